This design comes from an exercise in tuning for small area on the open sky130 flow, not from production work.
Where RTL was checked, it was by simulation tests only, not by an equivalence proof against the original.
Runs are listed by start time; runs that overlapped did not see each other's results, and the first one shown may already differ from the original design.
Some runs may be left out. An edit can pass the tests and still lose a function that they never use.
Function not checked in runs 1 and 3 to 5: the RTL went through the layout flow alone.
No driver is modelled on the clock port, so clocking that relies on it looks cheaper here than on a real chip.
No activity file was given, so power comes from the tool's default toggle rates.

<file path="flow/constraint.sdc">
create_clock -name core_clock -period 12.0 [get_ports {clk}]
set_input_delay 2.4000 -clock core_clock [delete_from_list [all_inputs] [get_ports {clk}]]
set_output_delay 2.4000 -clock core_clock [all_outputs]
set_load 0.01 [all_outputs]
</file>
<file path="flow/config.mk">
export PLATFORM = sky130hd
export DESIGN_NAME = Stopwatch_main
export DESIGN_NICKNAME = Stopwatch_main
export VERILOG_FILES = /design/flow/design.v
export SDC_FILE = /design/flow/constraint.sdc
export NUM_CORES = 4
export LEC_CHECK = 0
export CAP_MARGIN = 20
export CORE_MARGIN = 2
export CORE_UTILIZATION = 40
export SLEW_MARGIN = 20
</file>
<file path="flow/design.v">
`timescale 1ns / 1ps
module hexto7segment(
    input [3:0] x,
    output reg [7:0] r
    );
    always @(*)
        case(x)
            4'b0000: r = 8'b10000001;
            4'b0001: r = 8'b11001111;
            4'b0010: r = 8'b10010010;
            4'b0011: r = 8'b10000110;
            4'b0100: r = 8'b11001100;
            4'b0101: r = 8'b10100100;
            4'b0110: r = 8'b10100000;
            4'b0111: r = 8'b10001111;
            4'b1000: r = 8'b10000000;
            4'b1001: r = 8'b10001100;
            4'b1010: r = 8'b10001000;
            4'b1011: r = 8'b11100000;
            4'b1100: r = 8'b10110001;
            4'b1101: r = 8'b11000010;
            4'b1110: r = 8'b10110000;
            4'b1111: r = 8'b10111000;
        endcase
endmodule
`timescale 1ns / 1ps
module Mux_behavioral(
    input [13:0] i0,
    input [13:0] i1,
    input [13:0] i2,
    input [13:0] i3,
    input wire [1:0] s,
    output reg [13:0] y
    );
    always @(*) begin
        y = 1'b0;
            case(s)
            2'b00 : y = i0;
            2'b01 : y = i1;
            2'b10 : y = i2;
            2'b11 : y = i3;
            default : begin
                y = 0;
            end
            endcase
    end
endmodule
`timescale 1ns / 1ps
module Mux_input(
    input wire [13:0] A,
    input [13:0] i0,
    input [13:0] i1,
    input [13:0] i2,
    input [13:0] i3,
    input [1:0] s,
    output reg [13:0] x,
    output reg [13:0] y
    );
    always@(*) begin
        case(s)
            2'b00:begin
                x = A + 1;
                y = i0; 
            end
            2'b01:begin
                x = A + 1;
                y = i1; 
            end
            2'b10:begin
                x = A - 1;
                y = i2; 
            end
            2'b11:begin
                x = A - 1;
                y = i1; 
            end
            default begin
                x = 0;
                y = 0;
            end
        endcase
    end
endmodule
`timescale 1ns / 1ps
module clk_div_display(
    input clk,
    input rst,
    output wire clk_out_state,
    output wire clk_out_fast
    );
    reg [6:0] COUNT;
    reg [6:0] COUNT_next;
    always @(*) begin
            COUNT_next = COUNT + 1;
            if(COUNT_next >= 100) begin
                COUNT_next = 0;
            end
    end
    assign clk_out_state = COUNT_next[6] & ~COUNT[6];
    assign clk_out_fast = COUNT_next[1] & ~COUNT[1];
    always @(posedge clk) begin
            if(rst)
                COUNT <= 0;
            else
                COUNT <= COUNT_next;
    end
endmodule
`timescale 1ns / 1ps
module stopwatch_state(
    input clk,
    input en,
    input start,
    input rst,
    input T_comp,
    output reg [1:0] T_s,
    output reg T_ld
    );
    localparam [1:0] SW_Init = 0,
                     SW_Tick = 1,
                     SW_Pause = 2;
    reg [1:0] SW_State;
    reg [1:0] next_state;
    reg [1:0] State_Toggle;
    localparam [1:0] State_s0 = 0, State_s1 = 1, State_s2 = 2, State_s3 = 3;
    reg tick;
    always@(posedge clk) begin
      if(rst) begin
            SW_State = SW_Init;
            State_Toggle = State_s0;
            tick = 0;
            T_s <= 2'b00;
            T_ld <= 1'b1;
      end
      else if(en) begin
        if(rst) begin
            SW_State = SW_Init;
            State_Toggle = State_s0;
            tick = 0;
        end
        else begin
                case(State_Toggle)
                    State_s0 : begin
                        if(!start)
                            State_Toggle = State_s0;
                        else if(rst)
                            State_Toggle = State_s0;
                        else
                            State_Toggle = State_s1;
                    end
                    State_s1 : begin
                        if(start)
                            State_Toggle = State_s1;
                        else if(rst)
                            State_Toggle = State_s0;
                        else
                            State_Toggle = State_s2;
                    end
                    State_s2 : begin
                        if(!start)
                            State_Toggle = State_s2;
                        else if(rst)
                            State_Toggle = State_s0;
                        else
                            State_Toggle = State_s3;
                    end
                    State_s3 : begin
                        if(!start)
                            State_Toggle = State_s0;
                        else if(rst)
                            State_Toggle = State_s0;
                        else
                            State_Toggle = State_s3;
                    end
                    default : begin
                        State_Toggle = State_s0;
                    end
                endcase
                case(State_Toggle)
                    State_s0 : begin
                        tick = 1'b0;
                    end
                    State_s1 : begin
                        tick = 1'b1;
                    end
                    State_s2 : begin
                        tick = 1'b1;
                    end
                    State_s3 : begin
                        tick = 1'b0;
                    end
                    default : begin
                        tick = 1'b0;
                    end
                endcase                
                case(SW_State)
                    SW_Init : begin
                        if(rst) begin
                            SW_State = SW_Init;
                        end
                        else if(tick && !rst && !T_comp) begin
                            SW_State = SW_Tick;
                        end
                        else if(!rst && T_comp) begin
                            SW_State = SW_Pause;
                        end
                        else begin
                            SW_State = SW_Init;
                        end
                    end
                    SW_Tick : begin
                        if(rst) begin
                            SW_State = SW_Init;
                        end
                        else if(tick && !T_comp && !rst) begin
                            SW_State = SW_Tick;
                        end
                        else if(!rst &&(!tick || (tick && T_comp))) begin
                            SW_State = SW_Pause;
                        end
                        else begin
                            SW_State = SW_Init;
                        end
                    end
                    SW_Pause : begin
                        if(rst) begin
                            SW_State = SW_Init;
                        end
                        else if(!rst &&(!tick || (tick && T_comp))) begin
                            SW_State = SW_Pause;
                        end
                        else if(tick && !rst && !T_comp) begin
                            SW_State = SW_Tick;
                        end
                        else begin
                            SW_State = SW_Init;
                        end
                    end
                    default : begin
                        SW_State = SW_Init;
                    end
                endcase
        end
        case(SW_State)
            SW_Init : begin
                T_s <= 2'b00; 
                T_ld <= 1'b1;
            end
            SW_Tick : begin
                T_s <= 2'b01; 
                T_ld <= 1'b1;
            end
            SW_Pause : begin
                T_s <= 2'b10; 
                T_ld <= 1'b1;
            end
            default : begin
                T_s <= 2'b00;
                T_ld <= 1'b1;
            end
        endcase
      end
    end
endmodule
`timescale 1ns / 1ps
module stopwatch_datapath(
    input [1:0] T_s,
    input [1:0] mode,
    input [3:0] init_0,
    input [3:0] init_1,
    input T_ld,
    input clk,
    input en,
    input rst,
    output reg [13:0] T,
    output reg T_comp
    );
    wire [13:0] increment;
    wire [13:0] T_out;
    wire [13:0] T_initial;
    wire [13:0] T_init_low;
    wire [13:0] T_init_high;
    wire [13:0] init_value;
    wire data_clock;
    assign T_init_low = 0;
    assign T_init_high = 9999;
    assign init_value = (init_1*10)+init_0;
    assign data_clock = clk;
    localparam [1:0] Mux_i0 = 0, Mux_i1 = 1, Mux_i2 = 2;
    Mux_input m2(.A(T), .i0(T_init_low), .i1(init_value*(100)), .i2(T_init_high), .i3(11), .s(mode), .x(increment), .y(T_initial));
    Mux_behavioral m1(.i0(T_initial), .i1(increment), .i2(T), .i3(0), .s(T_s), .y(T_out));
    always@(posedge data_clock) begin
      if(rst) begin
        T_comp <= 0;
        T <= 0;
      end
      else if(en) begin
        case(mode)
            2'b00:begin
                if(T_out >= 9998) begin 
                    T_comp <= 1;
                end
                else begin
                    T_comp <= 0;
                end
            end
            2'b01:begin
                if(T_out >= 9998) begin 
                    T_comp <= 1;
                end
                else begin
                    T_comp <= 0;
                end
            end
            2'b10:begin
                if(T_out <= 0001 || T_out > 9999) begin 
                    T_comp <= 1;
                end
                else begin
                    T_comp <= 0;
                end
            end
            2'b11:begin
                if(T_out <= 0001 || T_out > 9999) begin 
                    T_comp <= 1;
                end
                else begin
                    T_comp <= 0;
                end
            end
        endcase
        if(T_ld)
            T <= T_out;
      end
    end
endmodule
`timescale 1ns / 1ps
module time_mux_state_machine(
    input clk,
    input en,
    input rst,
    input [7:0] in0,
    input [7:0] in1,
    input [7:0] in2,
    input [7:0] in3,
    output reg [3:0] an,
    output reg [7:0] sseg
    );
    reg [1:0] state;
    reg [1:0] next_state;
    always @(*) begin
        case(state)  
            2'b00: next_state = 2'b01;
            2'b01: next_state = 2'b10;
            2'b10: next_state = 2'b11;
            2'b11: next_state = 2'b00;
            default: begin
                next_state = 2'b00;
            end
        endcase
    end
    always @(posedge clk) begin
      if(rst) begin
        sseg <= 8'b11111111;
        an <= 4'b1111;
      end
      else if(en) begin
        case(state)  
            2'b00: sseg <= in0 & 8'b11111111;
            2'b01: sseg <= in1 & 8'b11111111;
            2'b10: sseg <= in2 & 8'b01111111;
            2'b11: sseg <= in3 & 8'b11111111;
            default: begin
                sseg <= in0;
            end
        endcase
        case(state)  
            2'b00: an <= 4'b1110;
            2'b01: an <= 4'b1101;
            2'b10: an <= 4'b1011;
            2'b11: an <= 4'b0111;
            default: begin
                an <= 4'b1110;
            end
        endcase
      end
    end
    always @(posedge clk) begin
            if(rst)
                state <= 2'b00;
            else if(en)
                state <= next_state;
    end
endmodule
`timescale 1ns / 1ps
module time_multiplexing_main(
    input clk,
    input en,
    input rst,
    input [15:0] sw,
    output [3:0] an,
    output [7:0] sseg
    );
    wire [7:0] in0, in1, in2, in3;
    hexto7segment c1 (.x(sw[3:0]), .r(in0));
    hexto7segment c2 (.x(sw[7:4]), .r(in1));
    hexto7segment c3 (.x(sw[11:8]), .r(in2));
    hexto7segment c4 (.x(sw[15:12]), .r(in3));
    time_mux_state_machine c6(
        .clk(clk),
        .en(en),
        .rst(rst),
        .in0(in0),
        .in1(in1),
        .in2(in2),
        .in3(in3),
        .an(an),
        .sseg(sseg));
endmodule
`timescale 1ns / 1ps
module Stopwatch_main(
    input clk,
    input wire rst,
    input wire start,
    input wire [1:0] mode,
    input wire [3:0] init_0,
    input wire [3:0] init_1,
    output [7:0] sseg,
    output [3:0] an
    );
    wire [1:0] T_s;
    wire T_ld, T_comp;
    wire [13:0] T;
    reg [15:0] sw;
    wire slow_clk;
    wire fast_clk;
    clk_div_display c0(.clk(clk), .rst(rst), .clk_out_state(slow_clk), .clk_out_fast(fast_clk));
    stopwatch_state s0(.clk(clk), .en(slow_clk), .start(start), .rst(rst), .T_comp(T_comp), .T_s(T_s), .T_ld(T_ld) );
    stopwatch_datapath s1(.T_s(T_s), .mode(mode), .init_0(init_0), .init_1(init_1), .T_ld(T_ld), .clk(clk), .en(slow_clk), .rst(rst), .T(T), .T_comp(T_comp));
    always@(T) begin
        sw[3:0] = T % 10;
        sw[7:4] = (T/10)%10;
        sw[11:8] = (T/100)%(10);
        sw[15:12] = (T/1000)%(10);
    end
    time_multiplexing_main d0(.clk(clk), .en(fast_clk), .rst(rst), .sw(sw), .an(an), .sseg(sseg));
endmodule
</file>
<file path="flow/run.sh">
#!/bin/bash
# synth_recipe.tcl (not shown) runs the flow's synth.tcl, then flattens the netlist and writes it again
# the make line also repeats each setting of config.mk as NAME=value (left out here)
make -C /OpenROAD-flow-scripts/flow DESIGN_CONFIG=/design/flow/config.mk WORK_HOME=/design/flow/orfs CLKGATE_MAP_FILE= SYNTH_SCRIPT=/design/flow/synth_recipe.tcl finish
</file>
==> results of run 1 <==
## cell usage after synthesis (17+ instances only)
library cell / n
sky130_fd_sc_hd__a211oi_1: 55
sky130_fd_sc_hd__a21o_1: 26
sky130_fd_sc_hd__a21oi_1: 133
sky130_fd_sc_hd__a31oi_1: 30
sky130_fd_sc_hd__clkbuf_1: 83
sky130_fd_sc_hd__dfxtp_1: 41
sky130_fd_sc_hd__ha_1: 94
sky130_fd_sc_hd__inv_1: 65
sky130_fd_sc_hd__mux2i_1: 25
sky130_fd_sc_hd__nand2_1: 163
sky130_fd_sc_hd__nand2b_1: 31
sky130_fd_sc_hd__nand3_1: 77
sky130_fd_sc_hd__nor2_1: 171
sky130_fd_sc_hd__nor2b_1: 19
sky130_fd_sc_hd__nor3_1: 54
sky130_fd_sc_hd__o211ai_1: 27
sky130_fd_sc_hd__o21a_1: 17
sky130_fd_sc_hd__o21ai_0: 106
sky130_fd_sc_hd__o22ai_1: 20
sky130_fd_sc_hd__o31ai_1: 25
sky130_fd_sc_hd__or2_2: 21
sky130_fd_sc_hd__or3_1: 18
sky130_fd_sc_hd__xnor2_1: 75
## flip-flops by register name, summed over array words and instances (netlist names)
name and cells:
s0.State_Toggle 2, s1.T 14, c0.COUNT 7, s0.SW_State 2, d0.c6.sseg 7, d0.c6.an 4, s0.T_s 2, d0.c6.state 2
s1.T_comp 1
## power breakdown
part,total (mW),switching [mW],leakage [nW],internal [mW]
combinational,0.306,0.166,4.45,0.140
sequential,0.152,0.00731,0.334,0.145
clock,0.135,0.0578,0.0652,0.0776
total,0.593,0.231,4.85,0.362
## area by class of cell
type	count	area (sq um)
Fill cell	3112	16900
Multi-Input combinational cell	1538	10410
Sequential cell	41	820.8
Tap cell	390	488.0
Timing Repair Buffer	52	450.4
Inverter	74	277.8
Clock buffer	8	136.4
## worst max-delay path: cells and delay by family (launching register included)
family / cells / cell delay, ps
AOI/OAI and AO/OA: 14 / 4490
xor gates and xnor gates: 1 / 190
adders and majority gates: 2 / 700
DFF: 1 / 300
and+or+nand+nor: 15 / 5300
## stage by stage
stage | setup slack [ps] | hold slack (ps)
floorplan | 2168 | 438.1
global placement | 825.4 | 446.4
detailed placement | 308.0 | 457.2
CTS | 245.4 | 472.0
global route | 125.4 | 492.5
finish | 891.5 | 468.9
## kinds of logic after synthesis
family / count (synthesis)
AOI/OAI and AO/OA: 637
xor gates and xnor gates: 90
adders and majority gates: 109
buffers and inverters: 184
DFF: 41
muxes: 43
and+or+nand+nor: 659
## worst paths after layout
kind / cells past startpoint / end / slack, ps / start
worst max-delay path: 32 / d0.c6.sseg[6] / 890 / s1.T[11]
worst min-delay path: 1 / d0.c6.an[1] / 470 / d0.c6.an[1]
worst min register to register: 1 / d0.c6.an[1] / 470 / d0.c6.an[1]
worst max register to register: 32 / d0.c6.sseg[6] / 890 / s1.T[11]
## timing repair
item	in CTS	in global routing
hold endpoints to repair	0	0
buffers inserted	0	8
setup endpoints to repair	0	7
gates resized for setup	0	6
## metal layers
layer  vias to the layer above  part of all wire [%]  GRT usage (%)
met2                       427                    46          38.67
met4                         0                   2.1          6.818
met5                         -                     0              0
met3                        58                   4.7          1.439
li1                       6580                     -              -
met1                      6395                    47          31.75
==> results.tsv, run 1 <==
metric	value	unit
Hold Vio Cnt, Final	0	
Max Clock Freq	0.09002	GHz
area of the die	31230	sq um
Top FF cell, synth	sky130_fd_sc_hd__dfxtp_1	
routability congestion estimate	0.9122	
nature of the critical path endpoint	flop	
TritonCTS clock tree	built	
final routed wirelength across all metal layers	36.97	mm
post-synthesis share of cell area spent on full adders, half adders and majority gates	11.70	%
number of failing setup endpoints in the final timing report	0	
per-instance average area after synthesis	6.768	sq um
post-synth design cell area	11930	sq um
type of the worst setup path	reg2reg	
commonest cells after routing, fill and taps aside	sky130_fd_sc_hd__nor2_1, sky130_fd_sc_hd__nand2_1, sky130_fd_sc_hd__a21oi_1	
Distinct cells, synth	106	
initial antenna violation count	0	
diode insertion count for antenna repair	0	
H-tree level count	2	
Post-synth EDFFs	0	
syn_nets	1877	
Post-Synth Simple-Gate Area	27.57	%
Critical Path Start Type	flop	
Total Power	0.5931	mW
Slew Limit Fails	0	
pin slew with the least headroom to its limit	929.6	ps
final worst path period need	11110	ps
sequential share of the synthesized area	6.879	%
Layout Cells excl Fill	2103	
data required time of the critical path	12180	ps
post-route design area	12580	sq um
number of buffers on the longest clock path	2	
per-cell routed wire length	17.58	um
Die Y	176.7	um
Post-CTS Hold Buffers	0	
cell types with the largest area share after synthesis	sky130_fd_sc_hd__ha_1, sky130_fd_sc_hd__dfxtp_1, sky130_fd_sc_hd__a21oi_1, sky130_fd_sc_hd__xnor2_1, sky130_fd_sc_hd__nor2_1	
first-pass GRT wire length	60.84	mm
TritonCTS Sinks	41	
number of nets still failing antenna checks after routing	0	
peak supply drop	0.00005523	V
share of final-layout standard cells stronger than drive strength 1	6.830	%
clock latency of the later-clocked register in the worst-skew pair	300	ps
synthesis-to-finish area growth	5.463	%
DP HPWL	28.19	mm
slowest stage cell, crit path	sky130_fd_sc_hd__or3b_2	
pin count of the biggest net entering global routing	39	
portion of synthesized cell area occupied by the leading cell type	9.857	%
Congestion Overflow GR	0	
DRC marker count from the first detailed-route iteration	1112	
Port Buffer Count	24	
Die Wd	176.7	um
total number of yosys warnings	11	
Max-Slew Margin vs Limit	37.50	%
total CTS buffers	5	
total via count in the routed design	13460	
number of vias per cell	6.400	
clock-pin transition on the worst setup and hold timing paths	70	ps
layout net count	1826	
#FFs+latches synth	41	
post-synthesis compound-gate area fraction	37.04	%
worst clock skew on the final layout	12.46	ps
synthesized netlist cell count	1763	
setup repair after global routing missed its margin	false	
most common cell after layout, fill and taps aside	sky130_fd_sc_hd__nor2_1	
Overall Global Routing Usage	23.07	%
cell count after placement	2087	
initial core utilization	40.47	%
largest area contributor in the synthesized netlist	sky130_fd_sc_hd__ha_1	
iteration count of the initial detailed-routing pass	6	
Maximum Capacitance Violations	0	
highest net fanout along the worst path	15	
data arrival time of the critical path	11280	ps
Finished Core Util	42.68	%
stage delay of the slowest cell on the critical path	640	ps
area inside the core boundary	29480	sq um
cell leakage power	4.850	nW
total placed instance area	12360	sq um
multiplexer fraction of the synthesized cell area	3.943	%
outcome	no timing/DRC/antenna violations	
dominant combinational cell family by area after synthesis	compound AO/OA/AOI/OAI gates	
Period Utilization, post-route	92.57	%
class of the tightest hold or removal check	reg2reg	
vias in the first global route	12250	
Clk Tree Root Cell	sky130_fd_sc_hd__clkbuf_16	
number of top-level design ports	25	
Synth async-reset ratio	0	%
DRC violation count after routing	0	
row count	63	
pwr dens	47.14	nW/um^2
final total negative setup slack	0	ps
parity-gate share of the synthesized area counting xor and xnor cells	6.732	%
==> run 2, diff against run 1 <==
==> flow/design.v (replaced) <==
`timescale 1ns / 1ps
module Stopwatch_main(
    input clk,
    input wire rst,
    input wire start,
    input wire [1:0] mode,
    input wire [3:0] init_0,
    input wire [3:0] init_1,
    output [7:0] sseg,
    output [3:0] an
    );
    reg [3:0] e;
    reg [4:0] m;
    wire fast = e[1] & e[0];                           
    wire blk  = ~e[1] & e[0];                          
    wire step = blk & ~m[4] & m[3] & m[2] & m[1] & m[0];  
    always @(posedge clk) begin
        if (rst) e <= 4'd14;
        else     e <= e + 4'd1;
        if (rst)      m <= 5'd0;
        else if (blk) m <= (m[4] & m[3]) ? 5'd0 : m + 5'd1;
    end
    reg p, t, started, run;
    wire tick = t ^ (start & ~p);
    wire T_comp;
    always @(posedge clk) begin
        if (rst) begin
            p <= 1'b0;
            t <= 1'b0;
            started <= 1'b0;
        end else if (step) begin
            p <= start;
            t <= tick;
            started <= started | tick | T_comp;
        end
        if (step) run <= tick & ~T_comp;
    end
    reg q;
    reg [3:0] d0, d1, d2, d3;
    reg cu;                 
    wire up = ~mode[1];
    wire n0 = d0[3] & d0[0];
    wire n1 = d1[3] & d1[0];
    wire n2 = d2[3] & d2[0];
    wire n3 = d3[3] & d3[0];
    wire z0 = ~(d0[3] | d0[2] | d0[1] | d0[0]);
    wire z1 = ~(d1[3] | d1[2] | d1[1] | d1[0]);
    wire z2 = ~(d2[3] | d2[2] | d2[1] | d2[0]);
    wire z3 = ~(d3[3] | d3[2] | d3[1] | d3[0]);
    assign T_comp = q | (cu ? (n3 & n2 & n1 & d0[3])
                            : (z3 & z2 & z1 & ~d0[3] & ~d0[2] & ~d0[1]));
    wire c1 = up ? n0 : z0;
    wire c2 = c1 & (up ? n1 : z1);
    wire c3 = c2 & (up ? n2 : z2);
    wire c4 = c3 & (up ? n3 : z3);
    wire top  = q & d3[2] & d3[1] & d2[1] & d2[0] & d1[3] & d0[1] & d0[0];
    wire wrap = up ? top : (c4 & ~q);
    function [3:0] bump;
        input [3:0] d;
        input u;
        reg z;
        begin
            z = ~(d[3] | d[2] | d[1] | d[0]);
            bump[0] = ~d[0];
            bump[1] = u ? ((d[1] ^ d[0]) & ~d[3]) : (~(d[1] ^ d[0]) & (d[3] | d[2] | d[1]));
            bump[2] = u ? (d[2] ^ (d[1] & d[0])) : ((d[2] ^ (~d[1] & ~d[0])) & ~z);
            bump[3] = u ? ((d[2] & d[1] & d[0]) | (d[3] & ~d[0])) : (z | (d[3] & d[0]));
        end
    endfunction
    wire [3:0] s0 = wrap ? {1'b0, 1'b0, ~up, ~up} : bump(d0, up);
    wire [3:0] s1 = wrap ? {~up, 1'b0, 1'b0, 1'b0} : bump(d1, up);
    wire [3:0] s2 = wrap ? {1'b0, 1'b0, ~up, ~up} : bump(d2, up);
    wire [3:0] s3 = wrap ? {1'b0, ~up, ~up, 1'b0} : bump(d3, up);
    wire sq = q ^ c4 ^ (up & top);
    wire ia = init_0[3] & (init_0[2] | init_0[1]);           
    wire [3:0] ih = {init_0[3] & ~ia,
                     ia ? (init_0[2] & init_0[1]) : init_0[2],
                     init_0[1] ^ ia,
                     init_0[0]};                             
    wire [4:0] ik = {1'b0, init_1} + {4'd0, ia};             
    wire ibig = ik[4] | (ik[3] & (ik[2] | ik[1]));
    wire [3:0] ith = ibig ? ik[3:0] + 4'd6 : ik[3:0];
    wire iwrap = init_1[3] & init_1[2] & init_1[1] & init_1[0]
               & init_0[3] & init_0[2] & init_0[1];          
    wire [3:0] p0, p1, p2, p3;
    wire pq = mode[0] & ibig & ~iwrap;
    assign p3 = mode[0] ? (iwrap ? 4'd0 : ith)
                        : {mode[1], 2'b00, mode[1]};
    assign p2 = mode[0] ? (iwrap ? {3'd0, init_0[0]} : ih)
                        : {mode[1], 2'b00, mode[1]};
    assign p1 = mode[0] ? {3'd0, iwrap}
                        : {mode[1], 2'b00, mode[1]};
    assign p0 = mode[0] ? {1'b0, iwrap, iwrap, 1'b0}
                        : {mode[1], 2'b00, mode[1]};
    wire go  = step & (~started | run);
    wire ld  = ~started;
    wire ww  = ~started | wrap;
    wire e0 = go;
    wire e1 = go & (ww | c1);
    wire e2 = go & (ww | c2);
    wire e3 = go & (ww | c3);
    wire eq = go & (ww | c4);
    always @(posedge clk) begin
        if (rst) begin
            q <= 1'b0; d3 <= 4'd0; d2 <= 4'd0; d1 <= 4'd0; d0 <= 4'd0;
            cu <= 1'b1;
        end else begin
            if (step) cu <= up;
            if (e0) d0 <= ld ? p0 : s0;
            if (e1) d1 <= ld ? p1 : s1;
            if (e2) d2 <= ld ? p2 : s2;
            if (e3) d3 <= ld ? p3 : s3;
            if (eq) q  <= ld ? pq : sq;
        end
    end
    reg [3:0] dig;
    wire [1:0] nx = {e[3] ^ e[2], ~e[2]};    
    always @(posedge clk) begin
        if (rst) dig <= 4'd15;
        else if (fast) begin
            case (nx)
                2'd0: dig <= d0;
                2'd1: dig <= d1;
                2'd2: dig <= d2;
                2'd3: dig <= d3;
            endcase
        end
    end
    wire [6:0] seg;
    assign seg[0] = (dig[0]&dig[1]&dig[2]) | (~dig[1]&~dig[2]&~dig[3]);
    assign seg[1] = (dig[0]&dig[1]) | (dig[1]&~dig[2]) | (dig[0]&~dig[2]&~dig[3]);
    assign seg[2] = (dig[0]) | (~dig[1]&dig[2]);
    assign seg[3] = (dig[0]&~dig[1]&~dig[2]) | (~dig[0]&~dig[1]&dig[2]) | (dig[0]&dig[1]&dig[2]);
    assign seg[4] = (~dig[0]&dig[1]&~dig[2]) | (dig[1]&dig[3]);
    assign seg[5] = ~((~dig[0]&~dig[1]) | (~dig[2]) | (dig[0]&dig[1]&~dig[3]));
    assign seg[6] = (~dig[0]&~dig[1]&dig[2]) | (dig[1]&dig[3]) | (dig[0]&~dig[1]&~dig[2]&~dig[3]);
    wire dark = dig[1] & dig[3];
    assign an[0] = dark | ~(~e[3] & ~e[2]);
    assign an[1] = dark | ~(~e[3] &  e[2]);
    assign an[2] = dark | ~( e[3] & ~e[2]);
    assign an[3] = dark | ~( e[3] &  e[2]);
    assign sseg = {an[2], seg};
endmodule
--- a/flow/config.mk
+++ b/flow/config.mk
@@ -5,6 +5,7 @@
 export SDC_FILE = /design/flow/constraint.sdc
 export NUM_CORES = 4
 export LEC_CHECK = 0
+export ABC_AREA = 1
 export CAP_MARGIN = 20
 export CORE_MARGIN = 2
 export CORE_UTILIZATION = 40
==> run 2 against run 1 <==
First-iteration DRC count down 90%. Clock power shrank 27%. Synthesized cell count shrank 76%. Area after synthesis fell by 78%. Routed wire length is 81% lower. Global-route usage shrank 2.9 points. Largest cell class unchanged. Total power shrank 54%. Clock skew shrank 5.9 ps.
==> results.tsv, run 2 <==
metric	value	unit	change
layout net count	472		-74%
Die Y	85.67	um	-52%
DP HPWL	5.481	mm	-81%
synthesized netlist cell count	423		-76%
flip-flop count of the largest register, all copies and words added	5		-9
pin slew with the least headroom to its limit	727.2	ps	-202.4 ps
share of final-layout standard cells stronger than drive strength 1	5.631	%	-1.2 points
Max-Slew Margin vs Limit	51.37	%	+14 points
Synth async-reset ratio	0	%	unchanged
final total negative setup slack	0	ps	unchanged
number of vias per cell	5.209		-19%
per-instance average area after synthesis	6.306	sq um	-6.8%
Maximum Capacitance Violations	0		unchanged
Port Buffer Count	24		unchanged
outcome	no timing/DRC/antenna violations		
TritonCTS Sinks	35		-15%
most flop-heavy register	m		
type of the worst setup path	in2reg		
pin count of the biggest net entering global routing	20		-49%
setup repair after global routing missed its margin	false		
Die Wd	85.67	um	-52%
total via count in the routed design	2714		-80%
TritonCTS clock tree	built		
most common cell in the synthesized netlist	sky130_fd_sc_hd__nand2_1		
Total Power	0.2710	mW	-54%
pwr dens	88.81	nW/um^2	+88%
Congestion Overflow GR	0		unchanged
most common cell after layout, fill and taps aside	sky130_fd_sc_hd__nand2_1		
data arrival time of the critical path	5680	ps	-5600 ps
number of buffers on the longest clock path	2		unchanged
Hold Vio Cnt, Final	0		unchanged
routability congestion estimate	0.9355		+2.6%
total CTS buffers	5		unchanged
portion of synthesized cell area occupied by the leading cell type	25.52	%	+16 points
H-tree level count	2		unchanged
initial core utilization	41.77	%	+1.3 points
initial antenna violation count	0		unchanged
Period Utilization, post-route	46.01	%	-47 points
sequential share of the synthesized area	26.64	%	+20 points
class of the tightest hold or removal check	reg2reg		
peak supply drop	0.00007327	V	+33%
number of buffers inserted by post-CTS setup repair	0		unchanged
largest area contributor in the synthesized netlist	sky130_fd_sc_hd__dfxtp_1		
data required time of the critical path	12160	ps	-20 ps
number of gates given a new drive strength after cts	0		unchanged
cell leakage power	1.378	nW	-72%
number of top-level design ports	25		unchanged
nature of the critical path endpoint	flop		
syn_nets	452		-76%
row count	29		-54%
area of the die	7338	sq um	-76%
synthesis-to-finish area growth	14.40	%	
DRC marker count from the first detailed-route iteration	108		-90%
Post-synth EDFFs	1		+1
Max Clock Freq	0.1811	GHz	+100%
post-synth design cell area	2668	sq um	-78%
clock-pin transition on the worst setup and hold timing paths	80	ps	about the same
per-cell routed wire length	13.52	um	-23%
worst clock skew on the final layout	6.545	ps	-5.912 ps
area inside the core boundary	6386	sq um	-78%
vias in the first global route	2511		-80%
DRC violation count after routing	0		unchanged
first-pass GRT wire length	11.89	mm	-80%
Top FF cell, synth	sky130_fd_sc_hd__dfxtp_1		
most frequent cells after synthesis	sky130_fd_sc_hd__nand2_1, sky130_fd_sc_hd__inv_1, sky130_fd_sc_hd__nor2_1		
final routed wirelength across all metal layers	7.045	mm	-81%
total number of yosys warnings	1		-10
iteration count of the initial detailed-routing pass	5		-1
Slew Limit Fails	0		unchanged
cell types with the largest area share after synthesis	sky130_fd_sc_hd__dfxtp_1, sky130_fd_sc_hd__nand2_1, sky130_fd_sc_hd__ha_1, sky130_fd_sc_hd__inv_1, sky130_fd_sc_hd__nor2_1		
number of nets still failing antenna checks after routing	0		unchanged
Clk Tree Root Cell	sky130_fd_sc_hd__clkbuf_8		
number of failing setup endpoints in the final timing report	0		unchanged
Overall Global Routing Usage	20.16	%	-2.9 points
commonest cells after routing, fill and taps aside	sky130_fd_sc_hd__nand2_1, sky130_fd_sc_hd__inv_1, sky130_fd_sc_hd__nor2_1		
Post-CTS Hold Buffers	0		unchanged
clock latency of the later-clocked register in the worst-skew pair	290	ps	about the same
Distinct cells, synth	41		-61%
Critical Path Start Type	primary input		
diode insertion count for antenna repair	0		unchanged
final worst path period need	5521	ps	-5587 ps
#FFs+latches synth	35		-15%
highest net fanout along the worst path	19		+4
## run 2: cell types whose count changed after synthesis, sizes merged, moves of 27 or more
cell    before  now
a31oi       31    0
mux2i       27    0
ha          94   16
a211oi      56    1
nand2b      31    0
clkbuf      85    5
a21oi      135   35
nand3       78   35
nand2      164  111
nor2       172   55
nor3        58    9
o21ai      114   29
xnor2       77    5
## run 2: cells by family after synthesis
| group | after synthesis | share of synthesized area (%) |
|---|---|---|
| flops | 35 | 26.64 |
| fa+ha+maj | 16 | 7.505 |
| simple gates | 215 | 34.90 |
| xor+xnor | 9 | 2.955 |
| buf+inv | 66 | 10.13 |
| compound gates | 82 | 17.87 |
## run 2: per-stage QoR
| step | util (%) | setup WS, ps | instances | cell area, sq um | hold WS [ps] |
|---|---|---|---|---|---|
| CTS | 47.79 | 6540 | 521 | 3052 | 466.7 |
| finish | 47.79 | 6479 | 521 | 3052 | 464.6 |
| global placement | 46.10 | 6380 | 513 | 2944 | 443.1 |
| floorplan | - | 7757 | 423 | 2668 | 429.1 |
| detailed placement | 46.10 | 6241 | 513 | 2944 | 454.1 |
| global route | 47.79 | 6197 | 521 | 3052 | 503.0 |
## run 2: layout make-up
| cell class | count | area [sq um] |
|---|---|---|
| Inverter | 55 | 210.2 |
| Fill cell | 676 | 3334 |
| Clock buffer | 6 | 93.84 |
| Tap cell | 77 | 96.34 |
| Multi-Input combinational cell | 322 | 1687 |
| Sequential cell | 35 | 710.7 |
| Timing Repair Buffer | 24 | 240.2 |
| Clock inverter | 2 | 13.76 |
## run 2: layer usage
layer	vias up	part of all wire [%]	track usage (%)	wire length, um
li1	1429	-	-	-
met1	1212	51	29.18	3576
met2	68	44	31.39	3086
met3	5	4.5	3.176	320
met4	0	0.88	4.906	62
met5	-	0	0	0
## run 2: final timing paths
kind / from / endpoint / slack (ps) / cells after the start
worst max register to register: d2[0] / d3[1] / 9320 / 18
worst min register to register: p / p / 460 / 2
worst min-delay path: p / p / 460 / 2
worst max-delay path: mode[1] / d1[1] / 6480 / 17
## run 2: worst max-delay path, stage by stage
cell                              delay [ps]
sky130_fd_sc_hd__clkdlybuf4s50_1         940
sky130_fd_sc_hd__inv_1                   410
sky130_fd_sc_hd__o21ai_1                 200
sky130_fd_sc_hd__nand2_2                 110
sky130_fd_sc_hd__nor2_2                  210
sky130_fd_sc_hd__nand3_1                 120
sky130_fd_sc_hd__inv_1                    70
sky130_fd_sc_hd__ha_1                    130
sky130_fd_sc_hd__nand2_1                 140
sky130_fd_sc_hd__inv_1                   200
sky130_fd_sc_hd__nor2_1                   80
sky130_fd_sc_hd__nand2_4                 140
sky130_fd_sc_hd__inv_4                    80
sky130_fd_sc_hd__a21oi_4                 210
sky130_fd_sc_hd__o21ai_0                 110
sky130_fd_sc_hd__o21ai_0                  80
sky130_fd_sc_hd__nor2_1                   50
## run 2: power breakdown
| group | internal [mW] | switching [mW] | total, mW |
|---|---|---|---|
| clock | 0.0535 | 0.0452 | 0.0987 |
| sequential | 0.120 | 0.00368 | 0.123 |
| combinational | 0.0222 | 0.0269 | 0.0491 |
==> run 3, diff against run 2 <==
==> flow/design.v (replaced) <==
`timescale 1ns / 1ps
module Stopwatch_main(
    input clk,
    input wire rst,
    input wire start,
    input wire [1:0] mode,
    input wire [3:0] init_0,
    input wire [3:0] init_1,
    output [7:0] sseg,
    output [3:0] an
    );
    reg [3:0] e;
    reg [4:0] s;
    wire fast = e[1] & e[0];                     
    wire step = ~e[1] & e[0] & s[2] & s[1] & s[0];
    always @(posedge clk) begin
        if (rst) e <= 4'd2;
        else     e <= e + 4'd1;
        if (rst) s <= 5'd0;
        else     s <= {s[3:0], s[4] ^ s[1] ^ ~(s[2] | s[3])};
    end
    reg p, t, started, run;
    wire tick = t ^ (start & ~p);
    wire T_comp;
    always @(posedge clk) begin
        if (rst) begin
            p <= 1'b0;
            t <= 1'b0;
            started <= 1'b0;
        end else if (step) begin
            p <= start;
            t <= tick;
            started <= started | tick | T_comp;
        end
        if (step) run <= tick & ~T_comp;
    end
    reg [4:0] k;
    reg [3:0] d0, d1, d2;
    reg cu;                 
    wire up = ~mode[1];
    wire n0 = d0[3] & d0[0];
    wire n1 = d1[3] & d1[0];
    wire n2 = d2[3] & d2[0];
    wire z0 = ~(d0[3] | d0[2] | d0[1] | d0[0]);
    wire z1 = ~(d1[3] | d1[2] | d1[1] | d1[0]);
    wire z2 = ~(d2[3] | d2[2] | d2[1] | d2[0]);
    wire big = k[4] | (k[3] & (k[2] | k[1]));    
    wire k9  = k[3] & k[0] & ~k[4];              
    wire kz  = ~(k[4] | k[3] | k[2] | k[1] | k[0]);
    assign T_comp = big | (cu ? (k9 & n2 & n1 & d0[3])
                              : (kz & z2 & z1 & ~d0[3] & ~d0[2] & ~d0[1]));
    wire c1 = up ? n0 : z0;
    wire c2 = c1 & (up ? n1 : z1);
    wire c3 = c2 & (up ? n2 : z2);
    wire top = k[4] & d2[1] & d2[0] & d1[3] & d0[1] & d0[0];
    wire wd  = ~up & c3 & kz;
    function [3:0] bump;
        input [3:0] d;
        input u;
        reg z;
        begin
            z = ~(d[3] | d[2] | d[1] | d[0]);
            bump[0] = ~d[0];
            bump[1] = u ? ((d[1] ^ d[0]) & ~d[3]) : (~(d[1] ^ d[0]) & (d[3] | d[2] | d[1]));
            bump[2] = u ? (d[2] ^ (d[1] & d[0])) : ((d[2] ^ (~d[1] & ~d[0])) & ~z);
            bump[3] = u ? ((d[2] & d[1] & d[0]) | (d[3] & ~d[0])) : (z | (d[3] & d[0]));
        end
    endfunction
    wire [3:0] b0 = bump(d0, up);
    wire [3:0] b1 = bump(d1, up);
    wire [3:0] b2 = bump(d2, up);
    wire [3:0] s0 = {b0[3] & ~wd, b0[2], b0[1] | wd, b0[0]};
    wire [3:0] s1 = {b1[3], b1[2], b1[1], b1[0] & ~wd};
    wire [3:0] s2 = {b2[3] & ~wd, b2[2], b2[1] | wd, b2[0]};
    wire [4:0] kb = up ? k + 5'd1 : k - 5'd1;
    wire [4:0] sk = {kb[4], kb[3:0] & {4{~wd}}};
    wire ia = init_0[3] & (init_0[2] | init_0[1]);           
    wire [3:0] ih = {init_0[3] & ~ia,
                     ia ? (init_0[2] & init_0[1]) : init_0[2],
                     init_0[1] ^ ia,
                     init_0[0]};                             
    wire [4:0] ik = {1'b0, init_1} + {4'd0, ia};             
    wire iwrap = ik[4] & ih[2];                              
    wire [4:0] pk;
    wire [3:0] p0, p1, p2;
    assign pk = mode[0] ? (iwrap ? 5'd0 : ik)
                        : {1'b0, mode[1], 2'b00, mode[1]};
    assign p2 = mode[0] ? (iwrap ? {3'd0, init_0[0]} : ih)
                        : {mode[1], 2'b00, mode[1]};
    assign p1 = mode[0] ? {3'd0, iwrap}
                        : {mode[1], 2'b00, mode[1]};
    assign p0 = mode[0] ? {1'b0, iwrap, iwrap, 1'b0}
                        : {mode[1], 2'b00, mode[1]};
    wire ld  = ~started;
    wire go  = step & (ld | run);
    wire e1 = go & (ld | c1);
    wire e2 = go & (ld | c2);
    wire ek = go & (ld | c3);
    wire rT = rst | (step & started & run & up & top);
    always @(posedge clk) begin
        if (rst) cu <= 1'b1;
        else if (step) cu <= up;
        if (rT) begin
            k <= 5'd0; d2 <= 4'd0; d1 <= 4'd0; d0 <= 4'd0;
        end else begin
            if (go) d0 <= ld ? p0 : s0;
            if (e1) d1 <= ld ? p1 : s1;
            if (e2) d2 <= ld ? p2 : s2;
            if (ek) k  <= ld ? pk : sk;
        end
    end
    reg [3:0] dig;
    wire [3:0] d3 = big ? k[3:0] + 4'd6 : k[3:0];    
    always @(posedge clk) begin
        if (rst) dig <= 4'd15;
        else if (fast) begin
            case (e[3:2])
                2'd0: dig <= d0;
                2'd1: dig <= d1;
                2'd2: dig <= d2;
                2'd3: dig <= d3;
            endcase
        end
    end
    wire [6:0] seg;
    assign seg[0] = (dig[0]&dig[1]&dig[2]) | (~dig[1]&~dig[2]&~dig[3]);
    assign seg[1] = (dig[0]&dig[1]) | (dig[1]&~dig[2]) | (dig[0]&~dig[2]&~dig[3]);
    assign seg[2] = (dig[0]) | (~dig[1]&dig[2]);
    assign seg[3] = (dig[0]&~dig[1]&~dig[2]) | (~dig[0]&~dig[1]&dig[2]) | (dig[0]&dig[1]&dig[2]);
    assign seg[4] = (~dig[0]&dig[1]&~dig[2]) | (dig[1]&dig[3]);
    assign seg[5] = ~((~dig[0]&~dig[1]) | (~dig[2]) | (dig[0]&dig[1]&~dig[3]));
    assign seg[6] = (~dig[0]&~dig[1]&dig[2]) | (dig[1]&dig[3]) | (dig[0]&~dig[1]&~dig[2]&~dig[3]);
    wire dark = dig[1] & dig[3];
    assign an[0] = dark | ~(~e[3] &  e[2]);
    assign an[1] = dark | ~( e[3] & ~e[2]);
    assign an[2] = dark | ~( e[3] &  e[2]);
    assign an[3] = dark | ~(~e[3] & ~e[2]);
    assign sseg = {an[2], seg};
endmodule
==> flow/flow/run.sh (new file) <==
#!/bin/bash
# Own layout flow: the standard flow (standard.sh) with these changes.
#  1. Synthesis is the standard synthesis (synth_recipe.tcl), except that
#     the final ABC technology mapping is run once with each of the scripts
#     flow/abc_map*.script (area-oriented: deepsyn with different seeds, then
#     &nf; no buffering or upsizing), and the mapping with the smallest cell
#     area is kept. Registers are not touched by ABC, so their names and
#     cell types are those of the standard synthesis.
#     Yosys's half/full adder extraction is off (ADDER_MAP_FILE empty), so
#     ABC maps the adders' logic with the rest.
#  2. Port buffers are sky130_fd_sc_hd__buf_1 (BUFFER_PORTS_ARGS).
#  3. Clock tree: CTS_ARGS below (clkbuf_4 buffers, no dummy loads).
# Every tool's full output goes to a log file in the work folder; ORFS's own
# logs are under orfs/logs/.
set -euo pipefail
W=$(pwd)
FL="$W/flow"

# synthesis script: synth_recipe.tcl with ABC's mapping replaced
{
  head -n 1 synth_recipe.tcl
  cat <<TCL
proc abc {args} {
  set i [lsearch -exact \$args -script]
  set libs {}
  foreach lib \$::env(LIB_FILES) { lappend libs -liberty \$lib }
  yosys design -save own_abc_pre
  set best -1
  foreach s [lsort [glob "$FL/abc_map*.script"]] {
    yosys design -load own_abc_pre
    lset args [expr {\$i + 1}] \$s
    yosys abc {*}\$args
    yosys tee -q -o {$W/own_abc_area.txt} stat {*}\$libs
    set fh [open {$W/own_abc_area.txt} r]
    set txt [read \$fh]
    close \$fh
    if {![regexp {Chip area for module[^:]*:\s*([0-9.]+)} \$txt -> a]} { error "no area" }
    puts "own abc: \$s area \$a"
    if {\$best < 0 || \$a < \$best} {
      set best \$a
      yosys design -save own_abc_best
    }
  }
  yosys design -load own_abc_best
  puts "own abc: kept area \$best"
}
TCL
  tail -n +2 synth_recipe.tcl
} > own_synth.tcl

# standard.sh with the synthesis script swapped
sed "s#$W/synth_recipe.tcl#$W/own_synth.tcl#g" standard.sh > own_standard.sh
grep -q own_synth.tcl own_standard.sh

export ADDER_MAP_FILE=
export BUFFER_PORTS_ARGS="-buffer_cell sky130_fd_sc_hd__buf_1"
export CTS_ARGS="-root_buf sky130_fd_sc_hd__clkbuf_4 -buf_list sky130_fd_sc_hd__clkbuf_4 -sink_clustering_enable -dont_use_dummy_load -repair_clock_nets"
bash own_standard.sh > "$W/flow_make.log" 2>&1
test -s out/final.def
==> flow/flow/abc_map0.script (new file) <==
strash
&get -n
&deepsyn -T 40 -S 0
&dch -f
&nf -p -R 1000
&put
topo
dnsize
==> flow/flow/abc_map1.script (new file) <==
strash
&get -n
&deepsyn -T 40 -S 1
&dch -f
&nf -p -R 1000
&put
topo
dnsize
==> flow/flow/abc_map2.script (new file) <==
strash
&get -n
&deepsyn -T 40 -S 2
&dch -f
&nf -p -R 1000
&put
topo
dnsize
==> flow/flow/abc_map3.script (new file) <==
strash
&get -n
&deepsyn -T 40 -S 3
&dch -f
&nf -p -R 1000
&put
topo
dnsize
==> flow/flow/abc_map4.script (new file) <==
strash
&get -n
&deepsyn -T 40 -S 4
&dch -f
&nf -p -R 1000
&put
topo
dnsize
==> flow/flow/abc_map5.script (new file) <==
strash
&get -n
&deepsyn -T 40 -S 5
&dch -f
&nf -p -R 1000
&put
topo
dnsize
==> flow/standard.sh (new file) <==
#!/bin/bash
# synth_recipe.tcl (not shown) runs the flow's synth.tcl, then flattens the netlist and writes it again
# the make line also repeats each setting of config.mk as NAME=value (left out here)
make -C /OpenROAD-flow-scripts/flow DESIGN_CONFIG=/design/flow/config.mk WORK_HOME=/design/flow/orfs CLKGATE_MAP_FILE= SYNTH_SCRIPT=/design/flow/synth_recipe.tcl "${@:-finish}"
--- a/flow/config.mk
+++ b/flow/config.mk
@@ -5,8 +5,7 @@
 export SDC_FILE = /design/flow/constraint.sdc
 export NUM_CORES = 4
 export LEC_CHECK = 0
-export ABC_AREA = 1
 export CAP_MARGIN = 20
 export CORE_MARGIN = 2
-export CORE_UTILIZATION = 40
+export CORE_UTILIZATION = 70
 export SLEW_MARGIN = 20
removed: flow/run.sh
==> run 3 against run 2 <==
Maximum frequency rose by 2.3%. Synthesized cell count fell by 35%. Clock power fell by 43%. Sequential power barely moved. Die area fell by 55%. Non-clock buffer count rose by 1. Global-route usage rose by 10 points. Clock skew rose by 25 ps. Register-to-register slack got worse by 1200 ps. Area after synthesis fell by 25%. Final area fell by 28%. Largest power group unchanged. Highest routed layer unchanged.
==> results.tsv, run 3 <==
metric	value	unit	change
outcome	no timing/DRC/antenna violations		
DP HPWL	3.456	mm	-37%
synthesis-to-finish area growth	8.655	%	
cell leakage power	0.7696	nW	-44%
cell count of the worst hold path	2		unchanged
syn_nets	287		-37%
Slew Limit Fails	0		unchanged
post-route design area	2183	sq um	-28%
peak supply drop	0.0001171	V	+60%
diode insertion count for antenna repair	0		unchanged
area of the die	3315	sq um	-55%
vias in the first global route	1673		-33%
final worst path period need	5399	ps	-122.3 ps
TritonCTS clock tree	built		
final routed wirelength across all metal layers	4.744	mm	-33%
worst flop-to-flop path startpoint	s[1]		
total placed instance area	2146	sq um	-27%
pin slew with the least headroom to its limit	771.7	ps	+44.46 ps
pwr dens	95.92	nW/um^2	+8.0%
endpoint of the worst-slack reg-to-reg timing path	k[3]		
Hold Vio Cnt, Final	0		unchanged
data arrival time of the critical path	5650	ps	-30 ps
final total negative setup slack	0	ps	unchanged
number of buffers on the longest clock path	2		unchanged
Congestion Overflow GR	0		unchanged
synthesized netlist cell count	274		-35%
Max Clock Freq	0.1852	GHz	+2.3%
DRC violation count after routing	0		unchanged
number of vias per cell	6.290		+21%
class of the tightest hold or removal check	reg2reg		
WHS Endpoint	t		
per-cell routed wire length	14.20	um	+5.0%
Die Y	57.58	um	-33%
total via count in the routed design	2101		-23%
H-tree level count	2		unchanged
Die Wd	57.58	um	-33%
layout net count	318		-33%
Overall Global Routing Usage	30.65	%	+10 points
number of buffers inserted by post-CTS setup repair	0		unchanged
portion of synthesized cell area occupied by the leading cell type	33.87	%	+8.4 points
Distinct cells, synth	43		+4.9%
share of final-layout standard cells stronger than drive strength 1	2.310	%	-3.3 points
iteration count of the initial detailed-routing pass	5		unchanged
Period Utilization, post-route	44.99	%	-1.0 points
Port Buffer Count	24		unchanged
TritonCTS Sinks	35		unchanged
Post-CTS Hold Buffers	0		unchanged
clock latency of the later-clocked register in the worst-skew pair	360	ps	+70 ps
#FFs+latches synth	35		unchanged
row count	19		-34%
start point of the worst min-delay path	t		
Layout Cells excl Fill	334		-36%
reg2reg path depth	13		-5
first-pass GRT wire length	7.769	mm	-35%
type of the worst setup path	in2reg		
area inside the core boundary	2734	sq um	-57%
cell count after placement	329		-36%
Worst R2R Setup Slack	8120	ps	-1200 ps
Top FF cell, synth	sky130_fd_sc_hd__dfxtp_1		
highest net fanout along the worst path	11		-8
routability congestion estimate	0.9467		+1.2%
clock-pin transition on the worst setup and hold timing paths	100	ps	+20 ps
number of failing setup endpoints in the final timing report	0		unchanged
Synth async-reset ratio	0	%	unchanged
largest area contributor in the synthesized netlist	sky130_fd_sc_hd__dfxtp_1		
total CTS buffers	5		unchanged
DRC marker count from the first detailed-route iteration	226		+110%
initial antenna violation count	0		unchanged
Maximum Capacitance Violations	0		unchanged
number of nets still failing antenna checks after routing	0		unchanged
sequential share of the synthesized area	35.37	%	+8.7 points
worst clock skew on the final layout	32.01	ps	+25.47 ps
nature of the critical path endpoint	flop		
commonest cells after routing, fill and taps aside	sky130_fd_sc_hd__nor2_1, sky130_fd_sc_hd__nand2_1, sky130_fd_sc_hd__dfxtp_1		
setup repair after global routing missed its margin	false		
pin count of the biggest net entering global routing	21		+5.0%
number of gates given a new drive strength after cts	0		unchanged
initial core utilization	73.50	%	+32 points
Clk Tree Root Cell	sky130_fd_sc_hd__clkbuf_4		
total number of yosys warnings	1		unchanged
cell types with the largest area share after synthesis	sky130_fd_sc_hd__dfxtp_1, sky130_fd_sc_hd__nand2_1, sky130_fd_sc_hd__nor2_1, sky130_fd_sc_hd__nor3_1, sky130_fd_sc_hd__a21oi_1		
most frequent cells after synthesis	sky130_fd_sc_hd__nand2_1, sky130_fd_sc_hd__nor2_1, sky130_fd_sc_hd__dfxtp_1		
Largest regs	k x5, s x5		
post-synth design cell area	2009	sq um	-25%
Post-synth EDFFs	1		unchanged
per-instance average area after synthesis	7.334	sq um	+16%
data required time of the critical path	12250	ps	+90 ps
Critical Path Start Type	primary input		
number of top-level design ports	25		unchanged
Max-Slew Margin vs Limit	48.44	%	-2.9 points
==> run 3: cell count changes after synthesis, sizes merged, moves of 5 or more <==
cell / delta
clkbuf: -5
buf: -5
nor2: -15
nand2: -71
nand3: -25
and2: +6
a31oi: +9
nand2b: +11
nor2b: +13
o21ai: -15
ha: -16
a21oi: -16
nor3: +12
inv: -54
==> run 3: logic make-up (layout without fill, tap and decap cells) <==
| family | after synthesis | after routing | synth area share [%] |
|---|---|---|---|
| AND/OR/NAND/NOR | 153 | 153 | 35.87 |
| buffers and inverters | 6 | 35 | 1.308 |
| XOR/XNOR | 7 | 7 | 3.051 |
| AO/OA/AOI/OAI | 71 | 71 | 23.35 |
| multiplexers | 2 | 2 | 1.059 |
| flip-flops | 35 | 35 | 35.37 |
==> run 3: critical path: stages <==
cell                       delay [ps]
sky130_fd_sc_hd__buf_1            440
sky130_fd_sc_hd__clkinv_1         250
sky130_fd_sc_hd__nand2_1          260
sky130_fd_sc_hd__o22ai_1          170
sky130_fd_sc_hd__nand2b_1         210
sky130_fd_sc_hd__a31oi_1          350
sky130_fd_sc_hd__nor3b_1          590
sky130_fd_sc_hd__and2_0           300
sky130_fd_sc_hd__o21ai_0          180
sky130_fd_sc_hd__a31oi_1          230
sky130_fd_sc_hd__o2111a_1         220
sky130_fd_sc_hd__nor3_1            50
==> run 3: stage by stage <==
step | power (mW) | worst slack, ps | hold slack [ps] | utilization [%]
2_1_floorplan | 0.1448 | 7301 | 434.9 | -
3_3_place_gp | 0.1546 | 6543 | 444.6 | 78.49
3_5_place_dp | 0.1553 | 6353 | 452.2 | 78.49
4_1_cts | 0.2091 | 6686 | 469.8 | 79.86
5_1_grt | 0.2199 | 6301 | 494.5 | 79.86
6_report | 0.2094 | 6601 | 465.1 | 79.86
==> run 3: power breakdown <==
group	internal [mW]	switching, mW
combinational	0.0110	0.0181
clock	0.0195	0.0371
sequential	0.120	0.00374
total	0.151	0.0589
==> run 3: cell type report <==
| class | instances | area, sq um |
|---|---|---|
| fill | 213 | 550.5 |
| multi-input combinational | 233 | 1280 |
| sequential | 35 | 710.7 |
| inverter | 5 | 18.77 |
| clock buffer | 5 | 37.54 |
| tap | 31 | 38.79 |
| timing repair buffer | 25 | 97.59 |
==> run 3: worst max-delay path by stage <==
stage | cells past startpoint | to | start | slack, ps
floorplan | 11 | k[3] | mode[1] | 7300
CTS | 12 | k[3] | mode[1] | 6690
global route | 12 | k[3] | mode[1] | 6300
detailed placement | 12 | k[3] | mode[1] | 6350
global placement | 12 | k[3] | mode[1] | 6540
finish | 12 | k[3] | mode[1] | 6600
==> run 3: metal layers <==
| metal | up-vias | global-route usage [%] | wire [um] |
|---|---|---|---|
| met4 | 0 | 10.63 | 94 |
| met3 | 13 | 9.297 | 453 |
| met1 | 911 | 44.71 | 2145 |
| li1 | 1062 | - | - |
| met2 | 115 | 42.86 | 2050 |
| met5 | - | 0 | 0 |
==> run 4, diff against run 3 <==
--- a/flow/design.v
+++ b/flow/design.v
@@ -14,7 +14,7 @@
     wire fast = e[1] & e[0];                     
     wire step = ~e[1] & e[0] & s[2] & s[1] & s[0];
     always @(posedge clk) begin
-        if (rst) e <= 4'd2;
+        if (rst) e <= 4'd14;
         else     e <= e + 4'd1;
         if (rst) s <= 5'd0;
         else     s <= {s[3:0], s[4] ^ s[1] ^ ~(s[2] | s[3])};
@@ -63,7 +63,7 @@
             bump[0] = ~d[0];
             bump[1] = u ? ((d[1] ^ d[0]) & ~d[3]) : (~(d[1] ^ d[0]) & (d[3] | d[2] | d[1]));
             bump[2] = u ? (d[2] ^ (d[1] & d[0])) : ((d[2] ^ (~d[1] & ~d[0])) & ~z);
-            bump[3] = u ? ((d[2] & d[1] & d[0]) | (d[3] & ~d[0])) : (z | (d[3] & d[0]));
+            bump[3] = u ? (d[3] ? ~d[0] : (d[2] & d[1] & d[0])) : (d[3] ? d[0] : z);
         end
     endfunction
     wire [3:0] b0 = bump(d0, up);
@@ -110,11 +110,12 @@
         end
     end
     reg [3:0] dig;
+    wire [1:0] nx = {e[3] ^ e[2], ~e[2]};    
     wire [3:0] d3 = big ? k[3:0] + 4'd6 : k[3:0];    
     always @(posedge clk) begin
         if (rst) dig <= 4'd15;
         else if (fast) begin
-            case (e[3:2])
+            case (nx)
                 2'd0: dig <= d0;
                 2'd1: dig <= d1;
                 2'd2: dig <= d2;
@@ -131,9 +132,9 @@
     assign seg[5] = ~((~dig[0]&~dig[1]) | (~dig[2]) | (dig[0]&dig[1]&~dig[3]));
     assign seg[6] = (~dig[0]&~dig[1]&dig[2]) | (dig[1]&dig[3]) | (dig[0]&~dig[1]&~dig[2]&~dig[3]);
     wire dark = dig[1] & dig[3];
-    assign an[0] = dark | ~(~e[3] &  e[2]);
-    assign an[1] = dark | ~( e[3] & ~e[2]);
-    assign an[2] = dark | ~( e[3] &  e[2]);
-    assign an[3] = dark | ~(~e[3] & ~e[2]);
+    assign an[0] = dark | ~(~e[3] & ~e[2]);
+    assign an[1] = dark | ~(~e[3] &  e[2]);
+    assign an[2] = dark | ~( e[3] & ~e[2]);
+    assign an[3] = dark | ~( e[3] &  e[2]);
     assign sseg = {an[2], seg};
 endmodule
--- a/flow/flow/run.sh
+++ b/flow/flow/run.sh
@@ -52,8 +52,27 @@
 sed "s#$W/synth_recipe.tcl#$W/own_synth.tcl#g" standard.sh > own_standard.sh
 grep -q own_synth.tcl own_standard.sh
 
+# The standard synthesis in a folder of its own, to check register names
+sed "s#WORK_HOME=$W/orfs #WORK_HOME=$W/orfs_std #" standard.sh > std_synth.sh
+grep -q orfs_std std_synth.sh
+bash std_synth.sh synth > "$W/std_synth.log" 2>&1
+
 export ADDER_MAP_FILE=
 export BUFFER_PORTS_ARGS="-buffer_cell sky130_fd_sc_hd__buf_1"
-export CTS_ARGS="-root_buf sky130_fd_sc_hd__clkbuf_4 -buf_list sky130_fd_sc_hd__clkbuf_4 -sink_clustering_enable -dont_use_dummy_load -repair_clock_nets"
+export CTS_ARGS="-root_buf sky130_fd_sc_hd__clkbuf_4 -buf_list sky130_fd_sc_hd__clkbuf_4 -sink_clustering_enable -sink_clustering_max_diameter 25 -dont_use_dummy_load -repair_clock_nets"
+bash own_standard.sh synth > "$W/flow_synth.log" 2>&1
+
+regs() {
+  grep -E '^ *sky130_fd_sc_hd__[a-z0-9]*df[a-z0-9]*_[0-9]+ ' "$1" \
+    | awk '{sub(/_[0-9]+$/, "", $1); print $1, $2}' | sort
+}
+regs orfs_std/results/sky130hd/Stopwatch_main/base/1_2_yosys.v > regs_std.txt
+regs orfs/results/sky130hd/Stopwatch_main/base/1_2_yosys.v > regs_own.txt
+if ! cmp -s regs_std.txt regs_own.txt || grep -qE ' _[0-9]+_$' regs_own.txt; then
+  echo "register names differ from the standard synthesis" >&2
+  diff regs_std.txt regs_own.txt >&2 || true
+  exit 1
+fi
+
 bash own_standard.sh > "$W/flow_make.log" 2>&1
 test -s out/final.def
==> flow/flow/abc_map0.script (replaced) <==
strash
&get -n
&deepsyn -T 5 -S 0
&dch -f
&nf -p -R 1000
&put
topo
dnsize
removed: flow/flow/abc_map1.script
removed: flow/flow/abc_map2.script
removed: flow/flow/abc_map3.script
removed: flow/flow/abc_map4.script
removed: flow/flow/abc_map5.script
==> run 4 against run 3 <==
Global-route usage rose by 4.0 points. Setup slack improved by 540 ps. Sequential share of layout area decreased by 0.57 points. Via count grew 9.1%. Clock skew decreased by 2.1 ps. Area after synthesis up 2.7%. Utilization about the same. Sequential power is 3% higher. Die area is 2.5% higher. First-iteration DRC count is 2.2% higher. Largest power group unchanged. Highest routed layer unchanged.
==> results.tsv, run 4 <==
metric	value	unit	change
Max-Slew Margin vs Limit	31.32	%	-17 points
data arrival time of the critical path	5090	ps	-560 ps
layout net count	328		+3.1%
Period Utilization, post-route	40.49	%	-4.5 points
Overall Global Routing Usage	34.60	%	+4.0 points
number of buffers and inverters on the critical path	1		-1
Post-CTS Hold Buffers	0		unchanged
worst clock skew on the final layout	29.88	ps	-2.136 ps
initial core utilization	74.18	%	+0.68 points
pin count of the biggest net entering global routing	18		-14%
synthesized netlist cell count	285		+4.0%
Congestion Overflow GR	0		unchanged
cell types with the largest area share after synthesis	sky130_fd_sc_hd__dfxtp_1, sky130_fd_sc_hd__nand2_1, sky130_fd_sc_hd__nor2_1, sky130_fd_sc_hd__o21ai_0, sky130_fd_sc_hd__a21oi_1		
number of nets still failing antenna checks after routing	0		unchanged
cell leakage power	0.7551	nW	-1.9%
syn_nets	298		+3.8%
TritonCTS clock tree	built		
highest net fanout along the worst path	17		+6
per-cell routed wire length	15.46	um	+8.9%
row count	19		unchanged
DRC violation count after routing	0		unchanged
portion of synthesized cell area occupied by the leading cell type	32.99	%	-0.88 points
vias in the first global route	1962		+17%
Clk Tree Root Cell	sky130_fd_sc_hd__clkbuf_4		
total number of yosys warnings	1		unchanged
first-pass GRT wire length	9.032	mm	+16%
nature of the critical path endpoint	flop		
Synth async-reset ratio	0	%	unchanged
peak supply drop	0.0001164	V	-0.59%
Finished Core Util	79.89	%	about the same
outcome	no timing/DRC/antenna violations		
Die Y	58.29	um	+1.2%
synthesis-to-finish area growth	7.702	%	
number of failing setup endpoints in the final timing report	0		unchanged
Port Buffer Count	24		unchanged
post-synth design cell area	2063	sq um	+2.7%
largest area contributor in the synthesized netlist	sky130_fd_sc_hd__dfxtp_1		
Slew Limit Fails	0		unchanged
commonest cells after routing, fill and taps aside	sky130_fd_sc_hd__nor2_1, sky130_fd_sc_hd__nand2_1, sky130_fd_sc_hd__dfxtp_1		
clock latency of the later-clocked register in the worst-skew pair	340	ps	-20 ps
area inside the core boundary	2781	sq um	+1.7%
cell breakdown of the critical path	buf_1, nor2_1, nand2_1, nor3_1, a21oi_1, o21ai_0, a21oi_1, mux2_1		
clock-pin transition on the worst setup and hold timing paths	100	ps	about the same
# fillers	215		+0.94%
final worst path period need	4859	ps	-539.4 ps
initial antenna violation count	0		unchanged
sequential share of the synthesized area	34.45	%	-0.92 points
data required time of the critical path	12230	ps	-20 ps
Critical Path Start Type	primary input		
area of the die	3398	sq um	+2.5%
slowest stage cell, crit path	sky130_fd_sc_hd__a21oi_1		
share of final-layout standard cells stronger than drive strength 1	1.597	%	-0.71 points
most frequent cells after synthesis	sky130_fd_sc_hd__nand2_1, sky130_fd_sc_hd__nor2_1, sky130_fd_sc_hd__dfxtp_1		
number of buffers on the longest clock path	2		unchanged
number of top-level design ports	25		unchanged
TritonCTS Sinks	35		unchanged
Maximum Capacitance Violations	0		unchanged
number of gates given a new drive strength after cts	0		unchanged
Distinct cells, synth	42		-2.3%
setup repair after global routing missed its margin	false		
library cell appearing most often on the critical path	sky130_fd_sc_hd__a21oi_1		
Die Wd	58.29	um	+1.2%
#FFs+latches synth	35		unchanged
pwr dens	99.01	nW/um^2	+3.2%
number of vias per cell	6.663		+5.9%
Post-synth EDFFs	1		unchanged
pin slew with the least headroom to its limit	1019	ps	+247.8 ps
H-tree level count	2		unchanged
class of the tightest hold or removal check	reg2reg		
diode insertion count for antenna repair	0		unchanged
DP HPWL	4.000	mm	+16%
DRC marker count from the first detailed-route iteration	231		+2.2%
Hold Vio Cnt, Final	0		unchanged
iteration count of the initial detailed-routing pass	5		unchanged
kind of cell with the highest combined delay on the critical path	compound AO/OA/AOI/OAI gates		
Max Clock Freq	0.2058	GHz	+11%
final total negative setup slack	0	ps	unchanged
routability congestion estimate	0.9596		+1.4%
Largest regs	k x5, s x5		
Top FF cell, synth	sky130_fd_sc_hd__dfxtp_1		
number of buffers inserted by post-CTS setup repair	0		unchanged
total CTS buffers	5		unchanged
total via count in the routed design	2292		+9.1%
worst hold-check slack	473.1	ps	+8.073 ps
type of the worst setup path	in2reg		
per-instance average area after synthesis	7.239	sq um	-1.3%
stage delay of the slowest cell on the critical path	670	ps	+80 ps
final routed wirelength across all metal layers	5.319	mm	+12%
[run 4: cell types whose count changed after synthesis, moves of 4 or more]
| cell | change |
|---|---|
| sky130_fd_sc_hd__nand3_1 | +13 |
| sky130_fd_sc_hd__o21ai_0 | +12 |
| sky130_fd_sc_hd__nor3_1 | -9 |
| sky130_fd_sc_hd__a21oi_1 | +6 |
| sky130_fd_sc_hd__and2_0 | -4 |
| sky130_fd_sc_hd__nand2_1 | -4 |
| sky130_fd_sc_hd__nor2_1 | -4 |
[run 4: stage by stage]
stage / instance area, sq um / cells / setup WS, ps / total power [mW]
2_1_floorplan: 2063 / 285 / 7845 / 0.1532
3_3_place_gp: 2185 / 339 / 7006 / 0.1647
3_5_place_dp: 2185 / 339 / 6880 / 0.1661
4_1_cts: 2222 / 344 / 7215 / 0.2197
5_1_grt: 2222 / 344 / 6906 / 0.2318
6_report: 2222 / 344 / 7141 / 0.2200
[run 4: worst paths after layout]
check | depth (start not counted) | from | endpoint | slack (ps)
worst max-delay path | 8 | mode[1] | k[4] | 7140
worst min-delay path | 1 | e[0] | e[0] | 470
worst max register to register | 7 | e[0] | k[4] | 9100
worst min register to register | 1 | e[0] | e[0] | 470
[run 4: kinds of logic after synthesis]
group | after synthesis | share of synthesized area, %
DFF | 35 | 34.45
AOI/OAI and AO/OA | 89 | 26.93
xor gates and xnor gates | 8 | 3.396
and+or+nand+nor | 144 | 33.05
muxes | 1 | 0.5457
buffers and inverters | 8 | 1.638
[run 4: power by group]
part	total (mW)	switching, mW	internal (mW)
Sequential	0.128	0.00690	0.121
Combinational	0.0365	0.0228	0.0136
Clock	0.0557	0.0362	0.0196
[run 4: cell type report]
| cell class | count | area, sq um | share of cell area (%) |
|---|---|---|---|
| Tap cell | 31 | 38.79 | 1.745 |
| Inverter | 7 | 26.28 | 1.182 |
| Clock buffer | 5 | 37.54 | 1.689 |
| Multi-Input combinational cell | 242 | 1319 | 59.35 |
| Timing Repair Buffer | 24 | 90.09 | 4.054 |
| Sequential cell | 35 | 710.7 | 31.98 |
[run 4: routing by layer]
layer	part of all wire, %	vias to the layer above	wire (um)	track usage [%]
li1	-	1105	-	-
met1	43	1025	2295	48.40
met2	44	135	2320	52.81
met3	10	27	554	7.912
met4	2.8	0	148	11.63
met5	0	-	0	0
==> run 5, diff against run 4 <==
--- a/flow/flow/run.sh
+++ b/flow/flow/run.sh
@@ -59,7 +59,7 @@
 
 export ADDER_MAP_FILE=
 export BUFFER_PORTS_ARGS="-buffer_cell sky130_fd_sc_hd__buf_1"
-export CTS_ARGS="-root_buf sky130_fd_sc_hd__clkbuf_4 -buf_list sky130_fd_sc_hd__clkbuf_4 -sink_clustering_enable -sink_clustering_max_diameter 25 -dont_use_dummy_load -repair_clock_nets"
+export CTS_ARGS="-root_buf sky130_fd_sc_hd__clkbuf_4 -buf_list sky130_fd_sc_hd__clkbuf_4 -sink_clustering_enable -dont_use_dummy_load -repair_clock_nets"
 bash own_standard.sh synth > "$W/flow_synth.log" 2>&1
 
 regs() {
==> flow/flow/abc_map0.script (replaced) <==
strash
&get -n
&deepsyn -T 40 -S 0
&dch -f
&nf -p -R 1000
&put
topo
dnsize
==> flow/flow/abc_map1.script (new file) <==
strash
&get -n
&deepsyn -T 40 -S 1
&dch -f
&nf -p -R 1000
&put
topo
dnsize
==> flow/flow/abc_map2.script (new file) <==
strash
&get -n
&deepsyn -T 40 -S 2
&dch -f
&nf -p -R 1000
&put
topo
dnsize
==> flow/flow/abc_map3.script (new file) <==
strash
&get -n
&deepsyn -T 40 -S 3
&dch -f
&nf -p -R 1000
&put
topo
dnsize
==> flow/flow/abc_map4.script (new file) <==
strash
&get -n
&deepsyn -T 40 -S 4
&dch -f
&nf -p -R 1000
&put
topo
dnsize
==> flow/flow/abc_map5.script (new file) <==
strash
&get -n
&deepsyn -T 40 -S 5
&dch -f
&nf -p -R 1000
&put
topo
dnsize
==> run 5 against run 4 <==
Still clean on timing, DRC and antenna. Clock power down 3%. Utilization down 0.49 points. Global-route usage down 1.4 points. Setup slack worse by 300 ps. Sequential power about the same. Register-to-register slack worse by 970 ps. Combinational power down 6.6%. Final area down 1.5%. Area after synthesis down 1.6%. Sequential cell count unchanged. Critical path depth up 2. Via count down 4.1%. Critical endpoint is now k[3]. Largest power group unchanged.
==> results.tsv, run 5 <==
metric	value	unit	change
outcome	no timing/DRC/antenna violations		
Port Buffer Count	24		unchanged
synthesized netlist cell count	274		-3.9%
most common cell in the synthesized netlist	sky130_fd_sc_hd__nor2_1		
routability congestion estimate	0.9915		+3.3%
Reg power frac	58.7	%	+0.6 points
Largest regs	k x5, s x5		
pwr dens	97.35	nW/um^2	-1.7%
total CTS buffers	5		unchanged
initial antenna violation count	0		unchanged
number of nets still failing antenna checks after routing	0		unchanged
most common cell after layout, fill and taps aside	sky130_fd_sc_hd__nor2_1		
share of final-layout standard cells stronger than drive strength 1	1.656	%	+0.058 points
layout net count	317		-3.4%
post-route design area	2190	sq um	-1.5%
synthesis-to-finish area growth	7.825	%	
area inside the core boundary	2758	sq um	-0.85%
number of vias per cell	6.601		-0.93%
data arrival time of the critical path	5370	ps	+280 ps
iteration count of the initial detailed-routing pass	4		-1
syn_nets	287		-3.7%
Synth async-reset ratio	0	%	unchanged
area of the die	3348	sq um	-1.5%
highest net fanout along the worst path	13		-4
Hold Vio Cnt, Final	0		unchanged
vias in the first global route	1924		-1.9%
pin slew with the least headroom to its limit	921.9	ps	-97.58 ps
clock latency of the later-clocked register in the worst-skew pair	340	ps	about the same
type of the worst setup path	in2reg		
M1 wire length	2.258	mm	-1.6%
Post-CTS Hold Buffers	0		unchanged
first-pass GRT wire length	8.618	mm	-4.6%
H-tree level count	2		unchanged
Max Clock Freq	0.1939	GHz	-5.8%
total number of yosys warnings	1		unchanged
start point of the worst min-delay path	s[3]		
nature of the critical path endpoint	flop		
number of gates given a new drive strength after cts	0		unchanged
number of top-level design ports	25		unchanged
total via count in the routed design	2198		-4.1%
commonest cells after routing, fill and taps aside	sky130_fd_sc_hd__nor2_1, sky130_fd_sc_hd__dfxtp_1, sky130_fd_sc_hd__nand2_1		
highest routing layer actually used	met4		
diode insertion count for antenna repair	0		unchanged
Post-synth EDFFs	1		unchanged
Top FF cell, synth	sky130_fd_sc_hd__dfxtp_1		
Clk Tree Root Cell	sky130_fd_sc_hd__clkbuf_4		
DRC violation count after routing	0		unchanged
TritonCTS Sinks	35		unchanged
Congestion Overflow GR	0		unchanged
setup repair after global routing missed its margin	false		
initial core utilization	73.64	%	-0.54 points
total placed instance area	2152	sq um	-1.5%
switching power summed over all nets	0.06050	mW	-8.2%
number of buffers on the longest clock path	2		unchanged
DRC marker count from the first detailed-route iteration	210		-9.1%
pin count of the biggest net entering global routing	20		+2
Period Utilization, post-route	42.99	%	+2.5 points
Critical Path Start Type	primary input		
Finished Core Util	79.40	%	-0.49 points
worst flop-to-flop path startpoint	e[0]		
clock-pin transition on the worst setup and hold timing paths	110	ps	about the same
most frequent cells after synthesis	sky130_fd_sc_hd__nor2_1, sky130_fd_sc_hd__dfxtp_1, sky130_fd_sc_hd__nand2_1		
DP HPWL	3.867	mm	-3.3%
per-instance average area after synthesis	7.411	sq um	+2.4%
per-cell routed wire length	15.71	um	+1.6%
largest area contributor in the synthesized netlist	sky130_fd_sc_hd__dfxtp_1		
#FFs+latches synth	35		unchanged
number of buffers inserted by post-CTS setup repair	0		unchanged
cell count after placement	328		-3.2%
Max-Slew Margin vs Limit	38.07	%	+6.8 points
Slew Limit Fails	0		unchanged
Maximum Capacitance Violations	0		unchanged
class of the tightest hold or removal check	reg2reg		
Layout Cells excl Fill	333		-3.2%
final routed wirelength across all metal layers	5.231	mm	-1.7%
startpoint of the worst setup timing path	mode[1]		
row count	19		unchanged
wire length on met3	455	um	-18%
worst clock skew on the final layout	23.18	ps	-6.701 ps
peak supply drop	0.0001404	V	+21%
Distinct cells, synth	44		+4.8%
data required time of the critical path	12210	ps	-20 ps
Internal Pwr Total	0.1526	mW	-0.95%
sequential share of the synthesized area	35.00	%	+0.55 points
Overall Global Routing Usage	33.22	%	-1.4 points
cell types with the largest area share after synthesis	sky130_fd_sc_hd__dfxtp_1, sky130_fd_sc_hd__nor2_1, sky130_fd_sc_hd__nand2_1, sky130_fd_sc_hd__a21oi_1, sky130_fd_sc_hd__o21ai_0		
TritonCTS clock tree	built		
Die Y	57.86	um	-0.74%
Clock power frac	25.4	%	about the same
cell leakage power	0.7804	nW	+3.4%
number of failing setup endpoints in the final timing report	0		unchanged
sum of met2 wire segment lengths after detailed routing	2.463	mm	+6.2%
post-synth design cell area	2031	sq um	-1.6%
switching part of the total	28.38	%	-1.6 points
final worst path period need	5158	ps	+298.9 ps
combinational share of power	16.0	%	-0.6 points
final total negative setup slack	0	ps	unchanged
portion of synthesized cell area occupied by the leading cell type	33.52	%	+0.53 points
Die Wd	57.86	um	-0.74%
run 5: cell types whose count changed after synthesis, moves of 4 or more:
| cell | before | now |
|---|---|---|
| sky130_fd_sc_hd__nand3_1 | 23 | 9 |
| sky130_fd_sc_hd__o31ai_1 | 2 | 8 |
| sky130_fd_sc_hd__a211oi_1 | 1 | 6 |
| sky130_fd_sc_hd__a31oi_1 | 7 | 3 |
| sky130_fd_sc_hd__and3_1 | 0 | 4 |
| sky130_fd_sc_hd__nand4_1 | 5 | 1 |
| sky130_fd_sc_hd__nor3_1 | 12 | 16 |
run 5: logic make-up (layout without fill, tap and decap cells):
logic type,Yosys count,after routing,share of synthesized area [%]
buffers and inverters,9,37,1.849
AOI/OAI and AO/OA,92,92,28.90
and+or+nand+nor,128,128,29.95
DFF,35,35,35.00
xor gates and xnor gates,10,10,4.313
run 5: through the flow:
step                setup WS (ps)  total power, mW  hold WS (ps)
global placement             6757           0.1601         438.7
global route                 6514           0.2242         491.7
detailed placement           6596           0.1613         462.7
CTS                          6936           0.2124         478.8
floorplan                    7603           0.1494         422.2
finish                       6842           0.2131         478.9
run 5: area by class of cell:
type | count | area [sq um]
Fill cell | 225 | 568.0
Clock buffer | 5 | 37.54
Tap cell | 31 | 38.79
Sequential cell | 35 | 710.7
Inverter | 8 | 30.03
Multi-Input combinational cell | 230 | 1282
Timing Repair Buffer | 24 | 90.09
run 5: worst max-delay path, stage by stage:
cell,delay (ps)
sky130_fd_sc_hd__buf_1,470
sky130_fd_sc_hd__and3_1,280
sky130_fd_sc_hd__a21oi_1,70
sky130_fd_sc_hd__a21oi_1,200
sky130_fd_sc_hd__nand2_1,150
sky130_fd_sc_hd__o22ai_1,460
sky130_fd_sc_hd__o21ai_0,460
sky130_fd_sc_hd__a2111oi_0,560
sky130_fd_sc_hd__o31ai_1,150
sky130_fd_sc_hd__o311a_1,160
run 5: per-layer routing:
layer | up-vias | track usage [%]
met5 | - | 0
met3 | 11 | 4.241
li1 | 1074 | -
met1 | 999 | 45.47
met2 | 114 | 54.38
met4 | 0 | 11.30
run 5: power groups by stage:
stage	combinational [mW]	clock, mW	sequential [mW]
final	0.0341	0.0541	0.125
after global routing	0.0378	0.0605	0.126
after CTS	0.0338	0.0537	0.125
after detailed placement	0.0336	0	0.128
after global placement	0.0326	0	0.128
after floorplan	0.0228	0	0.127
run 5: final timing paths:
kind	slack, ps	cells after the start	endpoint
hold reg to reg	480	1	s[4]
hold / removal	480	1	s[4]
setup / recovery	6840	10	k[3]
setup reg to reg	8130	14	k[3]
==> run 6, diff against run 5 <==
--- a/flow/design.v
+++ b/flow/design.v
@@ -27,15 +27,16 @@
             p <= 1'b0;
             t <= 1'b0;
             started <= 1'b0;
+            run <= 1'b0;
         end else if (step) begin
             p <= start;
             t <= tick;
             started <= started | tick | T_comp;
+            run <= tick & ~T_comp;
         end
-        if (step) run <= tick & ~T_comp;
     end
-    reg [4:0] k;
-    reg [3:0] d0, d1, d2;
+    reg q;
+    reg [3:0] d0, d1, d2, d3;
     reg cu;                 
     wire up = ~mode[1];
     wire n0 = d0[3] & d0[0];
@@ -44,16 +45,16 @@
     wire z0 = ~(d0[3] | d0[2] | d0[1] | d0[0]);
     wire z1 = ~(d1[3] | d1[2] | d1[1] | d1[0]);
     wire z2 = ~(d2[3] | d2[2] | d2[1] | d2[0]);
-    wire big = k[4] | (k[3] & (k[2] | k[1]));    
-    wire k9  = k[3] & k[0] & ~k[4];              
-    wire kz  = ~(k[4] | k[3] | k[2] | k[1] | k[0]);
-    assign T_comp = big | (cu ? (k9 & n2 & n1 & d0[3])
-                              : (kz & z2 & z1 & ~d0[3] & ~d0[2] & ~d0[1]));
+    wire n3 = d3[3] & d3[0];
+    wire z3 = ~(d3[3] | d3[2] | d3[1] | d3[0]);
+    assign T_comp = q | (cu ? (n3 & n2 & n1 & d0[3])
+                            : (z3 & z2 & z1 & ~d0[3] & ~d0[2] & ~d0[1]));
     wire c1 = up ? n0 : z0;
     wire c2 = c1 & (up ? n1 : z1);
     wire c3 = c2 & (up ? n2 : z2);
-    wire top = k[4] & d2[1] & d2[0] & d1[3] & d0[1] & d0[0];
-    wire wd  = ~up & c3 & kz;
+    wire c4 = c3 & (up ? n3 : z3);
+    wire top = q & d3[2] & d3[1] & d2[1] & d2[0] & d1[3] & d0[1] & d0[0];
+    wire wd  = ~up & c4 & ~q;
     function [3:0] bump;
         input [3:0] d;
         input u;
@@ -69,22 +70,25 @@
     wire [3:0] b0 = bump(d0, up);
     wire [3:0] b1 = bump(d1, up);
     wire [3:0] b2 = bump(d2, up);
+    wire [3:0] b3 = bump(d3, up);
     wire [3:0] s0 = {b0[3] & ~wd, b0[2], b0[1] | wd, b0[0]};
     wire [3:0] s1 = {b1[3], b1[2], b1[1], b1[0] & ~wd};
     wire [3:0] s2 = {b2[3] & ~wd, b2[2], b2[1] | wd, b2[0]};
-    wire [4:0] kb = up ? k + 5'd1 : k - 5'd1;
-    wire [4:0] sk = {kb[4], kb[3:0] & {4{~wd}}};
+    wire [3:0] s3 = {b3[3] & ~wd, b3[2] | wd, b3[1] | wd, b3[0] & ~wd};
+    wire sq = q ^ c4;
     wire ia = init_0[3] & (init_0[2] | init_0[1]);           
     wire [3:0] ih = {init_0[3] & ~ia,
                      ia ? (init_0[2] & init_0[1]) : init_0[2],
                      init_0[1] ^ ia,
                      init_0[0]};                             
     wire [4:0] ik = {1'b0, init_1} + {4'd0, ia};             
+    wire ibig = ik[4] | (ik[3] & (ik[2] | ik[1]));
+    wire [3:0] ith = ibig ? ik[3:0] + 4'd6 : ik[3:0];       
     wire iwrap = ik[4] & ih[2];                              
-    wire [4:0] pk;
-    wire [3:0] p0, p1, p2;
-    assign pk = mode[0] ? (iwrap ? 5'd0 : ik)
-                        : {1'b0, mode[1], 2'b00, mode[1]};
+    wire pq = mode[0] & ibig & ~iwrap;
+    wire [3:0] p0, p1, p2, p3;
+    assign p3 = mode[0] ? (iwrap ? 4'd0 : ith)
+                        : {mode[1], 2'b00, mode[1]};
     assign p2 = mode[0] ? (iwrap ? {3'd0, init_0[0]} : ih)
                         : {mode[1], 2'b00, mode[1]};
     assign p1 = mode[0] ? {3'd0, iwrap}
@@ -95,23 +99,24 @@
     wire go  = step & (ld | run);
     wire e1 = go & (ld | c1);
     wire e2 = go & (ld | c2);
-    wire ek = go & (ld | c3);
+    wire e3 = go & (ld | c3);
+    wire eq = go & (ld | c4);
     wire rT = rst | (step & started & run & up & top);
     always @(posedge clk) begin
         if (rst) cu <= 1'b1;
         else if (step) cu <= up;
         if (rT) begin
-            k <= 5'd0; d2 <= 4'd0; d1 <= 4'd0; d0 <= 4'd0;
+            q <= 1'b0; d3 <= 4'd0; d2 <= 4'd0; d1 <= 4'd0; d0 <= 4'd0;
         end else begin
             if (go) d0 <= ld ? p0 : s0;
             if (e1) d1 <= ld ? p1 : s1;
             if (e2) d2 <= ld ? p2 : s2;
-            if (ek) k  <= ld ? pk : sk;
+            if (e3) d3 <= ld ? p3 : s3;
+            if (eq) q  <= ld ? pq : sq;
         end
     end
     reg [3:0] dig;
     wire [1:0] nx = {e[3] ^ e[2], ~e[2]};    
-    wire [3:0] d3 = big ? k[3:0] + 4'd6 : k[3:0];    
     always @(posedge clk) begin
         if (rst) dig <= 4'd15;
         else if (fast) begin
--- a/flow/flow/run.sh
+++ b/flow/flow/run.sh
@@ -9,7 +9,7 @@
 #     Yosys's half/full adder extraction is off (ADDER_MAP_FILE empty), so
 #     ABC maps the adders' logic with the rest.
 #  2. Port buffers are sky130_fd_sc_hd__buf_1 (BUFFER_PORTS_ARGS).
-#  3. Clock tree: CTS_ARGS below (clkbuf_4 buffers, no dummy loads).
+#  3. Clock tree: CTS_ARGS below (clkbuf_8 buffers, no dummy loads).
 # Every tool's full output goes to a log file in the work folder; ORFS's own
 # logs are under orfs/logs/.
 set -euo pipefail
@@ -59,7 +59,7 @@
 
 export ADDER_MAP_FILE=
 export BUFFER_PORTS_ARGS="-buffer_cell sky130_fd_sc_hd__buf_1"
-export CTS_ARGS="-root_buf sky130_fd_sc_hd__clkbuf_4 -buf_list sky130_fd_sc_hd__clkbuf_4 -sink_clustering_enable -dont_use_dummy_load -repair_clock_nets"
+export CTS_ARGS="-root_buf sky130_fd_sc_hd__clkbuf_8 -buf_list sky130_fd_sc_hd__clkbuf_8 -sink_clustering_enable -dont_use_dummy_load -repair_clock_nets"
 bash own_standard.sh synth > "$W/flow_synth.log" 2>&1
 
 regs() {
==> flow/flow/abc_map6.script (new file) <==
strash
&get -n
&deepsyn -T 40 -S 6
&dch -f
&nf -p -R 1000
&put
topo
dnsize
==> flow/flow/abc_map7.script (new file) <==
strash
&get -n
&deepsyn -T 40 -S 7
&dch -f
&nf -p -R 1000
&put
topo
dnsize
--- a/flow/config.mk
+++ b/flow/config.mk
@@ -7,5 +7,5 @@
 export LEC_CHECK = 0
 export CAP_MARGIN = 20
 export CORE_MARGIN = 2
-export CORE_UTILIZATION = 70
+export CORE_UTILIZATION = 50
 export SLEW_MARGIN = 20
==> run 6 against run 5 <==
Setup slack improved by 330 ps. Cell count rose by 6.6%. Via count fell by 5.6%. Utilization fell by 20 points. Combinational power barely moved. Synthesized cell count rose by 1.1%. Register-to-register slack improved by 490 ps. Count of clock-buffer cells in the layout did not move. Sequential power barely moved. Clock power rose by 39%. Sequential share of layout area fell by 0.89 points. Die area rose by 35%. Critical endpoint is now d1[2]. Largest cell class unchanged. Highest routed layer unchanged.
==> results.tsv, run 6 <==
metric	value	unit	change
outcome	no timing/DRC/antenna violations		
Post-synth EDFFs	0		-1
pin count of the biggest net entering global routing	19		-5.0%
initial core utilization	53.24	%	-20 points
layout net count	322		+1.6%
Die Wd	67.14	um	+16%
diode insertion count for antenna repair	0		unchanged
total number of yosys warnings	1		unchanged
stage delay of the slowest cell on the critical path	520	ps	-40 ps
Max Clock Freq	0.2069	GHz	+6.7%
switching power summed over all nets	0.06427	mW	+6.2%
final total negative setup slack	0	ps	unchanged
cell breakdown of the critical path	buf_1, xor2_1, and3_1, nor2b_1, nand2_1, nor2_1, nor2_1, a21oi_1, nor2_1, and3_1, a22o_1, o21ai_0, a21oi_1		
Synth async-reset ratio	0	%	unchanged
DRC marker count from the first detailed-route iteration	189		-10%
cell count of the worst hold path	1		unchanged
number of top-level design ports	25		unchanged
per-instance average area after synthesis	7.196	sq um	-2.9%
Period Utilization, post-route	40.27	%	-2.7 points
number of nets still failing antenna checks after routing	0		unchanged
Top FF cell, synth	sky130_fd_sc_hd__dfxtp_1		
final routed wirelength across all metal layers	5.136	mm	-1.8%
Reg power frac	53.3	%	-5.4 points
area of the die	4507	sq um	+35%
slowest stage cell, crit path	sky130_fd_sc_hd__buf_1		
data arrival time of the critical path	4990	ps	-380 ps
most common cell in the synthesized netlist	sky130_fd_sc_hd__nor2_1		
number of failing setup endpoints in the final timing report	0		unchanged
peak supply drop	0.00007537	V	-46%
per-cell routed wire length	14.47	um	-7.9%
highest net fanout along the worst path	16		+3
synthesized netlist cell count	277		+1.1%
most common cell after layout, fill and taps aside	sky130_fd_sc_hd__nor2_1		
TritonCTS Sinks	35		unchanged
clock latency of the later-clocked register in the worst-skew pair	290	ps	-50 ps
Clk Tree Root Cell	sky130_fd_sc_hd__clkbuf_8		
data required time of the critical path	12150	ps	-60 ps
total via count in the routed design	2076		-5.6%
most frequent cells after synthesis	sky130_fd_sc_hd__nor2_1, sky130_fd_sc_hd__nand2_1, sky130_fd_sc_hd__dfxtp_1		
commonest cells after routing, fill and taps aside	sky130_fd_sc_hd__nor2_1, sky130_fd_sc_hd__nand2_1, sky130_fd_sc_hd__dfxtp_1		
share of final-layout standard cells stronger than drive strength 1	2.280	%	+0.62 points
routability congestion estimate	0.8996		-9.3%
post-synth design cell area	1993	sq um	-1.8%
number of buffers inserted by post-CTS setup repair	0		unchanged
H-tree level count	2		unchanged
Slew Limit Fails	0		unchanged
Finished Core Util	59.29	%	-20 points
cell leakage power	0.7977	nW	+2.2%
library cell appearing most often on the critical path	sky130_fd_sc_hd__nor2_1		
Max-Slew Margin vs Limit	37.00	%	-1.1 points
syn_nets	290		+1.0%
switching part of the total	27.47	%	-0.92 points
Overall Global Routing Usage	25.33	%	-7.9 points
final worst path period need	4832	ps	-326.1 ps
Die Y	67.14	um	+16%
synthesis-to-finish area growth	11.36	%	
total CTS buffers	5		unchanged
Internal Pwr Total	0.1697	mW	+11%
post-placement setup slack	6940	ps	+343.7 ps
first-pass GRT wire length	8.673	mm	+0.64%
reg2reg path depth	13		-1
pin slew with the least headroom to its limit	942.9	ps	+20.98 ps
most flop-heavy register	s		
Hold Vio Cnt, Final	0		unchanged
Post-CTS Hold Buffers	0		unchanged
vias in the first global route	1842		-4.3%
sequential share of the synthesized area	35.15	%	+0.16 points
number of gates given a new drive strength after cts	0		unchanged
Distinct cells, synth	39		-11%
type of the worst setup path	in2reg		
worst clock skew on the final layout	17.64	ps	-5.542 ps
row count	22		+3
iteration count of the initial detailed-routing pass	5		+1
area inside the core boundary	3744	sq um	+36%
initial antenna violation count	0		unchanged
worst flop-to-flop path startpoint	s[2]		
class of the tightest hold or removal check	reg2reg		
worst-case setup margin in the final layout	7168	ps	+326.1 ps
Worst R2R Setup Slack	8620	ps	+490 ps
Critical Path Start Type	primary input		
start point of the worst min-delay path	t		
Maximum Capacitance Violations	0		unchanged
DP HPWL	3.879	mm	+0.31%
Clock power frac	32.2	%	+6.8 points
nature of the critical path endpoint	flop		
portion of synthesized cell area occupied by the leading cell type	35.15	%	+1.6 points
endpoint of the worst-slack reg-to-reg timing path	d1[2]		
pwr dens	105.4	nW/um^2	+8.3%
cell types with the largest area share after synthesis	sky130_fd_sc_hd__dfxtp_1, sky130_fd_sc_hd__nor2_1, sky130_fd_sc_hd__nand2_1, sky130_fd_sc_hd__a21oi_1, sky130_fd_sc_hd__o21ai_0		
setup repair after global routing missed its margin	false		
largest area contributor in the synthesized netlist	sky130_fd_sc_hd__dfxtp_1		
Port Buffer Count	24		unchanged
WHS Endpoint	t		
combinational share of power	14.5	%	-1.5 points
DRC violation count after routing	0		unchanged
clock-pin transition on the worst setup and hold timing paths	80	ps	-30 ps
#FFs+latches synth	35		unchanged
flip-flop count of the largest register, all copies and words added	5		
Congestion Overflow GR	0		unchanged
number of buffers on the longest clock path	2		unchanged
number of vias per cell	5.848		-11%
TritonCTS clock tree	built		
-- run 6: changes by cell type in the layout (fill, tap and decap cells not counted), moves of 4 or more --
cell / before / now
sky130_fd_sc_hd__clkbuf_8: 0 / 5
sky130_fd_sc_hd__clkbuf_4: 5 / 0
sky130_fd_sc_hd__o21ai_0: 23 / 17
sky130_fd_sc_hd__and2_0: 1 / 5
sky130_fd_sc_hd__nor2_1: 36 / 52
sky130_fd_sc_hd__o31ai_1: 8 / 1
sky130_fd_sc_hd__a21oi_1: 24 / 20
-- run 6: how the worst max path moves through the flow --
| stage | from | to |
|---|---|---|
| floorplan | mode[1] | d1[2] |
| global placement | mode[1] | d1[2] |
| detailed placement | mode[1] | d1[2] |
| CTS | mode[1] | d1[2] |
| global route | mode[1] | d1[2] |
| finish | mode[1] | d1[2] |
-- run 6: kinds of logic (layout without fill, tap and decap cells) --
logic type,Yosys count,count (layout),share of synthesized area [%]
DFF,35,35,35.15
and+or+nand+nor,151,151,35.22
xor gates and xnor gates,7,7,3.076
buffers and inverters,7,37,1.507
AOI/OAI and AO/OA,77,77,25.05
-- run 6: metal layers --
| layer | vias to the layer above | part of all wire (%) | global-route usage, % |
|---|---|---|---|
| met5 | - | 0 | 0 |
| met4 | 0 | 0.60 | 7.398 |
| met3 | 5 | 6.1 | 4.000 |
| met2 | 70 | 43 | 38.37 |
| met1 | 946 | 50 | 37.06 |
| li1 | 1055 | - | - |
-- run 6: critical path: cells and delay by family --
kind	cells	cell delay (ps)
AOI/OAI and AO/OA	4	630
xor gates and xnor gates	1	190
buffers and inverters	1	520
and+or+nand+nor	7	1250
-- run 6: layout make-up --
| class | count | area [sq um] |
|---|---|---|
| clock buffer | 5 | 68.82 |
| fill | 387 | 1524 |
| tap | 48 | 60.06 |
| timing repair buffer | 26 | 105.1 |
| sequential | 35 | 700.7 |
| multi-input combinational | 235 | 1262 |
| inverter | 6 | 22.52 |
-- run 6: power groups by stage --
stage          logic (mW)  clock network (mW)  registers [mW]
2_1_floorplan      0.0223                   0           0.126
3_3_place_gp       0.0333                   0           0.127
3_5_place_dp       0.0338                   0           0.127
4_1_cts            0.0339              0.0766           0.125
5_1_grt            0.0389              0.0800           0.125
6_report           0.0338              0.0754           0.125
-- run 6: per-stage QoR --
stage               std cells  cell area (sq um)  power (mW)  hold slack [ps]
floorplan                 277               1993      0.1483            420.4
global placement          350               2151      0.1604            438.8
detailed placement        350               2151      0.1611            444.3
CTS                       355               2220      0.2352            456.9
global route              355               2220      0.2443            470.7
finish                    355               2220      0.2340            451.7
==> run 7, diff against run 6 <==
--- a/flow/design.v
+++ b/flow/design.v
@@ -35,8 +35,8 @@
             run <= tick & ~T_comp;
         end
     end
-    reg q;
-    reg [3:0] d0, d1, d2, d3;
+    reg [4:0] k;
+    reg [3:0] d0, d1, d2;
     reg cu;                 
     wire up = ~mode[1];
     wire n0 = d0[3] & d0[0];
@@ -45,16 +45,16 @@
     wire z0 = ~(d0[3] | d0[2] | d0[1] | d0[0]);
     wire z1 = ~(d1[3] | d1[2] | d1[1] | d1[0]);
     wire z2 = ~(d2[3] | d2[2] | d2[1] | d2[0]);
-    wire n3 = d3[3] & d3[0];
-    wire z3 = ~(d3[3] | d3[2] | d3[1] | d3[0]);
-    assign T_comp = q | (cu ? (n3 & n2 & n1 & d0[3])
-                            : (z3 & z2 & z1 & ~d0[3] & ~d0[2] & ~d0[1]));
+    wire big = k[4] | (k[3] & (k[2] | k[1]));    
+    wire k9  = k[3] & k[0] & ~k[4];              
+    wire kz  = ~(k[4] | k[3] | k[2] | k[1] | k[0]);
+    assign T_comp = big | (cu ? (k9 & n2 & n1 & d0[3])
+                              : (kz & z2 & z1 & ~d0[3] & ~d0[2] & ~d0[1]));
     wire c1 = up ? n0 : z0;
     wire c2 = c1 & (up ? n1 : z1);
     wire c3 = c2 & (up ? n2 : z2);
-    wire c4 = c3 & (up ? n3 : z3);
-    wire top = q & d3[2] & d3[1] & d2[1] & d2[0] & d1[3] & d0[1] & d0[0];
-    wire wd  = ~up & c4 & ~q;
+    wire top = k[4] & d2[1] & d2[0] & d1[3] & d0[1] & d0[0];
+    wire wd  = ~up & c3 & kz;
     function [3:0] bump;
         input [3:0] d;
         input u;
@@ -70,25 +70,22 @@
     wire [3:0] b0 = bump(d0, up);
     wire [3:0] b1 = bump(d1, up);
     wire [3:0] b2 = bump(d2, up);
-    wire [3:0] b3 = bump(d3, up);
     wire [3:0] s0 = {b0[3] & ~wd, b0[2], b0[1] | wd, b0[0]};
     wire [3:0] s1 = {b1[3], b1[2], b1[1], b1[0] & ~wd};
     wire [3:0] s2 = {b2[3] & ~wd, b2[2], b2[1] | wd, b2[0]};
-    wire [3:0] s3 = {b3[3] & ~wd, b3[2] | wd, b3[1] | wd, b3[0] & ~wd};
-    wire sq = q ^ c4;
+    wire [4:0] kb = up ? k + 5'd1 : k - 5'd1;
+    wire [4:0] sk = {kb[4], kb[3:0] & {4{~wd}}};
     wire ia = init_0[3] & (init_0[2] | init_0[1]);           
     wire [3:0] ih = {init_0[3] & ~ia,
                      ia ? (init_0[2] & init_0[1]) : init_0[2],
                      init_0[1] ^ ia,
                      init_0[0]};                             
     wire [4:0] ik = {1'b0, init_1} + {4'd0, ia};             
-    wire ibig = ik[4] | (ik[3] & (ik[2] | ik[1]));
-    wire [3:0] ith = ibig ? ik[3:0] + 4'd6 : ik[3:0];       
     wire iwrap = ik[4] & ih[2];                              
-    wire pq = mode[0] & ibig & ~iwrap;
-    wire [3:0] p0, p1, p2, p3;
-    assign p3 = mode[0] ? (iwrap ? 4'd0 : ith)
-                        : {mode[1], 2'b00, mode[1]};
+    wire [4:0] pk;
+    wire [3:0] p0, p1, p2;
+    assign pk = mode[0] ? (iwrap ? 5'd0 : ik)
+                        : {1'b0, mode[1], 2'b00, mode[1]};
     assign p2 = mode[0] ? (iwrap ? {3'd0, init_0[0]} : ih)
                         : {mode[1], 2'b00, mode[1]};
     assign p1 = mode[0] ? {3'd0, iwrap}
@@ -99,24 +96,23 @@
     wire go  = step & (ld | run);
     wire e1 = go & (ld | c1);
     wire e2 = go & (ld | c2);
-    wire e3 = go & (ld | c3);
-    wire eq = go & (ld | c4);
+    wire ek = go & (ld | c3);
     wire rT = rst | (step & started & run & up & top);
     always @(posedge clk) begin
         if (rst) cu <= 1'b1;
         else if (step) cu <= up;
         if (rT) begin
-            q <= 1'b0; d3 <= 4'd0; d2 <= 4'd0; d1 <= 4'd0; d0 <= 4'd0;
+            k <= 5'd0; d2 <= 4'd0; d1 <= 4'd0; d0 <= 4'd0;
         end else begin
             if (go) d0 <= ld ? p0 : s0;
             if (e1) d1 <= ld ? p1 : s1;
             if (e2) d2 <= ld ? p2 : s2;
-            if (e3) d3 <= ld ? p3 : s3;
-            if (eq) q  <= ld ? pq : sq;
+            if (ek) k  <= ld ? pk : sk;
         end
     end
     reg [3:0] dig;
     wire [1:0] nx = {e[3] ^ e[2], ~e[2]};    
+    wire [3:0] d3 = big ? k[3:0] + 4'd6 : k[3:0];    
     always @(posedge clk) begin
         if (rst) dig <= 4'd15;
         else if (fast) begin
==> run 7 against run 6 <==
Non-clock buffer count stayed put. Clock skew decreased by 11 ps. Routed wire length decreased by 2.1%. Critical path type unchanged. Global-route usage decreased by 0.46 points. Cell count up 0.85%. Largest power group unchanged. Highest routed layer unchanged. Synthesized cell count is 1.1% higher. Sequential share of layout area fell by 0.071 points. First-iteration DRC count is 13% lower.
==> results.tsv, run 7 <==
metric	value	unit	change
Top FF cell, synth	sky130_fd_sc_hd__dfxtp_1		
iteration count of the initial detailed-routing pass	4		-1
number of failing setup endpoints in the final timing report	0		unchanged
per-cell routed wire length	14.04	um	-3.0%
reg2reg path depth	14		+1
number of top-level design ports	25		unchanged
class of the tightest hold or removal check	reg2reg		
clock-pin transition on the worst setup and hold timing paths	70	ps	about the same
number of vias per cell	5.899		+0.88%
first-pass GRT wire length	8.625	mm	-0.55%
diode insertion count for antenna repair	0		unchanged
Critical Path Start Type	primary input		
initial core utilization	53.38	%	+0.13 points
final routed wirelength across all metal layers	5.026	mm	-2.1%
# fillers	394		+1.8%
clock latency of the later-clocked register in the worst-skew pair	280	ps	about the same
DP HPWL	3.833	mm	-1.2%
final worst path period need	4620	ps	-212.4 ps
Clk Tree Root Cell	sky130_fd_sc_hd__clkbuf_8		
Synth async-reset ratio	0	%	unchanged
number of gates given a new drive strength after cts	0		unchanged
Port Buffer Count	24		unchanged
DRC violation count after routing	0		unchanged
Post-synth EDFFs	0		unchanged
per-instance average area after synthesis	7.136	sq um	-0.82%
H-tree level count	2		unchanged
Clock power frac	32.0	%	-0.2 points
Internal Pwr Total	0.1704	mW	+0.36%
most common cell in the synthesized netlist	sky130_fd_sc_hd__nor2_1		
commonest cells after routing, fill and taps aside	sky130_fd_sc_hd__nor2_1, sky130_fd_sc_hd__nand2_1, sky130_fd_sc_hd__dfxtp_1		
Largest regs	k x5, s x5		
Post-CTS Hold Buffers	0		unchanged
data arrival time of the critical path	4810	ps	-180 ps
total via count in the routed design	2112		+1.7%
sequential share of the synthesized area	35.07	%	-0.088 points
area of the die	4518	sq um	+0.24%
largest area contributor in the synthesized netlist	sky130_fd_sc_hd__dfxtp_1		
nature of the critical path endpoint	flop		
DRC marker count from the first detailed-route iteration	164		-13%
Period Utilization, post-route	38.50	%	-1.8 points
cell types with the largest area share after synthesis	sky130_fd_sc_hd__dfxtp_1, sky130_fd_sc_hd__nor2_1, sky130_fd_sc_hd__nand2_1, sky130_fd_sc_hd__a21oi_1, sky130_fd_sc_hd__o21ai_0		
Worst R2R Setup Slack	9060	ps	+440 ps
Overall Global Routing Usage	24.88	%	-0.46 points
portion of synthesized cell area occupied by the leading cell type	35.07	%	-0.088 points
switching power summed over all nets	0.06228	mW	-3.1%
synthesized netlist cell count	280		+1.1%
combinational share of power	13.8	%	-0.7 points
TritonCTS Sinks	35		unchanged
Maximum Capacitance Violations	0		unchanged
Distinct cells, synth	38		-2.6%
area inside the core boundary	3744	sq um	unchanged
setup repair after global routing missed its margin	false		
Slew Limit Fails	0		unchanged
most frequent cells after synthesis	sky130_fd_sc_hd__nor2_1, sky130_fd_sc_hd__nand2_1, sky130_fd_sc_hd__dfxtp_1		
Congestion Overflow GR	0		unchanged
cell count of the worst hold path	1		unchanged
Reg power frac	54.2	%	+0.9 points
pin slew with the least headroom to its limit	813.8	ps	-129.1 ps
Finished Core Util	59.43	%	+0.13 points
switching part of the total	26.77	%	-0.69 points
most common cell after layout, fill and taps aside	sky130_fd_sc_hd__nor2_1		
Die Wd	67.22	um	+0.12%
share of final-layout standard cells stronger than drive strength 1	2.258	%	-0.022 points
number of buffers inserted by post-CTS setup repair	0		unchanged
post-synth design cell area	1998	sq um	+0.25%
row count	22		unchanged
pwr dens	104.6	nW/um^2	-0.81%
worst-case setup margin in the final layout	7380	ps	+212.4 ps
total number of yosys warnings	1		unchanged
number of nets still failing antenna checks after routing	0		unchanged
highest net fanout along the worst path	19		+3
type of the worst setup path	in2reg		
startpoint of the worst setup timing path	mode[1]		
initial antenna violation count	0		unchanged
layout net count	325		+0.93%
worst clock skew on the final layout	6.759	ps	-10.88 ps
pin count of the biggest net entering global routing	20		+1
synthesis-to-finish area growth	11.33	%	about the same
syn_nets	293		+1.0%
vias in the first global route	1831		-0.60%
outcome	no timing/DRC/antenna violations		
post-placement setup slack	7173	ps	+232.6 ps
Max Clock Freq	0.2165	GHz	+4.6%
endpoint of the worst-slack reg-to-reg timing path	k[2]		
final total negative setup slack	0	ps	unchanged
peak supply drop	0.00008581	V	+14%
Die Y	67.22	um	+0.12%
cell leakage power	0.7451	nW	-6.6%
worst flop-to-flop path startpoint	s[1]		
data required time of the critical path	12190	ps	+40 ps
critical path endpoint	k[2]		
#FFs+latches synth	35		unchanged
number of buffers on the longest clock path	2		unchanged
routability congestion estimate	0.8690		-3.4%
Max-Slew Margin vs Limit	45.75	%	+8.7 points
TritonCTS clock tree	built		
Hold Vio Cnt, Final	0		unchanged
total CTS buffers	5		unchanged
-- run 7: stage by stage --
step | instances | hold slack [ps] | total power, mW | instance area (sq um)
CTS | 358 | 464.2 | 0.2357 | 2225
floorplan | 280 | 422.0 | 0.1491 | 1998
detailed placement | 353 | 448.0 | 0.1609 | 2156
finish | 358 | 458.1 | 0.2326 | 2225
global route | 358 | 490.8 | 0.2460 | 2225
global placement | 353 | 438.1 | 0.1606 | 2156
-- run 7: cell type report --
| class | instances | area [sq um] | area share, % |
|---|---|---|---|
| multi-input cells | 240 | 1275 | 57.31 |
| repair buffers | 26 | 105.1 | 4.724 |
| clock buffers | 5 | 68.82 | 3.093 |
| inverters | 4 | 15.01 | 0.6749 |
| well taps | 48 | 60.06 | 2.700 |
| flip-flops and latches | 35 | 700.7 | 31.50 |
-- run 7: kinds of logic after synthesis --
group                  synth area share, %
AO/OA/AOI/OAI                        24.42
XOR/XNOR                             2.630
buffers and inverters                1.127
flip-flops                           35.07
multiplexers                        0.5010
AND/OR/NAND/NOR                      36.26
-- run 7: critical path: stages --
cell and delay (ps):
sky130_fd_sc_hd__buf_1 600, sky130_fd_sc_hd__nand3_1 260, sky130_fd_sc_hd__o22ai_1 330, sky130_fd_sc_hd__nand2_1 120, sky130_fd_sc_hd__a21oi_1 220, sky130_fd_sc_hd__a21oi_1 120
sky130_fd_sc_hd__a31oi_1 260, sky130_fd_sc_hd__o21ai_0 160, sky130_fd_sc_hd__nor2b_1 160, sky130_fd_sc_hd__nor3_1 180
-- run 7: worst min-delay path by stage --
stage	from	endpoint	slack, ps
floorplan	e[0]	e[0]	420
global placement	e[0]	e[0]	440
detailed placement	e[0]	e[0]	450
CTS	e[0]	e[0]	460
global route	s[0]	s[1]	490
finish	e[0]	e[0]	460
-- run 7: metal layers --
layer | up-vias | GRT usage (%) | share of wire (%)
li1 | 1076 | - | -
met1 | 958 | 37.01 | 49
met2 | 71 | 35.52 | 43
met3 | 7 | 5.333 | 6.4
met4 | 0 | 7.908 | 1.1
met5 | - | 0 | 0
-- run 7: power by group through the flow --
stage | logic, mW | registers, mW | clock network [mW]
global route | 0.0369 | 0.127 | 0.0821
detailed placement | 0.0323 | 0.129 | 0
floorplan | 0.0220 | 0.127 | 0
CTS | 0.0324 | 0.126 | 0.0773
finish | 0.0321 | 0.126 | 0.0744
global placement | 0.0321 | 0.129 | 0
==> run 8, diff against run 7 <==
==> flow/design.v: back to that of run 6 <==
--- a/flow/flow/run.sh
+++ b/flow/flow/run.sh
@@ -59,7 +59,7 @@
 
 export ADDER_MAP_FILE=
 export BUFFER_PORTS_ARGS="-buffer_cell sky130_fd_sc_hd__buf_1"
-export CTS_ARGS="-root_buf sky130_fd_sc_hd__clkbuf_8 -buf_list sky130_fd_sc_hd__clkbuf_8 -sink_clustering_enable -dont_use_dummy_load -repair_clock_nets"
+export CTS_ARGS="-root_buf sky130_fd_sc_hd__clkbuf_8 -buf_list sky130_fd_sc_hd__clkbuf_8 -dont_use_dummy_load -repair_clock_nets"
 bash own_standard.sh synth > "$W/flow_synth.log" 2>&1
 
 regs() {
==> flow/flow/abc_map0.script (replaced) <==
strash
&get -n
&deepsyn -T 5 -S 0
&dch -f
&nf -p -R 1000
&put
topo
dnsize
removed: flow/flow/abc_map1.script
removed: flow/flow/abc_map2.script
removed: flow/flow/abc_map3.script
removed: flow/flow/abc_map4.script
removed: flow/flow/abc_map5.script
removed: flow/flow/abc_map6.script
removed: flow/flow/abc_map7.script
==> run 8 against run 7 <==
Area after synthesis grew 4.1%. Utilization shrank 2.1 points. Non-clock buffer count shrank 2. Critical path depth grew 5. Synthesized cell count grew 7.5%. Via count grew 8.4%. Sequential power is essentially flat. Setup slack lost 900 ps. Sequential cell count is the same. Critical endpoint is now d3[2]. Largest power group unchanged.
==> results.tsv, run 8 <==
metric	value	unit	change
outcome	no timing/DRC/antenna violations		
Max Clock Freq	0.1811	GHz	-16%
post-synthesis share of cell area spent on full adders, half adders and majority gates	0	%	unchanged
number of buffers on the longest clock path	2		unchanged
Post-CTS Hold Buffers	0		unchanged
Max-Slew Margin vs Limit	38.15	%	-7.6 points
Slew Limit Fails	0		unchanged
post-synth design cell area	2079	sq um	+4.1%
Overall Global Routing Usage	24.66	%	-0.22 points
syn_nets	314		+7.2%
number of nets still failing antenna checks after routing	0		unchanged
sequential share of the synthesized area	33.69	%	-1.4 points
number of failing setup endpoints in the final timing report	0		unchanged
Layout Cells excl Fill	379		+5.9%
Total Power	0.2396	mW	+3.0%
routability congestion estimate	0.9564		+10%
Reg power frac	53.0	%	-1.2 points
total via count in the routed design	2290		+8.4%
H-tree level count	2		unchanged
dominant combinational cell family by area after synthesis	simple AND/OR/NAND/NOR gates		
area of the die	4691	sq um	+3.8%
most common cell after layout, fill and taps aside	sky130_fd_sc_hd__nor2_1		
cell count after placement	374		+5.9%
portion of synthesized cell area occupied by the leading cell type	33.69	%	-1.4 points
Distinct cells, synth	38		unchanged
DRC marker count from the first detailed-route iteration	122		-26%
vias in the first global route	1904		+4.0%
worst-case setup margin in the final layout	6479	ps	-901.7 ps
switching part of the total	28.32	%	+1.5 points
start point of the worst min-delay path	s[3]		
worst hold-check slack	470.4	ps	+12.34 ps
pwr dens	104.5	nW/um^2	-0.12%
number of vias per cell	6.042		+2.4%
worst clock skew on the final layout	19.03	ps	+12.27 ps
final total negative setup slack	0	ps	unchanged
row count	23		+4.5%
Internal Pwr Total	0.1717	mW	+0.80%
Port Buffer Count	24		unchanged
TritonCTS clock tree	built		
clock latency of the later-clocked register in the worst-skew pair	290	ps	about the same
post-synthesis compound-gate area fraction	26.05	%	+1.6 points
most flop-heavy register	s		
TritonCTS Sinks	35		unchanged
Clock power frac	31.1	%	-0.9 points
cell leakage power	0.7667	nW	+2.9%
pin count of the biggest net entering global routing	22		+10%
clock-pin transition on the worst setup and hold timing paths	80	ps	about the same
setup repair after global routing missed its margin	false		
per-cell routed wire length	14.23	um	+1.4%
nature of the critical path endpoint	flop		
type of the worst setup path	in2reg		
layout net count	344		+5.8%
per-instance average area after synthesis	6.909	sq um	-3.2%
final routed wirelength across all metal layers	5.395	mm	+7.3%
highest net fanout along the worst path	21		+2
data required time of the critical path	12200	ps	about the same
iteration count of the initial detailed-routing pass	6		+2
Critical Path Start Type	primary input		
worst flop-to-flop path startpoint	d0[0]		
area inside the core boundary	4000	sq um	+6.9%
post-placement setup slack	6284	ps	-888.6 ps
#FFs+latches synth	35		unchanged
DP HPWL	4.003	mm	+4.4%
initial core utilization	51.99	%	-1.4 points
Die Wd	68.49	um	+1.9%
parity-gate share of the synthesized area counting xor and xnor cells	1.685	%	-0.95 points
total CTS buffers	5		unchanged
Period Utilization, post-route	46.01	%	+7.5 points
Post-Synth Simple-Gate Area	37.48	%	+1.2 points
commonest cells after routing, fill and taps aside	sky130_fd_sc_hd__nor2_1, sky130_fd_sc_hd__nand2_1, sky130_fd_sc_hd__dfxtp_1		
data arrival time of the critical path	5730	ps	+920 ps
startpoint of the worst setup timing path	mode[1]		
diode insertion count for antenna repair	0		unchanged
synthesized netlist cell count	301		+7.5%
class of the tightest hold or removal check	reg2reg		
share of final-layout standard cells stronger than drive strength 1	1.520	%	-0.74 points
peak supply drop	0.00005321	V	-38%
synthesis-to-finish area growth	10.29	%	
switching power summed over all nets	0.06784	mW	+8.9%
number of gates given a new drive strength after cts	0		unchanged
final worst path period need	5521	ps	+901.7 ps
number of buffers inserted by post-CTS setup repair	0		unchanged
total number of yosys warnings	1		unchanged
Clk Tree Root Cell	sky130_fd_sc_hd__clkbuf_8		
most frequent cells after synthesis	sky130_fd_sc_hd__nor2_1, sky130_fd_sc_hd__nand2_1, sky130_fd_sc_hd__dfxtp_1		
Synth async-reset ratio	0	%	unchanged
Maximum Capacitance Violations	0		unchanged
pin slew with the least headroom to its limit	927.8	ps	+114.0 ps
combinational share of power	15.9	%	+2.1 points
most common cell in the synthesized netlist	sky130_fd_sc_hd__nor2_1		
largest area contributor in the synthesized netlist	sky130_fd_sc_hd__dfxtp_1		
Top FF cell, synth	sky130_fd_sc_hd__dfxtp_1		
Hold Vio Cnt, Final	0		unchanged
Post-synth EDFFs	0		unchanged
number of top-level design ports	25		unchanged
first-pass GRT wire length	8.694	mm	+0.80%
Congestion Overflow GR	0		unchanged
multiplexer fraction of the synthesized cell area	0	%	-0.50 points
initial antenna violation count	0		unchanged
DRC violation count after routing	0		unchanged
Die Y	68.49	um	+1.9%
cell types with the largest area share after synthesis	sky130_fd_sc_hd__dfxtp_1, sky130_fd_sc_hd__nor2_1, sky130_fd_sc_hd__nand2_1, sky130_fd_sc_hd__a21oi_1, sky130_fd_sc_hd__nor3_1		
flip-flop count of the largest register, all copies and words added	5		
-- run 8: changes by cell type after synthesis, moves of 3 or more --
cell / before / now
sky130_fd_sc_hd__nor2_1: 44 / 55
sky130_fd_sc_hd__o21ai_0: 24 / 13
sky130_fd_sc_hd__nand2_1: 39 / 48
sky130_fd_sc_hd__nand2b_1: 11 / 3
sky130_fd_sc_hd__nand3_1: 17 / 9
sky130_fd_sc_hd__nor3_1: 12 / 20
sky130_fd_sc_hd__a21oi_1: 26 / 33
sky130_fd_sc_hd__nor2b_1: 9 / 14
sky130_fd_sc_hd__a22oi_1: 0 / 4
sky130_fd_sc_hd__nor3b_1: 5 / 1
sky130_fd_sc_hd__o22ai_1: 3 / 7
sky130_fd_sc_hd__or3_1: 1 / 5
sky130_fd_sc_hd__a221oi_1: 3 / 0
sky130_fd_sc_hd__nor4_1: 1 / 4
-- run 8: critical path: stages --
cell,delay (ps)
sky130_fd_sc_hd__buf_1,670
sky130_fd_sc_hd__xnor2_1,210
sky130_fd_sc_hd__nor2_1,130
sky130_fd_sc_hd__nand2_1,70
sky130_fd_sc_hd__or3_1,430
sky130_fd_sc_hd__or3_1,370
sky130_fd_sc_hd__a21oi_1,170
sky130_fd_sc_hd__nor2b_1,330
sky130_fd_sc_hd__nand2_1,150
sky130_fd_sc_hd__o21a_1,190
sky130_fd_sc_hd__nor3_1,130
sky130_fd_sc_hd__a21oi_1,70
sky130_fd_sc_hd__nor3_1,130
sky130_fd_sc_hd__o21ai_0,110
sky130_fd_sc_hd__a21oi_1,160
-- run 8: cell type report --
| cell class | count | area (sq um) |
|---|---|---|
| clock buffers | 5 | 68.82 |
| fillers | 435 | 1707 |
| inverters | 4 | 15.01 |
| multi-input cells | 261 | 1356 |
| flip-flops and latches | 35 | 700.7 |
| well taps | 50 | 62.56 |
| repair buffers | 24 | 90.09 |
-- run 8: cells by family after synthesis --
family                 after synthesis
AND/OR/NAND/NOR                    171
AO/OA/AOI/OAI                       86
buffers and inverters                5
XOR/XNOR                             4
flip-flops                          35
-- run 8: path summary, 6_finish.rpt --
check / endpoint / slack (ps) / cells after the start
max: d3[2] / 6480 / 15
min: s[4] / 470 / 1
max reg2reg: d3[2] / 8810 / 14
min reg2reg: s[4] / 470 / 1
-- run 8: per-layer routing --
layer	up-vias	global-route usage, %	routed length (um)
li1	1167	-	-
met1	1018	33.43	2475
met2	94	38.46	2362
met3	11	5.357	452
met4	0	8.750	104
met5	-	0	0
-- run 8: stage by stage --
step	utilization, %	instance area [sq um]
floorplan	-	2079
global placement	55.61	2225
detailed placement	55.61	2225
CTS	57.34	2293
global route	57.34	2293
finish	57.34	2293
-- run 8: power groups by stage --
stage | Sequential, mW | Clock [mW] | Combinational, mW
finish | 0.127 | 0.0744 | 0.0381
global route | 0.128 | 0.0816 | 0.0441
CTS | 0.127 | 0.0769 | 0.0378
detailed placement | 0.130 | 0 | 0.0377
global placement | 0.129 | 0 | 0.0374
floorplan | 0.128 | 0 | 0.0264
==> run 9, diff against run 8 <==
--- a/flow/flow/run.sh
+++ b/flow/flow/run.sh
@@ -59,7 +59,7 @@
 
 export ADDER_MAP_FILE=
 export BUFFER_PORTS_ARGS="-buffer_cell sky130_fd_sc_hd__buf_1"
-export CTS_ARGS="-root_buf sky130_fd_sc_hd__clkbuf_8 -buf_list sky130_fd_sc_hd__clkbuf_8 -dont_use_dummy_load -repair_clock_nets"
+export CTS_ARGS="-root_buf sky130_fd_sc_hd__clkbuf_16 -buf_list sky130_fd_sc_hd__clkbuf_16 -sink_clustering_enable -sink_clustering_size 40 -sink_clustering_max_diameter 1000 -dont_use_dummy_load -repair_clock_nets"
 bash own_standard.sh synth > "$W/flow_synth.log" 2>&1
 
 regs() {
==> run 9 against run 8 <==
Largest cell class unchanged. Hold slack worse by 1.0 ps. Routed wire length up 0.96%. Cell count unchanged. Still clean on timing, DRC and antenna. Global-route usage up 0.41 points. Combinational power about the same. Maximum frequency down 0.36%. Register-to-register slack about the same. Critical path depth unchanged. Sequential cell count unchanged. Utilization up 1.4 points. Via count up 0.61%. Area after synthesis unchanged.
==> results.tsv, run 9 <==
metric	value	unit	change
Die Y	68.49	um	unchanged
Slew Limit Fails	0		unchanged
initial core utilization	51.99	%	unchanged
most congested layer reported by global routing	met2		
pwr dens	119.3	nW/um^2	+14%
Max-Slew Margin vs Limit	37.95	%	-0.20 points
number of nets still failing antenna checks after routing	0		unchanged
Synth async-reset ratio	0	%	unchanged
row count	23		unchanged
final worst path period need	5542	ps	+20.13 ps
dominant combinational cell family by area after synthesis	simple AND/OR/NAND/NOR gates		
number of buffers inserted by post-CTS setup repair	0		unchanged
clock latency of the later-clocked register in the worst-skew pair	280	ps	about the same
number of gates given a new drive strength after cts	0		unchanged
total placed instance area	2225	sq um	unchanged
most common cell in the synthesized netlist	sky130_fd_sc_hd__nor2_1		
first-pass GRT wire length	8.811	mm	+1.3%
post-placement setup slack	6284	ps	unchanged
total number of yosys warnings	1		unchanged
data required time of the critical path	12200	ps	about the same
final total negative setup slack	0	ps	unchanged
Overall Global Routing Usage	25.07	%	+0.41 points
most flop-heavy register	s		
class of the tightest hold or removal check	reg2reg		
number of failing setup endpoints in the final timing report	0		unchanged
Max Clock Freq	0.1805	GHz	-0.36%
post-synthesis compound-gate area fraction	26.05	%	unchanged
Period Utilization, post-route	46.18	%	+0.17 points
largest area contributor in the synthesized netlist	sky130_fd_sc_hd__dfxtp_1		
synthesized netlist cell count	301		unchanged
GR met2 Demand/Resource	39.18	%	+0.72 points
Hold Vio Cnt, Final	0		unchanged
Clk Tree Root Cell	sky130_fd_sc_hd__clkbuf_16		
Port Buffer Count	24		unchanged
TritonCTS Sinks	35		unchanged
Post-CTS Hold Buffers	0		unchanged
worst clock skew on the final layout	15.73	ps	-3.300 ps
DRC violation count after routing	0		unchanged
clock-pin transition on the worst setup and hold timing paths	60	ps	-20 ps
Post-Synth Simple-Gate Area	37.48	%	unchanged
Distinct cells, synth	38		unchanged
area of the die	4691	sq um	unchanged
flip-flop count of the largest register, all copies and words added	5		unchanged
# fillers	424		-2.5%
TritonCTS clock tree	built		
sequential share of the synthesized area	33.69	%	unchanged
total via count in the routed design	2304		+0.61%
layout net count	344		unchanged
Congestion Overflow GR	0		unchanged
parity-gate share of the synthesized area counting xor and xnor cells	1.685	%	unchanged
data arrival time of the critical path	5740	ps	about the same
total CTS buffers	5		unchanged
final routed wirelength across all metal layers	5.447	mm	+0.96%
cell leakage power	0.7924	nW	+3.3%
setup repair after global routing missed its margin	false		
pin count of the biggest net entering global routing	22		unchanged
number of top-level design ports	25		unchanged
post-route design area	2350	sq um	+2.5%
number of buffers on the longest clock path	2		unchanged
peak supply drop	0.00006473	V	+22%
H-tree level count	2		unchanged
#FFs+latches synth	35		unchanged
share of final-layout standard cells stronger than drive strength 1	1.520	%	unchanged
portion of synthesized cell area occupied by the leading cell type	33.69	%	unchanged
most frequent cells after synthesis	sky130_fd_sc_hd__nor2_1, sky130_fd_sc_hd__nand2_1, sky130_fd_sc_hd__dfxtp_1		
Die Wd	68.49	um	unchanged
DRC marker count from the first detailed-route iteration	127		+4.1%
worst-case setup margin in the final layout	6458	ps	-20.13 ps
post-synthesis share of cell area spent on full adders, half adders and majority gates	0	%	unchanged
iteration count of the initial detailed-routing pass	5		-1
Post-synth EDFFs	0		unchanged
met1 track demand over resource in global routing	34.14	%	+0.70 points
vias in the first global route	1899		-0.26%
synthesis-to-finish area growth	13.00	%	
Worst R2R Setup Slack	8810	ps	about the same
per-instance average area after synthesis	6.909	sq um	unchanged
number of vias per cell	6.079		+0.61%
syn_nets	314		unchanged
DP HPWL	4.003	mm	unchanged
initial antenna violation count	0		unchanged
type of the worst setup path	in2reg		
post-synth design cell area	2079	sq um	unchanged
most common cell after layout, fill and taps aside	sky130_fd_sc_hd__nor2_1		
nature of the critical path endpoint	flop		
Maximum Capacitance Violations	0		unchanged
Multi-input gate area	1356	sq um	unchanged
Top FF cell, synth	sky130_fd_sc_hd__dfxtp_1		
highest net fanout along the worst path	21		unchanged
area inside the core boundary	4000	sq um	unchanged
pin slew with the least headroom to its limit	930.8	ps	+3.002 ps
per-cell routed wire length	14.37	um	+0.96%
M3 GR Usage	5.519	%	+0.16 points
multiplexer fraction of the synthesized cell area	0	%	unchanged
diode insertion count for antenna repair	0		unchanged
Critical Path Start Type	primary input		
cell types with the largest area share after synthesis	sky130_fd_sc_hd__dfxtp_1, sky130_fd_sc_hd__nor2_1, sky130_fd_sc_hd__nand2_1, sky130_fd_sc_hd__a21oi_1, sky130_fd_sc_hd__nor3_1		
outcome	no timing/DRC/antenna violations		
Seq. cell area	700.7	sq um	unchanged
commonest cells after routing, fill and taps aside	sky130_fd_sc_hd__nor2_1, sky130_fd_sc_hd__nand2_1, sky130_fd_sc_hd__dfxtp_1		
routability congestion estimate	0.9564		unchanged
[run 9: stage by stage]
stage               hold WS, ps  util [%]  total power [mW]  cells
global placement          444.9     55.61            0.1669    374
CTS                       468.6     58.74            0.2820    379
global route              496.2     58.74            0.2947    379
detailed placement        455.6     55.61            0.1672    374
floorplan                 430.7         -            0.1541    301
finish                    469.4     58.74            0.2804    379
[run 9: cell families after synthesis]
| kind of cell | Yosys count |
|---|---|
| and+or+nand+nor | 171 |
| DFF | 35 |
| AOI/OAI and AO/OA | 86 |
| xor gates and xnor gates | 4 |
| buffers and inverters | 5 |
[run 9: metal layers]
layer	share of wire (%)	up-vias
li1	-	1171
met1	45	1021
met2	45	102
met3	7.9	10
met4	1.8	0
met5	0	-
[run 9: worst paths after layout]
| check | endpoint | cells past startpoint | startpoint |
|---|---|---|---|
| worst min register to register | p | 2 | p |
| worst max register to register | d3[2] | 14 | d0[0] |
| worst min-delay path | p | 2 | p |
| worst max-delay path | d3[2] | 15 | mode[1] |
[run 9: worst max-delay path: stages]
cell	delay [ps]
sky130_fd_sc_hd__buf_1	680
sky130_fd_sc_hd__xnor2_1	210
sky130_fd_sc_hd__nor2_1	130
sky130_fd_sc_hd__nand2_1	70
sky130_fd_sc_hd__or3_1	430
sky130_fd_sc_hd__or3_1	370
sky130_fd_sc_hd__a21oi_1	170
sky130_fd_sc_hd__nor2b_1	330
sky130_fd_sc_hd__nand2_1	150
sky130_fd_sc_hd__o21a_1	190
sky130_fd_sc_hd__nor3_1	130
sky130_fd_sc_hd__a21oi_1	70
sky130_fd_sc_hd__nor3_1	130
sky130_fd_sc_hd__o21ai_0	110
sky130_fd_sc_hd__a21oi_1	160
[run 9: power breakdown]
group          total [mW]  internal (mW)  switching, mW
clock               0.115         0.0729         0.0420
combinational      0.0381         0.0137         0.0244
sequential          0.127          0.121        0.00638
[run 9: area by class of cell]
type / instances / area share, %
inverter: 4 / 0.6390
sequential: 35 / 29.82
timing repair buffer: 24 / 3.834
multi-input combinational: 261 / 57.72
clock buffer: 5 / 5.325
tap: 50 / 2.662
==> run 10, diff against run 9 <==
--- a/flow/flow/run.sh
+++ b/flow/flow/run.sh
@@ -9,7 +9,9 @@
 #     Yosys's half/full adder extraction is off (ADDER_MAP_FILE empty), so
 #     ABC maps the adders' logic with the rest.
 #  2. Port buffers are sky130_fd_sc_hd__buf_1 (BUFFER_PORTS_ARGS).
-#  3. Clock tree: CTS_ARGS below (clkbuf_8 buffers, no dummy loads).
+#  3. Clock tree: CTS_ARGS below (clkbuf_8 buffers, no dummy loads), then
+#     flow/post_cts.tcl (POST_CTS_TCL) sizes lightly loaded clock buffers
+#     down.
 # Every tool's full output goes to a log file in the work folder; ORFS's own
 # logs are under orfs/logs/.
 set -euo pipefail
@@ -59,7 +61,7 @@
 
 export ADDER_MAP_FILE=
 export BUFFER_PORTS_ARGS="-buffer_cell sky130_fd_sc_hd__buf_1"
-export CTS_ARGS="-root_buf sky130_fd_sc_hd__clkbuf_16 -buf_list sky130_fd_sc_hd__clkbuf_16 -sink_clustering_enable -sink_clustering_size 40 -sink_clustering_max_diameter 1000 -dont_use_dummy_load -repair_clock_nets"
+export CTS_ARGS="-root_buf sky130_fd_sc_hd__clkbuf_8 -buf_list sky130_fd_sc_hd__clkbuf_8 -sink_clustering_enable -dont_use_dummy_load -repair_clock_nets"
 bash own_standard.sh synth > "$W/flow_synth.log" 2>&1
 
 regs() {
@@ -74,5 +76,6 @@
   exit 1
 fi
 
+export POST_CTS_TCL="$FL/post_cts.tcl"
 bash own_standard.sh > "$W/flow_make.log" 2>&1
 test -s out/final.def
==> flow/flow/post_cts.tcl (new file) <==
# After CTS: size clock buffers down where their load is small. The root
# buffer, which drives only the other clock buffers, becomes clkbuf_2; a leaf
# buffer driving at most 8 clock pins becomes clkbuf_4. Cells only shrink in
# place, so placement stays legal.
set db [ord::get_db]
set block [ord::get_db_block]
foreach inst [$block getInsts] {
  set m [[$inst getMaster] getName]
  if {![string match "sky130_fd_sc_hd__clkbuf_*" $m]} { continue }
  set onet [[$inst findITerm X] getNet]
  if {$onet eq "NULL"} { continue }
  set nsinks 0
  set nbuf 0
  foreach it [$onet getITerms] {
    if {[$it getIoType] ne "INPUT"} { continue }
    incr nsinks
    if {[string match "sky130_fd_sc_hd__clkbuf_*" [[[$it getInst] getMaster] getName]]} { incr nbuf }
  }
  if {$nsinks > 0 && $nsinks == $nbuf} {
    set new sky130_fd_sc_hd__clkbuf_2
  } elseif {$nsinks <= 8} {
    set new sky130_fd_sc_hd__clkbuf_4
  } else {
    continue
  }
  if {$new eq $m} { continue }
  $inst swapMaster [$db findMaster $new]
  puts "post_cts: [$inst getName] $m -> $new ($nsinks sinks)"
}
--- a/flow/config.mk
+++ b/flow/config.mk
@@ -8,4 +8,5 @@
 export CAP_MARGIN = 20
 export CORE_MARGIN = 2
 export CORE_UTILIZATION = 50
+export GPL_TIMING_DRIVEN = 0
 export SLEW_MARGIN = 20
==> run 10 against run 9 <==
Sequential cell count did not move. Routed wire length increased by 0.40%. Total power fell by 19%. Final area down 3.0%. Global-route usage rose by 0.50 points. Synthesized cell count stayed put. Maximum frequency rose by 1.3%. Cell count up 0.26%. Via count shrank 0.43%. Utilization is 1.8 points lower. Clock power is 45% lower. Critical path type unchanged. Largest power group unchanged.
==> results.tsv, run 10 <==
metric	value	unit	change
area inside the core boundary	4000	sq um	unchanged
most common cell in the synthesized netlist	sky130_fd_sc_hd__nor2_1		
Critical Path Start Type	primary input		
endpoint of the worst-slack reg-to-reg timing path	d3[2]		
final routed wirelength across all metal layers	5.469	mm	+0.40%
clock latency of the later-clocked register in the worst-skew pair	370	ps	+90 ps
most flop-heavy register	s		
most common cell after layout, fill and taps aside	sky130_fd_sc_hd__nor2_1		
area of the die	4691	sq um	unchanged
pin slew with the least headroom to its limit	877.2	ps	-53.58 ps
Post-synth EDFFs	0		unchanged
Die Wd	68.49	um	unchanged
number of vias per cell	6.037		-0.70%
Congestion Overflow GR	0		unchanged
number of nets still failing antenna checks after routing	0		unchanged
Clock power frac	27.6	%	-13 points
DRC violation count after routing	0		unchanged
total number of yosys warnings	1		unchanged
number of failing setup endpoints in the final timing report	0		unchanged
cell leakage power	0.7627	nW	-3.7%
post-synth design cell area	2079	sq um	unchanged
Hold Vio Cnt, Final	0		unchanged
TritonCTS clock tree	built		
flip-flop count of the largest register, all copies and words added	5		unchanged
Max-Slew Margin vs Limit	41.52	%	+3.6 points
Overall Global Routing Usage	25.57	%	+0.50 points
Top FF cell, synth	sky130_fd_sc_hd__dfxtp_1		
Slew Limit Fails	0		unchanged
nature of the critical path endpoint	flop		
first-pass GRT wire length	9.018	mm	+2.3%
start point of the worst min-delay path	p		
Die Y	68.49	um	unchanged
post-placement setup slack	6217	ps	-66.68 ps
WHS Endpoint	p		
worst flop-to-flop path startpoint	d0[0]		
cell count of the worst hold path	2		unchanged
synthesized netlist cell count	301		unchanged
diode insertion count for antenna repair	0		unchanged
Synth async-reset ratio	0	%	unchanged
vias in the first global route	1985		+4.5%
worst clock skew on the final layout	18.21	ps	+2.483 ps
final total negative setup slack	0	ps	unchanged
sequential share of the synthesized area	33.69	%	unchanged
Worst R2R Setup Slack	8760	ps	-50 ps
cell types with the largest area share after synthesis	sky130_fd_sc_hd__dfxtp_1, sky130_fd_sc_hd__nor2_1, sky130_fd_sc_hd__nand2_1, sky130_fd_sc_hd__a21oi_1, sky130_fd_sc_hd__nor3_1		
syn_nets	314		unchanged
number of top-level design ports	25		unchanged
switching part of the total	30.28	%	+4.3 points
initial antenna violation count	0		unchanged
#FFs+latches synth	35		unchanged
Internal Pwr Total	0.1592	mW	-23%
commonest cells after routing, fill and taps aside	sky130_fd_sc_hd__nor2_1, sky130_fd_sc_hd__nand2_1, sky130_fd_sc_hd__dfxtp_1		
synthesis-to-finish area growth	9.627	%	
clock-pin transition on the worst setup and hold timing paths	80	ps	+20 ps
per-cell routed wire length	14.39	um	+0.14%
per-instance average area after synthesis	6.909	sq um	unchanged
total via count in the routed design	2294		-0.43%
Reg power frac	55.6	%	+10 points
initial core utilization	51.99	%	unchanged
Maximum Capacitance Violations	0		unchanged
class of the tightest hold or removal check	reg2reg		
routability congestion estimate	0.8962		-6.3%
switching power summed over all nets	0.06915	mW	-5.0%
setup repair after global routing missed its margin	false		
data arrival time of the critical path	5780	ps	+40 ps
DRC marker count from the first detailed-route iteration	86		-32%
DP HPWL	4.064	mm	+1.5%
highest net fanout along the worst path	21		unchanged
share of final-layout standard cells stronger than drive strength 1	1.818	%	+0.30 points
largest area contributor in the synthesized netlist	sky130_fd_sc_hd__dfxtp_1		
portion of synthesized cell area occupied by the leading cell type	33.69	%	unchanged
combinational share of power	16.8	%	+3.2 points
final worst path period need	5472	ps	-69.56 ps
Distinct cells, synth	38		unchanged
worst-case setup margin in the final layout	6528	ps	+69.56 ps
pin count of the biggest net entering global routing	22		unchanged
worst hold-check slack	463.5	ps	-5.884 ps
row count	23		unchanged
peak supply drop	0.00005306	V	-18%
layout net count	345		+0.29%
Max Clock Freq	0.1827	GHz	+1.3%
Period Utilization, post-route	45.60	%	-0.58 points
Port Buffer Count	24		unchanged
TritonCTS Sinks	35		unchanged
pwr dens	100.2	nW/um^2	-16%
most frequent cells after synthesis	sky130_fd_sc_hd__nor2_1, sky130_fd_sc_hd__nand2_1, sky130_fd_sc_hd__dfxtp_1		
outcome	no timing/DRC/antenna violations		
reg2reg path depth	14		unchanged
data required time of the critical path	12300	ps	+100 ps
# fillers	427		+0.71%
iteration count of the initial detailed-routing pass	4		-1
type of the worst setup path	in2reg		
## run 10: worst max-delay path, stage by stage
cell	delay [ps]
sky130_fd_sc_hd__buf_1	640
sky130_fd_sc_hd__xnor2_1	210
sky130_fd_sc_hd__nor2_1	130
sky130_fd_sc_hd__nand2_1	70
sky130_fd_sc_hd__or3_1	440
sky130_fd_sc_hd__or3_1	370
sky130_fd_sc_hd__a21oi_1	170
sky130_fd_sc_hd__nor2b_1	340
sky130_fd_sc_hd__nand2_1	170
sky130_fd_sc_hd__o21a_1	200
sky130_fd_sc_hd__nor3_1	130
sky130_fd_sc_hd__a21oi_1	70
sky130_fd_sc_hd__nor3_1	120
sky130_fd_sc_hd__o21ai_0	120
sky130_fd_sc_hd__a21oi_1	170
## run 10: worst max-delay path by stage
stage | slack [ps] | cells after the start | startpoint | to
6_report | 6530 | 15 | mode[1] | d3[2]
2_1_floorplan | 7400 | 14 | mode[1] | d3[2]
5_1_grt | 6130 | 15 | mode[1] | d3[2]
3_3_place_gp | 6220 | 15 | mode[1] | d3[2]
3_5_place_dp | 6220 | 15 | mode[1] | d3[2]
## run 10: layout make-up
cell class	instances	area, sq um	share of cell area (%)
Buffer	1	7.507	0.3293
Tap cell	50	62.56	2.744
Clock buffer	5	47.55	2.086
Timing Repair Buffer	24	90.09	3.952
Sequential cell	35	700.7	30.74
Inverter	4	15.01	0.6586
Multi-Input combinational cell	261	1356	59.49
## run 10: power groups by stage
stage	sequential [mW]	clock (mW)	combinational [mW]
detailed placement	0.129	0	0.0383
global route	0.128	0.0687	0.0449
finish	0.127	0.0630	0.0385
floorplan	0.128	0	0.0264
global placement	0.129	0	0.0379
## run 10: cell families after synthesis
kind of cell	after synthesis	share of synthesized area, %
AOI/OAI and AO/OA	86	26.05
xor gates and xnor gates	4	1.685
buffers and inverters	5	1.083
and+or+nand+nor	171	37.49
DFF	35	33.69
## run 10: stage by stage
| stage | instances | power [mW] | area [sq um] | utilization, % |
|---|---|---|---|---|
| 2_1_floorplan | 301 | 0.1541 | 2079 | - |
| 3_3_place_gp | 375 | 0.1672 | 2232 | 55.80 |
| 3_5_place_dp | 375 | 0.1677 | 2232 | 55.80 |
| 5_1_grt | 380 | 0.2413 | 2280 | 56.99 |
| 6_report | 380 | 0.2284 | 2280 | 56.99 |
## run 10: routing by layer
layer	GRT usage, %	up-vias	wire length [um]
li1	-	1173	-
met5	0	-	0
met1	34.00	1021	2591
met2	40.99	86	2455
met3	3.896	14	314
met4	11.00	0	106
==> run 11, diff against run 10 <==
--- a/flow/flow/run.sh
+++ b/flow/flow/run.sh
@@ -8,6 +8,8 @@
 #     cell types are those of the standard synthesis.
 #     Yosys's half/full adder extraction is off (ADDER_MAP_FILE empty), so
 #     ABC maps the adders' logic with the rest.
+#     Yosys's insbuf (a buffer between two outputs that carry the same
+#     signal) uses sky130_fd_sc_hd__buf_1 instead of buf_4.
 #  2. Port buffers are sky130_fd_sc_hd__buf_1 (BUFFER_PORTS_ARGS).
 #  3. Clock tree: CTS_ARGS below (clkbuf_8 buffers, no dummy loads), then
 #     flow/post_cts.tcl (POST_CTS_TCL) sizes lightly loaded clock buffers
@@ -46,6 +48,9 @@
   yosys design -load own_abc_best
   puts "own abc: kept area \$best"
 }
+proc insbuf {args} {
+  yosys insbuf -buf sky130_fd_sc_hd__buf_1 A X
+}
 TCL
   tail -n +2 synth_recipe.tcl
 } > own_synth.tcl
==> flow/flow/abc_map00.script (new file) <==
strash
&get -n
&deepsyn -T 35 -S 0
&dch -f
&nf -p -R 1000
&put
topo
dnsize
==> flow/flow/abc_map01.script (new file) <==
strash
&get -n
&deepsyn -T 35 -S 1
&dch -f
&nf -p -R 1000
&put
topo
dnsize
==> flow/flow/abc_map02.script (new file) <==
strash
&get -n
&deepsyn -T 35 -S 2
&dch -f
&nf -p -R 1000
&put
topo
dnsize
==> flow/flow/abc_map03.script (new file) <==
strash
&get -n
&deepsyn -T 35 -S 3
&dch -f
&nf -p -R 1000
&put
topo
dnsize
==> flow/flow/abc_map04.script (new file) <==
strash
&get -n
&deepsyn -T 35 -S 4
&dch -f
&nf -p -R 1000
&put
topo
dnsize
==> flow/flow/abc_map05.script (new file) <==
strash
&get -n
&deepsyn -T 35 -S 5
&dch -f
&nf -p -R 1000
&put
topo
dnsize
==> flow/flow/abc_map06.script (new file) <==
strash
&get -n
&deepsyn -T 35 -S 6
&dch -f
&nf -p -R 1000
&put
topo
dnsize
==> flow/flow/abc_map07.script (new file) <==
strash
&get -n
&deepsyn -T 35 -S 7
&dch -f
&nf -p -R 1000
&put
topo
dnsize
==> flow/flow/abc_map08.script (new file) <==
strash
&get -n
&deepsyn -T 35 -S 8
&dch -f
&nf -p -R 1000
&put
topo
dnsize
==> flow/flow/abc_map09.script (new file) <==
strash
&get -n
&deepsyn -T 35 -S 9
&dch -f
&nf -p -R 1000
&put
topo
dnsize
==> flow/flow/abc_map10.script (new file) <==
strash
&get -n
&deepsyn -T 35 -S 10
&dch -f
&nf -p -R 1000
&put
topo
dnsize
==> flow/flow/abc_map11.script (new file) <==
strash
&get -n
&deepsyn -T 35 -S 11
&dch -f
&nf -p -R 1000
&put
topo
dnsize
removed: flow/flow/abc_map0.script
==> run 11 against run 10 <==
Still clean. Register-to-register slack worse by 150 ps. Clock power hardly changed. Die area is 4.1% lower. Setup slack better by 690 ps. Non-clock buffer count stayed put. Area after synthesis is 4.3% lower. Critical endpoint is now d1[2].
==> results.tsv, run 11 <==
metric	value	unit	change
pin count of the biggest net entering global routing	20		-9.1%
Worst R2R Setup Slack	8610	ps	-150 ps
most frequent cells after synthesis	sky130_fd_sc_hd__nor2_1, sky130_fd_sc_hd__nand2_1, sky130_fd_sc_hd__dfxtp_1		
clock latency of the later-clocked register in the worst-skew pair	380	ps	about the same
data required time of the critical path	12240	ps	-60 ps
sequential share of the synthesized area	35.22	%	+1.5 points
Die Y	67.08	um	-2.1%
Overall Global Routing Usage	24.49	%	-1.1 points
switching power summed over all nets	0.06350	mW	-8.2%
Reg power frac	56.5	%	+0.9 points
Critical Path Start Type	primary input		
TritonCTS clock tree	built		
post-synth design cell area	1989	sq um	-4.3%
peak supply drop	0.00008499	V	+60%
class of the tightest hold or removal check	reg2reg		
total number of yosys warnings	1		unchanged
post-route design area	2187	sq um	-4.1%
number of failing setup endpoints in the final timing report	0		unchanged
Congestion Overflow GR	0		unchanged
Max Clock Freq	0.2090	GHz	+14%
stage delay of the slowest cell on the critical path	540	ps	-100 ps
Hold Vio Cnt, Final	0		unchanged
Period Utilization, post-route	39.87	%	-5.7 points
type of the worst setup path	in2reg		
Slew Limit Fails	0		unchanged
Internal Pwr Total	0.1567	mW	-1.6%
area inside the core boundary	3744	sq um	-6.4%
pwr dens	100.7	nW/um^2	+0.51%
DRC marker count from the first detailed-route iteration	163		+90%
highest net fanout along the worst path	16		-24%
Port Buffer Count	24		unchanged
routability congestion estimate	0.8875		-0.97%
library cell appearing most often on the critical path	sky130_fd_sc_hd__nor2_1		
slowest stage cell, crit path	sky130_fd_sc_hd__buf_1		
row count	22		-4.3%
most common cell in the synthesized netlist	sky130_fd_sc_hd__nor2_1		
number of nets still failing antenna checks after routing	0		unchanged
syn_nets	290		-7.6%
diode insertion count for antenna repair	0		unchanged
switching part of the total	28.83	%	-1.4 points
worst hold-check slack	450.9	ps	-12.64 ps
flip-flop count of the largest register, all copies and words added	5		unchanged
per-cell routed wire length	13.56	um	-5.8%
total placed instance area	2140	sq um	-4.1%
endpoint of the worst-slack reg-to-reg timing path	d1[2]		
final total negative setup slack	0	ps	unchanged
WHS Endpoint	t		
initial antenna violation count	0		unchanged
cell types with the largest area share after synthesis	sky130_fd_sc_hd__dfxtp_1, sky130_fd_sc_hd__nor2_1, sky130_fd_sc_hd__nand2_1, sky130_fd_sc_hd__a21oi_1, sky130_fd_sc_hd__o21ai_0		
commonest cells after routing, fill and taps aside	sky130_fd_sc_hd__nor2_1, sky130_fd_sc_hd__nand2_1, sky130_fd_sc_hd__dfxtp_1		
startpoint of the worst setup timing path	mode[1]		
iteration count of the initial detailed-routing pass	4		unchanged
Top FF cell, synth	sky130_fd_sc_hd__dfxtp_1		
# fillers	394		-7.7%
Max-Slew Margin vs Limit	33.28	%	-8.2 points
final worst path period need	4784	ps	-688.1 ps
largest area contributor in the synthesized netlist	sky130_fd_sc_hd__dfxtp_1		
Die Wd	67.08	um	-2.1%
cell count of the worst hold path	1		-1
most flop-heavy register	s		
Clock power frac	28.5	%	+0.9 points
TritonCTS Sinks	35		unchanged
share of final-layout standard cells stronger than drive strength 1	1.634	%	-0.18 points
cell leakage power	0.7807	nW	+2.4%
number of top-level design ports	25		unchanged
outcome	no timing/DRC/antenna violations		
most common cell after layout, fill and taps aside	sky130_fd_sc_hd__nor2_1		
reg2reg path depth	13		-1
start point of the worst min-delay path	t		
area of the die	4499	sq um	-4.1%
combinational share of power	14.9	%	-1.9 points
worst clock skew on the final layout	33.23	ps	+15.02 ps
synthesized netlist cell count	277		-8.0%
number of vias per cell	5.780		-4.3%
nature of the critical path endpoint	flop		
vias in the first global route	1809		-8.9%
first-pass GRT wire length	8.355	mm	-7.4%
Post-synth EDFFs	0		unchanged
data arrival time of the critical path	5020	ps	-760 ps
DRC violation count after routing	0		unchanged
Synth async-reset ratio	0	%	unchanged
pin slew with the least headroom to its limit	998.7	ps	+121.4 ps
worst flop-to-flop path startpoint	s[1]		
cell breakdown of the critical path	buf_1, xor2_1, and3_1, nor2b_1, nand2_1, nor2_1, nor2_1, a21oi_1, nor2_1, and3_1, a22o_1, o21ai_0, a21oi_1		
initial core utilization	53.14	%	+1.2 points
clock-pin transition on the worst setup and hold timing paths	70	ps	about the same
setup repair after global routing missed its margin	false		
portion of synthesized cell area occupied by the leading cell type	35.22	%	+1.5 points
per-instance average area after synthesis	7.182	sq um	+4.0%
final routed wirelength across all metal layers	4.800	mm	-12%
Maximum Capacitance Violations	0		unchanged
layout net count	321		-7.0%
Distinct cells, synth	39		+2.6%
DP HPWL	3.696	mm	-9.1%
synthesis-to-finish area growth	9.937	%	
total via count in the routed design	2046		-11%
#FFs+latches synth	35		unchanged
[run 11: cell type report]
class / count / area [sq um] / share of cell area, %
multi-input combinational: 235 / 1262 / 57.72
sequential: 35 / 700.7 / 32.04
timing repair buffer: 24 / 90.09 / 4.119
tap: 48 / 60.06 / 2.746
clock buffer: 5 / 47.55 / 2.174
inverter: 6 / 22.52 / 1.030
buffer: 1 / 3.754 / 0.1716
[run 11: how the worst max path moves through the flow]
stage               endpoint  slack, ps  depth (start not counted)
finish                 d1[2]       7220                         13
detailed placement     d1[2]       6860                         13
global route           d1[2]       6900                         13
floorplan              d1[2]       7750                         12
global placement       d1[2]       6870                         13
[run 11: power groups by stage]
stage | sequential, mW | combinational [mW] | clock, mW
6_report | 0.125 | 0.0329 | 0.0628
5_1_grt | 0.125 | 0.0380 | 0.0678
3_5_place_dp | 0.127 | 0.0330 | 0
3_3_place_gp | 0.127 | 0.0327 | 0
2_1_floorplan | 0.126 | 0.0221 | 0
[run 11: per-layer routing]
layer / up-vias / global-route usage (%) / routed length, um
met4: 0 / 5.612 / 44
met5: - / 0 / 0
met2: 51 / 36.88 / 2100
met3: 6 / 5.068 / 254
met1: 932 / 35.55 / 2401
li1: 1057 / - / -
[run 11: worst max-delay path: cells and delay by family]
family / cells / cell delay (ps)
xor gates and xnor gates: 1 / 180
AOI/OAI and AO/OA: 4 / 600
and+or+nand+nor: 7 / 1290
buffers and inverters: 1 / 540
[run 11: kinds of logic after synthesis]
group                     after synthesis  share of synthesized area (%)
AOI/OAI and AO/OA                      77                          25.10
xor gates and xnor gates                7                          3.082
buffers and inverters                   7                          1.320
DFF                                    35                          35.22
and+or+nand+nor                       151                          35.28
[run 11: stage by stage]
step	std cells	power, mW	utilization (%)	worst slack [ps]
finish	354	0.2202	58.42	7216
global route	354	0.2311	58.42	6903
detailed placement	349	0.1602	57.15	6865
global placement	349	0.1599	57.15	6868
floorplan	277	0.1482	-	7752
==> run 12, diff against run 11 <==
==> flow/design.v: back to that of run 7 <==
==> run 12 against run 11 <==
Largest power group unchanged. Setup slack improved by 180 ps. Critical path depth fell by 3. Critical endpoint is now k[2]. Total power fell by 0.77%. Non-clock buffer count did not move. Clock power fell by 3%. Register-to-register slack got worse by 180 ps. Largest cell class unchanged. Global-route usage fell by 0.17 points.
==> results.tsv, run 12 <==
metric	value	unit	change
TritonCTS clock tree	built		
most common cell after layout, fill and taps aside	sky130_fd_sc_hd__nor2_1		
portion of synthesized cell area occupied by the leading cell type	35.13	%	-0.088 points
Hold Vio Cnt, Final	0		unchanged
cell types with the largest area share after synthesis	sky130_fd_sc_hd__dfxtp_1, sky130_fd_sc_hd__nor2_1, sky130_fd_sc_hd__nand2_1, sky130_fd_sc_hd__a21oi_1, sky130_fd_sc_hd__o21ai_0		
commonest cells after routing, fill and taps aside	sky130_fd_sc_hd__nor2_1, sky130_fd_sc_hd__nand2_1, sky130_fd_sc_hd__dfxtp_1		
Top FF cell, synth	sky130_fd_sc_hd__dfxtp_1		
number of buffers and inverters on the critical path	1		unchanged
Post-Synth Simple-Gate Area	36.32	%	+1.0 points
Max-Slew Margin vs Limit	34.23	%	+0.96 points
Synth async-reset ratio	0	%	unchanged
DRC violation count after routing	0		unchanged
Largest regs	k x5, s x5		
Maximum Capacitance Violations	0		unchanged
worst hold-check slack	457.9	ps	+7.009 ps
number of failing setup endpoints in the final timing report	0		unchanged
area inside the core boundary	3744	sq um	unchanged
Critical Path Start Type	primary input		
dominant combinational cell family by area after synthesis	simple AND/OR/NAND/NOR gates		
start point of the worst min-delay path	e[0]		
final worst path period need	4605	ps	-179.1 ps
Worst R2R Setup Slack	8430	ps	-180 ps
parity-gate share of the synthesized area counting xor and xnor cells	2.635	%	-0.45 points
DRC marker count from the first detailed-route iteration	199		+22%
number of nets still failing antenna checks after routing	0		unchanged
Congestion Overflow GR	0		unchanged
per-cell routed wire length	13.83	um	+2.0%
slowest stage cell, crit path	sky130_fd_sc_hd__buf_1		
layout net count	324		+0.93%
wire length on met3	247	um	-2.8%
clock latency of the later-clocked register in the worst-skew pair	360	ps	-20 ps
sequential share of the synthesized area	35.13	%	-0.088 points
initial core utilization	53.28	%	+0.13 points
number of top-level design ports	25		unchanged
WHS Endpoint	e[0]		
worst flop-to-flop path startpoint	s[1]		
vias in the first global route	1841		+1.8%
stage delay of the slowest cell on the critical path	590	ps	+50 ps
synthesized netlist cell count	280		+1.1%
TritonCTS Sinks	35		unchanged
worst clock skew on the final layout	16.52	ps	-16.71 ps
first-pass GRT wire length	8.424	mm	+0.83%
share of final-layout standard cells stronger than drive strength 1	1.942	%	+0.31 points
pwr dens	99.47	nW/um^2	-1.2%
pin slew with the least headroom to its limit	984.4	ps	-14.30 ps
Seq. cell area	700.7	sq um	unchanged
sum of met2 wire segment lengths after detailed routing	2.155	mm	+2.6%
syn_nets	293		+1.0%
Max Clock Freq	0.2172	GHz	+3.9%
highest routing layer actually used	met4		
peak supply drop	0.00008960	V	+5.4%
kind of cell with the highest combined delay on the critical path	compound AO/OA/AOI/OAI gates		
total via count in the routed design	2097		+2.5%
area of the die	4510	sq um	+0.24%
M1 wire length	2.436	mm	+1.5%
iteration count of the initial detailed-routing pass	4		unchanged
post-placement setup slack	7122	ps	+257.7 ps
pin count of the biggest net entering global routing	20		unchanged
setup repair after global routing missed its margin	false		
Multi-input gate area	1280	sq um	+1.4%
post-synthesis share of cell area spent on full adders, half adders and majority gates	0	%	unchanged
Port Buffer Count	24		unchanged
number of vias per cell	5.874		+1.6%
cell breakdown of the critical path	buf_1, nand3_1, o22ai_1, nand2_1, a21oi_1, a21oi_1, a31oi_1, o21ai_0, nor2b_1, nor3_1		
Slew Limit Fails	0		unchanged
type of the worst setup path	in2reg		
Total Power	0.2185	mW	-0.77%
cell leakage power	0.7288	nW	-6.6%
synthesis-to-finish area growth	10.16	%	
#FFs+latches synth	35		unchanged
largest area contributor in the synthesized netlist	sky130_fd_sc_hd__dfxtp_1		
final total negative setup slack	0	ps	unchanged
Post-synth EDFFs	0		unchanged
most common cell in the synthesized netlist	sky130_fd_sc_hd__nor2_1		
post-route design area	2197	sq um	+0.46%
total placed instance area	2150	sq um	+0.47%
endpoint of the worst-slack reg-to-reg timing path	k[2]		
post-synth design cell area	1994	sq um	+0.25%
# fillers	410		+4.1%
library cell appearing most often on the critical path	sky130_fd_sc_hd__a21oi_1		
nature of the critical path endpoint	flop		
final routed wirelength across all metal layers	4.939	mm	+2.9%
Overall Global Routing Usage	24.31	%	-0.17 points
routability congestion estimate	0.9046		+1.9%
class of the tightest hold or removal check	reg2reg		
Die Wd	67.16	um	+0.12%
DP HPWL	3.685	mm	-0.30%
post-synthesis compound-gate area fraction	24.47	%	-0.63 points
Distinct cells, synth	38		-2.6%
diode insertion count for antenna repair	0		unchanged
reg2reg path depth	13		unchanged
most frequent cells after synthesis	sky130_fd_sc_hd__nor2_1, sky130_fd_sc_hd__nand2_1, sky130_fd_sc_hd__dfxtp_1		
row count	22		unchanged
highest net fanout along the worst path	19		+3
clock-pin transition on the worst setup and hold timing paths	80	ps	about the same
worst-case setup margin in the final layout	7395	ps	+179.1 ps
Die Y	67.16	um	+0.12%
multiplexer fraction of the synthesized cell area	0.5019	%	+0.50 points
data arrival time of the critical path	4870	ps	-150 ps
data required time of the critical path	12270	ps	+30 ps
Period Utilization, post-route	38.37	%	-1.5 points
cell count of the worst hold path	1		unchanged
per-instance average area after synthesis	7.123	sq um	-0.82%
outcome	no timing/DRC/antenna violations		
initial antenna violation count	0		unchanged
total number of yosys warnings	1		unchanged
## run 12: cell types whose count changed in the layout (fill, tap and decap cells not counted), sizes merged, moves of 3 or more
cell	delta
nand4	+3
nand2	+3
o21ai	+7
a211oi	-4
a221oi	+3
o31ai	+3
nor2	-8
nor3b	+3
a222oi	-3
nand3	+7
nor2b	-4
a21oi	+6
## run 12: layout make-up
type / count / area share (%)
Buffer: 1 / 0.1708
Clock buffer: 5 / 2.164
Inverter: 4 / 0.6834
Multi-Input combinational cell: 240 / 58.26
Sequential cell: 35 / 31.89
Tap cell: 48 / 2.733
Timing Repair Buffer: 24 / 4.100
## run 12: logic make-up after synthesis
| logic type | Yosys count |
|---|---|
| and+or+nand+nor | 153 |
| AOI/OAI and AO/OA | 80 |
| DFF | 35 |
| xor gates and xnor gates | 6 |
| buffers and inverters | 5 |
| muxes | 1 |
## run 12: worst register-to-register path: cells and delay by family, from the launching register on
kind | cells | cell delay [ps]
flip-flops | 1 | 360
AND/OR/NAND/NOR | 8 | 2000
AO/OA/AOI/OAI | 5 | 1120
## run 12: worst max path at each step
stage / startpoint / end / slack, ps / depth (start not counted)
2_1_floorplan: mode[1] / d0[1] / 7910 / 7
3_3_place_gp: mode[1] / d0[1] / 6840 / 8
3_5_place_dp: mode[1] / k[2] / 7120 / 10
5_1_grt: mode[1] / k[2] / 7030 / 10
6_report: mode[1] / k[2] / 7400 / 10
## run 12: where the power goes
| part | total, mW | internal, mW | switching (mW) |
|---|---|---|---|
| clock | 0.0608 | 0.0247 | 0.0360 |
| combinational | 0.0319 | 0.0125 | 0.0194 |
| sequential | 0.126 | 0.120 | 0.00559 |
| total | 0.219 | 0.158 | 0.0610 |
## run 12: per-layer routing
| metal | GRT usage (%) | up-vias |
|---|---|---|
| met2 | 35.64 | 53 |
| li1 | - | 1073 |
| met3 | 5.000 | 11 |
| met4 | 8.418 | 0 |
| met5 | 0 | - |
| met1 | 35.34 | 960 |
## run 12: through the flow
stage / utilization (%) / instances
final: 58.69 / 357
after global routing: 58.69 / 357
after detailed placement: 57.42 / 352
after global placement: 57.29 / 352
after floorplan: - / 280
==> run 13, diff against run 12 <==
==> flow/design.v (replaced) <==
`timescale 1ns / 1ps
module Stopwatch_main(
    input clk,
    input wire rst,
    input wire start,
    input wire [1:0] mode,
    input wire [3:0] init_0,
    input wire [3:0] init_1,
    output [7:0] sseg,
    output [3:0] an
    );
    reg [3:0] e;
    reg [4:0] s;
    wire fast = e[1] & e[0];                     
    wire step = ~e[1] & e[0] & s[2] & s[1] & s[0];
    always @(posedge clk) begin
        if (rst) e <= 4'd14;
        else     e <= e + 4'd1;
        if (rst) s <= 5'd0;
        else     s <= {s[3:0], s[4] ^ s[1] ^ ~(s[2] | s[3])};
    end
    reg p, t, started, run;
    wire tick = t ^ (start & ~p);
    wire T_comp;
    always @(posedge clk) begin
        if (rst) begin
            p <= 1'b0;
            t <= 1'b0;
            started <= 1'b0;
            run <= 1'b0;
        end else if (step) begin
            p <= start;
            t <= tick;
            started <= started | tick | T_comp;
            run <= tick & ~T_comp;
        end
    end
    reg q;
    reg [3:0] d0, d1, d2, d3;
    reg cu;                 
    wire up = ~mode[1];
    wire n0 = d0[3] & d0[0];
    wire n1 = d1[3] & d1[0];
    wire n2 = d2[3] & d2[0];
    wire z0 = ~(d0[3] | d0[2] | d0[1] | d0[0]);
    wire z1 = ~(d1[3] | d1[2] | d1[1] | d1[0]);
    wire z2 = ~(d2[3] | d2[2] | d2[1] | d2[0]);
    wire n3 = d3[3] & d3[0];
    wire z3 = ~(d3[3] | d3[2] | d3[1] | d3[0]);
    assign T_comp = q | (cu ? (n3 & n2 & n1 & d0[3])
                            : (z3 & z2 & z1 & ~d0[3] & ~d0[2] & ~d0[1]));
    wire L0 = up ? n0 : z0;
    wire L1 = up ? n1 : z1;
    wire L2 = up ? n2 : z2;
    wire L3 = up ? n3 : z3;
    wire c1 = L0;
    wire c2 = c1 & L1;
    wire c3 = c2 & L2;
    wire c4 = c3 & L3;
    wire top = q & d3[2] & d3[1] & d2[1] & d2[0] & d1[3] & d0[1] & d0[0];
    wire wd  = ~up & c4 & ~q;
    wire [1:0] nx = {e[3] ^ e[2], ~e[2]};             
    wire [1:0] ai = {L0 & L1, L0 & (~L1 | L2)};       
    wire [1:0] sel = e[1] ? nx : ai;
    reg [3:0] md;
    always @(*) begin
        case (sel)
            2'd0: md = d0;
            2'd1: md = d1;
            2'd2: md = d2;
            2'd3: md = d3;
        endcase
    end
    wire [3:0] pm = up ? md + 4'd1 : md - 4'd1;
    wire nu = ~up;
    wire [3:0] s0 = ~L0 ? pm : {nu & ~wd, 1'b0, wd, nu};
    wire [3:0] s1 = ~L1 ? pm : {nu, 1'b0, 1'b0, nu & ~wd};
    wire [3:0] s2 = ~L2 ? pm : {nu & ~wd, 1'b0, wd, nu};
    wire [3:0] s3 = ~L3 ? pm : {nu & ~wd, wd, wd, nu & ~wd};
    wire sq = q ^ c4;
    wire ia = init_0[3] & (init_0[2] | init_0[1]);           
    wire [3:0] ih = {init_0[3] & ~ia,
                     ia ? (init_0[2] & init_0[1]) : init_0[2],
                     init_0[1] ^ ia,
                     init_0[0]};                             
    wire [4:0] ik = {1'b0, init_1} + {4'd0, ia};             
    wire ibig = ik[4] | (ik[3] & (ik[2] | ik[1]));
    wire [3:0] ith = ibig ? ik[3:0] + 4'd6 : ik[3:0];       
    wire iwrap = ik[4] & ih[2];                              
    wire pq = mode[0] & ibig & ~iwrap;
    wire [3:0] p0, p1, p2, p3;
    assign p3 = mode[0] ? (iwrap ? 4'd0 : ith)
                        : {mode[1], 2'b00, mode[1]};
    assign p2 = mode[0] ? (iwrap ? {3'd0, init_0[0]} : ih)
                        : {mode[1], 2'b00, mode[1]};
    assign p1 = mode[0] ? {3'd0, iwrap}
                        : {mode[1], 2'b00, mode[1]};
    assign p0 = mode[0] ? {1'b0, iwrap, iwrap, 1'b0}
                        : {mode[1], 2'b00, mode[1]};
    wire ld  = ~started;
    wire go  = step & (ld | run);
    wire e1 = go & (ld | c1);
    wire e2 = go & (ld | c2);
    wire e3 = go & (ld | c3);
    wire eq = go & (ld | c4);
    wire rT = rst | (step & started & run & up & top);
    always @(posedge clk) begin
        if (rst) cu <= 1'b1;
        else if (step) cu <= up;
        if (rT) begin
            q <= 1'b0; d3 <= 4'd0; d2 <= 4'd0; d1 <= 4'd0; d0 <= 4'd0;
        end else begin
            if (go) d0 <= ld ? p0 : s0;
            if (e1) d1 <= ld ? p1 : s1;
            if (e2) d2 <= ld ? p2 : s2;
            if (e3) d3 <= ld ? p3 : s3;
            if (eq) q  <= ld ? pq : sq;
        end
    end
    reg [3:0] dig;
    always @(posedge clk) begin
        if (rst) dig <= 4'd15;
        else if (fast) dig <= md;
    end
    wire [6:0] seg;
    assign seg[0] = (dig[0]&dig[1]&dig[2]) | (~dig[1]&~dig[2]&~dig[3]);
    assign seg[1] = (dig[0]&dig[1]) | (dig[1]&~dig[2]) | (dig[0]&~dig[2]&~dig[3]);
    assign seg[2] = (dig[0]) | (~dig[1]&dig[2]);
    assign seg[3] = (dig[0]&~dig[1]&~dig[2]) | (~dig[0]&~dig[1]&dig[2]) | (dig[0]&dig[1]&dig[2]);
    assign seg[4] = (~dig[0]&dig[1]&~dig[2]) | (dig[1]&dig[3]);
    assign seg[5] = ~((~dig[0]&~dig[1]) | (~dig[2]) | (dig[0]&dig[1]&~dig[3]));
    assign seg[6] = (~dig[0]&~dig[1]&dig[2]) | (dig[1]&dig[3]) | (dig[0]&~dig[1]&~dig[2]&~dig[3]);
    wire dark = dig[1] & dig[3];
    assign an[0] = dark | ~(~e[3] & ~e[2]);
    assign an[1] = dark | ~(~e[3] &  e[2]);
    assign an[2] = dark | ~( e[3] & ~e[2]);
    assign an[3] = dark | ~( e[3] &  e[2]);
    assign sseg = {an[2], seg};
endmodule
==> run 13 against run 12 <==
Sequential share of layout area up 0.97 points. Highest routed layer unchanged. Clock power down 4.6%. Critical path type unchanged. Routed wire length fell by 2.4%. Cell count decreased by 3.9%. Via count fell by 5.9%. Sequential cell count unchanged. Critical path depth is 4 higher. Clock skew shrank 3.1 ps. Non-clock buffer count unchanged. Largest cell class unchanged.
==> results.tsv, run 13 <==
metric	value	unit	change
outcome	no timing/DRC/antenna violations		
Synth async-reset ratio	0	%	unchanged
TritonCTS clock tree	built		
pin count of the biggest net entering global routing	18		-10%
pin slew with the least headroom to its limit	687.8	ps	-296.6 ps
pwr dens	111.6	nW/um^2	+12%
highest net fanout along the worst path	14		-5
final routed wirelength across all metal layers	4.818	mm	-2.4%
worst clock skew on the final layout	13.46	ps	-3.057 ps
first-pass GRT wire length	8.238	mm	-2.2%
Total Power	0.2379	mW	+8.9%
cell count after placement	338		-4.0%
number of buffers and inverters on the critical path	1		unchanged
cell leakage power	0.7428	nW	+1.9%
area inside the core boundary	3689	sq um	-1.5%
synthesis-to-finish area growth	9.864	%	
portion of synthesized cell area occupied by the leading cell type	36.11	%	+0.97 points
Post-synth EDFFs	0		unchanged
type of the worst setup path	in2reg		
post-route design area	2132	sq um	-3.0%
commonest cells after routing, fill and taps aside	sky130_fd_sc_hd__nand2_1, sky130_fd_sc_hd__dfxtp_1, sky130_fd_sc_hd__nor2_1		
number of failing setup endpoints in the final timing report	0		unchanged
setup repair after global routing missed its margin	false		
stage delay of the slowest cell on the critical path	460	ps	-130 ps
DRC marker count from the first detailed-route iteration	163		-18%
per-cell routed wire length	14.05	um	+1.5%
total via count in the routed design	1973		-5.9%
Slew Limit Fails	0		unchanged
Overall Global Routing Usage	24.06	%	-0.26 points
post-synthesis share of cell area spent on full adders, half adders and majority gates	0	%	unchanged
# fillers	386		-5.9%
Maximum Capacitance Violations	0		unchanged
area of the die	4396	sq um	-2.5%
class of the tightest hold or removal check	reg2reg		
sequential share of the synthesized area	36.11	%	+0.97 points
library cell appearing most often on the critical path	sky130_fd_sc_hd__nor2_1		
multiplexer fraction of the synthesized cell area	0	%	-0.50 points
Die Wd	66.30	um	-1.3%
initial core utilization	52.61	%	-0.66 points
DRC violation count after routing	0		unchanged
Critical Path Start Type	primary input		
Hold Vio Cnt, Final	0		unchanged
Congestion Overflow GR	0		unchanged
number of vias per cell	5.752		-2.1%
Port Buffer Count	24		unchanged
Distinct cells, synth	38		unchanged
clock latency of the later-clocked register in the worst-skew pair	340	ps	-20 ps
flip-flop count of the largest register, all copies and words added	5		
DP HPWL	3.730	mm	+1.2%
worst hold-check slack	463.6	ps	+5.738 ps
number of top-level design ports	25		unchanged
#FFs+latches synth	35		unchanged
final total negative setup slack	0	ps	unchanged
peak supply drop	0.00008317	V	-7.2%
data arrival time of the critical path	5650	ps	+780 ps
most common cell after layout, fill and taps aside	sky130_fd_sc_hd__nand2_1		
post-synthesis compound-gate area fraction	26.82	%	+2.4 points
nature of the critical path endpoint	flop		
vias in the first global route	1761		-4.3%
routability congestion estimate	0.9489		+4.9%
post-synth design cell area	1941	sq um	-2.7%
dominant combinational cell family by area after synthesis	simple AND/OR/NAND/NOR gates		
total number of yosys warnings	1		unchanged
Die Y	66.30	um	-1.3%
Max Clock Freq	0.1840	GHz	-15%
Post-Synth Simple-Gate Area	33.72	%	-2.6 points
iteration count of the initial detailed-routing pass	4		unchanged
Max-Slew Margin vs Limit	54.15	%	+20 points
parity-gate share of the synthesized area counting xor and xnor cells	1.805	%	-0.83 points
largest area contributor in the synthesized netlist	sky130_fd_sc_hd__dfxtp_1		
TritonCTS Sinks	35		unchanged
kind of cell with the highest combined delay on the critical path	compound AO/OA/AOI/OAI gates		
layout net count	310		-4.3%
Layout Cells excl Fill	343		-3.9%
per-instance average area after synthesis	7.296	sq um	+2.4%
share of final-layout standard cells stronger than drive strength 1	1.695	%	-0.25 points
final worst path period need	5435	ps	+830.3 ps
total placed instance area	2091	sq um	-2.7%
Top FF cell, synth	sky130_fd_sc_hd__dfxtp_1		
synthesized netlist cell count	266		-5.0%
initial antenna violation count	0		unchanged
cell breakdown of the critical path	buf_1, nor4b_1, o21ai_0, o31ai_1, nand2b_1, o22ai_1, nor2_1, nand2_1, nor2_1, nor2_1, a22oi_1, nor2_1, a211oi_1, a21oi_1		
number of nets still failing antenna checks after routing	0		unchanged
diode insertion count for antenna repair	0		unchanged
data required time of the critical path	12220	ps	-50 ps
cell types with the largest area share after synthesis	sky130_fd_sc_hd__dfxtp_1, sky130_fd_sc_hd__nand2_1, sky130_fd_sc_hd__nor2_1, sky130_fd_sc_hd__a21oi_1, sky130_fd_sc_hd__o21ai_0		
most flop-heavy register	s		
most common cell in the synthesized netlist	sky130_fd_sc_hd__nand2_1		
most frequent cells after synthesis	sky130_fd_sc_hd__nand2_1, sky130_fd_sc_hd__dfxtp_1, sky130_fd_sc_hd__nor2_1		
clock-pin transition on the worst setup and hold timing paths	80	ps	about the same
slowest stage cell, crit path	sky130_fd_sc_hd__buf_1		
Period Utilization, post-route	45.29	%	+6.9 points
row count	22		unchanged
syn_nets	279		-4.8%
## run 13: routing by layer
| metal | global-route usage (%) | vias up | routed length (um) |
|---|---|---|---|
| li1 | - | 1035 | - |
| met4 | 4.592 | 0 | 27 |
| met2 | 37.50 | 48 | 2151 |
| met5 | 0 | - | 0 |
| met3 | 4.089 | 4 | 284 |
| met1 | 34.87 | 886 | 2354 |
## run 13: layout make-up
| cell class | count | area (sq um) | area share, % |
|---|---|---|---|
| plain buffers | 1 | 3.754 | 0.1761 |
| clock buffers | 5 | 41.29 | 1.937 |
| inverters | 7 | 26.28 | 1.232 |
| multi-input cells | 223 | 1210 | 56.75 |
| flip-flops and latches | 35 | 700.7 | 32.86 |
| well taps | 48 | 60.06 | 2.817 |
| repair buffers | 24 | 90.09 | 4.225 |
## run 13: metrics by stage
stage / util, % / worst slack [ps]
floorplan: - / 7382
global placement: 56.68 / 6287
detailed placement: 56.68 / 6246
global route: 57.80 / 6110
finish: 57.80 / 6565
## run 13: logic make-up after synthesis
logic type / Yosys count
and+or+nand+nor: 137
AOI/OAI and AO/OA: 82
DFF: 35
buffers and inverters: 8
xor gates and xnor gates: 4
## run 13: where the power goes
| group | internal [mW] | switching (mW) | leakage (nW) |
|---|---|---|---|
| sequential | 0.120 | 0.00570 | 0.285 |
| clock | 0.0214 | 0.0367 | 0.0251 |
| combinational | 0.0194 | 0.0345 | 0.433 |
## run 13: path summary, 6_finish.rpt
path | start | to | slack, ps | depth (start not counted)
min reg2reg | s[3] | s[4] | 460 | 1
max | mode[1] | d3[1] | 6560 | 14
max reg2reg | d1[3] | d3[1] | 8500 | 15
min | s[3] | s[4] | 460 | 1
==> run 14, diff against run 13 <==
==> flow/flow/abc_map12.script (new file) <==
strash
&get -n
&deepsyn -T 35 -S 12
&dch -f
&nf -p -R 1000
&put
topo
dnsize
==> flow/flow/abc_map13.script (new file) <==
strash
&get -n
&deepsyn -T 35 -S 13
&dch -f
&nf -p -R 1000
&put
topo
dnsize
==> flow/flow/abc_map14.script (new file) <==
strash
&get -n
&deepsyn -T 35 -S 14
&dch -f
&nf -p -R 1000
&put
topo
dnsize
==> flow/flow/abc_map15.script (new file) <==
strash
&get -n
&deepsyn -T 35 -S 15
&dch -f
&nf -p -R 1000
&put
topo
dnsize
==> run 14 against run 13 <==
Total power shrank 8.0%. Utilization shrank 0.24 points. Still clean on timing, DRC and antenna. Register-to-register slack lost 320 ps. Critical path type unchanged. Clock skew grew 5.8 ps. Global-route usage grew 0.90 points. Highest routed layer unchanged. Combinational power shrank 34%. Sequential power is essentially flat. Sequential share of layout area grew 0.14 points. Clock power grew 1%. Critical path depth grew 3. Routed wire length grew 3.5%. Non-clock buffer count is the same.
==> results.tsv, run 14 <==
metric	value	unit	change
most congested layer reported by global routing	met2		
pin count of the biggest net entering global routing	18		unchanged
flip-flop count of the largest register, all copies and words added	5		unchanged
largest area contributor in the synthesized netlist	sky130_fd_sc_hd__dfxtp_1		
first-pass GRT wire length	8.376	mm	+1.7%
#FFs+latches synth	35		unchanged
Layout Cells excl Fill	327		-4.7%
data arrival time of the critical path	5910	ps	+260 ps
number of nets still failing antenna checks after routing	0		unchanged
TritonCTS clock tree	built		
Port Buffer Count	24		unchanged
# fillers	374		-3.1%
most flop-heavy register	s		
Congestion Overflow GR	0		unchanged
met1 track demand over resource in global routing	35.41	%	+0.54 points
Multi-input gate area	1197	sq um	-1.0%
Top FF cell, synth	sky130_fd_sc_hd__dfxtp_1		
number of top-level design ports	25		unchanged
cell leakage power	0.7475	nW	+0.63%
number of failing setup endpoints in the final timing report	0		unchanged
post-synthesis compound-gate area fraction	28.76	%	+1.9 points
M3 GR Usage	4.940	%	+0.85 points
TritonCTS Sinks	35		unchanged
Die Y	66.16	um	-0.21%
Max-Slew Margin vs Limit	44.35	%	-9.8 points
cell types with the largest area share after synthesis	sky130_fd_sc_hd__dfxtp_1, sky130_fd_sc_hd__nand2_1, sky130_fd_sc_hd__o21ai_0, sky130_fd_sc_hd__a21oi_1, sky130_fd_sc_hd__nor2_1		
parity-gate share of the synthesized area counting xor and xnor cells	1.813	%	+0.0082 points
DRC violation count after routing	0		unchanged
sequential share of the synthesized area	36.27	%	+0.16 points
dominant combinational cell family by area after synthesis	simple AND/OR/NAND/NOR gates		
class of the tightest hold or removal check	reg2reg		
commonest cells after routing, fill and taps aside	sky130_fd_sc_hd__dfxtp_1, sky130_fd_sc_hd__nand2_1, sky130_fd_sc_hd__buf_1		
initial core utilization	52.37	%	-0.24 points
synthesis-to-finish area growth	9.910	%	about the same
diode insertion count for antenna repair	0		unchanged
final worst path period need	5644	ps	+208.5 ps
setup repair after global routing missed its margin	false		
initial antenna violation count	0		unchanged
per-cell routed wire length	15.24	um	+8.5%
routability congestion estimate	0.9281		-2.2%
Die Wd	66.16	um	-0.21%
Hold Vio Cnt, Final	0		unchanged
most frequent cells after synthesis	sky130_fd_sc_hd__dfxtp_1, sky130_fd_sc_hd__nand2_1, sky130_fd_sc_hd__nor2_1		
iteration count of the initial detailed-routing pass	6		+2
final routed wirelength across all metal layers	4.985	mm	+3.5%
Post-Synth Simple-Gate Area	30.83	%	-2.9 points
DRC marker count from the first detailed-route iteration	154		-5.5%
Post-synth EDFFs	0		unchanged
Distinct cells, synth	43		+13%
data required time of the critical path	12270	ps	+50 ps
outcome	no timing/DRC/antenna violations		
most common cell after layout, fill and taps aside	sky130_fd_sc_hd__dfxtp_1		
Slew Limit Fails	0		unchanged
Synth async-reset ratio	0	%	unchanged
GR met2 Demand/Resource	38.13	%	+0.62 points
Seq. cell area	700.7	sq um	unchanged
cell count after placement	322		-4.7%
type of the worst setup path	in2reg		
Max Clock Freq	0.1772	GHz	-3.7%
highest net fanout along the worst path	9		-5
total via count in the routed design	2009		+1.8%
worst clock skew on the final layout	19.22	ps	+5.761 ps
portion of synthesized cell area occupied by the leading cell type	36.27	%	+0.16 points
Critical Path Start Type	primary input		
share of final-layout standard cells stronger than drive strength 1	1.792	%	+0.097 points
area inside the core boundary	3689	sq um	unchanged
nature of the critical path endpoint	flop		
post-synth design cell area	1932	sq um	-0.45%
total number of yosys warnings	1		unchanged
DP HPWL	3.703	mm	-0.73%
Period Utilization, post-route	47.03	%	+1.7 points
Overall Global Routing Usage	24.96	%	+0.90 points
number of vias per cell	6.144		+6.8%
multiplexer fraction of the synthesized cell area	0.5829	%	+0.58 points
post-synthesis share of cell area spent on full adders, half adders and majority gates	0	%	unchanged
pwr dens	103.1	nW/um^2	-7.6%
area of the die	4377	sq um	-0.42%
peak supply drop	0.00007780	V	-6.5%
final total negative setup slack	0	ps	unchanged
Maximum Capacitance Violations	0		unchanged
synthesized netlist cell count	250		-6.0%
row count	22		unchanged
most common cell in the synthesized netlist	sky130_fd_sc_hd__dfxtp_1		
per-instance average area after synthesis	7.727	sq um	+5.9%
vias in the first global route	1803		+2.4%
clock latency of the later-clocked register in the worst-skew pair	360	ps	+20 ps
syn_nets	263		-5.7%
clock-pin transition on the worst setup and hold timing paths	80	ps	about the same
layout net count	294		-5.2%
pin slew with the least headroom to its limit	832.9	ps	+145.1 ps
## run 14: changes by cell type in the layout (fill, tap and decap cells not counted), sizes merged, moves of 3 or more
cell,previous run,this run
o22ai,9,2
a41oi,0,3
nand2,46,29
and2,1,6
nor2b,11,8
nor2,29,22
## run 14: routing by layer
| metal | vias to the layer above | part of all wire [%] |
|---|---|---|
| met5 | - | 0 |
| met4 | 0 | 1.9 |
| met3 | 12 | 8.3 |
| met2 | 86 | 43 |
| met1 | 904 | 47 |
| li1 | 1007 | - |
## run 14: cells by family (layout without fill, tap and decap cells)
kind of cell / Yosys count / count (layout)
DFF: 35 / 35
muxes: 1 / 1
and+or+nand+nor: 118 / 118
xor gates and xnor gates: 4 / 4
buffers and inverters: 9 / 38
AOI/OAI and AO/OA: 83 / 83
## run 14: through the flow
step | hold slack, ps | setup WS (ps) | util (%) | cell area, sq um | total power [mW]
after floorplan | 425.7 | 7119 | - | 1932 | 0.1505
after global placement | 440.3 | 6061 | 56.45 | 2082 | 0.1622
after detailed placement | 447.4 | 6114 | 56.45 | 2082 | 0.1625
after global routing | 482.4 | 6081 | 57.56 | 2123 | 0.2305
final | 461.4 | 6356 | 57.56 | 2123 | 0.2189
## run 14: worst max-delay path, cell delays in order
cell and delay, ps:
sky130_fd_sc_hd__buf_1 270, sky130_fd_sc_hd__clkinv_1 370, sky130_fd_sc_hd__nand3_1 210, sky130_fd_sc_hd__o21ai_0 130
sky130_fd_sc_hd__a211oi_1 280, sky130_fd_sc_hd__a21oi_1 110, sky130_fd_sc_hd__a21boi_0 200, sky130_fd_sc_hd__a22o_1 270
sky130_fd_sc_hd__a221o_1 320, sky130_fd_sc_hd__nand3_1 120, sky130_fd_sc_hd__nor2b_1 210, sky130_fd_sc_hd__nor2_1 70
sky130_fd_sc_hd__a41oi_1 440, sky130_fd_sc_hd__nand3_1 140, sky130_fd_sc_hd__nand2_1 100, sky130_fd_sc_hd__nand2_1 70
sky130_fd_sc_hd__o22ai_1 190
## run 14: final cells by class
| class | instances | share of cell area [%] |
|---|---|---|
| well taps | 48 | 2.829 |
| flip-flops and latches | 35 | 33.00 |
| clock buffers | 5 | 1.945 |
| plain buffers | 1 | 0.1768 |
| inverters | 8 | 1.414 |
| multi-input cells | 206 | 56.39 |
| repair buffers | 24 | 4.243 |
## run 14: final timing paths
kind,from,end,slack [ps],depth (start not counted)
max,mode[1],d3[3],6360,17
min,p,p,460,2
max reg2reg,d1[0],d3[3],8180,15
min reg2reg,p,p,460,2
## run 14: power by group
group	internal [mW]	switching [mW]
clock	0.0213	0.0375
combinational	0.0136	0.0222
sequential	0.120	0.00461
total	0.155	0.0643
==> run 15, diff against run 14 <==
--- a/flow/design.v
+++ b/flow/design.v
@@ -119,18 +119,18 @@
     end
     reg [3:0] dig;
     always @(posedge clk) begin
-        if (rst) dig <= 4'd15;
+        if (rst) dig <= 4'd14;
         else if (fast) dig <= md;
     end
     wire [6:0] seg;
-    assign seg[0] = (dig[0]&dig[1]&dig[2]) | (~dig[1]&~dig[2]&~dig[3]);
-    assign seg[1] = (dig[0]&dig[1]) | (dig[1]&~dig[2]) | (dig[0]&~dig[2]&~dig[3]);
-    assign seg[2] = (dig[0]) | (~dig[1]&dig[2]);
-    assign seg[3] = (dig[0]&~dig[1]&~dig[2]) | (~dig[0]&~dig[1]&dig[2]) | (dig[0]&dig[1]&dig[2]);
+    assign seg[0] = (dig[0]&dig[1]&dig[2]) | (dig[1]&dig[3]) | (~dig[1]&~dig[2]&~dig[3]);
+    assign seg[1] = (dig[0]&dig[1]) | (dig[1]&~dig[2]) | (dig[1]&dig[3]) | (dig[0]&~dig[2]&~dig[3]);
+    assign seg[2] = (dig[0]) | (~dig[1]&dig[2]) | (dig[1]&dig[3]);
+    assign seg[3] = (dig[0]&~dig[1]&~dig[2]) | (~dig[0]&~dig[1]&dig[2]) | (dig[0]&dig[1]&dig[2]) | (dig[1]&dig[3]);
     assign seg[4] = (~dig[0]&dig[1]&~dig[2]) | (dig[1]&dig[3]);
-    assign seg[5] = ~((~dig[0]&~dig[1]) | (~dig[2]) | (dig[0]&dig[1]&~dig[3]));
+    assign seg[5] = (dig[0]&~dig[1]&dig[2]) | (~dig[0]&dig[1]&dig[2]);
     assign seg[6] = (~dig[0]&~dig[1]&dig[2]) | (dig[1]&dig[3]) | (dig[0]&~dig[1]&~dig[2]&~dig[3]);
-    wire dark = dig[1] & dig[3];
+    wire dark = (dig[1]&dig[3]);
     assign an[0] = dark | ~(~e[3] & ~e[2]);
     assign an[1] = dark | ~(~e[3] &  e[2]);
     assign an[2] = dark | ~( e[3] & ~e[2]);
==> run 15 against run 14 <==
Still clean. Clock skew up 13 ps. Utilization up 0.19 points. Synthesized cell count up 4.4%. Clock power up 7.7%. Routed wire length up 0.56%. Register-to-register slack better by 540 ps. Final area down 0.41%. Critical path type unchanged. Largest cell class unchanged. Largest power group unchanged.
==> results.tsv, run 15 <==
metric	value	unit	change
outcome	no timing/DRC/antenna violations		
Max Clock Freq	0.1897	GHz	+7.1%
clock-pin transition on the worst setup and hold timing paths	80	ps	about the same
share of final-layout standard cells stronger than drive strength 1	1.724	%	-0.068 points
iteration count of the initial detailed-routing pass	5		-1
post-route design area	2115	sq um	-0.41%
syn_nets	274		+4.2%
Die Wd	65.92	um	-0.37%
initial antenna violation count	0		unchanged
worst hold-check slack	452.7	ps	-8.739 ps
most congested layer reported by global routing	met1		
number of nets still failing antenna checks after routing	0		unchanged
peak supply drop	0.00008536	V	+9.7%
Period Utilization, post-route	43.93	%	-3.1 points
nature of the critical path endpoint	flop		
Die Y	65.92	um	-0.37%
final worst path period need	5272	ps	-371.8 ps
Distinct cells, synth	39		-9.3%
DRC violation count after routing	0		unchanged
Finished Core Util	57.76	%	+0.19 points
number of top-level design ports	25		unchanged
layout net count	305		+3.7%
Critical Path Start Type	primary input		
sequential share of the synthesized area	36.55	%	+0.28 points
first-pass GRT wire length	8.666	mm	+3.5%
met1 track demand over resource in global routing	37.14	%	+1.7 points
cell leakage power	0.7346	nW	-1.7%
Layout Cells excl Fill	338		+3.4%
largest area contributor in the synthesized netlist	sky130_fd_sc_hd__dfxtp_1		
most frequent cells after synthesis	sky130_fd_sc_hd__nand2_1, sky130_fd_sc_hd__dfxtp_1, sky130_fd_sc_hd__nor2_1		
cell types with the largest area share after synthesis	sky130_fd_sc_hd__dfxtp_1, sky130_fd_sc_hd__nand2_1, sky130_fd_sc_hd__o21ai_0, sky130_fd_sc_hd__nor2_1, sky130_fd_sc_hd__a21oi_1		
pin slew with the least headroom to its limit	870.5	ps	+37.61 ps
post-synth design cell area	1917	sq um	-0.78%
highest net fanout along the worst path	16		+7
commonest cells after routing, fill and taps aside	sky130_fd_sc_hd__nand2_1, sky130_fd_sc_hd__dfxtp_1, sky130_fd_sc_hd__nor2_1		
area of the die	4345	sq um	-0.74%
Top FF cell, synth	sky130_fd_sc_hd__dfxtp_1		
area inside the core boundary	3661	sq um	-0.75%
cell count after placement	333		+3.4%
setup repair after global routing missed its margin	false		
synthesis-to-finish area growth	10.31	%	
post-placement setup slack	6479	ps	+364.5 ps
#FFs+latches synth	35		unchanged
TritonCTS clock tree	built		
Congestion Overflow GR	0		unchanged
total placed instance area	2067	sq um	-0.72%
routability congestion estimate	0.9937		+7.1%
Synth async-reset ratio	0	%	unchanged
Maximum Capacitance Violations	0		unchanged
per-cell routed wire length	14.83	um	-2.7%
Total Power	0.2423	mW	+11%
M3 GR Usage	9.199	%	+4.3 points
class of the tightest hold or removal check	reg2reg		
Post-synth EDFFs	0		unchanged
Hold Vio Cnt, Final	0		unchanged
total number of yosys warnings	1		unchanged
GR met2 Demand/Resource	36.74	%	-1.4 points
DP HPWL	3.832	mm	+3.5%
data arrival time of the critical path	5550	ps	-360 ps
per-instance average area after synthesis	7.344	sq um	-5.0%
pwr dens	114.6	nW/um^2	+11%
number of failing setup endpoints in the final timing report	0		unchanged
final total negative setup slack	0	ps	unchanged
worst-case setup margin in the final layout	6728	ps	+371.8 ps
most flop-heavy register	s		
Max-Slew Margin vs Limit	41.52	%	-2.8 points
row count	22		unchanged
Slew Limit Fails	0		unchanged
TritonCTS Sinks	35		unchanged
type of the worst setup path	in2reg		
most common cell after layout, fill and taps aside	sky130_fd_sc_hd__nand2_1		
most common cell in the synthesized netlist	sky130_fd_sc_hd__nand2_1		
pin count of the biggest net entering global routing	17		-1
data required time of the critical path	12280	ps	about the same
vias in the first global route	1840		+2.1%
flip-flop count of the largest register, all copies and words added	5		unchanged
Port Buffer Count	24		unchanged
diode insertion count for antenna repair	0		unchanged
initial core utilization	52.36	%	about the same
DRC marker count from the first detailed-route iteration	207		+34%
portion of synthesized cell area occupied by the leading cell type	36.55	%	+0.28 points
worst clock skew on the final layout	32.64	ps	+13.42 ps
Overall Global Routing Usage	26.29	%	+1.3 points
final routed wirelength across all metal layers	5.013	mm	+0.56%
clock latency of the later-clocked register in the worst-skew pair	390	ps	+30 ps
total via count in the routed design	1998		-0.55%
synthesized netlist cell count	261		+4.4%
number of vias per cell	5.911		-3.8%
run 15: changes by cell type after synthesis, sizes merged, moves of 3 or more:
cell / previous run / this run
a21oi: 19 / 15
nand2: 29 / 43
a32o: 0 / 3
o21ai: 21 / 27
nand2b: 12 / 7
nor2b: 8 / 11
nand3: 14 / 8
nor3: 6 / 11
and2: 6 / 2
nor2: 22 / 33
run 15: kinds of logic (layout without fill, tap and decap cells):
family	Yosys count	count (layout)	share of synthesized area, %
compound gates	84	84	28.26
simple gates	131	131	31.98
flops	35	35	36.55
xor+xnor	4	4	1.828
buf+inv	7	36	1.370
run 15: layout make-up:
type                            instances  area, sq um
Buffer                                  1        3.754
Clock buffer                            5        47.55
Fill cell                             365         1546
Inverter                                6        22.52
Multi-Input combinational cell        219         1190
Sequential cell                        35        700.7
Tap cell                               48        60.06
Timing Repair Buffer                   24        90.09
run 15: per-layer routing:
layer	vias up	share of wire, %
met4	0	2.0
met1	885	50
met2	66	40
met3	11	7.8
met5	-	0
li1	1036	-
run 15: worst paths after layout:
kind         slack [ps]    start  cells after the start     to
max                6730  mode[1]                     14  d2[3]
min                 450     s[0]                      1   s[1]
max reg2reg        8720    d0[1]                     14  d2[3]
min reg2reg         450     s[0]                      1   s[1]
run 15: worst max-delay path: stages:
cell and delay, ps:
sky130_fd_sc_hd__buf_1 540, sky130_fd_sc_hd__nand3b_1 190, sky130_fd_sc_hd__o21a_1 210, sky130_fd_sc_hd__nor2_1 180, sky130_fd_sc_hd__nand2_1 100, sky130_fd_sc_hd__o21ai_0 190, sky130_fd_sc_hd__nor3_1 100, sky130_fd_sc_hd__nor4_1 470
sky130_fd_sc_hd__nand2_1 130, sky130_fd_sc_hd__nor2_1 140, sky130_fd_sc_hd__a21oi_1 80, sky130_fd_sc_hd__o22ai_1 460, sky130_fd_sc_hd__nand2_1 110, sky130_fd_sc_hd__a32o_1 230
run 15: report_power, final:
part           leakage [nW]  internal, mW  switching, mW
Combinational         0.422        0.0187         0.0344
Clock                0.0277        0.0247         0.0386
Sequential            0.285         0.120        0.00560
Total                 0.735         0.164         0.0786
==> run 16, diff against run 15 <==
--- a/flow/design.v
+++ b/flow/design.v
@@ -119,18 +119,18 @@
     end
     reg [3:0] dig;
     always @(posedge clk) begin
-        if (rst) dig <= 4'd14;
+        if (rst) dig <= 4'd15;
         else if (fast) dig <= md;
     end
     wire [6:0] seg;
-    assign seg[0] = (dig[0]&dig[1]&dig[2]) | (dig[1]&dig[3]) | (~dig[1]&~dig[2]&~dig[3]);
-    assign seg[1] = (dig[0]&dig[1]) | (dig[1]&~dig[2]) | (dig[1]&dig[3]) | (dig[0]&~dig[2]&~dig[3]);
-    assign seg[2] = (dig[0]) | (~dig[1]&dig[2]) | (dig[1]&dig[3]);
-    assign seg[3] = (dig[0]&~dig[1]&~dig[2]) | (~dig[0]&~dig[1]&dig[2]) | (dig[0]&dig[1]&dig[2]) | (dig[1]&dig[3]);
+    assign seg[0] = (dig[0]&dig[1]&dig[2]) | (~dig[1]&~dig[2]&~dig[3]);
+    assign seg[1] = (dig[0]&dig[1]) | (dig[1]&~dig[2]) | (dig[0]&~dig[2]&~dig[3]);
+    assign seg[2] = (dig[0]) | (~dig[1]&dig[2]);
+    assign seg[3] = (dig[0]&~dig[1]&~dig[2]) | (~dig[0]&~dig[1]&dig[2]) | (dig[0]&dig[1]&dig[2]);
     assign seg[4] = (~dig[0]&dig[1]&~dig[2]) | (dig[1]&dig[3]);
-    assign seg[5] = (dig[0]&~dig[1]&dig[2]) | (~dig[0]&dig[1]&dig[2]);
+    assign seg[5] = ~((~dig[0]&~dig[1]) | (~dig[2]) | (dig[0]&dig[1]&~dig[3]));
     assign seg[6] = (~dig[0]&~dig[1]&dig[2]) | (dig[1]&dig[3]) | (dig[0]&~dig[1]&~dig[2]&~dig[3]);
-    wire dark = (dig[1]&dig[3]);
+    wire dark = dig[1] & dig[3];
     assign an[0] = dark | ~(~e[3] & ~e[2]);
     assign an[1] = dark | ~(~e[3] &  e[2]);
     assign an[2] = dark | ~( e[3] & ~e[2]);
==> flow/flow/abc_map00.script (replaced) <==
strash
&get -n
&deepsyn -T 90 -S 20
&dch -f
&nf -p -R 1000
&put
topo
dnsize
==> flow/flow/abc_map01.script (replaced) <==
strash
&get -n
&deepsyn -T 90 -S 21
&dch -f
&nf -p -R 1000
&put
topo
dnsize
==> flow/flow/abc_map02.script (replaced) <==
strash
&get -n
&deepsyn -T 90 -S 22
&dch -f
&nf -p -R 1000
&put
topo
dnsize
==> flow/flow/abc_map03.script (replaced) <==
strash
&get -n
&deepsyn -T 90 -S 23
&dch -f
&nf -p -R 1000
&put
topo
dnsize
==> flow/flow/abc_map04.script (replaced) <==
strash
&get -n
&deepsyn -T 90 -S 24
&dch -f
&nf -p -R 1000
&put
topo
dnsize
==> flow/flow/abc_map05.script (replaced) <==
strash
&get -n
&deepsyn -T 90 -S 25
&dch -f
&nf -p -R 1000
&put
topo
dnsize
==> flow/flow/abc_map06.script (replaced) <==
strash
&get -n
&deepsyn -T 90 -S 26
&dch -f
&nf -p -R 1000
&put
topo
dnsize
==> flow/flow/abc_map07.script (replaced) <==
strash
&get -n
&deepsyn -T 90 -S 27
&dch -f
&nf -p -R 1000
&put
topo
dnsize
==> flow/flow/abc_map08.script (replaced) <==
strash
&get -n
&deepsyn -T 90 -S 28
&dch -f
&nf -p -R 1000
&put
topo
dnsize
==> flow/flow/abc_map09.script (replaced) <==
strash
&get -n
&deepsyn -T 90 -S 29
&dch -f
&nf -p -R 1000
&put
topo
dnsize
removed: flow/flow/abc_map10.script
removed: flow/flow/abc_map11.script
removed: flow/flow/abc_map12.script
removed: flow/flow/abc_map13.script
removed: flow/flow/abc_map14.script
removed: flow/flow/abc_map15.script
==> run 16 against run 15 <==
Still clean on timing, DRC and antenna. Combinational power up 21%. Routed wire length is 6.0% lower. Clock skew down 2.9 ps. Critical path depth up 3. Clock power fell by 2%. Sequential power is essentially flat. Register-to-register slack got worse by 250 ps. Sequential share of layout area is 0.26 points higher. Non-clock buffer count stayed put. Maximum frequency decreased by 10%. First-iteration DRC count fell by 18%. Largest cell class unchanged. Highest routed layer unchanged.
==> results.tsv, run 16 <==
metric	value	unit	change
layout net count	292		-4.3%
first-pass GRT wire length	8.190	mm	-5.5%
Congestion Overflow GR	0		unchanged
number of top-level design ports	25		unchanged
TritonCTS Sinks	35		unchanged
clock-pin transition on the worst setup and hold timing paths	70	ps	about the same
final routed wirelength across all metal layers	4.713	mm	-6.0%
sum of met2 wire segment lengths after detailed routing	1.991	mm	-1.8%
start point of the worst min-delay path	t		
Synth async-reset ratio	0	%	unchanged
post-placement setup slack	5853	ps	-625.6 ps
Distinct cells, synth	42		+7.7%
Max-Slew Margin vs Limit	52.44	%	+11 points
Total Power	0.2517	mW	+3.9%
worst-case setup margin in the final layout	6120	ps	-607.8 ps
Hold Vio Cnt, Final	0		unchanged
syn_nets	261		-4.7%
per-cell routed wire length	14.50	um	-2.2%
worst hold-check slack	448.6	ps	-4.017 ps
setup repair after global routing missed its margin	false		
total number of yosys warnings	1		unchanged
synthesis-to-finish area growth	10.62	%	
routability congestion estimate	0.9132		-8.1%
post-synth design cell area	1897	sq um	-1.0%
Port Buffer Count	24		unchanged
worst clock skew on the final layout	29.70	ps	-2.938 ps
diode insertion count for antenna repair	0		unchanged
largest area contributor in the synthesized netlist	sky130_fd_sc_hd__dfxtp_1		
data arrival time of the critical path	6110	ps	+560 ps
highest routing layer actually used	met4		
# fillers	355		-2.7%
share of final-layout standard cells stronger than drive strength 1	2.166	%	+0.44 points
flip-flop count of the largest register, all copies and words added	5		unchanged
number of failing setup endpoints in the final timing report	0		unchanged
final total negative setup slack	0	ps	unchanged
pin slew with the least headroom to its limit	713.4	ps	-157.1 ps
clock latency of the later-clocked register in the worst-skew pair	370	ps	-20 ps
area inside the core boundary	3661	sq um	unchanged
vias in the first global route	1707		-7.2%
Top FF cell, synth	sky130_fd_sc_hd__dfxtp_1		
DRC marker count from the first detailed-route iteration	170		-18%
most flop-heavy register	s		
final worst path period need	5880	ps	+607.8 ps
portion of synthesized cell area occupied by the leading cell type	36.94	%	+0.39 points
iteration count of the initial detailed-routing pass	5		unchanged
Critical Path Start Type	primary input		
Die Y	65.59	um	-0.49%
Maximum Capacitance Violations	0		unchanged
DP HPWL	3.471	mm	-9.4%
sequential share of the synthesized area	36.94	%	+0.39 points
outcome	no timing/DRC/antenna violations		
number of vias per cell	6.055		+2.4%
pin count of the biggest net entering global routing	18		+1
Overall Global Routing Usage	24.77	%	-1.5 points
row count	22		unchanged
class of the tightest hold or removal check	reg2reg		
total via count in the routed design	1968		-1.5%
worst flop-to-flop path startpoint	d1[3]		
M1 wire length	2.307	mm	-7.4%
Slew Limit Fails	0		unchanged
pwr dens	120.0	nW/um^2	+4.7%
Period Utilization, post-route	49.00	%	+5.1 points
#FFs+latches synth	35		unchanged
type of the worst setup path	in2reg		
area of the die	4302	sq um	-0.98%
DRC violation count after routing	0		unchanged
data required time of the critical path	12230	ps	-50 ps
most common cell after layout, fill and taps aside	sky130_fd_sc_hd__dfxtp_1		
number of nets still failing antenna checks after routing	0		unchanged
initial antenna violation count	0		unchanged
Die Wd	65.59	um	-0.49%
Post-synth EDFFs	0		unchanged
nature of the critical path endpoint	flop		
wire length on met3	351	um	-11%
Finished Core Util	57.31	%	-0.44 points
highest net fanout along the worst path	12		-4
startpoint of the worst setup timing path	mode[1]		
cell leakage power	0.7517	nW	+2.3%
most common cell in the synthesized netlist	sky130_fd_sc_hd__dfxtp_1		
commonest cells after routing, fill and taps aside	sky130_fd_sc_hd__dfxtp_1, sky130_fd_sc_hd__nand2_1, sky130_fd_sc_hd__nor2_1		
synthesized netlist cell count	248		-5.0%
initial core utilization	51.81	%	-0.55 points
peak supply drop	0.00006437	V	-25%
per-instance average area after synthesis	7.648	sq um	+4.1%
TritonCTS clock tree	built		
most frequent cells after synthesis	sky130_fd_sc_hd__dfxtp_1, sky130_fd_sc_hd__nand2_1, sky130_fd_sc_hd__nor2_1		
cell types with the largest area share after synthesis	sky130_fd_sc_hd__dfxtp_1, sky130_fd_sc_hd__nand2_1, sky130_fd_sc_hd__nor2_1, sky130_fd_sc_hd__o21ai_0, sky130_fd_sc_hd__nand2b_1		
Max Clock Freq	0.1701	GHz	-10%
[run 16: changes by cell type after synthesis, sizes merged, moves of 3 or more]
cell and delta:
nand2 -12, o21ai -9, o22ai +5, nand2b +4
a22oi -3, a32o -3, nand3 +3, nor2 -3
o211ai -3
[run 16: per-layer routing]
metal / track usage (%) / vias up
li1: - / 988
met5: 0 / -
met2: 35.08 / 77
met4: 7.292 / 0
met3: 7.021 / 8
met1: 36.20 / 895
[run 16: power breakdown]
part	switching, mW	internal (mW)	leakage (nW)
clock	0.0370	0.0248	0.0277
sequential	0.00524	0.120	0.285
combinational	0.0414	0.0231	0.439
total	0.0836	0.168	0.752
[run 16: through the flow]
stage,cells,cell area [sq um]
3_5_place_dp,320,2047
5_1_grt,325,2098
6_report,325,2098
3_3_place_gp,320,2047
2_1_floorplan,248,1897
[run 16: cell families after synthesis]
family,share of synthesized area (%)
AND/OR/NAND/NOR,33.58
XOR/XNOR,1.385
flip-flops,36.94
AO/OA/AOI/OAI,26.32
multiplexers,0.5936
buffers and inverters,1.187
[run 16: worst paths after layout]
check,endpoint,slack [ps],cells after the start
worst min register to register,t,450,1
worst min-delay path,t,450,1
worst max register to register,d2[3],8470,13
worst max-delay path,d3[1],6120,17
[run 16: area by class of cell]
cell class	count	area (sq um)	share of cell area, %
clock buffer	5	47.55	2.266
buffer	1	3.754	0.1789
sequential	35	700.7	33.39
tap	48	60.06	2.862
inverter	5	18.77	0.8945
multi-input combinational	207	1177	56.11
timing repair buffer	24	90.09	4.293
[run 16: critical path, cell delays in order]
cell,delay (ps)
sky130_fd_sc_hd__buf_1,390
sky130_fd_sc_hd__clkinv_1,290
sky130_fd_sc_hd__or3_1,390
sky130_fd_sc_hd__nor3_1,220
sky130_fd_sc_hd__a31oi_1,90
sky130_fd_sc_hd__nor2_1,150
sky130_fd_sc_hd__a22o_1,210
sky130_fd_sc_hd__or2_0,230
sky130_fd_sc_hd__o22ai_1,110
sky130_fd_sc_hd__nor2_1,240
sky130_fd_sc_hd__nand2_1,110
sky130_fd_sc_hd__nor2_1,170
sky130_fd_sc_hd__nor2_1,70
sky130_fd_sc_hd__a22oi_1,470
sky130_fd_sc_hd__nor2_1,110
sky130_fd_sc_hd__a2111oi_0,380
sky130_fd_sc_hd__nor2_1,90
==> run 17, diff against run 16 <==
--- a/flow/design.v
+++ b/flow/design.v
@@ -119,18 +119,18 @@
     end
     reg [3:0] dig;
     always @(posedge clk) begin
-        if (rst) dig <= 4'd15;
+        if (rst) dig <= 4'd14;
         else if (fast) dig <= md;
     end
     wire [6:0] seg;
-    assign seg[0] = (dig[0]&dig[1]&dig[2]) | (~dig[1]&~dig[2]&~dig[3]);
-    assign seg[1] = (dig[0]&dig[1]) | (dig[1]&~dig[2]) | (dig[0]&~dig[2]&~dig[3]);
-    assign seg[2] = (dig[0]) | (~dig[1]&dig[2]);
-    assign seg[3] = (dig[0]&~dig[1]&~dig[2]) | (~dig[0]&~dig[1]&dig[2]) | (dig[0]&dig[1]&dig[2]);
+    assign seg[0] = (dig[0]&dig[1]&dig[2]) | (dig[1]&dig[3]) | (~dig[1]&~dig[2]&~dig[3]);
+    assign seg[1] = (dig[0]&dig[1]) | (dig[1]&~dig[2]) | (dig[1]&dig[3]) | (dig[0]&~dig[2]&~dig[3]);
+    assign seg[2] = (dig[0]) | (~dig[1]&dig[2]) | (dig[1]&dig[3]);
+    assign seg[3] = (dig[0]&~dig[1]&~dig[2]) | (~dig[0]&~dig[1]&dig[2]) | (dig[0]&dig[1]&dig[2]) | (dig[1]&dig[3]);
     assign seg[4] = (~dig[0]&dig[1]&~dig[2]) | (dig[1]&dig[3]);
-    assign seg[5] = ~((~dig[0]&~dig[1]) | (~dig[2]) | (dig[0]&dig[1]&~dig[3]));
+    assign seg[5] = (dig[0]&~dig[1]&dig[2]) | (~dig[0]&dig[1]&dig[2]);
     assign seg[6] = (~dig[0]&~dig[1]&dig[2]) | (dig[1]&dig[3]) | (dig[0]&~dig[1]&~dig[2]&~dig[3]);
-    wire dark = dig[1] & dig[3];
+    wire dark = (dig[1]&dig[3]);
     assign an[0] = dark | ~(~e[3] & ~e[2]);
     assign an[1] = dark | ~(~e[3] &  e[2]);
     assign an[2] = dark | ~( e[3] & ~e[2]);
==> flow/flow/abc_map10.script (new file) <==
strash
&get -n
&deepsyn -T 90 -S 30
&dch -f
&nf -p -R 1000
&put
topo
dnsize
==> flow/flow/abc_map11.script (new file) <==
strash
&get -n
&deepsyn -T 90 -S 31
&dch -f
&nf -p -R 1000
&put
topo
dnsize
==> run 17 against run 16 <==
Cell count rose by 2.2%. Critical path type unchanged. Sequential power barely moved. Highest routed layer unchanged. Synthesized cell count rose by 2.8%. Setup slack improved by 450 ps. Clock skew fell by 4.9 ps. Sequential cell count did not move. Clock power barely moved.
==> results.tsv, run 17 <==
metric	value	unit	change
Congestion Overflow GR	0		unchanged
#FFs+latches synth	35		unchanged
post-synth design cell area	1914	sq um	+0.92%
number of nets still failing antenna checks after routing	0		unchanged
type of the worst setup path	in2reg		
combinational share of power	25.8	%	+0.2 points
Die Wd	65.88	um	+0.43%
DRC violation count after routing	0		unchanged
switching power summed over all nets	0.08421	mW	+0.74%
share of final-layout standard cells stronger than drive strength 1	1.761	%	-0.41 points
Clock power frac	24.5	%	about the same
Distinct cells, synth	39		-7.1%
cell types with the largest area share after synthesis	sky130_fd_sc_hd__dfxtp_1, sky130_fd_sc_hd__nand2_1, sky130_fd_sc_hd__o21ai_0, sky130_fd_sc_hd__a21oi_1, sky130_fd_sc_hd__nor2_1		
flip-flop count of the largest register, all copies and words added	5		unchanged
layout net count	299		+2.4%
final total negative setup slack	0	ps	unchanged
first-pass GRT wire length	8.224	mm	+0.42%
clock-pin transition on the worst setup and hold timing paths	70	ps	about the same
Slew Limit Fails	0		unchanged
stage delay of the slowest cell on the critical path	490	ps	+20 ps
syn_nets	268		+2.7%
total via count in the routed design	1975		+0.36%
pin count of the biggest net entering global routing	18		unchanged
DRC marker count from the first detailed-route iteration	196		+15%
pwr dens	118.8	nW/um^2	-0.96%
Period Utilization, post-route	45.27	%	-3.7 points
pin slew with the least headroom to its limit	729.3	ps	+15.86 ps
iteration count of the initial detailed-routing pass	5		unchanged
Top FF cell, synth	sky130_fd_sc_hd__dfxtp_1		
most flop-heavy register	s		
row count	22		unchanged
outcome	no timing/DRC/antenna violations		
Port Buffer Count	24		unchanged
synthesized netlist cell count	255		+2.8%
Synth async-reset ratio	0	%	unchanged
per-instance average area after synthesis	7.507	sq um	-1.8%
switching part of the total	33.55	%	+0.35 points
number of top-level design ports	25		unchanged
area of the die	4340	sq um	+0.87%
TritonCTS Sinks	35		unchanged
diode insertion count for antenna repair	0		unchanged
class of the tightest hold or removal check	reg2reg		
routability congestion estimate	0.8901		-2.5%
worst hold-check slack	465.7	ps	+17.09 ps
Hold Vio Cnt, Final	0		unchanged
TritonCTS clock tree	built		
Maximum Capacitance Violations	0		unchanged
peak supply drop	0.00007640	V	+19%
slowest stage cell, crit path	sky130_fd_sc_hd__buf_1		
Worst R2R Setup Slack	8480	ps	about the same
data required time of the critical path	12290	ps	+60 ps
# fillers	370		+4.2%
area inside the core boundary	3661	sq um	unchanged
most common cell after layout, fill and taps aside	sky130_fd_sc_hd__dfxtp_1		
most frequent cells after synthesis	sky130_fd_sc_hd__dfxtp_1, sky130_fd_sc_hd__nand2_1, sky130_fd_sc_hd__nor2_1		
Max-Slew Margin vs Limit	51.28	%	-1.2 points
setup repair after global routing missed its margin	false		
cell leakage power	0.7651	nW	+1.8%
number of vias per cell	5.949		-1.8%
Overall Global Routing Usage	24.56	%	-0.20 points
final routed wirelength across all metal layers	4.883	mm	+3.6%
per-cell routed wire length	14.71	um	+1.4%
number of failing setup endpoints in the final timing report	0		unchanged
portion of synthesized cell area occupied by the leading cell type	36.60	%	-0.34 points
synthesis-to-finish area growth	10.33	%	
largest area contributor in the synthesized netlist	sky130_fd_sc_hd__dfxtp_1		
Post-synth EDFFs	0		unchanged
initial core utilization	52.29	%	+0.48 points
Internal Pwr Total	0.1668	mW	-0.83%
Die Y	65.88	um	+0.43%
DP HPWL	3.703	mm	+6.7%
data arrival time of the critical path	5730	ps	-380 ps
Max Clock Freq	0.1841	GHz	+8.2%
kind of cell with the highest combined delay on the critical path	compound AO/OA/AOI/OAI gates		
most common cell in the synthesized netlist	sky130_fd_sc_hd__dfxtp_1		
initial antenna violation count	0		unchanged
vias in the first global route	1735		+1.6%
Critical Path Start Type	primary input		
total number of yosys warnings	1		unchanged
final worst path period need	5433	ps	-446.7 ps
library cell appearing most often on the critical path	sky130_fd_sc_hd__nand2_1		
number of buffers and inverters on the critical path	2		unchanged
sequential share of the synthesized area	36.60	%	-0.34 points
cell breakdown of the critical path	buf_1, nand2_1, nor3_1, a21oi_1, o32ai_1, or2_0, o22ai_1, nor2_1, nand2_1, a21o_1, o21ai_0, clkinv_1, o221ai_1, a22o_1		
clock latency of the later-clocked register in the worst-skew pair	370	ps	about the same
highest net fanout along the worst path	15		+3
worst clock skew on the final layout	24.83	ps	-4.871 ps
commonest cells after routing, fill and taps aside	sky130_fd_sc_hd__dfxtp_1, sky130_fd_sc_hd__nand2_1, sky130_fd_sc_hd__nor2_1		
Reg power frac	49.7	%	about the same
nature of the critical path endpoint	flop		
[run 17: changes by cell type after synthesis, sizes merged, moves of 3 or more]
cell    delta
nand2      +3
a21o       +3
a22o       +3
nor2b      +3
o21ai      +5
nor3       -8
a21oi      +9
o22a       -3
a32o       +3
nand2b     -3
[run 17: power by group through the flow]
stage	clock network, mW	registers, mW	logic, mW
6_report	0.0615	0.125	0.0648
3_5_place_dp	0	0.127	0.0639
3_3_place_gp	0	0.127	0.0639
2_1_floorplan	0	0.126	0.0444
5_1_grt	0.0665	0.125	0.0734
[run 17: path summary, 6_finish.rpt]
check / startpoint / end / cells after the start
min: s[0] / s[1] / 1
max: mode[1] / d2[1] / 14
min reg2reg: s[0] / s[1] / 1
max reg2reg: d1[3] / d2[1] / 12
[run 17: layout make-up]
type	instances	area [sq um]	share of cell area (%)
Buffer	1	3.754	0.1777
Clock buffer	5	47.55	2.251
Inverter	7	26.28	1.244
Multi-Input combinational cell	212	1184	56.04
Sequential cell	35	700.7	33.18
Tap cell	48	60.06	2.844
Timing Repair Buffer	24	90.09	4.265
[run 17: per-stage QoR]
step                util [%]  worst slack, ps  area (sq um)  total power [mW]  std cells
finish                 57.69             6567          2112            0.2510        332
detailed placement     56.39             6234          2064            0.1912        327
global route           57.69             6268          2112            0.2653        332
floorplan                  -             7474          1914            0.1707        255
global placement       56.39             6197          2064            0.1911        327
[run 17: cells by family (layout without fill, tap and decap cells)]
logic type | count (synthesis) | count (layout) | share of synthesized area (%)
compound gates | 88 | 88 | 29.28
xor+xnor | 3 | 3 | 1.373
buf+inv | 8 | 37 | 1.569
flops | 35 | 35 | 36.60
mux | 2 | 2 | 1.046
simple gates | 119 | 119 | 30.13
[run 17: layer usage]
| metal | up-vias | GRT usage [%] | routed length, um |
|---|---|---|---|
| li1 | 1000 | - | - |
| met1 | 898 | 35.05 | 2377 |
| met2 | 70 | 36.74 | 2076 |
| met3 | 7 | 6.133 | 373 |
| met4 | 0 | 6.250 | 56 |
| met5 | - | 0 | 0 |
[run 17: worst register-to-register path: stages, from the launching register on]
cell	delay [ps]
sky130_fd_sc_hd__dfxtp_1	380
sky130_fd_sc_hd__nor4_1	430
sky130_fd_sc_hd__a21oi_1	230
sky130_fd_sc_hd__o32ai_1	470
sky130_fd_sc_hd__or2_0	260
sky130_fd_sc_hd__o22ai_1	110
sky130_fd_sc_hd__nor2_1	210
sky130_fd_sc_hd__nand2_1	110
sky130_fd_sc_hd__a21o_1	180
sky130_fd_sc_hd__o21ai_0	480
sky130_fd_sc_hd__clkinv_1	220
sky130_fd_sc_hd__o221ai_1	230
sky130_fd_sc_hd__a22o_1	150

[static timing again, ports no longer ideal]
The flow's constraints put no driver on any port. The routed layouts listed below were extracted and timed again, unchanged, in two steps. Step 1 (the two cells are an assumption about what drives the block):
set clk [get_ports {clk}]
set_driving_cell -lib_cell sky130_fd_sc_hd__clkbuf_16 $clk
set_driving_cell -lib_cell sky130_fd_sc_hd__buf_2 [delete_from_list [all_inputs] $clk]
Step 2 times the ports against the registers' clock, not the clock port: input delays grow and output delays shrink by t, the midpoint of the rising clock arrivals with the driver on. Slacks: ideal ports / drivers / drivers and shift; pairs: ideal ports / drivers.
run	shift t [ns]	setup WS [ns]	hold WS [ns]	worst register clock-pin slew, ns
run 1	0.337	0.892 / 0.892 / 0.892	0.469 / 0.469 / 0.469	0.07 / 0.07
run 2	0.312	6.479 / 6.484 / 6.171	0.465 / 0.465 / 0.465	0.08 / 0.08
run 3	0.367	6.601 / 6.601 / 6.234	0.465 / 0.465 / 0.465	0.12 / 0.12
run 4	0.352	7.141 / 7.139 / 6.787	0.473 / 0.473 / 0.473	0.11 / 0.11
run 5	0.349	6.842 / 6.841 / 6.492	0.479 / 0.479 / 0.479	0.11 / 0.11
run 6	0.304	7.168 / 7.171 / 6.867	0.452 / 0.452 / 0.452	0.08 / 0.08
run 7	0.304	7.380 / 7.382 / 7.077	0.458 / 0.458 / 0.458	0.07 / 0.07
run 8	0.308	6.479 / 6.479 / 6.171	0.470 / 0.470 / 0.470	0.08 / 0.08
run 9	0.306	6.458 / 6.464 / 6.158	0.469 / 0.469 / 0.469	0.06 / 0.06
run 10	0.387	6.528 / 6.527 / 6.141	0.463 / 0.463 / 0.463	0.08 / 0.08
run 11	0.383	7.216 / 7.214 / 6.831	0.451 / 0.451 / 0.451	0.10 / 0.10
run 12	0.375	7.395 / 7.392 / 7.017	0.458 / 0.458 / 0.458	0.08 / 0.08
run 13	0.355	6.565 / 6.562 / 6.207	0.464 / 0.464 / 0.464	0.09 / 0.09
run 14	0.372	6.356 / 6.363 / 5.990	0.461 / 0.461 / 0.461	0.09 / 0.09
run 15	0.396	6.728 / 6.720 / 6.323	0.453 / 0.453 / 0.453	0.10 / 0.10
run 16	0.377	6.120 / 6.122 / 5.745	0.449 / 0.449 / 0.449	0.10 / 0.10
run 17	0.381	6.567 / 6.566 / 6.186	0.466 / 0.466 / 0.466	0.09 / 0.09
After both steps every run listed still meets setup and hold. The setup slack of run 15, which loses most, moves by -0.008 ns with the drivers and by -0.405 ns with both steps.
